Background: an optimization exercise with open tools, aiming at small area. Do not read the settings as production practice. Where RTL was checked, it was by simulation tests only, not by an equivalence proof against the original. Runs are listed by start time; runs that overlapped did not see each other's results, and the first one shown may already differ from the original design. Not every run is shown, and edits may drop behaviour that the tests do not exercise. Function not checked in runs 8 and 9: the RTL went through the layout flow alone.

--- design.v ---
`timescale 1ns / 1ps
module atomik_delta_acc #(
    parameter DELTA_WIDTH = 64       
)(
    input  wire                     clk,             
    input  wire                     rst_n,           
    input  wire [DELTA_WIDTH-1:0]   delta_in,        
    input  wire                     delta_valid,     
    input  wire [DELTA_WIDTH-1:0]   initial_state_in,    
    input  wire                     load_initial,        
    output wire [DELTA_WIDTH-1:0]   initial_state_out,       
    output wire [DELTA_WIDTH-1:0]   delta_accumulator_out,   
    output wire                     accumulator_zero     
);
    reg [DELTA_WIDTH-1:0] initial_state;
    reg [DELTA_WIDTH-1:0] delta_accumulator;
    always @(posedge clk or negedge rst_n) begin
        if (!rst_n) begin
            initial_state     <= {DELTA_WIDTH{1'b0}};
            delta_accumulator <= {DELTA_WIDTH{1'b0}};
        end
        else begin
            if (load_initial) begin
                initial_state     <= initial_state_in;
                delta_accumulator <= {DELTA_WIDTH{1'b0}};   
            end
            if (delta_valid) begin
                delta_accumulator <= delta_accumulator ^ delta_in;
            end
        end
    end
    assign initial_state_out     = initial_state;
    assign delta_accumulator_out = delta_accumulator;
    assign accumulator_zero = ~(|delta_accumulator);
endmodule
`timescale 1ns / 1ps
module atomik_parallel_acc #(
    parameter DELTA_WIDTH = 64,      
    parameter N_BANKS     = 4,       
    parameter BANK_SEL_W  = (N_BANKS > 1) ? $clog2(N_BANKS) : 1   
)(
    input  wire                              clk,
    input  wire                              rst_n,
    input  wire [DELTA_WIDTH-1:0]            delta_in,
    input  wire                              delta_valid,
    input  wire [N_BANKS*DELTA_WIDTH-1:0]    delta_parallel_in,
    input  wire [N_BANKS-1:0]                delta_parallel_valid,
    input  wire                              parallel_mode,
    input  wire [DELTA_WIDTH-1:0]            initial_state_in,
    input  wire                              load_initial,
    output wire [DELTA_WIDTH-1:0]            current_state,
    output wire [DELTA_WIDTH-1:0]            merged_accumulator,
    output wire                              accumulator_zero,
    output wire [BANK_SEL_W-1:0]             current_bank,
    output wire [N_BANKS-1:0]                bank_active
);
    reg [DELTA_WIDTH-1:0] initial_state  ;
    reg [BANK_SEL_W-1:0] bank_sel;
    always @(posedge clk or negedge rst_n) begin
        if (!rst_n) begin
            initial_state <= {DELTA_WIDTH{1'b0}};
        end
        else if (load_initial) begin
            initial_state <= initial_state_in;
        end
    end
    always @(posedge clk or negedge rst_n) begin
        if (!rst_n) begin
            bank_sel <= {BANK_SEL_W{1'b0}};
        end
        else if (load_initial) begin
            bank_sel <= {BANK_SEL_W{1'b0}};
        end
        else if (!parallel_mode && delta_valid) begin
            if (bank_sel == N_BANKS - 1)
                bank_sel <= {BANK_SEL_W{1'b0}};
            else
                bank_sel <= bank_sel + 1'b1;
        end
    end
    wire [N_BANKS-1:0] bank_delta_valid;
    wire [DELTA_WIDTH-1:0] bank_delta_in [0:N_BANKS-1];
    genvar gi;
    generate
        for (gi = 0; gi < N_BANKS; gi = gi + 1) begin : bank_input_mux
            assign bank_delta_valid[gi] = parallel_mode
                ? delta_parallel_valid[gi]
                : (delta_valid && (bank_sel == gi));
            assign bank_delta_in[gi] = parallel_mode
                ? delta_parallel_in[(gi+1)*DELTA_WIDTH-1 -: DELTA_WIDTH]
                : delta_in;
        end
    endgenerate
    wire [DELTA_WIDTH-1:0] bank_acc [0:N_BANKS-1];
    generate
        for (gi = 0; gi < N_BANKS; gi = gi + 1) begin : banks
            atomik_delta_acc #(
                .DELTA_WIDTH(DELTA_WIDTH)
            ) u_bank (
                .clk                  (clk),
                .rst_n                (rst_n),
                .delta_in             (bank_delta_in[gi]),
                .delta_valid          (bank_delta_valid[gi]),
                .initial_state_in     ({DELTA_WIDTH{1'b0}}),
                .load_initial         (load_initial),
                .initial_state_out    (),   
                .delta_accumulator_out(bank_acc[gi]),
                .accumulator_zero     ()    
            );
        end
    endgenerate
    wire [DELTA_WIDTH-1:0] merge_node [0:2*N_BANKS-2];
    generate
        for (gi = 0; gi < N_BANKS; gi = gi + 1) begin : merge_leaf
            assign merge_node[gi] = bank_acc[gi];
        end
        for (gi = 0; gi < N_BANKS - 1; gi = gi + 1) begin : merge_inner
            assign merge_node[N_BANKS + gi] = merge_node[2*gi] ^ merge_node[2*gi + 1];
        end
    endgenerate
    wire [DELTA_WIDTH-1:0] merged_acc_comb  ;
    assign merged_acc_comb = merge_node[2*N_BANKS - 2];
    wire [DELTA_WIDTH-1:0] state_recon  ;
    assign state_recon        = initial_state ^ merged_acc_comb;
    assign current_state      = state_recon;
    assign merged_accumulator = merged_acc_comb;
    assign accumulator_zero   = ~(|merged_acc_comb);
    assign current_bank = bank_sel;
    assign bank_active  = bank_delta_valid;
endmodule
module atomik_top_parallel #(
    parameter integer SYS_CLK_HZ = 94_500_000,
    parameter integer BAUD_RATE  = 115200,
    parameter integer N_BANKS    = 4
)(
    input  wire       sys_clk,
    input  wire       sys_rst_n,
    input  wire       uart_rx,
    output wire       uart_tx,
    output wire [5:0] led
);
    wire clk_int;
    wire pll_lock;
    assign clk_int  = sys_clk;
    assign pll_lock = 1'b1;
    reg [15:0] por_cnt;
    always @(posedge sys_clk or negedge sys_rst_n) begin
        if (!sys_rst_n)
            por_cnt <= 16'd0;
        else if (por_cnt != 16'hFFFF)
            por_cnt <= por_cnt + 16'd1;
    end
    wire por_done = (por_cnt == 16'hFFFF);
    reg [2:0] rst_sync;
    always @(posedge clk_int or negedge sys_rst_n) begin
        if (!sys_rst_n)
            rst_sync <= 3'b000;
        else
            rst_sync <= {rst_sync[1:0], (por_done & pll_lock)};
    end
    wire internal_rst_n = rst_sync[2];
    reg [23:0] heartbeat_cnt;
    always @(posedge clk_int or negedge internal_rst_n) begin
        if (!internal_rst_n)
            heartbeat_cnt <= 24'd0;
        else
            heartbeat_cnt <= heartbeat_cnt + 24'd1;
    end
    localparam integer BAUD_DIV = SYS_CLK_HZ / BAUD_RATE;
    localparam integer HALF_BIT = BAUD_DIV / 2;
    reg [15:0] rx_baud_cnt;
    reg [3:0]  rx_bit_cnt;
    reg [7:0]  rx_shift;
    reg [7:0]  rx_data;
    reg        rx_valid;
    reg [1:0]  rx_state;
    reg [2:0]  rx_sync;
    wire rx_pin = rx_sync[2];
    always @(posedge clk_int or negedge internal_rst_n) begin
        if (!internal_rst_n)
            rx_sync <= 3'b111;
        else
            rx_sync <= {rx_sync[1:0], uart_rx};
    end
    localparam RX_IDLE  = 2'd0;
    localparam RX_START = 2'd1;
    localparam RX_DATA  = 2'd2;
    localparam RX_STOP  = 2'd3;
    always @(posedge clk_int or negedge internal_rst_n) begin
        if (!internal_rst_n) begin
            rx_state    <= RX_IDLE;
            rx_baud_cnt <= 16'd0;
            rx_bit_cnt  <= 4'd0;
            rx_shift    <= 8'd0;
            rx_data     <= 8'd0;
            rx_valid    <= 1'b0;
        end else begin
            rx_valid <= 1'b0;
            case (rx_state)
                RX_IDLE: begin
                    if (!rx_pin) begin
                        rx_state    <= RX_START;
                        rx_baud_cnt <= 16'd0;
                    end
                end
                RX_START: begin
                    if (rx_baud_cnt == HALF_BIT[15:0]) begin
                        if (!rx_pin) begin
                            rx_state    <= RX_DATA;
                            rx_baud_cnt <= 16'd0;
                            rx_bit_cnt  <= 4'd0;
                        end else begin
                            rx_state <= RX_IDLE;
                        end
                    end else begin
                        rx_baud_cnt <= rx_baud_cnt + 16'd1;
                    end
                end
                RX_DATA: begin
                    if (rx_baud_cnt == BAUD_DIV[15:0] - 1) begin
                        rx_baud_cnt <= 16'd0;
                        rx_shift    <= {rx_pin, rx_shift[7:1]};
                        if (rx_bit_cnt == 4'd7)
                            rx_state <= RX_STOP;
                        else
                            rx_bit_cnt <= rx_bit_cnt + 4'd1;
                    end else begin
                        rx_baud_cnt <= rx_baud_cnt + 16'd1;
                    end
                end
                RX_STOP: begin
                    if (rx_baud_cnt == BAUD_DIV[15:0] - 1) begin
                        rx_data  <= rx_shift;
                        rx_valid <= 1'b1;
                        rx_state <= RX_IDLE;
                    end else begin
                        rx_baud_cnt <= rx_baud_cnt + 16'd1;
                    end
                end
            endcase
        end
    end
    reg [15:0] tx_baud_cnt;
    reg [3:0]  tx_bit_cnt;
    reg [7:0]  tx_shift;
    reg        tx_busy;
    reg        tx_out;
    reg        tx_start;
    reg [7:0]  tx_data;
    assign uart_tx = tx_out;
    always @(posedge clk_int or negedge internal_rst_n) begin
        if (!internal_rst_n) begin
            tx_baud_cnt <= 16'd0;
            tx_bit_cnt  <= 4'd0;
            tx_shift    <= 8'hFF;
            tx_busy     <= 1'b0;
            tx_out      <= 1'b1;
        end else begin
            if (!tx_busy && tx_start) begin
                tx_shift    <= tx_data;
                tx_busy     <= 1'b1;
                tx_bit_cnt  <= 4'd0;
                tx_baud_cnt <= 16'd0;
                tx_out      <= 1'b0;
            end else if (tx_busy) begin
                if (tx_baud_cnt == BAUD_DIV[15:0] - 1) begin
                    tx_baud_cnt <= 16'd0;
                    tx_bit_cnt  <= tx_bit_cnt + 4'd1;
                    case (tx_bit_cnt)
                        4'd0, 4'd1, 4'd2, 4'd3, 4'd4, 4'd5, 4'd6, 4'd7: begin
                            tx_out   <= tx_shift[0];
                            tx_shift <= {1'b1, tx_shift[7:1]};
                        end
                        4'd8: tx_out <= 1'b1;
                        4'd9: begin
                            tx_busy <= 1'b0;
                            tx_out  <= 1'b1;
                        end
                        default: begin
                            tx_busy <= 1'b0;
                            tx_out  <= 1'b1;
                        end
                    endcase
                end else begin
                    tx_baud_cnt <= tx_baud_cnt + 16'd1;
                end
            end
        end
    end
    reg         par_delta_valid;
    reg  [63:0] par_delta_in;
    reg         par_load_initial;
    reg  [63:0] par_initial_state_in;
    wire [63:0] par_current_state;
    wire [63:0] par_merged_acc;
    wire        par_acc_zero;
    atomik_parallel_acc #(
        .DELTA_WIDTH (64),
        .N_BANKS     (N_BANKS)
    ) u_parallel_acc (
        .clk                  (clk_int),
        .rst_n                (internal_rst_n),
        .delta_in             (par_delta_in),
        .delta_valid          (par_delta_valid),
        .delta_parallel_in    ({N_BANKS*64{1'b0}}),
        .delta_parallel_valid ({N_BANKS{1'b0}}),
        .parallel_mode        (1'b0),    
        .initial_state_in     (par_initial_state_in),
        .load_initial         (par_load_initial),
        .current_state        (par_current_state),
        .merged_accumulator   (par_merged_acc),
        .accumulator_zero     (par_acc_zero),
        .current_bank         (),
        .bank_active          ()
    );
    localparam CMD_IDLE      = 4'd0;
    localparam CMD_LOAD      = 4'd1;
    localparam CMD_ACCUM     = 4'd2;
    localparam CMD_READ      = 4'd3;
    localparam CMD_READ_WAIT = 4'd4;
    localparam CMD_STATUS    = 4'd5;
    localparam CMD_TX_START  = 4'd7;
    localparam CMD_TX_WAIT   = 4'd8;
    localparam CMD_TX_DONE   = 4'd9;
    reg [3:0]  cmd_state;
    reg [3:0]  byte_cnt;
    reg [63:0] cmd_buffer;
    reg [63:0] tx_buffer;
    reg [3:0]  tx_byte_cnt;
    reg [3:0]  tx_bytes_total;
    reg        cmd_active;
    always @(posedge clk_int or negedge internal_rst_n) begin
        if (!internal_rst_n) begin
            cmd_state            <= CMD_IDLE;
            byte_cnt             <= 4'd0;
            cmd_buffer           <= 64'd0;
            tx_buffer            <= 64'd0;
            tx_byte_cnt          <= 4'd0;
            tx_bytes_total       <= 4'd0;
            tx_start             <= 1'b0;
            tx_data              <= 8'd0;
            cmd_active           <= 1'b0;
            par_delta_valid      <= 1'b0;
            par_delta_in         <= 64'd0;
            par_load_initial     <= 1'b0;
            par_initial_state_in <= 64'd0;
        end else begin
            tx_start         <= 1'b0;
            par_delta_valid  <= 1'b0;
            par_load_initial <= 1'b0;
            case (cmd_state)
                CMD_IDLE: begin
                    cmd_active <= 1'b0;
                    if (rx_valid) begin
                        case (rx_data)
                            8'h4C: begin   
                                cmd_state  <= CMD_LOAD;
                                byte_cnt   <= 4'd0;
                                cmd_buffer <= 64'd0;
                                cmd_active <= 1'b1;
                            end
                            8'h41: begin   
                                cmd_state  <= CMD_ACCUM;
                                byte_cnt   <= 4'd0;
                                cmd_buffer <= 64'd0;
                                cmd_active <= 1'b1;
                            end
                            8'h52: begin   
                                cmd_state  <= CMD_READ;
                                cmd_active <= 1'b1;
                            end
                            8'h53: begin   
                                cmd_state  <= CMD_STATUS;
                                cmd_active <= 1'b1;
                            end
                            default: ;
                        endcase
                    end
                end
                CMD_LOAD: begin
                    if (rx_valid) begin
                        cmd_buffer <= {cmd_buffer[55:0], rx_data};
                        if (byte_cnt == 4'd7) begin
                            par_initial_state_in <= {cmd_buffer[55:0], rx_data};
                            par_load_initial     <= 1'b1;
                            cmd_state            <= CMD_IDLE;
                            cmd_active           <= 1'b0;
                        end else begin
                            byte_cnt <= byte_cnt + 4'd1;
                        end
                    end
                end
                CMD_ACCUM: begin
                    if (rx_valid) begin
                        cmd_buffer <= {cmd_buffer[55:0], rx_data};
                        if (byte_cnt == 4'd7) begin
                            par_delta_in    <= {cmd_buffer[55:0], rx_data};
                            par_delta_valid <= 1'b1;
                            cmd_state       <= CMD_IDLE;
                            cmd_active      <= 1'b0;
                        end else begin
                            byte_cnt <= byte_cnt + 4'd1;
                        end
                    end
                end
                CMD_READ: begin
                    cmd_state <= CMD_READ_WAIT;
                end
                CMD_READ_WAIT: begin
                    tx_buffer      <= par_current_state;
                    tx_byte_cnt    <= 4'd0;
                    tx_bytes_total <= 4'd8;
                    cmd_state      <= CMD_TX_START;
                end
                CMD_STATUS: begin
                    tx_buffer      <= {par_acc_zero, 63'd0};
                    tx_byte_cnt    <= 4'd0;
                    tx_bytes_total <= 4'd1;
                    cmd_state      <= CMD_TX_START;
                end
                CMD_TX_START: begin
                    if (tx_byte_cnt < tx_bytes_total) begin
                        tx_data     <= tx_buffer[63:56];
                        tx_buffer   <= {tx_buffer[55:0], 8'd0};
                        tx_start    <= 1'b1;
                        tx_byte_cnt <= tx_byte_cnt + 4'd1;
                        cmd_state   <= CMD_TX_WAIT;
                    end else begin
                        cmd_state <= CMD_IDLE;
                    end
                end
                CMD_TX_WAIT: begin
                    if (tx_busy)
                        cmd_state <= CMD_TX_DONE;
                end
                CMD_TX_DONE: begin
                    if (!tx_busy) begin
                        if (tx_byte_cnt < tx_bytes_total)
                            cmd_state <= CMD_TX_START;
                        else
                            cmd_state <= CMD_IDLE;
                    end
                end
                default: cmd_state <= CMD_IDLE;
            endcase
        end
    end
    reg [19:0] rx_activity;
    always @(posedge clk_int or negedge internal_rst_n) begin
        if (!internal_rst_n)
            rx_activity <= 20'd0;
        else if (rx_valid)
            rx_activity <= 20'hFFFFF;
        else if (rx_activity != 20'd0)
            rx_activity <= rx_activity - 20'd1;
    end
    assign led[5] = ~pll_lock;
    assign led[4] = ~heartbeat_cnt[23];
    assign led[3] = ~cmd_active;
    assign led[2] = ~par_acc_zero;
    assign led[1] = ~tx_busy;
    assign led[0] = ~(rx_activity != 20'd0);
endmodule
--- run.sh ---
#!/bin/bash
# synth_recipe.tcl (not shown) runs the flow's synth.tcl, then flattens the netlist and writes it again
# the make line also repeats each setting of config.mk as NAME=value (left out here)
make -C /OpenROAD-flow-scripts/flow DESIGN_CONFIG=/design/flow/config.mk WORK_HOME=/design/flow/orfs CLKGATE_MAP_FILE= SYNTH_SCRIPT=/design/flow/synth_recipe.tcl finish
--- config.mk ---
export PLATFORM = sky130hd
export DESIGN_NAME = atomik_top_parallel
export DESIGN_NICKNAME = atomik_top_parallel
export VERILOG_FILES = /design/flow/design.v
export SDC_FILE = /design/flow/constraint.sdc
export NUM_CORES = 4
export LEC_CHECK = 0
export CAP_MARGIN = 20
export CORE_MARGIN = 2
export CORE_UTILIZATION = 40
export PLACE_DENSITY = 0.6
export SLEW_MARGIN = 20
--- constraint.sdc ---
create_clock -name core_clock -period 10.0 [get_ports {sys_clk}]
set_input_delay 2.0000 -clock core_clock [delete_from_list [all_inputs] [get_ports {sys_clk}]]
set_output_delay 2.0000 -clock core_clock [all_outputs]
set_load 0.01 [all_outputs]
==> results of run 1 <==
## per-stage QoR
stage | instance area, um2 | setup slack [ps] | cells
final | 37600 | 4370 | 4699
after global routing | 37600 | 4220 | 4699
after CTS | 37600 | 4370 | 4699
after detailed placement | 34800 | 5090 | 4548
after global placement | 34800 | 5140 | 4548
after floorplan | 33900 | 3110 | 3621
## per-layer routing
layer | vias up | share of wire, %
met5 | - | 0
li1 | 11878 | -
met3 | 136 | 5.4
met1 | 12451 | 46
met4 | 0 | 2.2
met2 | 602 | 46
## cell type report
class,count,area (um2)
fillers,7999,46200
inverters,40,150
repair buffers,44,395
multi-input cells,2599,14500
flip-flops and latches,731,18300
well taps,1134,1420
clock buffers,119,2360
clock inverters,32,432
## synthesized netlist by cell type, types with 24 or more instances
cell type / n / area share, %
nand2_1: 961 / 11
xnor2_1: 224 / 5.8
dfrtp_1: 719 / 53
nand3_1: 39 / 0.58
xor2_1: 70 / 1.8
a21oi_1: 51 / 0.75
a31oi_1: 37 / 0.68
o21ai_0: 636 / 9.4
nand4_1: 24 / 0.44
buf_1: 28 / 0.31
nor2_1: 144 / 1.6
a221o_1: 28 / 0.83
mux2_2: 135 / 4.5
nand2b_1: 27 / 0.50
clkbuf_1: 205 / 2.3
inv_1: 40 / 0.44
## cell families after synthesis
logic type | count (synthesis)
DFF | 731
muxes | 147
buffers and inverters | 291
and+or+nand+nor | 1331
xor gates and xnor gates | 294
adders and majority gates | 19
AOI/OAI and AO/OA | 807
other | 1
## final timing paths
kind | startpoint | end | slack (ps)
setup / recovery | flop | led[2] | 4370
max in group asynchronous | rst_sync[2] | par_delta_in[2] | 7300
hold / removal | rst_sync[0] | rst_sync[1] | 350
hold reg to reg | rst_sync[0] | rst_sync[1] | 350
setup reg to reg | tx_byte_cnt[0] | tx_data[5] | 6800
min in group asynchronous | rst_sync[2] | u_parallel_acc.bank_sel[0] | 420
## flip-flops by register name (all words and copies together) (netlist names), 16 cells and up, named ones only
register,count
par_initial_state_in,64
par_delta_in,64
cmd_buffer,56
u_parallel_acc.initial_state,64
u_parallel_acc.banks.u_bank.delta_accumulator,256
rx_baud_cnt,16
rx_activity,20
tx_buffer,64
tx_baud_cnt,16
heartbeat_cnt,24
por_cnt,16
## critical path, cell delays in order, from the launching register on
cell and delay, ps:
dfrtp_1 400, xnor2_1 140, xnor2_1 360, nand4_1 420
nor4_1 790, nand4_1 220, clkdlybuf4s50_1 640
==> results.ini, run 1 <==
[sta]
relSlewSlack_pct = 23.1
fin_skew_ps = 35.6
fmax_mhz = 177
fin_setup_tns_ps = 0
hold_violations = 0
whs_ps = 346
timing.final.crit_period_ps = 5630
maxSlewViolCount = 0
tightest_slew_ps = 1150
fin_crit_sh_pct = 56.3
setup_violations = 0
rsz0062_at_grt = no

[clock_network]
cts_hold_buf = 0
clock-root-buffer = clkbuf_16
post_cts_buffers = 0
cts_tree = built
numCtsBuffers = 83
cts_resized = 0
clock-sinks = 731
path_clk_slew_ps = 60
clock_latency_ps = 650
cts_buffer_depth = 3
htreeDepth = 3

[yosys]
synth-compound-area-share_pct = 13.0
synthXorXnorAreaFrac_pct = 7.60
postSynthCellCount = 3621
yosys.area_share.simple_pct = 16.5
synth_flop_cell = dfrtp_1
yosys-mux-area-fraction_pct = 4.84
avgSynthCellArea_um2 = 9.36
synth-async-reset-ratio_pct = 100
synth_area_um2 = 33900
synth_seq_area_share_pct = 54.0
synth-seq-cells = 731
ys_warn_count = 3
synth_adder_area_share_pct = 0.702
synth_cell_types = 64
synth_top_family_by_area = simple AND/OR/NAND/NOR gates
synth_nets = 3643
synth-edff-count = 0

[status]
status = timing/DRC/antenna clean

[setup_path]
critPathRequiredTime_ps = 8000
worst_ep_arrival_time_ps = 3630
endpoint_kind = output pin
cp_max_fo = 3
reg2regPathDepth = 9
startpoint_type = flop
criticalPathCategory = reg2out

[drt]
ant_nets = 0
wl_um = 89500
routedWlPerCell_um = 19.0
via_count = 25067
first_pass_iters = 5
vias_per_cell = 5.33
drt-initial-drc-count = 2263
drcViolationCount = 0

[hold_path]
whs_path_depth = 0
hp-class = reg2reg

[final_layout]
final_cell_mix = nand2_1, dfrtp_1, o21ai_0
layout_commonest_cell = nand2_1
final_nets = 3521
diodes = 0
area_growth_pct = 10.9
final_core_util_pct = 44.8
layout-drive-gt1-share_pct = 9.71

[global_routing]
met2_usage_pct = 33.6
grt_pass1_wl_um = 143000
grt-ovfl-total = 0
grt_max_degree = 165
track_usage_pct = 20.9
grtUsageMet1_pct = 29.4
use_met3_pct = 3.04
first_global_vias = 24475
grt-busiest-layer = met2
antenna_found_initial = 0

[floorplan]
rows = 106
initial_core_util_pct = 40.4
core_area_um2 = 83800
die_x_um = 295
die_h_um = 295
pin_count = 10
dieArea_um2 = 87100

[job]
maxCapViolations = 0

[placed_design]
numPortBuffers = 8
dp_hpwl_um = 49500
globalplace.congestion = 0.770

Power of run 1 is not shown: the default activity estimate is doubtful for this run.
==> run 2, diff against run 1 <==
==> design.v (replaced) <==
module atomik_top_parallel #(
    parameter integer SYS_CLK_HZ = 94_500_000,
    parameter integer BAUD_RATE  = 115200,
    parameter integer N_BANKS    = 4
)(
    input  wire       sys_clk,
    input  wire       sys_rst_n,
    input  wire       uart_rx,
    output wire       uart_tx,
    output wire [5:0] led
);
    localparam integer BAUD_DIV = SYS_CLK_HZ / BAUD_RATE;    
    localparam integer HALF_BIT = BAUD_DIV / 2;              
    wire clk = sys_clk;
    wire rst_n = sys_rst_n;
    localparam [22:0] HB_INIT = 23'h0AFD85;
    reg [22:0] hb;
    reg        por_done;
    reg        hb_top;
    wire       hb_low0 = ~|hb[21:0];
    always @(posedge clk or negedge rst_n) begin
        if (!rst_n) begin
            hb       <= HB_INIT;
            por_done <= 1'b0;
            hb_top   <= 1'b0;
        end else begin
            hb <= {hb[21:0], hb[22] ^ hb[17] ^ hb_low0};
            if (hb_low0 & ~hb[22]) begin
                if (por_done)
                    hb_top <= ~hb_top;
                else
                    por_done <= 1'b1;
            end
        end
    end
    reg [2:0] rx_sync;
    always @(posedge clk or negedge rst_n) begin
        if (!rst_n)
            rx_sync <= 3'b111;
        else
            rx_sync <= {rx_sync[1:0], uart_rx | ~por_done};
    end
    wire rx_pin = rx_sync[2];
    localparam RX_IDLE  = 2'd0;
    localparam RX_START = 2'd1;
    localparam RX_DATA  = 2'd2;
    localparam RX_STOP  = 2'd3;
    reg [1:0] rx_state;
    reg       rx_valid;
    reg [9:0] rx_cnt;
    reg [2:0] rx_bit;       
    reg [7:0] rx_shift;
    wire rx_sample = (rx_state == RX_DATA) && (rx_cnt == BAUD_DIV - 1);
    always @(posedge clk or negedge rst_n) begin
        if (!rst_n) begin
            rx_state <= RX_IDLE;
            rx_valid <= 1'b0;
        end else begin
            rx_valid <= 1'b0;
            case (rx_state)
                RX_IDLE:  if (!rx_pin) rx_state <= RX_START;
                RX_START: if (rx_cnt == HALF_BIT) rx_state <= rx_pin ? RX_IDLE : RX_DATA;
                RX_DATA:  if (rx_sample && rx_bit == 3'd6) rx_state <= RX_STOP;
                RX_STOP:  if (rx_cnt == BAUD_DIV - 1) begin
                              rx_valid <= 1'b1;
                              rx_state <= RX_IDLE;
                          end
            endcase
        end
    end
    always @(posedge clk) begin
        case (rx_state)
            RX_IDLE:  rx_cnt <= 10'd0;
            RX_START: if (rx_cnt == HALF_BIT) begin
                          rx_cnt <= 10'd0;
                          rx_bit <= 3'd7;
                      end else
                          rx_cnt <= rx_cnt + 10'd1;
            default:  if (rx_cnt == BAUD_DIV - 1)
                          rx_cnt <= 10'd0;
                      else
                          rx_cnt <= rx_cnt + 10'd1;
        endcase
        if (rx_sample) begin
            rx_shift <= {rx_pin, rx_shift[7:1]};
            rx_bit   <= rx_bit + 3'd1;
        end
    end
    localparam CMD_IDLE      = 4'd0;
    localparam CMD_LOAD      = 4'd1;
    localparam CMD_ACCUM     = 4'd2;
    localparam CMD_READ      = 4'd3;
    localparam CMD_READ_WAIT = 4'd4;
    localparam CMD_STATUS    = 4'd5;
    localparam CMD_TX_START  = 4'd7;
    localparam CMD_TX_WAIT   = 4'd8;
    localparam CMD_TX_DONE   = 4'd9;
    reg [3:0] cmd_state;
    reg       cmd_active;
    reg [2:0] byte_cnt;      
    reg       is_status;
    reg       tx_start;
    reg       upd;           
    reg       init_valid;    
    reg       acc_nz;        
    reg       nz;            
    reg       tx_busy;
    wire in_load  = (cmd_state == CMD_LOAD);
    wire in_accum = (cmd_state == CMD_ACCUM);
    reg  [5:0] ph;
    reg  [3:0] tx_bitn;      
    wire [2:0] tx_bit = tx_bitn[2:0];
    wire [2:0] slot_bit = (in_load | in_accum) ? rx_bit : tx_bit[2:0];
    wire       match    = (ph == {byte_cnt, slot_bit});
    reg wpend;
    always @(posedge clk)
        wpend <= rx_sample | (wpend & ~match);
    wire wr_i = wpend & match & in_load;
    wire wr_d = wpend & match & in_accum;
    reg [63:0] ring_i;
    reg [63:0] ring_d;
    wire d_new = (ring_d[63] & acc_nz) ^ rx_shift[7];
    always @(posedge clk) begin
        ph     <= ph + 6'd1;
        ring_i <= {ring_i[62:0], wr_i ? rx_shift[7] : ring_i[63]};
        ring_d <= {ring_d[62:0], wr_d ? d_new : ring_d[63]};
    end
    wire rd_bit = (ring_i[63] & init_valid) ^ (ring_d[63] & acc_nz);
    always @(posedge clk) begin
        if (cmd_state == CMD_IDLE)
            nz <= 1'b0;
        else if (wr_d)
            nz <= nz | d_new;
    end
    always @(posedge clk or negedge rst_n) begin
        if (!rst_n) begin
            cmd_state  <= CMD_IDLE;
            cmd_active <= 1'b0;
            tx_start   <= 1'b0;
            upd        <= 1'b0;
            init_valid <= 1'b0;
            acc_nz     <= 1'b0;
        end else begin
            tx_start <= 1'b0;
            upd      <= 1'b0;
            if (upd)
                acc_nz <= nz;
            case (cmd_state)
                CMD_IDLE: begin
                    cmd_active <= 1'b0;
                    if (rx_valid) begin
                        case (rx_shift)
                            8'h4C: begin cmd_state <= CMD_LOAD;   cmd_active <= 1'b1; end
                            8'h41: begin cmd_state <= CMD_ACCUM;  cmd_active <= 1'b1; end
                            8'h52: begin cmd_state <= CMD_READ;   cmd_active <= 1'b1; end
                            8'h53: begin cmd_state <= CMD_STATUS; cmd_active <= 1'b1; end
                            default: ;
                        endcase
                    end
                end
                CMD_LOAD, CMD_ACCUM: begin
                    if (rx_valid && byte_cnt == 3'd7) begin
                        cmd_state  <= CMD_IDLE;
                        cmd_active <= 1'b0;
                        upd        <= 1'b1;
                        if (in_load) init_valid <= 1'b1;
                    end
                end
                CMD_READ:      cmd_state <= CMD_READ_WAIT;
                CMD_READ_WAIT: cmd_state <= CMD_TX_START;
                CMD_STATUS:    cmd_state <= CMD_TX_START;
                CMD_TX_START: begin
                    tx_start  <= 1'b1;
                    cmd_state <= CMD_TX_WAIT;
                end
                CMD_TX_WAIT: if (tx_busy) cmd_state <= CMD_TX_DONE;
                CMD_TX_DONE: if (!tx_busy)
                                 cmd_state <= (!is_status && byte_cnt != 3'd7) ? CMD_TX_START : CMD_IDLE;
                default: cmd_state <= CMD_IDLE;
            endcase
        end
    end
    always @(posedge clk) begin
        case (cmd_state)
            CMD_IDLE:            byte_cnt <= 3'd0;
            CMD_LOAD, CMD_ACCUM: if (rx_valid) byte_cnt <= byte_cnt + 3'd1;
            CMD_TX_DONE:         if (!tx_busy) byte_cnt <= byte_cnt + 3'd1;
            default: ;
        endcase
        if (cmd_state == CMD_READ_WAIT) is_status <= 1'b0;
        if (cmd_state == CMD_STATUS)    is_status <= 1'b1;
    end
    reg [9:0] tx_cnt;
    reg       tx_out;
    reg       nb;            
    always @(posedge clk)
        if (match) nb <= rd_bit;
    wire tx_data_bit = is_status ? ((tx_bitn[2:0] == 3'd7) & ~acc_nz) : nb;
    always @(posedge clk or negedge rst_n) begin
        if (!rst_n) begin
            tx_busy <= 1'b0;
            tx_out  <= 1'b1;
        end else if (!tx_busy) begin
            if (tx_start) begin
                tx_busy <= 1'b1;
                tx_out  <= 1'b0;
            end
        end else if (tx_cnt == BAUD_DIV - 1) begin
            tx_out <= tx_bitn[3] ? 1'b1 : tx_data_bit;
            if (tx_bitn[3] & tx_bitn[0]) tx_busy <= 1'b0;
        end
    end
    always @(posedge clk) begin
        if (!tx_busy) begin
            tx_cnt  <= 10'd0;
            tx_bitn <= 4'd0;
        end else if (tx_cnt == BAUD_DIV - 1) begin
            tx_cnt  <= 10'd0;
            tx_bitn <= tx_bitn + 4'd1;
        end else
            tx_cnt <= tx_cnt + 10'd1;
    end
    assign uart_tx = tx_out;
    reg [19:0] act;
    wire act_low0 = ~|act[18:0];
    always @(posedge clk or negedge rst_n) begin
        if (!rst_n)
            act <= 20'd0;
        else if (rx_valid)
            act <= 20'd1;
        else
            act <= {act[18:0], act[19] ^ act[16] ^ (act[19] & act_low0)};
    end
    assign led[5] = 1'b0;
    assign led[4] = ~hb_top;
    assign led[3] = ~cmd_active;
    assign led[2] = acc_nz;
    assign led[1] = ~tx_busy;
    assign led[0] = act_low0 & ~act[19];
endmodule
==> run 2 against run 1 <==
  * Routed wire length decreased by 88%
  * Die area is 78% lower
  * Worst setup slack gained 1200 ps
  * Sequential share of layout area up 15 points
  * Synthesized cell count down 85%
  * Non-clock buffer count down 35
  * Largest cell class unchanged
==> results.ini, run 2 <==
[yosys]
synth-edff-count = 15  ; +15
synth-seq-cells = 238  ; -67%
synth_seq_area_share_pct = 73.8  ; +20 points
synth_flop_cell = dfxtp_1
synthTopCellsByCount = dfxtp_1, nor2_1, dfrtp_1, nor2b_1, nand2_1
yosysMostFrequentCell = dfxtp_1
synth_area_leaders = dfxtp_1, dfrtp_1, edfxtp_1
avgSynthCellArea_um2 = 13.4  ; +43%
postSynthCellCount = 531  ; -85%
synth_nets = 548  ; -85%
synth-async-reset-ratio_pct = 26.1  ; -74 points
synth_area_um2 = 7110  ; -79%
synth_cell_types = 60  ; -6.3%
synth_top_area_share_pct = 45.3  ; -7.8 points
ys_warn_count = 1  ; -2
synth_top_area_cell = dfxtp_1

[setup_path]
worst_ep_arrival_time_ps = 2440  ; -1190 ps
slowest_delay_ps = 530  ; -260 ps
startpoint_type = flop
cp_max_fo = 3  ; unchanged
criticalPathCategory = reg2out
crit_slowest_cell = clkdlybuf4s50_1
critPathRequiredTime_ps = 8000  ; about the same
endpoint_kind = output pin
path_cells = nor4_1 > nand4_1 > or4_1 > nor2_1 > clkdlybuf4s50_1

[clock_network]
cts_tree = built
clock_latency_ps = 500  ; -150 ps
cts_hold_buf = 0  ; unchanged
post_cts_buffers = 0  ; unchanged
cts_buffer_depth = 3  ; unchanged
path_clk_slew_ps = 60  ; about the same
numCtsBuffers = 22  ; -73%
cts_resized = 0  ; unchanged
clock-root-buffer = clkbuf_16
clock-sinks = 238  ; -67%
htreeDepth = 1  ; -2

[placed_design]
place_area_um2 = 7420  ; -79%
globalplace.congestion = 0.789  ; +2.6%
dp_hpwl_um = 6520  ; -87%
numPortBuffers = 8  ; unchanged

[floorplan]
die_x_um = 137  ; -53%
die_h_um = 137  ; -53%
dieArea_um2 = 18900  ; -78%
initial_core_util_pct = 41.0  ; +0.55 points
pin_count = 10  ; unchanged
core_area_um2 = 17400  ; -79%
rows = 48  ; -55%

[drt]
ant_nets = 0  ; unchanged
via_count = 3701  ; -85%
wl_um = 10400  ; -88%
drt-initial-drc-count = 154  ; -93%
vias_per_cell = 4.66  ; -13%
routedWlPerCell_um = 13.0  ; -32%
first_pass_iters = 4  ; -1
drcViolationCount = 0  ; unchanged

[global_routing]
track_usage_pct = 11.9  ; -9.0 points
grt_pass1_wl_um = 18100  ; -87%
grt_max_degree = 63  ; -62%
antenna_found_initial = 0  ; unchanged
grt-ovfl-total = 0  ; unchanged
first_global_vias = 3725  ; -85%

[sta]
fin_crit_sh_pct = 44.4  ; -12 points
fin_setup_tns_ps = 0  ; unchanged
setup_violations = 0  ; unchanged
relSlewSlack_pct = 46.2  ; +23 points
fin_skew_ps = 9.12  ; -26.4 ps
timing.final.crit_period_ps = 4440  ; -1200 ps
rsz0062_at_grt = no
maxSlewViolCount = 0  ; unchanged
tightest_slew_ps = 806  ; -347 ps
fmax_mhz = 225  ; +27%
hold_violations = 0  ; unchanged

[final_layout]
layout_commonest_cell = dfxtp_1
area_growth_pct = 14.9
diodes = 0  ; unchanged
final_nets = 572  ; -84%
layout-drive-gt1-share_pct = 11.8  ; +2.0 points
design_area_um2 = 8170  ; -78%
multi_input_area_um2 = 1740  ; -88%
reg.largest.list = ring_d (64), ring_i (64), hb (23)
final_cell_mix = dfxtp_1, nor2_1, dfrtp_1
fill_cells = 1483  ; -81%
seq_area_um2 = 5250  ; -71%

[status]
status = timing/DRC/antenna clean

[job]
maxCapViolations = 0  ; unchanged

[hold_path]
hp-class = reg2reg

-- run 2: cell count changes after synthesis, moves of 53 or more --
| cell | previous run | this run |
|---|---|---|
| nand2_1 | 961 | 22 |
| dfrtp_1 | 719 | 46 |
| o21ai_0 | 636 | 4 |
| xnor2_1 | 224 | 18 |
| clkbuf_1 | 205 | 3 |
| dfxtp_1 | 0 | 161 |
| mux2_2 | 135 | 1 |
| nor2_1 | 144 | 48 |
| xor2_1 | 70 | 17 |
-- run 2: worst paths after layout --
path,startpoint,end,slack (ps),cells after the start
max in group asynchronous,sys_rst_n,acc_nz,7870,2
setup reg to reg,rx_cnt[0],rx_bit[0],7870,5
min in group asynchronous,sys_rst_n,hb_top,1650,2
hold / removal,ring_d[23],ring_d[24],320,0
setup / recovery,act[14],led[0],5560,5
hold reg to reg,ring_d[23],ring_d[24],320,0
-- run 2: area by class of cell --
cell class                      instances  share of cell area, %
Clock buffer                           31                   8.16
Clock inverter                          8                   1.06
Inverter                               18                  0.827
Multi-Input combinational cell        266                   21.3
Sequential cell                       238                   64.2
Tap cell                              225                   3.45
Timing Repair Buffer                    9                   1.01
-- run 2: kinds of logic (layout without fill, tap and decap cells) --
kind of cell    count (synthesis)  count (layout)  synth area share [%]
buf+inv                        27              66                  1.76
flops                         238             238                  73.8
mux                             6               6                 0.880
other cells                     1               1                0.0527
xor+xnor                       35              35                  4.31
compound gates                 40              40                  3.77
fa+ha+maj                      14              14                  2.46
simple gates                  170             170                  13.0
-- run 2: through the flow --
stage | hold slack [ps] | utilization (%) | setup slack [ps] | std cells
2_1_floorplan | 310 | - | 6680 | 531
3_3_place_gp | 313 | 42.7 | 6090 | 756
3_5_place_dp | 312 | 42.7 | 6060 | 756
4_1_cts | 323 | 47.1 | 5520 | 795
5_1_grt | 331 | 47.1 | 5430 | 795
6_report | 320 | 47.1 | 5560 | 795
-- run 2: routing by layer --
| metal | global-route usage (%) | up-vias | routed length [um] |
|---|---|---|---|
| met3 | 2.87 | 22 | 468 |
| li1 | - | 1829 | - |
| met5 | 0 | - | 0 |
| met2 | 18.4 | 63 | 4650 |
| met1 | 16.5 | 1787 | 5000 |
| met4 | 3.89 | 0 | 240 |
-- run 2: worst max-delay path, delay by kind of cell, from the launching register on --
family / cells / cell delay [ps]
simple gates: 4 / 1030
buf+inv: 1 / 530
flops: 1 / 370
Power of run 2 is not shown: the default activity estimate is doubtful for this run.
==> run 3, diff against run 2 <==
==> design.v (replaced) <==
module atomik_top_parallel #(
    parameter integer SYS_CLK_HZ = 94_500_000,
    parameter integer BAUD_RATE  = 115200,
    parameter integer N_BANKS    = 4
)(
    input  wire       sys_clk,
    input  wire       sys_rst_n,
    input  wire       uart_rx,
    output wire       uart_tx,
    output wire [5:0] led
);
    wire clk   = sys_clk;
    wire rst_n = sys_rst_n;
    localparam [22:0] HB_INIT = 23'h0AFD85;
    reg [22:0] hb;
    reg        por_done;
    reg        hb_top;
    wire       hb_low0 = ~|hb[21:0];
    always @(posedge clk or negedge rst_n) begin
        if (!rst_n) begin
            hb       <= HB_INIT;
            por_done <= 1'b0;
            hb_top   <= 1'b0;
        end else begin
            hb <= {hb[21:0], hb[22] ^ hb[17] ^ hb_low0};
            if (hb_low0 & ~hb[22]) begin
                if (por_done)
                    hb_top <= ~hb_top;
                else
                    por_done <= 1'b1;
            end
        end
    end
    localparam [9:0] RX_HALF = 10'h268;
    localparam [9:0] RX_FULL = 10'h248;
    localparam [9:0] RX_END  = 10'h377;
    reg [2:0] rx_sync;
    always @(posedge clk or negedge rst_n) begin
        if (!rst_n)
            rx_sync <= 3'b111;
        else
            rx_sync <= {rx_sync[1:0], uart_rx | ~por_done};
    end
    wire rx_pin = rx_sync[2];
    localparam RX_IDLE  = 2'd0;
    localparam RX_START = 2'd1;
    localparam RX_DATA  = 2'd2;
    localparam RX_STOP  = 2'd3;
    reg [1:0] rx_state;
    reg       rx_valid;
    reg [9:0] rx_cnt;
    reg [2:0] rx_bit;       
    reg       rx_b;         
    reg       c0, c1, c_ok;  
    wire rx_end    = (rx_cnt == RX_END);
    wire rx_sample = (rx_state == RX_DATA) && rx_end;
    always @(posedge clk or negedge rst_n) begin
        if (!rst_n) begin
            rx_state <= RX_IDLE;
            rx_valid <= 1'b0;
        end else begin
            rx_valid <= 1'b0;
            case (rx_state)
                RX_IDLE:  if (!rx_pin) rx_state <= RX_START;
                RX_START: if (rx_end) rx_state <= rx_pin ? RX_IDLE : RX_DATA;
                RX_DATA:  if (rx_end && rx_bit == 3'd6) rx_state <= RX_STOP;
                RX_STOP:  if (rx_end) begin
                              rx_valid <= 1'b1;
                              rx_state <= RX_IDLE;
                          end
            endcase
        end
    end
    wire [2:0] k = rx_bit + 3'd1;
    wire exp_bit = ((k == 3'd2 || k == 3'd3) & ~c0 & ~c1) | ((k == 3'd4) & c1) | (k == 3'd6);
    always @(posedge clk) begin
        if (rx_state == RX_IDLE)
            rx_cnt <= RX_HALF;
        else if (rx_end)
            rx_cnt <= RX_FULL;
        else
            rx_cnt <= {rx_cnt[8:0], ~(rx_cnt[9] ^ rx_cnt[6])};
        if (rx_state == RX_START && rx_end)
            rx_bit <= 3'd7;
        if (rx_sample) begin
            rx_b   <= rx_pin;
            rx_bit <= k;
            if (k == 3'd0) c0 <= rx_pin;
            if (k == 3'd1) c1 <= rx_pin;
            c_ok <= (k[2:1] == 2'b00) | (c_ok & (rx_pin == exp_bit));
        end
    end
    wire rx_is_L = c_ok & ~c0 & ~c1;
    wire rx_is_A = c_ok &  c0 & ~c1;
    wire rx_is_R = c_ok & ~c0 &  c1;
    wire rx_is_S = c_ok &  c0 &  c1;
    localparam CMD_IDLE      = 4'd0;
    localparam CMD_LOAD      = 4'd1;
    localparam CMD_ACCUM     = 4'd2;
    localparam CMD_READ      = 4'd3;
    localparam CMD_READ_WAIT = 4'd4;
    localparam CMD_STATUS    = 4'd5;
    localparam CMD_TX_START  = 4'd7;
    localparam CMD_TX_WAIT   = 4'd8;
    localparam CMD_TX_DONE   = 4'd9;
    reg [3:0] cmd_state;
    reg       cmd_active;
    reg [2:0] byte_cnt;      
    reg       is_status;
    reg       init_valid;    
    reg       acc_nz;        
    reg       nz;            
    reg       tx_busy;
    reg [3:0] tx_bitn;       
    wire in_idle  = (cmd_state == CMD_IDLE);
    wire in_load  = (cmd_state == CMD_LOAD);
    wire in_accum = (cmd_state == CMD_ACCUM);
    wire tx_start = (cmd_state == CMD_TX_WAIT) & ~tx_busy;
    reg  [5:0] ph;
    wire [2:0] slot_bit = (in_load | in_accum) ? rx_bit : tx_bitn[2:0];
    wire       match    = (ph == {byte_cnt, slot_bit});
    reg wpend;
    always @(posedge clk)
        wpend <= rx_sample | (wpend & ~match);
    wire wr_i = wpend & match & in_load;
    wire wr_d = wpend & match & in_accum;
    reg [63:0] ring_i;
    reg [63:0] ring_d;
    wire d_new = (ring_d[63] & acc_nz) ^ rx_b;
    always @(posedge clk) begin
        ph     <= {ph[4:0], ph[5] ^ ph[4] ^ ~|ph[4:0]};
        ring_i <= {ring_i[62:0], wr_i ? rx_b  : ring_i[63]};
        ring_d <= {ring_d[62:0], wr_d ? d_new : ring_d[63]};
    end
    wire rd_bit = (ring_i[63] & init_valid) ^ (ring_d[63] & acc_nz);
    always @(posedge clk or negedge rst_n) begin
        if (!rst_n) begin
            cmd_state  <= CMD_IDLE;
            cmd_active <= 1'b0;
            init_valid <= 1'b0;
            acc_nz     <= 1'b0;
            nz         <= 1'b0;
        end else begin
            if (in_idle)
                acc_nz <= nz;
            if (wr_d)
                nz <= nz | d_new;
            case (cmd_state)
                CMD_IDLE: begin
                    cmd_active <= 1'b0;
                    if (rx_valid) begin
                        if (rx_is_L) begin
                            cmd_state  <= CMD_LOAD;
                            init_valid <= 1'b1;
                            nz         <= 1'b0;
                        end
                        if (rx_is_A) begin
                            cmd_state  <= CMD_ACCUM;
                            nz         <= 1'b0;
                        end
                        if (rx_is_R) cmd_state <= CMD_READ;
                        if (rx_is_S) cmd_state <= CMD_STATUS;
                        if (c_ok)    cmd_active <= 1'b1;
                    end
                end
                CMD_LOAD, CMD_ACCUM: begin
                    if (rx_valid && byte_cnt == 3'd7) begin
                        cmd_state  <= CMD_IDLE;
                        cmd_active <= 1'b0;
                    end
                end
                CMD_READ:      cmd_state <= CMD_READ_WAIT;
                CMD_READ_WAIT: cmd_state <= CMD_TX_START;
                CMD_STATUS:    cmd_state <= CMD_TX_START;
                CMD_TX_START:  cmd_state <= CMD_TX_WAIT;
                CMD_TX_WAIT:   if (tx_busy) cmd_state <= CMD_TX_DONE;
                CMD_TX_DONE:   if (!tx_busy)
                                   cmd_state <= (!is_status && byte_cnt != 3'd7) ? CMD_TX_START : CMD_IDLE;
                default:       cmd_state <= CMD_IDLE;
            endcase
        end
    end
    always @(posedge clk) begin
        case (cmd_state)
            CMD_IDLE:            byte_cnt <= 3'd0;
            CMD_LOAD, CMD_ACCUM: if (rx_valid) byte_cnt <= byte_cnt + 3'd1;
            CMD_TX_DONE:         if (!tx_busy) byte_cnt <= byte_cnt + 3'd1;
            default: ;
        endcase
        if (cmd_state == CMD_READ_WAIT) is_status <= 1'b0;
        if (cmd_state == CMD_STATUS)    is_status <= 1'b1;
    end
    localparam [9:0] TX_END = 10'h084;
    reg [9:0] tx_cnt;
    reg       tx_out;
    reg       nb;            
    wire tx_end = (tx_cnt == TX_END);
    always @(posedge clk)
        if (match) nb <= rd_bit;
    wire tx_data_bit = is_status ? ((tx_bitn[2:0] == 3'd7) & ~acc_nz) : nb;
    always @(posedge clk or negedge rst_n) begin
        if (!rst_n) begin
            tx_busy <= 1'b0;
            tx_out  <= 1'b1;
        end else if (!tx_busy) begin
            if (tx_start) begin
                tx_busy <= 1'b1;
                tx_out  <= 1'b0;
            end
        end else if (tx_end) begin
            tx_out <= tx_bitn[3] ? 1'b1 : tx_data_bit;
            if (tx_bitn[3] & tx_bitn[0]) tx_busy <= 1'b0;
        end
    end
    always @(posedge clk) begin
        if (!tx_busy || tx_end)
            tx_cnt <= 10'd0;
        else
            tx_cnt <= {tx_cnt[8:0], ~(tx_cnt[9] ^ tx_cnt[6])};
        if (!tx_busy)
            tx_bitn <= 4'd0;
        else if (tx_end)
            tx_bitn <= tx_bitn + 4'd1;
    end
    assign uart_tx = tx_out;
    reg [19:0] act;
    reg        act_on;
    wire act_low0 = ~|act[18:0];
    always @(posedge clk) begin
        if (rx_valid)
            act <= 20'd1;
        else
            act <= {act[18:0], act[19] ^ act[16] ^ (act[19] & act_low0)};
    end
    always @(posedge clk or negedge rst_n) begin
        if (!rst_n)
            act_on <= 1'b0;
        else if (rx_valid)
            act_on <= 1'b1;
    end
    assign led[5] = 1'b0;
    assign led[4] = ~hb_top;
    assign led[3] = ~cmd_active;
    assign led[2] = acc_nz;
    assign led[1] = ~tx_busy;
    assign led[0] = ~act_on | (act_low0 & ~act[19]);
endmodule
==> run 3 against run 2 <==
  * Area after synthesis down 7.5%
  * Clock-buffer cell count up 2
  * Via count decreased by 11%
  * Largest cell class unchanged
  * Fmax is 7.3% higher
  * Utilization is 1.2 points higher
  * Hold slack got worse by 2.3 ps
  * Routed wire length down 7.7%
  * First-iteration DRC count grew 40%
  * Sequential share of layout area up 0.65 points
  * Final cell count fell by 7.4%
==> results.ini, run 3 <==
[setup_path]
worst_ep_arrival_time_ps = 2130  ; -310 ps
startpoint_type = flop
reg2reg_from = rx_bit[0]
cp_max_fo = 2  ; -1
r2r_slack_ps = 7940  ; +70 ps
criticalPathCategory = reg2out
critPathRequiredTime_ps = 8000  ; about the same
timing.rr.end = c_ok
endpoint_kind = output pin
reg2regPathDepth = 6  ; +1

[placed_design]
place_area_um2 = 6860  ; -7.6%
dp_hpwl_um = 5810  ; -11%
numPortBuffers = 8  ; unchanged
globalplace.congestion = 0.842  ; +6.6%
place_ws_ps = 6360  ; +301 ps

[final_layout]
design_area_um2 = 7720  ; -5.5%
area_growth_pct = 17.4
layout-drive-gt1-share_pct = 13.7  ; +1.9 points
reg.largest.list = ring_d (64), ring_i (64), hb (23)
final_nets = 514  ; -10%
final_cell_mix = dfxtp_1, clkbuf_16, nand2_1, dfrtp_1, nor2_1
layout_commonest_cell = dfxtp_1
fill_cells = 1448  ; -2.4%
diodes = 0  ; unchanged

[yosys]
synth_top_area_cell = dfxtp_1
synth_top_family_by_area = simple AND/OR/NAND/NOR gates
synth_cell_types = 58  ; -3.3%
synthTopCellsByCount = dfxtp_1, dfrtp_1, nand2_1, nor2_1, nor2b_1
ys_warn_count = 1  ; unchanged
synth_area_leaders = dfxtp_1, dfrtp_1, dfstp_2
synth-compound-area-share_pct = 4.57  ; +0.80 points
synth_adder_area_share_pct = 1.71  ; -0.75 points
postSynthCellCount = 481  ; -9.4%
avgSynthCellArea_um2 = 13.7  ; +2.1%
synth_area_um2 = 6580  ; -7.5%
synth-async-reset-ratio_pct = 18.0  ; -8.0 points
synth_top_area_share_pct = 54.8  ; +9.5 points
yosys.area_share.simple_pct = 11.8  ; -1.2 points
synth-edff-count = 11  ; -4
synth-seq-cells = 233  ; -2.1%
yosys-mux-area-fraction_pct = 1.14  ; +0.26 points
synthXorXnorAreaFrac_pct = 2.91  ; -1.4 points
synth_nets = 493  ; -10%
yosysMostFrequentCell = dfxtp_1
synth_seq_area_share_pct = 76.1  ; +2.4 points
synth_flop_cell = dfxtp_1

[floorplan]
initial_core_util_pct = 41.1  ; +0.13 points
die_x_um = 132  ; -3.7%
dieArea_um2 = 17500  ; -7.3%
core_area_um2 = 16000  ; -7.8%
pin_count = 10  ; unchanged
die_h_um = 132  ; -3.7%
rows = 46  ; -4.2%

[global_routing]
met2_usage_pct = 16.9  ; -1.5 points
first_global_vias = 3447  ; -7.5%
track_usage_pct = 11.5  ; -0.43 points
antenna_found_initial = 0  ; unchanged
grt_pass1_wl_um = 16800  ; -7.5%
use_met3_pct = 2.35  ; -0.52 points
grt-busiest-layer = met2
grt-ovfl-total = 0  ; unchanged
grtUsageMet1_pct = 16.3  ; -0.18 points
grt_max_degree = 43  ; -32%

[clock_network]
clock-sinks = 233  ; -2.1%
path_clk_slew_ps = 60  ; about the same
numCtsBuffers = 24  ; +9.1%
cts_tree = built
cts_resized = 0  ; unchanged
cts_hold_buf = 0  ; unchanged
htreeDepth = 1  ; unchanged
cts_buffer_depth = 3  ; unchanged
post_cts_buffers = 0  ; unchanged
clock_latency_ps = 490  ; about the same
clock-root-buffer = clkbuf_16

[job]
maxCapViolations = 0  ; unchanged

[drt]
ant_nets = 0  ; unchanged
routedWlPerCell_um = 13.0  ; -0.35%
vias_per_cell = 4.48  ; -3.8%
drcViolationCount = 0  ; unchanged
via_count = 3296  ; -11%
drt-initial-drc-count = 215  ; +40%
first_pass_iters = 4  ; unchanged
wl_um = 9550  ; -7.7%

[hold_path]
hp-class = reg2reg
hold_end = ring_d[27]
whs_path_depth = 0  ; unchanged
min_from = ring_d[26]

[sta]
maxSlewViolCount = 0  ; unchanged
tightest_slew_ps = 938  ; +131 ps
fin_ws_ps = 5870  ; +302 ps
setup_violations = 0  ; unchanged
fin_skew_ps = 8.25  ; -0.874 ps
fin_setup_tns_ps = 0  ; unchanged
timing.final.crit_period_ps = 4130  ; -302 ps
fmax_mhz = 242  ; +7.3%
hold_violations = 0  ; unchanged
fin_crit_sh_pct = 41.3  ; -3.0 points
relSlewSlack_pct = 37.5  ; -8.8 points
rsz0062_at_grt = no

[status]
status = timing/DRC/antenna clean

-- run 3: cell types whose count changed after synthesis, sizes merged, moves of 5 or more --
cell	before	now
and2	5	14
nor2	49	24
ha	14	9
inv	18	13
nand3	16	6
dfxtp	161	180
clkbuf	3	8
xor2	17	5
nand4	9	2
dfrtp	46	26
-- run 3: worst max-delay path, cell delays in order, from the launching register on --
cell	delay, ps
dfxtp_1	310
or3_1	380
o41ai_1	360
clkdlybuf4s50_1	590
-- run 3: final cells by class --
cell class	count	area (um2)	area share, %
flip-flops and latches	233	5000	64.8
clock buffers	33	749	9.71
inverters	13	48.8	0.632
multi-input cells	222	1460	18.9
clock inverters	11	113	1.46
well taps	216	270	3.50
repair buffers	8	75.1	0.973
-- run 3: logic make-up after synthesis --
| logic type | Yosys count |
|---|---|
| AOI/OAI and AO/OA | 43 |
| xor gates and xnor gates | 21 |
| adders and majority gates | 9 |
| buffers and inverters | 26 |
| DFF | 233 |
| muxes | 7 |
| other | 1 |
| and+or+nand+nor | 141 |
-- run 3: per-stage QoR --
step	cells	util [%]	hold WS, ps
final	736	48.2	317
after floorplan	481	-	310
after CTS	736	48.2	320
after global placement	692	42.9	311
after global routing	736	48.2	331
after detailed placement	692	42.9	312
-- run 3: how the worst max path moves through the flow --
stage                     startpoint      to  slack, ps  depth (start not counted)
after floorplan              act[14]  led[0]       6800                          2
after global placement       act[14]  led[0]       6400                          3
after detailed placement     act[14]  led[0]       6360                          3
after CTS                     act[2]  led[0]       5830                          4
after global routing          act[2]  led[0]       5680                          4
final                        act[14]  led[0]       5870                          3
-- run 3: layer usage --
metal  part of all wire [%]  wire (um)
met5                      0          0
met2                     41       3950
met4                    3.6        345
met1                     51       4880
met3                    3.9        377
Power of run 3 is not shown: the default activity estimate is doubtful for this run.
==> run 4, diff against run 3 <==
--- a/config.mk
+++ b/config.mk
@@ -8,5 +8,6 @@
 export CAP_MARGIN = 20
 export CORE_MARGIN = 2
 export CORE_UTILIZATION = 40
+export CTS_BUF_LIST = sky130_fd_sc_hd__clkbuf_4
 export PLACE_DENSITY = 0.6
 export SLEW_MARGIN = 20
==> run 4 against run 3 <==
  * Sequential share of layout area rose by 1.2 points
  * Routed wire length grew 1.6%
  * Register-to-register slack worse by 50 ps
  * Non-clock buffer count stayed put
  * Final area fell by 1.8%
  * Area after synthesis did not move
  * Clock-buffer cell count grew 49
  * Utilization is 0.88 points lower
  * Fmax is 2.6% lower
  * First-iteration DRC count is 0.93% lower
  * Synthesized cell count stayed put
  * Via count increased by 6.5%
  * Largest cell class unchanged
==> results.ini, run 4 <==
[sta]
setup_violations = 0  ; unchanged
hold_violations = 0  ; unchanged
fin_crit_sh_pct = 42.5  ; +1.1 points
rsz0062_at_grt = no
timing.final.crit_period_ps = 4250  ; +112 ps
maxSlewViolCount = 0  ; unchanged
fin_setup_tns_ps = 0  ; unchanged
relSlewSlack_pct = 37.4  ; -0.089 points
tightest_slew_ps = 939  ; +1.34 ps
fin_skew_ps = 28.9  ; +20.7 ps
fmax_mhz = 236  ; -2.6%

[yosys]
yosys-mux-area-fraction_pct = 1.14  ; unchanged
synth-edff-count = 11  ; unchanged
yosysMostFrequentCell = dfxtp_1
synth-async-reset-ratio_pct = 18.0  ; unchanged
synth_adder_area_share_pct = 1.71  ; unchanged
yosys.area_share.simple_pct = 11.8  ; unchanged
synth_cell_types = 58  ; unchanged
avgSynthCellArea_um2 = 13.7  ; unchanged
synth_area_um2 = 6580  ; unchanged
synth-compound-area-share_pct = 4.57  ; unchanged
synth_nets = 493  ; unchanged
synth_top_area_cell = dfxtp_1
postSynthCellCount = 481  ; unchanged
synthXorXnorAreaFrac_pct = 2.91  ; unchanged
synth_top_family_by_area = simple AND/OR/NAND/NOR gates
synthTopCellsByCount = dfxtp_1, dfrtp_1, nand2_1, nor2_1, nor2b_1
synth_area_leaders = dfxtp_1, dfrtp_1, dfstp_2
synth_seq_area_share_pct = 76.1  ; unchanged
synth_top_area_share_pct = 54.8  ; unchanged
synth-seq-cells = 233  ; unchanged
synth_flop_cell = dfxtp_1
ys_warn_count = 1  ; unchanged

[global_routing]
grt_pass1_wl_um = 17100  ; +2.2%
grt_max_degree = 43  ; unchanged
grtUsageMet1_pct = 15.9  ; -0.38 points
first_global_vias = 3725  ; +8.1%
met2_usage_pct = 16.6  ; -0.26 points
grt-busiest-layer = met2
antenna_found_initial = 1  ; +1
track_usage_pct = 11.8  ; +0.37 points
grt-ovfl-total = 0  ; unchanged
use_met3_pct = 4.08  ; +1.7 points

[placed_design]
numPortBuffers = 8  ; unchanged
dp_hpwl_um = 5810  ; unchanged
globalplace.congestion = 0.842  ; unchanged
place_area_um2 = 6860  ; unchanged

[drt]
routedWlPerCell_um = 12.2  ; -5.8%
drcViolationCount = 0  ; unchanged
drt-initial-drc-count = 213  ; -0.93%
via_count = 3509  ; +6.5%
ant_nets = 0  ; unchanged
first_pass_iters = 4  ; unchanged
wl_um = 9700  ; +1.6%
vias_per_cell = 4.42  ; -1.3%

[hold_path]
hp-class = reg2reg

[final_layout]
final_cell_mix = dfxtp_1, clkbuf_4, nand2_1, dfrtp_1, nor2_1
reg.largest.list = ring_d (64), ring_i (64), hb (23)
layout_commonest_cell = dfxtp_1
design_area_um2 = 7580  ; -1.8%
final_nets = 545  ; +6.0%
area_growth_pct = 15.2
layout-drive-gt1-share_pct = 19.9  ; +6.3 points

[floorplan]
pin_count = 10  ; unchanged
die_h_um = 132  ; unchanged
core_area_um2 = 16000  ; unchanged
die_x_um = 132  ; unchanged
initial_core_util_pct = 41.1  ; unchanged
rows = 46  ; unchanged
dieArea_um2 = 17500  ; unchanged

[clock_network]
cts_tree = built
path_clk_slew_ps = 70  ; about the same
post_cts_buffers = 0  ; unchanged
clock-sinks = 233  ; unchanged
cts_resized = 0  ; unchanged
cts_hold_buf = 0  ; unchanged
clock_latency_ps = 620  ; +130 ps
clock-root-buffer = clkbuf_4
cts_buffer_depth = 3  ; unchanged
htreeDepth = 2  ; +1
numCtsBuffers = 55  ; +130%

[setup_path]
worst_ep_arrival_time_ps = 2250  ; +120 ps
endpoint_kind = output pin
criticalPathCategory = reg2out
r2r_slack_ps = 7890  ; -50 ps
crit_start = act[2]
reg2reg_from = rx_bit[0]
setup.worst_path.end = led[0]
timing.rr.end = c_ok
reg2regPathDepth = 6  ; unchanged
cp_max_fo = 2  ; unchanged
critPathRequiredTime_ps = 8000  ; about the same
startpoint_type = flop

[status]
status = timing/DRC/antenna clean

[job]
maxCapViolations = 0  ; unchanged

-- run 4: cell counts after synthesis --
Identical to the previous run, type by type.
-- run 4: final cells by class --
class | instances | area [um2]
Sequential cell | 233 | 5000
Inverter | 13 | 48.8
Timing Repair Buffer | 8 | 75.1
Multi-Input combinational cell | 222 | 1460
Tap cell | 216 | 270
Antenna cell | 1 | 2.50
Clock buffer | 82 | 616
Clock inverter | 19 | 104
Fill cell | 1494 | 8420
-- run 4: cell families (layout without fill, tap and decap cells) --
logic type | after synthesis | after routing
buf+inv | 26 | 122
xor+xnor | 21 | 21
mux | 7 | 7
other cells | 1 | 2
fa+ha+maj | 9 | 9
simple gates | 141 | 141
flops | 233 | 233
compound gates | 43 | 43
-- run 4: per-layer routing --
| metal | routed length (um) | part of all wire (%) |
|---|---|---|
| met5 | 0 | 0 |
| met4 | 175 | 1.8 |
| met3 | 499 | 5.1 |
| met2 | 4150 | 43 |
| met1 | 4880 | 50 |
-- run 4: worst min-delay path by stage --
stage	start	to	slack [ps]	depth (start not counted)
floorplan	ring_d[9]	ring_d[10]	310	0
global placement	ring_i[45]	ring_i[46]	310	0
detailed placement	ring_d[18]	ring_d[19]	310	0
CTS	ring_d[26]	ring_d[27]	310	0
global route	ring_i[53]	ring_i[54]	320	0
finish	ring_d[60]	ring_d[61]	320	0
-- run 4: stage by stage --
| step | setup slack (ps) | hold slack, ps | util (%) | instances |
|---|---|---|---|---|
| floorplan | 6800 | 310 | - | 481 |
| global placement | 6400 | 311 | 42.9 | 692 |
| detailed placement | 6360 | 312 | 42.9 | 692 |
| CTS | 5650 | 309 | 47.3 | 793 |
| global route | 5500 | 324 | 47.4 | 794 |
| finish | 5750 | 319 | 47.4 | 794 |
-- run 4: critical path, cell delays in order, from the launching register on --
cell             delay, ps
dfxtp_1                310
nor4_1                 280
nand2_1                120
o41ai_1                330
clkdlybuf4s50_1        590
Power of run 4 is not shown: the default activity estimate is doubtful for this run.
==> run 5, diff against run 4 <==
--- a/config.mk
+++ b/config.mk
@@ -7,7 +7,9 @@
 export LEC_CHECK = 0
 export CAP_MARGIN = 20
 export CORE_MARGIN = 2
-export CORE_UTILIZATION = 40
-export CTS_BUF_LIST = sky130_fd_sc_hd__clkbuf_4
-export PLACE_DENSITY = 0.6
+export CORE_UTILIZATION = 70
+export CTS_BUF_LIST = sky130_fd_sc_hd__clkbuf_8
+export CTS_CLUSTER_DIAMETER = 60
+export CTS_CLUSTER_SIZE = 18
+export PLACE_DENSITY = 0.85
 export SLEW_MARGIN = 20
==> run 5 against run 4 <==
  * Still clean
  * Area after synthesis stayed put
  * Hold slack improved by 4.9 ps
  * Final area decreased by 7.3%
  * Synthesized cell count stayed put
  * Clock-buffer cell count down 65
  * Non-clock buffer count is the same
  * Global-route usage is 8.1 points higher
  * Clock skew fell by 0.75 ps
  * Routed wire length decreased by 1.5%
  * Sequential cell count unchanged
  * Utilization grew 29 points
  * Largest cell class unchanged
==> results.ini, run 5 <==
[floorplan]
initial_core_util_pct = 71.5  ; +30 points
rows = 35  ; -24%
pin_count = 10  ; unchanged
die_x_um = 101  ; -24%
core_area_um2 = 9200  ; -43%
dieArea_um2 = 10200  ; -42%
die_h_um = 101  ; -24%

[final_layout]
diodes = 0  ; -1
area_growth_pct = 6.83
multi_input_area_um2 = 1460  ; unchanged
final_cell_mix = dfxtp_1, nand2_1, dfrtp_1
layout_commonest_cell = dfxtp_1
layout-drive-gt1-share_pct = 9.78  ; -10 points
seq_area_um2 = 5000  ; unchanged
design_area_um2 = 7030  ; -7.3%
final_nets = 507  ; -7.0%
reg.largest.list = ring_d (64), ring_i (64), hb (23)
fill_cells = 531  ; -64%

[yosys]
synth_area_um2 = 6580  ; unchanged
avgSynthCellArea_um2 = 13.7  ; unchanged
synth_flop_cell = dfxtp_1
synth_cell_types = 58  ; unchanged
synth_area_leaders = dfxtp_1, dfrtp_1, dfstp_2
ys_warn_count = 1  ; unchanged
postSynthCellCount = 481  ; unchanged
synth-async-reset-ratio_pct = 18.0  ; unchanged
synth_top_area_share_pct = 54.8  ; unchanged
synth-edff-count = 11  ; unchanged
synth-seq-cells = 233  ; unchanged
synthTopCellsByCount = dfxtp_1, dfrtp_1, nand2_1, nor2_1, nor2b_1
synth_seq_area_share_pct = 76.1  ; unchanged
synth_top_area_cell = dfxtp_1
yosysMostFrequentCell = dfxtp_1
synth_nets = 493  ; unchanged

[global_routing]
first_global_vias = 3291  ; -12%
grt_max_degree = 43  ; unchanged
track_usage_pct = 20.0  ; +8.1 points
grt-ovfl-total = 0  ; unchanged
grt-busiest-layer = met2
use_met3_pct = 3.68  ; -0.40 points
met2_usage_pct = 30.6  ; +14 points
antenna_found_initial = 0  ; -1
grtUsageMet1_pct = 28.3  ; +12 points
grt_pass1_wl_um = 16000  ; -6.4%

[sta]
fmax_mhz = 240  ; +1.9%
relSlewSlack_pct = 37.6  ; +0.22 points
hold_violations = 0  ; unchanged
rsz0062_at_grt = no
tightest_slew_ps = 927  ; -11.8 ps
maxSlewViolCount = 0  ; unchanged
fin_setup_tns_ps = 0  ; unchanged
fin_skew_ps = 28.2  ; -0.754 ps
timing.final.crit_period_ps = 4170  ; -78.2 ps
fin_crit_sh_pct = 41.7  ; -0.78 points
setup_violations = 0  ; unchanged

[job]
maxCapViolations = 0  ; unchanged

[clock_network]
cts_buffer_depth = 3  ; unchanged
cts_tree = built
clock-root-buffer = clkbuf_8
cts_resized = 0  ; unchanged
clock-sinks = 233  ; unchanged
numCtsBuffers = 17  ; -69%
path_clk_slew_ps = 110  ; +40 ps
htreeDepth = 1  ; -1
cts_hold_buf = 0  ; unchanged
clock_latency_ps = 490  ; -130 ps
post_cts_buffers = 0  ; unchanged

[hold_path]
hp-class = reg2reg

[drt]
ant_nets = 0  ; unchanged
drcViolationCount = 0  ; unchanged
drt-initial-drc-count = 115  ; -46%
first_pass_iters = 4  ; unchanged
vias_per_cell = 5.45  ; +23%
routedWlPerCell_um = 15.6  ; +28%
wl_um = 9550  ; -1.5%
via_count = 3338  ; -4.9%

[status]
status = timing/DRC/antenna clean

[placed_design]
dp_hpwl_um = 6060  ; +4.4%
numPortBuffers = 8  ; unchanged
globalplace.congestion = 0.821  ; -2.4%
place_area_um2 = 6730  ; -1.9%

[setup_path]
startpoint_type = flop
cp_max_fo = 2  ; unchanged
endpoint_kind = output pin
worst_ep_arrival_time_ps = 2170  ; -80 ps
criticalPathCategory = reg2out
critPathRequiredTime_ps = 8000  ; about the same

[run 5: cell types whose count changed in the layout (fill, tap and decap cells not counted), sizes merged]
cell    before  now
clkbuf      82   17
clkinv      17    0
diode        1    0
inv         14   20
[run 5: path summary, 6_finish.rpt]
check,from,end,slack [ps],cells after the start
worst min register to register,ring_i[9],ring_i[10],320,0
max in group asynchronous,sys_rst_n,hb_top,7810,1
worst max-delay path,act[10],led[0],5830,4
min in group asynchronous,sys_rst_n,hb[3],1630,1
worst min-delay path,ring_i[9],ring_i[10],320,0
worst max register to register,rx_bit[0],c_ok,7890,6
[run 5: metrics by stage]
step                worst slack [ps]  hold WS [ps]  instances  utilization (%)
finish                          5830           324        612             76.4
global route                    5720           340        612             76.4
CTS                             5820           335        612             76.4
detailed placement              6370           312        587             73.1
global placement                6410           312        587             73.1
floorplan                       6800           310        481                -
[run 5: cells by family (layout without fill, tap and decap cells)]
kind of cell             count (synthesis)  in the layout  share of synthesized area, %
AO/OA/AOI/OAI                           43             43                          4.57
XOR/XNOR                                21             21                          2.91
adder cells (fa/ha/maj)                  9              9                          1.71
buffers and inverters                   26             46                          1.73
flip-flops                             233            233                          76.1
multiplexers                             7              7                          1.14
other                                    1              1                        0.0570
AND/OR/NAND/NOR                        141            141                          11.8
[run 5: critical path, stage by stage, from the launching register on]
cell and delay, ps:
dfxtp_1 330, nor4_1 370, nand2_1 130, o41ai_1 250
clkdlybuf4s50_1 590
[run 5: cell type report]
type / count / area share [%]
Sequential cell: 233 / 71.2
Multi-Input combinational cell: 222 / 20.7
Clock buffer: 17 / 3.33
Tap cell: 111 / 1.98
Timing Repair Buffer: 8 / 1.07
Clock inverter: 8 / 0.944
Inverter: 13 / 0.695
[run 5: routing by layer]
| metal | vias to the layer above | wire (um) |
|---|---|---|
| met5 | - | 0 |
| met4 | 0 | 313 |
| met3 | 26 | 313 |
| met2 | 66 | 4490 |
| met1 | 1616 | 4440 |
| li1 | 1630 | - |
Power of run 5 is not shown: the default activity estimate is doubtful for this run.
==> run 6, diff against run 5 <==
--- a/design.v
+++ b/design.v
@@ -35,12 +35,8 @@
     localparam [9:0] RX_FULL = 10'h248;
     localparam [9:0] RX_END  = 10'h377;
     reg [2:0] rx_sync;
-    always @(posedge clk or negedge rst_n) begin
-        if (!rst_n)
-            rx_sync <= 3'b111;
-        else
-            rx_sync <= {rx_sync[1:0], uart_rx | ~por_done};
-    end
+    always @(posedge clk)
+        rx_sync <= {rx_sync[1:0], uart_rx | ~por_done};
     wire rx_pin = rx_sync[2];
     localparam RX_IDLE  = 2'd0;
     localparam RX_START = 2'd1;
@@ -94,16 +90,14 @@
     wire rx_is_A = c_ok &  c0 & ~c1;
     wire rx_is_R = c_ok & ~c0 &  c1;
     wire rx_is_S = c_ok &  c0 &  c1;
-    localparam CMD_IDLE      = 4'd0;
-    localparam CMD_LOAD      = 4'd1;
-    localparam CMD_ACCUM     = 4'd2;
-    localparam CMD_READ      = 4'd3;
-    localparam CMD_READ_WAIT = 4'd4;
-    localparam CMD_STATUS    = 4'd5;
-    localparam CMD_TX_START  = 4'd7;
-    localparam CMD_TX_WAIT   = 4'd8;
-    localparam CMD_TX_DONE   = 4'd9;
-    reg [3:0] cmd_state;
+    localparam [1:0] M_IDLE  = 2'b00;
+    localparam [1:0] M_LOAD  = 2'b01;
+    localparam [1:0] M_ACCUM = 2'b11;
+    localparam [1:0] M_RESP  = 2'b10;
+    localparam [9:0] TX_END = 10'h084;    
+    localparam [9:0] TX_G2  = 10'h221;
+    localparam [9:0] TX_G3  = 10'h110;
+    reg [1:0] mode;
     reg       cmd_active;
     reg [2:0] byte_cnt;      
     reg       is_status;
@@ -111,13 +105,22 @@
     reg       acc_nz;        
     reg       nz;            
     reg       tx_busy;
-    reg [3:0] tx_bitn;       
-    wire in_idle  = (cmd_state == CMD_IDLE);
-    wire in_load  = (cmd_state == CMD_LOAD);
-    wire in_accum = (cmd_state == CMD_ACCUM);
-    wire tx_start = (cmd_state == CMD_TX_WAIT) & ~tx_busy;
+    reg       tx_out;
+    reg [3:0] tx_bitn;
+    reg [9:0] tx_cnt;
+    reg       nb;            
+    wire in_idle  = (mode == M_IDLE);
+    wire in_load  = (mode == M_LOAD);
+    wire in_accum = (mode == M_ACCUM);
+    wire in_resp  = (mode == M_RESP);
+    wire in_pay   = mode[0];
+    wire accept   = in_idle & rx_valid & c_ok;
+    wire tx_end   = (tx_cnt == TX_END);
+    wire tx_tick  = in_resp & tx_busy & tx_end;                  
+    wire tx_go    = in_resp & ~tx_busy & tx_bitn[1] & tx_end;    
+    wire resp_fin = in_resp & (tx_bitn == 4'd10) & (byte_cnt == 3'd0);
     reg  [5:0] ph;
-    wire [2:0] slot_bit = (in_load | in_accum) ? rx_bit : tx_bitn[2:0];
+    wire [2:0] slot_bit = in_pay ? rx_bit : tx_bitn[2:0];
     wire       match    = (ph == {byte_cnt, slot_bit});
     reg wpend;
     always @(posedge clk)
@@ -135,66 +138,46 @@
     wire rd_bit = (ring_i[63] & init_valid) ^ (ring_d[63] & acc_nz);
     always @(posedge clk or negedge rst_n) begin
         if (!rst_n) begin
-            cmd_state  <= CMD_IDLE;
+            mode       <= M_IDLE;
             cmd_active <= 1'b0;
             init_valid <= 1'b0;
             acc_nz     <= 1'b0;
             nz         <= 1'b0;
         end else begin
-            if (in_idle)
+            if (!in_pay)
                 acc_nz <= nz;
             if (wr_d)
                 nz <= nz | d_new;
-            case (cmd_state)
-                CMD_IDLE: begin
-                    cmd_active <= 1'b0;
-                    if (rx_valid) begin
-                        if (rx_is_L) begin
-                            cmd_state  <= CMD_LOAD;
-                            init_valid <= 1'b1;
-                            nz         <= 1'b0;
-                        end
-                        if (rx_is_A) begin
-                            cmd_state  <= CMD_ACCUM;
-                            nz         <= 1'b0;
-                        end
-                        if (rx_is_R) cmd_state <= CMD_READ;
-                        if (rx_is_S) cmd_state <= CMD_STATUS;
-                        if (c_ok)    cmd_active <= 1'b1;
+            if (in_idle) begin
+                cmd_active <= c_ok & rx_valid;
+                if (rx_valid) begin
+                    if (rx_is_L) begin
+                        mode       <= M_LOAD;
+                        init_valid <= 1'b1;
+                        nz         <= 1'b0;
                     end
+                    if (rx_is_A) begin
+                        mode <= M_ACCUM;
+                        nz   <= 1'b0;
+                    end
+                    if (rx_is_R | rx_is_S) mode <= M_RESP;
                 end
-                CMD_LOAD, CMD_ACCUM: begin
-                    if (rx_valid && byte_cnt == 3'd7) begin
-                        cmd_state  <= CMD_IDLE;
-                        cmd_active <= 1'b0;
-                    end
-                end
-                CMD_READ:      cmd_state <= CMD_READ_WAIT;
-                CMD_READ_WAIT: cmd_state <= CMD_TX_START;
-                CMD_STATUS:    cmd_state <= CMD_TX_START;
-                CMD_TX_START:  cmd_state <= CMD_TX_WAIT;
-                CMD_TX_WAIT:   if (tx_busy) cmd_state <= CMD_TX_DONE;
-                CMD_TX_DONE:   if (!tx_busy)
-                                   cmd_state <= (!is_status && byte_cnt != 3'd7) ? CMD_TX_START : CMD_IDLE;
-                default:       cmd_state <= CMD_IDLE;
-            endcase
-        end
-    end
-    always @(posedge clk) begin
-        case (cmd_state)
-            CMD_IDLE:            byte_cnt <= 3'd0;
-            CMD_LOAD, CMD_ACCUM: if (rx_valid) byte_cnt <= byte_cnt + 3'd1;
-            CMD_TX_DONE:         if (!tx_busy) byte_cnt <= byte_cnt + 3'd1;
-            default: ;
-        endcase
-        if (cmd_state == CMD_READ_WAIT) is_status <= 1'b0;
-        if (cmd_state == CMD_STATUS)    is_status <= 1'b1;
-    end
-    localparam [9:0] TX_END = 10'h084;
-    reg [9:0] tx_cnt;
-    reg       tx_out;
-    reg       nb;            
-    wire tx_end = (tx_cnt == TX_END);
+            end
+            if (in_pay && rx_valid && byte_cnt == 3'd7) begin
+                mode       <= M_IDLE;
+                cmd_active <= 1'b0;
+            end
+            if (resp_fin)
+                mode <= M_IDLE;
+        end
+    end
+    always @(posedge clk) begin
+        if (in_idle) begin
+            byte_cnt  <= {3{c0 & c1}};      
+            is_status <= c0 & c1;
+        end else if ((in_pay & rx_valid) | (tx_tick & tx_bitn[3] & tx_bitn[0]))
+            byte_cnt <= byte_cnt + 3'd1;
+    end
     always @(posedge clk)
         if (match) nb <= rd_bit;
     wire tx_data_bit = is_status ? ((tx_bitn[2:0] == 3'd7) & ~acc_nz) : nb;
@@ -202,24 +185,28 @@
         if (!rst_n) begin
             tx_busy <= 1'b0;
             tx_out  <= 1'b1;
-        end else if (!tx_busy) begin
-            if (tx_start) begin
-                tx_busy <= 1'b1;
-                tx_out  <= 1'b0;
-            end
-        end else if (tx_end) begin
+        end else if (tx_go) begin
+            tx_busy <= 1'b1;
+            tx_out  <= 1'b0;
+        end else if (tx_tick) begin
             tx_out <= tx_bitn[3] ? 1'b1 : tx_data_bit;
             if (tx_bitn[3] & tx_bitn[0]) tx_busy <= 1'b0;
         end
     end
     always @(posedge clk) begin
-        if (!tx_busy || tx_end)
+        if (accept)
+            tx_cnt <= c1 & ~c0 ? TX_G3 : TX_G2;
+        else if (tx_tick & tx_bitn[3] & tx_bitn[0])
+            tx_cnt <= TX_G2;
+        else if (tx_end)
             tx_cnt <= 10'd0;
         else
             tx_cnt <= {tx_cnt[8:0], ~(tx_cnt[9] ^ tx_cnt[6])};
-        if (!tx_busy)
+        if (accept)
+            tx_bitn <= 4'd15;
+        else if (tx_go)
             tx_bitn <= 4'd0;
-        else if (tx_end)
+        else if (tx_tick)
             tx_bitn <= tx_bitn + 4'd1;
     end
     assign uart_tx = tx_out;
==> run 6 against run 5 <==
  * Hold slack lost 6.6 ps
  * Sequential cell count shrank 2
  * Sequential share of layout area grew 1.3 points
  * Worst setup slack lost 160 ps
  * Highest routed layer unchanged
  * Fmax shrank 3.7%
  * Clock skew shrank 8.7 ps
==> results.ini, run 6 <==
[sta]
rsz0062_at_grt = no
fin_skew_ps = 19.5  ; -8.66 ps
fin_crit_sh_pct = 43.3  ; +1.6 points
hold_violations = 0  ; unchanged
setup_violations = 0  ; unchanged
relSlewSlack_pct = 45.8  ; +8.2 points
fin_ws_ps = 5670  ; -158 ps
timing.final.crit_period_ps = 4330  ; +158 ps
maxSlewViolCount = 0  ; unchanged
fin_setup_tns_ps = 0  ; unchanged
tightest_slew_ps = 813  ; -115 ps
fmax_mhz = 231  ; -3.7%

[clock_network]
cts_hold_buf = 0  ; unchanged
clock-root-buffer = clkbuf_8
htreeDepth = 1  ; unchanged
cts_tree = built
path_clk_slew_ps = 110  ; about the same
cts_buffer_depth = 3  ; unchanged
numCtsBuffers = 16  ; -1
post_cts_buffers = 0  ; unchanged
clock-sinks = 231  ; -0.86%
cts_resized = 0  ; unchanged
clock_latency_ps = 490  ; about the same

[drt]
ant_nets = 0  ; unchanged
first_pass_iters = 4  ; unchanged
drt-initial-drc-count = 132  ; +15%
vias_per_cell = 5.37  ; -1.6%
via_count = 3151  ; -5.6%
wl_um = 9170  ; -4.1%
routedWlPerCell_um = 15.6  ; about the same
drcViolationCount = 0  ; unchanged

[final_layout]
final_nets = 488  ; -3.7%
layout_commonest_cell = dfxtp_1
reg.largest.list = ring_d (64), ring_i (64), hb (23)
final_cell_mix = dfxtp_1, dfrtp_1, nand2_1, nor2b_1, inv_1
diodes = 0  ; unchanged
layout-drive-gt1-share_pct = 9.81  ; +0.032 points
area_growth_pct = 6.70
fill_cells = 511  ; -3.8%

[status]
status = timing/DRC/antenna clean

[placed_design]
dp_hpwl_um = 5950  ; -1.9%
place_ws_ps = 6270  ; -101 ps
globalplace.congestion = 0.813  ; -1.1%
numPortBuffers = 8  ; unchanged

[setup_path]
crit_start = act[14]
startpoint_type = flop
endpoint_kind = output pin
critPathRequiredTime_ps = 8000  ; about the same
reg2reg_from = mode[0]
criticalPathCategory = reg2out
cp_max_fo = 2  ; unchanged
worst_ep_arrival_time_ps = 2330  ; +160 ps

[global_routing]
track_usage_pct = 19.7  ; -0.24 points
first_global_vias = 3324  ; +1.0%
grt_max_degree = 38  ; -12%
grt_pass1_wl_um = 15600  ; -2.4%
grt-ovfl-total = 0  ; unchanged
antenna_found_initial = 0  ; unchanged

[floorplan]
die_x_um = 99.5  ; -1.4%
rows = 34  ; -2.9%
core_area_um2 = 8810  ; -4.2%
initial_core_util_pct = 72.6  ; +1.1 points
die_h_um = 99.5  ; -1.4%
pin_count = 10  ; unchanged
dieArea_um2 = 9910  ; -2.7%

[hold_path]
hp-class = reg2reg
min_from = ring_d[60]

[yosys]
synth_top_area_cell = dfxtp_1
synthTopCellsByCount = dfxtp_1, dfrtp_1, nand2_1, nor2b_1, nor2_1
yosysMostFrequentCell = dfxtp_1
synth_top_area_share_pct = 57.0  ; +2.2 points
synth_flop_cell = dfxtp_1
synth-edff-count = 12  ; +1
synth_area_um2 = 6390  ; -2.8%
synth_nets = 470  ; -4.7%
ys_warn_count = 1  ; unchanged
synth-seq-cells = 231  ; -0.86%
avgSynthCellArea_um2 = 14.0  ; +2.5%
synth_seq_area_share_pct = 77.4  ; +1.3 points
postSynthCellCount = 456  ; -5.2%
synth-async-reset-ratio_pct = 16.0  ; -2.0 points
synth_cell_types = 47  ; -19%
synth_area_leaders = dfxtp_1, dfrtp_1, edfxtp_1

[job]
maxCapViolations = 0  ; unchanged

## run 6: metrics by stage
step / hold WS, ps / util, % / std cells / area (um2)
after floorplan: 310 / - / 456 / 6390
after CTS: 322 / 77.4 / 587 / 6820
after global routing: 324 / 77.4 / 587 / 6820
after detailed placement: 312 / 74.5 / 564 / 6560
after global placement: 312 / 74.5 / 564 / 6560
final: 318 / 77.4 / 587 / 6820
## run 6: critical path, stage by stage, from the launching register on
cell and delay [ps]:
dfxtp_1 330, or3_1 380, o41ai_1 490, clkdlybuf4s50_1 650
## run 6: cell type report
class	count	area (um2)	area share, %
Clock buffer	17	234	3.43
Clock inverter	6	23.8	0.349
Inverter	15	56.3	0.826
Multi-Input combinational cell	202	1350	19.8
Sequential cell	231	4950	72.5
Tap cell	108	135	1.98
Timing Repair Buffer	8	75.1	1.10
## run 6: path summary, 6_finish.rpt
kind / to / slack [ps] / depth (start not counted)
min in group asynchronous: hb[21] / 1600 / 1
max in group asynchronous: por_done / 7890 / 1
min: ring_d[61] / 320 / 0
max reg2reg: byte_cnt[0] / 7940 / 4
min reg2reg: ring_d[61] / 320 / 0
max: led[0] / 5670 / 3
## run 6: per-layer routing
metal | vias up | global-route usage [%] | wire (um)
li1 | 1552 | - | -
met1 | 1508 | 27.3 | 4320
met2 | 62 | 31.5 | 4250
met3 | 29 | 3.51 | 332
met4 | 0 | 7.59 | 267
met5 | - | 0 | 0
## run 6: logic make-up after synthesis
logic type | share of synthesized area, %
AND/OR/NAND/NOR | 11.5
adder cells (fa/ha/maj) | 2.15
buffers and inverters | 1.51
multiplexers | 1.33
AO/OA/AOI/OAI | 3.88
flip-flops | 77.4
XOR/XNOR | 2.19
other | 0.0587
Power of run 6 is not shown: the default activity estimate is doubtful for this run.
==> run 7, diff against run 6 <==
==> flow/run.sh (new file) <==
#!/bin/bash
# Own flow: the standard layout, with CTS told not to add dummy loads
# and with the smallest buffer on the ports.  Full tool output: flow.log
# here, ORFS's per-step logs under orfs/logs.
set -euo pipefail
export CTS_ARGS="-sink_clustering_enable -repair_clock_nets -dont_use_dummy_load -buf_list sky130_fd_sc_hd__clkbuf_8 -sink_clustering_size 18 -sink_clustering_max_diameter 60"
export BUFFER_PORTS_ARGS="-buffer_cell sky130_fd_sc_hd__buf_1"
bash standard.sh > flow.log 2>&1
==> standard.sh (new file) <==
#!/bin/bash
# synth_recipe.tcl (not shown) runs the flow's synth.tcl, then flattens the netlist and writes it again
# the make line also repeats each setting of config.mk as NAME=value (left out here)
make -C /OpenROAD-flow-scripts/flow DESIGN_CONFIG=/design/flow/config.mk WORK_HOME=/design/flow/orfs CLKGATE_MAP_FILE= SYNTH_SCRIPT=/design/flow/synth_recipe.tcl "${@:-finish}"
removed: run.sh
==> run 7 against run 6 <==
  * Fmax is 13% higher
  * Utilization is 0.92 points lower
  * Clock-buffer cell count is 1 lower
  * Via count is 0.32% lower
==> results.ini, run 7 <==
[setup_path]
endpoint_kind = output pin
startpoint_type = flop
critical_path_buf_inv_count = 1  ; unchanged
crit_slowest_cell = dfxtp_1
criticalPathCategory = reg2out
worst_ep_arrival_time_ps = 1810  ; -520 ps
critPathRequiredTime_ps = 8000  ; about the same
cp_max_fo = 2  ; unchanged
crit_start = act[2]
reg2reg_from = mode[0]
path_cells = nor4_1 > nand2_1 > o41ai_1 > buf_1
critPathTopFamily = simple AND/OR/NAND/NOR gates
slowest_delay_ps = 340  ; -310 ps

[final_layout]
seq_area_um2 = 4950  ; unchanged
reg.largest.list = ring_d (64), ring_i (64), hb (23)
final_cell_mix = dfxtp_1, dfrtp_1, nand2_1, nor2b_1, nor2_1
final_nets = 488  ; unchanged
area_growth_pct = 5.42
layout_commonest_cell = dfxtp_1
diodes = 0  ; unchanged
fill_cells = 517  ; +1.2%
multi_input_area_um2 = 1350  ; unchanged
layout-drive-gt1-share_pct = 9.53  ; -0.28 points

[sta]
hold_violations = 0  ; unchanged
setup_violations = 0  ; unchanged
rsz0062_at_grt = no
tightest_slew_ps = 879  ; +66.4 ps
fin_crit_sh_pct = 38.1  ; -5.1 points
fmax_mhz = 262  ; +13%
fin_setup_tns_ps = 0  ; unchanged
fin_skew_ps = 25.0  ; +5.52 ps
timing.final.crit_period_ps = 3810  ; -511 ps
maxSlewViolCount = 0  ; unchanged
relSlewSlack_pct = 41.4  ; -4.4 points

[clock_network]
cts_buffer_depth = 3  ; unchanged
path_clk_slew_ps = 100  ; about the same
cts_hold_buf = 0  ; unchanged
clock-root-buffer = clkbuf_8
clock-sinks = 231  ; unchanged
numCtsBuffers = 16  ; unchanged
htreeDepth = 1  ; unchanged
cts_resized = 0  ; unchanged
clock_latency_ps = 480  ; about the same
cts_tree = built
post_cts_buffers = 0  ; unchanged

[global_routing]
antenna_found_initial = 0  ; unchanged
track_usage_pct = 19.4  ; -0.36 points
grt_pass1_wl_um = 15400  ; -1.6%
grt-ovfl-total = 0  ; unchanged
grt_max_degree = 38  ; unchanged
first_global_vias = 3173  ; -4.5%

[yosys]
synth_top_area_share_pct = 57.0  ; unchanged
synth-async-reset-ratio_pct = 16.0  ; unchanged
synth-edff-count = 12  ; unchanged
synth-seq-cells = 231  ; unchanged
synth_cell_types = 47  ; unchanged
postSynthCellCount = 456  ; unchanged
synth_top_area_cell = dfxtp_1
synth_flop_cell = dfxtp_1
ys_warn_count = 1  ; unchanged
synth_seq_area_share_pct = 77.4  ; unchanged
synth_area_leaders = dfxtp_1, dfrtp_1, edfxtp_1
synthTopCellsByCount = dfxtp_1, dfrtp_1, nand2_1, nor2b_1, nor2_1
synth_area_um2 = 6390  ; unchanged
yosysMostFrequentCell = dfxtp_1
synth_nets = 470  ; unchanged
avgSynthCellArea_um2 = 14.0  ; unchanged

[drt]
drcViolationCount = 0  ; unchanged
wl_met2_um = 4130  ; -2.8%
ant_nets = 0  ; unchanged
wl_um = 8950  ; -2.4%
vias_per_cell = 5.42  ; +0.89%
drt-initial-drc-count = 227  ; +72%
wl_met1_um = 4220  ; -2.2%
top_layer = met4
routedWlPerCell_um = 15.4  ; -1.2%
first_pass_iters = 4  ; unchanged
wl_met3_um = 408  ; +23%
via_count = 3141  ; -0.32%

[status]
status = timing/DRC/antenna clean

[floorplan]
rows = 34  ; unchanged
initial_core_util_pct = 72.6  ; unchanged
pin_count = 10  ; unchanged
die_x_um = 99.5  ; unchanged
dieArea_um2 = 9910  ; unchanged
die_h_um = 99.5  ; unchanged
core_area_um2 = 8810  ; unchanged

[hold_path]
min_from = rx_sync[1]
hp-class = reg2reg

[placed_design]
globalplace.congestion = 0.817  ; +0.57%
dp_hpwl_um = 5710  ; -4.0%
numPortBuffers = 8  ; unchanged

[job]
maxCapViolations = 0  ; unchanged

-- run 7: area by class of cell --
| cell class | instances | share of cell area (%) |
|---|---|---|
| multi-input cells | 202 | 20.0 |
| well taps | 108 | 2.01 |
| repair buffers | 8 | 0.464 |
| flip-flops and latches | 231 | 73.4 |
| inverters | 15 | 0.836 |
| clock buffers | 16 | 3.27 |
-- run 7: cells by family after synthesis --
kind of cell,Yosys count,synth area share [%]
flops,231,77.4
simple gates,128,11.5
compound gates,38,3.88
buf+inv,23,1.51
xor+xnor,16,2.19
fa+ha+maj,11,2.15
mux,8,1.33
other cells,1,0.0587
-- run 7: path summary, 6_finish.rpt --
kind,cells past startpoint,to,slack (ps)
min,0,rx_sync[2],320
max in group asynchronous,1,hb[18],7810
min reg2reg,0,rx_sync[2],320
max,4,led[0],6190
min in group asynchronous,1,hb[16],1630
max reg2reg,4,byte_cnt[0],8030
-- run 7: worst reg2reg max path, cell delays in order (launching register included) --
cell     delay, ps
dfrtp_1        610
nor2b_1        330
and4_1         320
nand4_1        210
nand2_1        210
-- run 7: routing by layer --
layer | vias up | GRT usage (%)
met2 | 60 | 30.4
li1 | 1549 | -
met1 | 1515 | 28.0
met4 | 0 | 5.58
met5 | - | 0
met3 | 17 | 3.87
-- run 7: metrics by stage --
step | setup WS, ps | std cells | util, % | cell area (um2) | hold slack [ps]
floorplan | 6810 | 456 | - | 6390 | 310
global route | 6120 | 580 | 76.5 | 6740 | 331
CTS | 6180 | 580 | 76.5 | 6740 | 321
finish | 6190 | 580 | 76.5 | 6740 | 317
global placement | 6820 | 564 | 74.0 | 6520 | 312
detailed placement | 6710 | 564 | 74.0 | 6520 | 312
Power of run 7 is not shown: the default activity estimate is doubtful for this run.
==> run 8, diff against run 7 <==
--- a/design.v
+++ b/design.v
@@ -116,9 +116,9 @@
     wire in_pay   = mode[0];
     wire accept   = in_idle & rx_valid & c_ok;
     wire tx_end   = (tx_cnt == TX_END);
-    wire tx_tick  = in_resp & tx_busy & tx_end;                  
-    wire tx_go    = in_resp & ~tx_busy & tx_bitn[1] & tx_end;    
-    wire resp_fin = in_resp & (tx_bitn == 4'd10) & (byte_cnt == 3'd0);
+    wire tx_last  = tx_bitn[3] & tx_bitn[0];                   
+    wire tx_tick  = in_resp & ~(tx_last & tx_bitn[1]) & tx_end;  
+    wire resp_fin = in_resp & (tx_last & tx_bitn[1]);           
     reg  [5:0] ph;
     wire [2:0] slot_bit = in_pay ? rx_bit : tx_bitn[2:0];
     wire       match    = (ph == {byte_cnt, slot_bit});
@@ -175,7 +175,7 @@
         if (in_idle) begin
             byte_cnt  <= {3{c0 & c1}};      
             is_status <= c0 & c1;
-        end else if ((in_pay & rx_valid) | (tx_tick & tx_bitn[3] & tx_bitn[0]))
+        end else if ((in_pay & rx_valid) | (tx_tick & tx_last))
             byte_cnt <= byte_cnt + 3'd1;
     end
     always @(posedge clk)
@@ -185,29 +185,30 @@
         if (!rst_n) begin
             tx_busy <= 1'b0;
             tx_out  <= 1'b1;
-        end else if (tx_go) begin
-            tx_busy <= 1'b1;
-            tx_out  <= 1'b0;
         end else if (tx_tick) begin
-            tx_out <= tx_bitn[3] ? 1'b1 : tx_data_bit;
-            if (tx_bitn[3] & tx_bitn[0]) tx_busy <= 1'b0;
+            tx_busy <= ~tx_last;
+            tx_out  <= tx_bitn[3] ? ~tx_bitn[1] : tx_data_bit;
         end
     end
     always @(posedge clk) begin
         if (accept)
             tx_cnt <= c1 & ~c0 ? TX_G3 : TX_G2;
-        else if (tx_tick & tx_bitn[3] & tx_bitn[0])
+        else if (tx_tick & tx_last)
             tx_cnt <= TX_G2;
         else if (tx_end)
             tx_cnt <= 10'd0;
         else
             tx_cnt <= {tx_cnt[8:0], ~(tx_cnt[9] ^ tx_cnt[6])};
         if (accept)
-            tx_bitn <= 4'd15;
-        else if (tx_go)
-            tx_bitn <= 4'd0;
-        else if (tx_tick)
-            tx_bitn <= tx_bitn + 4'd1;
+            tx_bitn <= 4'd10;
+        else if (tx_tick) begin
+            if (tx_bitn[3] & tx_bitn[1])
+                tx_bitn <= 4'd0;
+            else if (tx_last)
+                tx_bitn <= {3'b101, byte_cnt == 3'd7};
+            else
+                tx_bitn <= tx_bitn + 4'd1;
+        end
     end
     assign uart_tx = tx_out;
     reg [19:0] act;
==> flow/run.sh (replaced) <==
#!/bin/bash
# Own flow: the standard layout, with CTS told not to add dummy loads
# and with the smallest buffer on the ports.  Full tool output: flow.log
# here, ORFS's per-step logs under orfs/logs.
set -euo pipefail
export CTS_ARGS="-sink_clustering_enable -repair_clock_nets -dont_use_dummy_load -buf_list sky130_fd_sc_hd__clkbuf_16 -sink_clustering_size 30 -sink_clustering_max_diameter 80"
export BUFFER_PORTS_ARGS="-buffer_cell sky130_fd_sc_hd__buf_1"
bash standard.sh > flow.log 2>&1
==> run 8 against run 7 <==
  * Still clean
  * Hold slack gained 8.6 ps
  * Clock skew shrank 3.9 ps
  * Global-route usage grew 1.4 points
  * Sequential share of layout area shrank 0.58 points
  * Clock-buffer cell count shrank 5
  * Area after synthesis is essentially flat
  * Final area grew 0.80%
  * Via count is essentially flat
  * Routed wire length grew 4.3%
  * First-iteration DRC count shrank 25%
  * Register-to-register slack lost 100 ps
  * Critical path type unchanged
  * Largest cell class unchanged
==> results.ini, run 8 <==
[status]
status = timing/DRC/antenna clean

[drt]
drcViolationCount = 0  ; unchanged
wl_um = 9330  ; +4.3%
via_count = 3138  ; -0.096%
first_pass_iters = 4  ; unchanged
ant_nets = 0  ; unchanged
vias_per_cell = 5.48  ; +1.1%
routedWlPerCell_um = 16.3  ; +5.6%
drt-initial-drc-count = 171  ; -25%

[yosys]
synth_area_um2 = 6390  ; about the same
synth_flop_cell = dfxtp_1
ys_warn_count = 1  ; unchanged
synth_top_area_share_pct = 57.1  ; about the same
synth-seq-cells = 231  ; unchanged
synth_seq_area_share_pct = 77.4  ; about the same
avgSynthCellArea_um2 = 14.1  ; +0.38%
synth_nets = 466  ; -0.85%
synth_cell_types = 51  ; +8.5%
synth_top_area_cell = dfxtp_1
synth_area_leaders = dfxtp_1, dfrtp_1, edfxtp_1
synthTopCellsByCount = dfxtp_1, nor2b_1, dfrtp_1, nand2_1, nor2_1
synth-edff-count = 12  ; unchanged
yosysMostFrequentCell = dfxtp_1
synth-async-reset-ratio_pct = 16.0  ; unchanged
postSynthCellCount = 454  ; -0.44%

[setup_path]
slowest_delay_ps = 320  ; -20 ps
criticalPathCategory = reg2out
cp_max_fo = 2  ; unchanged
endpoint_kind = output pin
startpoint_type = flop
critPathRequiredTime_ps = 8000  ; about the same
worst_ep_arrival_time_ps = 1680  ; -130 ps
path_cells = nor4_1 > nand2_1 > o41ai_1 > buf_1
crit_slowest_cell = dfxtp_1

[sta]
fin_setup_tns_ps = 0  ; unchanged
tightest_slew_ps = 903  ; +24.3 ps
fin_skew_ps = 21.1  ; -3.92 ps
rsz0062_at_grt = no
fmax_mhz = 272  ; +3.7%
maxSlewViolCount = 0  ; unchanged
setup_violations = 0  ; unchanged
fin_crit_sh_pct = 36.8  ; -1.4 points
hold_violations = 0  ; unchanged
timing.final.crit_period_ps = 3680  ; -136 ps
relSlewSlack_pct = 39.8  ; -1.6 points

[global_routing]
grt-ovfl-total = 0  ; unchanged
grt_pass1_wl_um = 16300  ; +6.3%
first_global_vias = 3248  ; +2.4%
track_usage_pct = 20.7  ; +1.4 points
antenna_found_initial = 0  ; unchanged
grt_max_degree = 38  ; unchanged

[placed_design]
globalplace.congestion = 0.792  ; -3.1%
numPortBuffers = 8  ; unchanged
dp_hpwl_um = 5540  ; -3.0%

[clock_network]
numCtsBuffers = 11  ; -5
cts_resized = 0  ; unchanged
clock-sinks = 231  ; unchanged
htreeDepth = 1  ; unchanged
cts_tree = built
cts_buffer_depth = 3  ; unchanged
path_clk_slew_ps = 100  ; about the same
clock_latency_ps = 450  ; -30 ps
clock-root-buffer = clkbuf_16
cts_hold_buf = 0  ; unchanged
post_cts_buffers = 0  ; unchanged

[floorplan]
die_x_um = 99.5  ; about the same
rows = 34  ; unchanged
dieArea_um2 = 9900  ; about the same
pin_count = 10  ; unchanged
die_h_um = 99.5  ; about the same
core_area_um2 = 8760  ; -0.48%
initial_core_util_pct = 72.9  ; +0.31 points

[final_layout]
diodes = 0  ; unchanged
layout-drive-gt1-share_pct = 9.46  ; -0.072 points
final_cell_mix = dfxtp_1, nor2b_1, dfrtp_1
area_growth_pct = 6.33
reg.largest.list = ring_d (64), ring_i (64), hb (23)
final_nets = 479  ; -1.8%
layout_commonest_cell = dfxtp_1

[hold_path]
hp-class = reg2reg

[job]
maxCapViolations = 0  ; unchanged

-- run 8: changes by cell type after synthesis, sizes merged, moves of 3 or more --
cell,delta
nor2b,+4
and2,-4
a21oi,+5
inv,-3
nor2,-3
a31oi,-3
-- run 8: final cells by class --
| type | instances | area, um2 |
|---|---|---|
| clock buffers | 11 | 275 |
| flip-flops and latches | 231 | 4950 |
| inverters | 12 | 45.0 |
| multi-input cells | 202 | 1350 |
| fillers | 506 | 1970 |
| repair buffers | 9 | 38.8 |
| well taps | 108 | 135 |
-- run 8: path summary, 6_finish.rpt --
kind,start,to,slack (ps),depth (start not counted)
max,act[2],led[0],6320,4
min,rx_sync[0],rx_sync[1],330,0
max reg2reg,rx_bit[0],c_ok,7930,5
min reg2reg,rx_sync[0],rx_sync[1],330,0
max in group asynchronous,sys_rst_n,act_on,7760,1
min in group asynchronous,sys_rst_n,rx_valid,1670,1
-- run 8: kinds of logic (layout without fill, tap and decap cells) --
family / Yosys count / count (layout) / share of synthesized area (%)
buffers and inverters: 21 / 32 / 1.41
muxes: 10 / 10 / 1.68
and+or+nand+nor: 124 / 124 / 11.2
AOI/OAI and AO/OA: 42 / 42 / 4.23
other: 1 / 1 / 0.0587
xor gates and xnor gates: 16 / 16 / 2.19
DFF: 231 / 231 / 77.4
adders and majority gates: 9 / 9 / 1.76
-- run 8: stage by stage --
step | instances | instance area (um2) | worst slack [ps] | hold slack [ps] | util, %
2_1_floorplan | 454 | 6390 | 6810 | 310 | -
3_3_place_gp | 562 | 6520 | 6820 | 311 | 74.3
3_5_place_dp | 562 | 6520 | 6820 | 312 | 74.3
4_1_cts | 573 | 6790 | 6320 | 332 | 77.5
5_1_grt | 573 | 6790 | 6190 | 338 | 77.5
6_report | 573 | 6790 | 6320 | 326 | 77.5
-- run 8: worst max-delay path: cells and delay by family, from the launching register on --
kind	cells	cell delay (ps)
AND/OR/NAND/NOR	2	410
flip-flops	1	320
buffers and inverters	1	180
AO/OA/AOI/OAI	1	320
-- run 8: layer usage --
| metal | vias to the layer above | share of wire (%) | global-route usage (%) |
|---|---|---|---|
| met5 | - | 0 | 0 |
| met2 | 56 | 47 | 32.7 |
| met1 | 1519 | 47 | 30.0 |
| met4 | 0 | 2.5 | 6.43 |
| li1 | 1543 | - | - |
| met3 | 20 | 3.8 | 3.58 |
Power of run 8 is not shown: the default activity estimate is doubtful for this run.
==> run 9, diff against run 8 <==
==> flow/run.sh (replaced) <==
#!/bin/bash
# Own flow: the standard layout, with CTS told not to add dummy loads
# and with the smallest buffer on the ports.  Full tool output: flow.log
# here, ORFS's per-step logs under orfs/logs.
set -euo pipefail
export CTS_ARGS="-sink_clustering_enable -repair_clock_nets -dont_use_dummy_load -buf_list sky130_fd_sc_hd__clkbuf_4 -sink_clustering_size 9 -sink_clustering_max_diameter 40"
export BUFFER_PORTS_ARGS="-buffer_cell sky130_fd_sc_hd__buf_1"
bash standard.sh > flow.log 2>&1
==> run 9 against run 8 <==
  * Final cell count grew 3.1%
  * Via count grew 1.1%
  * Register-to-register slack improved by 80 ps
  * Global-route usage down 1.6 points
  * First-iteration DRC count down 4.1%
  * Routed wire length is 7.8% lower
  * Non-clock buffer count stayed put
  * Sequential share of layout area grew 0.62 points
  * Critical endpoint unchanged
  * Largest cell class unchanged
==> results.ini, run 9 <==
[final_layout]
area_growth_pct = 5.43
multi_input_area_um2 = 1350  ; unchanged
final_cell_mix = dfxtp_1, clkbuf_4, nor2b_1
layout-drive-gt1-share_pct = 12.8  ; +3.4 points
final_nets = 497  ; +3.8%
final_core_util_pct = 76.8  ; -0.66 points
seq_area_um2 = 4950  ; unchanged
fill_cells = 529  ; +4.5%
layout_commonest_cell = dfxtp_1
reg.largest.list = ring_d (64), ring_i (64), hb (23)
diodes = 0  ; unchanged

[global_routing]
antenna_found_initial = 0  ; unchanged
track_usage_pct = 19.2  ; -1.6 points
grt_pass1_wl_um = 15300  ; -6.1%
first_global_vias = 3310  ; +1.9%
grt-ovfl-total = 0  ; unchanged
grt_max_degree = 38  ; unchanged

[placed_design]
numPortBuffers = 8  ; unchanged
globalplace.congestion = 0.792  ; unchanged
dp_hpwl_um = 5540  ; unchanged

[drt]
via_count = 3173  ; +1.1%
drcViolationCount = 0  ; unchanged
first_pass_iters = 4  ; unchanged
routedWlPerCell_um = 14.6  ; -11%
drt-initial-drc-count = 164  ; -4.1%
wl_um = 8600  ; -7.8%
ant_nets = 0  ; unchanged
vias_per_cell = 5.37  ; -2.0%

[floorplan]
die_h_um = 99.5  ; unchanged
core_area_um2 = 8760  ; unchanged
pin_count = 10  ; unchanged
dieArea_um2 = 9900  ; unchanged
initial_core_util_pct = 72.9  ; unchanged
die_x_um = 99.5  ; unchanged
rows = 34  ; unchanged

[setup_path]
critPathTopFamily = simple AND/OR/NAND/NOR gates
slowest_delay_ps = 380  ; +60 ps
critical_path_buf_inv_count = 1  ; unchanged
endpoint_kind = output pin
path_cells = or3_1 > o41ai_1 > buf_1
crit_slowest_cell = or3_1
criticalPathCategory = reg2out
critPathRequiredTime_ps = 8000  ; about the same
worst_ep_arrival_time_ps = 1800  ; +120 ps
startpoint_type = flop
cp_max_fo = 2  ; unchanged

[clock_network]
clock_latency_ps = 580  ; +130 ps
cts_resized = 0  ; unchanged
path_clk_slew_ps = 90  ; about the same
htreeDepth = 1  ; unchanged
post_cts_buffers = 0  ; unchanged
clock-sinks = 231  ; unchanged
clock-root-buffer = clkbuf_4
numCtsBuffers = 29  ; +18
cts_tree = built
cts_hold_buf = 0  ; unchanged
cts_buffer_depth = 3  ; unchanged

[yosys]
synth_top_area_cell = dfxtp_1
synth_cell_types = 51  ; unchanged
synth_seq_area_share_pct = 77.4  ; unchanged
synth_area_um2 = 6390  ; unchanged
synthTopCellsByCount = dfxtp_1, nor2b_1, dfrtp_1, nand2_1, nor2_1
ys_warn_count = 1  ; unchanged
synth_top_area_share_pct = 57.1  ; unchanged
synth-seq-cells = 231  ; unchanged
synth-async-reset-ratio_pct = 16.0  ; unchanged
synth_area_leaders = dfxtp_1, dfrtp_1, edfxtp_1
postSynthCellCount = 454  ; unchanged
synth-edff-count = 12  ; unchanged
yosysMostFrequentCell = dfxtp_1
synth_flop_cell = dfxtp_1
synth_nets = 466  ; unchanged
avgSynthCellArea_um2 = 14.1  ; unchanged

[sta]
rsz0062_at_grt = no
maxSlewViolCount = 0  ; unchanged
whs_ps = 327  ; +0.964 ps
hold_violations = 0  ; unchanged
fin_skew_ps = 24.1  ; +2.96 ps
fin_crit_sh_pct = 38.0  ; +1.2 points
fin_setup_tns_ps = 0  ; unchanged
setup_violations = 0  ; unchanged
fmax_mhz = 263  ; -3.2%
tightest_slew_ps = 894  ; -8.91 ps
timing.final.crit_period_ps = 3800  ; +120 ps
relSlewSlack_pct = 40.4  ; +0.59 points

[status]
status = timing/DRC/antenna clean

[hold_path]
hp-class = reg2reg

[job]
maxCapViolations = 0  ; unchanged

-- run 9: cell count changes in the layout (fill, tap and decap cells not counted) --
cell	previous run	this run
clkbuf_16	11	0
clkbuf_4	0	29
-- run 9: cell type report --
type	count	share of cell area, %
multi-input cells	202	20.1
flip-flops and latches	231	73.5
well taps	108	2.01
clock buffers	29	3.23
repair buffers	9	0.576
inverters	12	0.669
-- run 9: path summary, 6_finish.rpt --
path                            start    endpoint  slack, ps  depth (start not counted)
hold reg to reg            ring_i[50]  ring_i[51]        330                          0
hold / removal             ring_i[50]  ring_i[51]        330                          0
max in group asynchronous   sys_rst_n      acc_nz       7900                          1
setup reg to reg            rx_bit[0]        c_ok       8010                          5
setup / recovery              act[14]      led[0]       6200                          3
min in group asynchronous   sys_rst_n       hb[5]       1530                          1
-- run 9: metal layers --
layer	share of wire [%]	wire (um)	GRT usage, %
met5	0	0	0
met4	2.5	215	5.90
met3	4.0	341	3.51
met2	46	3950	29.4
met1	48	4090	28.4
-- run 9: logic make-up (layout without fill, tap and decap cells) --
logic type / Yosys count / count (layout) / synth area share (%)
DFF: 231 / 231 / 77.4
other: 1 / 1 / 0.0587
muxes: 10 / 10 / 1.68
buffers and inverters: 21 / 50 / 1.41
and+or+nand+nor: 124 / 124 / 11.2
AOI/OAI and AO/OA: 42 / 42 / 4.23
adders and majority gates: 9 / 9 / 1.76
xor gates and xnor gates: 16 / 16 / 2.19
-- run 9: worst register-to-register path, cell delays in order (launching register included) --
cell,delay (ps)
edfxtp_1,500
ha_1,260
xnor2_1,470
a21oi_1,180
o221ai_1,230
nand3_1,100
-- run 9: per-stage QoR --
stage                     cells  worst slack, ps  area, um2
final                       591             6200       6730
after global routing        591             6040       6730
after CTS                   591             6150       6730
after detailed placement    562             6820       6520
after global placement      562             6820       6520
after floorplan             454             6810       6390
Power of run 9 is not shown: the default activity estimate is doubtful for this run.
==> run 10, diff against run 9 <==
--- a/design.v
+++ b/design.v
@@ -38,52 +38,47 @@
     always @(posedge clk)
         rx_sync <= {rx_sync[1:0], uart_rx | ~por_done};
     wire rx_pin = rx_sync[2];
-    localparam RX_IDLE  = 2'd0;
-    localparam RX_START = 2'd1;
-    localparam RX_DATA  = 2'd2;
-    localparam RX_STOP  = 2'd3;
-    reg [1:0] rx_state;
+    localparam [3:0] RXP_IDLE = 4'd13;
+    reg [3:0] rx_ph;
     reg       rx_valid;
     reg [9:0] rx_cnt;
-    reg [2:0] rx_bit;       
-    reg       rx_b;         
+    reg       rx_b;          
     reg       c0, c1, c_ok;  
     wire rx_end    = (rx_cnt == RX_END);
-    wire rx_sample = (rx_state == RX_DATA) && rx_end;
-    always @(posedge clk or negedge rst_n) begin
-        if (!rst_n) begin
-            rx_state <= RX_IDLE;
+    wire rx_idle   = (rx_ph == RXP_IDLE);
+    wire rx_start  = (rx_ph == 4'd14);
+    wire rx_stop   = (rx_ph == 4'd7);
+    wire rx_data   = rx_ph[3] ? (rx_ph[1:0] == 2'b11) : ~rx_stop;    
+    wire rx_sample = rx_data & rx_end;
+    always @(posedge clk or negedge rst_n) begin
+        if (!rst_n) begin
+            rx_ph    <= RXP_IDLE;
             rx_valid <= 1'b0;
         end else begin
-            rx_valid <= 1'b0;
-            case (rx_state)
-                RX_IDLE:  if (!rx_pin) rx_state <= RX_START;
-                RX_START: if (rx_end) rx_state <= rx_pin ? RX_IDLE : RX_DATA;
-                RX_DATA:  if (rx_end && rx_bit == 3'd6) rx_state <= RX_STOP;
-                RX_STOP:  if (rx_end) begin
-                              rx_valid <= 1'b1;
-                              rx_state <= RX_IDLE;
-                          end
-            endcase
-        end
-    end
-    wire [2:0] k = rx_bit + 3'd1;
-    wire exp_bit = ((k == 3'd2 || k == 3'd3) & ~c0 & ~c1) | ((k == 3'd4) & c1) | (k == 3'd6);
-    always @(posedge clk) begin
-        if (rx_state == RX_IDLE)
+            rx_valid <= rx_stop & rx_end;
+            if (rx_idle) begin
+                if (!rx_pin) rx_ph <= 4'd14;
+            end else if (rx_end) begin
+                if (rx_stop | (rx_start & rx_pin))
+                    rx_ph <= RXP_IDLE;
+                else
+                    rx_ph <= rx_ph + 4'd1;
+            end
+        end
+    end
+    wire exp_bit = ((rx_ph == 4'd1 || rx_ph == 4'd2) & ~c0 & ~c1) | ((rx_ph == 4'd3) & c1) | (rx_ph == 4'd5);
+    always @(posedge clk) begin
+        if (rx_idle)
             rx_cnt <= RX_HALF;
         else if (rx_end)
             rx_cnt <= RX_FULL;
         else
             rx_cnt <= {rx_cnt[8:0], ~(rx_cnt[9] ^ rx_cnt[6])};
-        if (rx_state == RX_START && rx_end)
-            rx_bit <= 3'd7;
         if (rx_sample) begin
-            rx_b   <= rx_pin;
-            rx_bit <= k;
-            if (k == 3'd0) c0 <= rx_pin;
-            if (k == 3'd1) c1 <= rx_pin;
-            c_ok <= (k[2:1] == 2'b00) | (c_ok & (rx_pin == exp_bit));
+            rx_b <= rx_pin;
+            if (rx_ph == 4'd15) c0 <= rx_pin;
+            if (rx_ph == 4'd0)  c1 <= rx_pin;
+            c_ok <= (rx_ph == 4'd15) | (c_ok & ((rx_ph == 4'd0) | (rx_pin == exp_bit)));
         end
     end
     wire rx_is_L = c_ok & ~c0 & ~c1;
@@ -120,7 +115,7 @@
     wire tx_tick  = in_resp & ~(tx_last & tx_bitn[1]) & tx_end;  
     wire resp_fin = in_resp & (tx_last & tx_bitn[1]);           
     reg  [5:0] ph;
-    wire [2:0] slot_bit = in_pay ? rx_bit : tx_bitn[2:0];
+    wire [2:0] slot_bit = in_pay ? rx_ph[2:0] : tx_bitn[2:0];
     wire       match    = (ph == {byte_cnt, slot_bit});
     reg wpend;
     always @(posedge clk)
==> flow/run.sh (replaced) <==
#!/bin/bash
# Own flow: the standard layout, with CTS told not to add dummy loads
# and with the smallest buffer on the ports.  Full tool output: flow.log
# here, ORFS's per-step logs under orfs/logs.
set -euo pipefail
export CTS_ARGS="-sink_clustering_enable -repair_clock_nets -dont_use_dummy_load -buf_list sky130_fd_sc_hd__clkbuf_8 -sink_clustering_size 21 -sink_clustering_max_diameter 45"
export BUFFER_PORTS_ARGS="-buffer_cell sky130_fd_sc_hd__buf_1"
bash standard.sh > flow.log 2>&1
==> run 10 against run 9 <==
  * First-iteration DRC count shrank 7.3%
  * Final cell count down 0.34%
  * Routed wire length up 9.6%
  * Sequential cell count down 1
  * Synthesized cell count grew 3.1%
  * Area after synthesis decreased by 0.45%
  * Die area fell by 0.43%
  * Utilization shrank 0.51 points
  * Final area down 0.67%
  * Global-route usage grew 1.1 points
==> results.ini, run 10 <==
[yosys]
synth_nets = 479  ; +2.8%
synth_top_area_cell = dfxtp_1
synth-edff-count = 9  ; -3
synthTopCellsByCount = dfxtp_1, nand2_1, dfrtp_1, nor2b_1, o21ai_0
synth-seq-cells = 230  ; -0.43%
synth_seq_area_share_pct = 77.2  ; -0.22 points
postSynthCellCount = 468  ; +3.1%
yosysMostFrequentCell = dfxtp_1
synth_top_area_share_pct = 57.3  ; +0.26 points
avgSynthCellArea_um2 = 13.6  ; -3.4%
synth_area_um2 = 6360  ; -0.45%
synth-async-reset-ratio_pct = 17.0  ; +0.94 points
synth_cell_types = 48  ; -5.9%
synth_area_leaders = dfxtp_1, dfrtp_1, dfstp_2
synth_flop_cell = dfxtp_1
ys_warn_count = 1  ; unchanged

[placed_design]
dp_cells = 573  ; +2.0%
globalplace.congestion = 0.766  ; -3.3%
numPortBuffers = 8  ; unchanged
dp_hpwl_um = 5940  ; +7.3%
place_area_um2 = 6470  ; -0.73%

[sta]
fin_crit_sh_pct = 37.4  ; -0.61 points
timing.final.crit_period_ps = 3740  ; -61.4 ps
fin_skew_ps = 56.3  ; +32.3 ps
maxSlewViolCount = 0  ; unchanged
relSlewSlack_pct = 35.8  ; -4.6 points
hold_violations = 0  ; unchanged
fmax_mhz = 268  ; +1.6%
tightest_slew_ps = 964  ; +69.3 ps
fin_setup_tns_ps = 0  ; unchanged
setup_violations = 0  ; unchanged
rsz0062_at_grt = no

[setup_path]
worstSetupPathDepth = 3  ; unchanged
cp_max_fo = 2  ; unchanged
worst_ep_arrival_time_ps = 1740  ; -60 ps
startpoint_type = flop
critical_path_buf_inv_count = 1  ; unchanged
endpoint_kind = output pin
path_cells = or3_1 > o41ai_1 > buf_1
reg2regPathDepth = 4  ; -1
criticalPathCategory = reg2out
critPathTopFamily = simple AND/OR/NAND/NOR gates
crit_slowest_cell = or3_1
critPathRequiredTime_ps = 8000  ; about the same
slowest_delay_ps = 390  ; about the same

[clock_network]
cts_resized = 0  ; unchanged
htreeDepth = 1  ; unchanged
clock_latency_ps = 490  ; -90 ps
post_cts_buffers = 0  ; unchanged
numCtsBuffers = 16  ; -45%
cts_tree = built
clock-root-buffer = clkbuf_8
path_clk_slew_ps = 120  ; +30 ps
cts_hold_buf = 0  ; unchanged
clock-sinks = 230  ; -0.43%
cts_buffer_depth = 3  ; unchanged

[drt]
vias_per_cell = 5.51  ; +2.6%
drt-initial-drc-count = 152  ; -7.3%
routedWlPerCell_um = 16.0  ; +10%
via_count = 3246  ; +2.3%
first_pass_iters = 4  ; unchanged
ant_nets = 0  ; unchanged
wl_um = 9430  ; +9.6%
drcViolationCount = 0  ; unchanged

[final_layout]
design_area_um2 = 6690  ; -0.67%
area_growth_pct = 5.20
final_cell_mix = dfxtp_1, nand2_1, nor2b_1, dfrtp_1, o21ai_0
layout_commonest_cell = dfxtp_1
diodes = 0  ; unchanged
final_nets = 494  ; -0.60%
final_core_util_pct = 76.3  ; -0.51 points
reg.largest.list = ring_d (64), ring_i (64), hb (23)
final_cell_count_no_fill = 589  ; -0.34%
layout-drive-gt1-share_pct = 8.94  ; -3.9 points

[floorplan]
pin_count = 10  ; unchanged
dieArea_um2 = 9860  ; -0.43%
rows = 34  ; unchanged
die_h_um = 99.3  ; -0.22%
core_area_um2 = 8760  ; unchanged
initial_core_util_pct = 72.5  ; -0.33 points
die_x_um = 99.3  ; -0.22%

[global_routing]
grt_pass1_wl_um = 15800  ; +3.3%
first_global_vias = 3287  ; -0.69%
track_usage_pct = 20.2  ; +1.1 points
antenna_found_initial = 0  ; unchanged
grt-ovfl-total = 0  ; unchanged
grt_max_degree = 40  ; +5.3%

[job]
maxCapViolations = 0  ; unchanged

[hold_path]
whs_path_depth = 0  ; unchanged
hp-class = reg2reg

[status]
status = timing/DRC/antenna clean

run 10: cell type report:
type	count	area (um2)
timing repair buffer	8	31.3
sequential	230	4910
tap	108	135
fill	522	2080
inverter	11	41.3
clock buffer	16	220
multi-input combinational	216	1350
run 10: worst paths after layout:
kind / end / startpoint / slack (ps)
min in group asynchronous: rx_ph[1] / sys_rst_n / 1650
min reg2reg: ring_d[54] / ring_d[53] / 320
max in group asynchronous: mode[1] / sys_rst_n / 7720
min: ring_d[54] / ring_d[53] / 320
max reg2reg: byte_cnt[0] / tx_cnt[5] / 7800
max: led[0] / act[14] / 6260
run 10: logic make-up (layout without fill, tap and decap cells):
family	after synthesis	count (layout)	synth area share, %
AOI/OAI and AO/OA	49	49	4.47
xor gates and xnor gates	14	14	1.93
adders and majority gates	8	8	1.57
buffers and inverters	22	35	1.54
DFF	230	230	77.2
muxes	7	7	1.14
other	1	1	0.0590
and+or+nand+nor	137	137	12.1
run 10: metal layers:
layer	vias to the layer above	part of all wire, %	wire length (um)	GRT usage, %
li1	1583	-	-	-
met1	1571	46	4330	28.5
met2	70	48	4490	32.4
met3	22	3.6	340	3.44
met4	0	2.8	263	7.06
met5	-	0	0	0
run 10: worst reg2reg max path, delay by kind of cell, from the launching register on:
family           cells  cell delay [ps]
DFF                  1              320
and+or+nand+nor      4             1560
run 10: metrics by stage:
step,worst slack (ps),hold slack (ps)
after CTS,6260,334
after global routing,6100,336
after global placement,6800,312
after detailed placement,6780,312
final,6260,322
after floorplan,6800,310
Power of run 10 is not shown: the default activity estimate is doubtful for this run.
==> run 11, diff against run 10 <==
==> flow/run.sh (replaced) <==
#!/bin/bash
# Own flow: the standard layout, with CTS told not to add dummy loads
# and with the smallest buffer on the ports.  Full tool output: flow.log
# here, ORFS's per-step logs under orfs/logs.
set -euo pipefail
export CTS_ARGS="-sink_clustering_enable -repair_clock_nets -dont_use_dummy_load -buf_list sky130_fd_sc_hd__clkbuf_4 -sink_clustering_size 11 -sink_clustering_max_diameter 40"
export BUFFER_PORTS_ARGS="-buffer_cell sky130_fd_sc_hd__buf_1"
bash standard.sh > flow.log 2>&1
==> run 11 against run 10 <==
  * Hold slack got worse by 0.90 ps
  * Via count increased by 0.96%
  * Largest cell class unchanged
  * Critical path depth unchanged
==> results.ini, run 11 <==
[status]
status = timing/DRC/antenna clean

[clock_network]
cts_resized = 0  ; unchanged
numCtsBuffers = 25  ; +9
path_clk_slew_ps = 110  ; about the same
htreeDepth = 1  ; unchanged
cts_tree = built
clock-root-buffer = clkbuf_4
clock-sinks = 230  ; unchanged
cts_buffer_depth = 3  ; unchanged
clock_latency_ps = 600  ; +110 ps
cts_hold_buf = 0  ; unchanged
post_cts_buffers = 0  ; unchanged

[setup_path]
endpoint_kind = output pin
worst_ep_arrival_time_ps = 1860  ; +120 ps
criticalPathCategory = reg2out
critPathRequiredTime_ps = 8000  ; about the same
crit_slowest_cell = or3_1
cp_max_fo = 2  ; unchanged
slowest_delay_ps = 380  ; about the same
path_cells = or3_1 > o41ai_1 > buf_1
startpoint_type = flop

[sta]
relSlewSlack_pct = 36.0  ; +0.26 points
fmax_mhz = 259  ; -3.2%
rsz0062_at_grt = no
hold_violations = 0  ; unchanged
maxSlewViolCount = 0  ; unchanged
setup_violations = 0  ; unchanged
timing.final.crit_period_ps = 3860  ; +124 ps
fin_setup_tns_ps = 0  ; unchanged
tightest_slew_ps = 960  ; -3.88 ps
fin_skew_ps = 53.7  ; -2.62 ps
fin_crit_sh_pct = 38.6  ; +1.2 points

[yosys]
synth_top_area_cell = dfxtp_1
ys_warn_count = 1  ; unchanged
yosysMostFrequentCell = dfxtp_1
postSynthCellCount = 468  ; unchanged
synth_nets = 479  ; unchanged
synth-async-reset-ratio_pct = 17.0  ; unchanged
synth_seq_area_share_pct = 77.2  ; unchanged
synth_top_area_share_pct = 57.3  ; unchanged
synth_flop_cell = dfxtp_1
synthTopCellsByCount = dfxtp_1, nand2_1, dfrtp_1, nor2b_1, o21ai_0
avgSynthCellArea_um2 = 13.6  ; unchanged
synth_area_leaders = dfxtp_1, dfrtp_1, dfstp_2
synth_area_um2 = 6360  ; unchanged
synth-edff-count = 9  ; unchanged
synth_cell_types = 48  ; unchanged
synth-seq-cells = 230  ; unchanged

[global_routing]
grt-ovfl-total = 0  ; unchanged
first_global_vias = 3321  ; +1.0%
grt_max_degree = 40  ; unchanged
track_usage_pct = 19.8  ; -0.47 points
grt_pass1_wl_um = 15700  ; -1.2%
antenna_found_initial = 0  ; unchanged

[floorplan]
core_area_um2 = 8760  ; unchanged
initial_core_util_pct = 72.5  ; unchanged
die_x_um = 99.3  ; unchanged
dieArea_um2 = 9860  ; unchanged
die_h_um = 99.3  ; unchanged
pin_count = 10  ; unchanged
rows = 34  ; unchanged

[final_layout]
fill_cells = 517  ; -0.96%
final_core_util_pct = 75.9  ; -0.37 points
layout-drive-gt1-share_pct = 10.6  ; +1.7 points
area_growth_pct = 4.68
final_cell_count_no_fill = 598  ; +1.5%
design_area_um2 = 6660  ; -0.49%
final_cell_mix = dfxtp_1, nand2_1, clkbuf_4
layout_commonest_cell = dfxtp_1
diodes = 0  ; unchanged
final_nets = 503  ; +1.8%
reg.largest.list = ring_d (64), ring_i (64), hb (23)

[placed_design]
place_area_um2 = 6470  ; unchanged
numPortBuffers = 8  ; unchanged
dp_cells = 573  ; unchanged
dp_hpwl_um = 5940  ; unchanged
globalplace.congestion = 0.766  ; unchanged

[drt]
drcViolationCount = 0  ; unchanged
routedWlPerCell_um = 15.5  ; -3.0%
first_pass_iters = 4  ; unchanged
wl_um = 9290  ; -1.5%
via_count = 3277  ; +0.96%
ant_nets = 0  ; unchanged
vias_per_cell = 5.48  ; -0.56%
drt-initial-drc-count = 126  ; -17%

[hold_path]
hp-class = reg2reg

[job]
maxCapViolations = 0  ; unchanged

[run 11: cell counts after synthesis]
No cell type changed its count.
[run 11: path summary, 6_finish.rpt]
kind                                to  startpoint  slack, ps  cells after the start
min reg2reg                 ring_i[21]  ring_i[20]        320                      0
min in group asynchronous       hb[21]   sys_rst_n       1570                      1
max                             led[0]     act[14]       6140                      3
max reg2reg                byte_cnt[2]   tx_cnt[5]       7820                      4
max in group asynchronous      mode[1]   sys_rst_n       7820                      1
min                         ring_i[21]  ring_i[20]        320                      0
[run 11: through the flow]
stage	setup WS, ps	hold WS, ps
floorplan	6800	310
global placement	6800	312
detailed placement	6780	312
CTS	6100	323
global route	5960	306
finish	6140	321
[run 11: layout make-up]
type	instances	area (um2)	area share [%]
flip-flops and latches	230	4910	73.8
well taps	108	135	2.03
repair buffers	8	31.3	0.470
multi-input cells	216	1350	20.3
clock buffers	25	188	2.82
inverters	11	41.3	0.620
[run 11: cell families after synthesis]
logic type / count (synthesis) / synth area share [%]
flops: 230 / 77.2
buf+inv: 22 / 1.54
simple gates: 137 / 12.1
compound gates: 49 / 4.47
other cells: 1 / 0.0590
xor+xnor: 14 / 1.93
mux: 7 / 1.14
fa+ha+maj: 8 / 1.57
[run 11: critical path: cells and delay by family, from the launching register on]
kind                   cells  cell delay (ps)
buffers and inverters      1              190
AOI/OAI and AO/OA          1              370
DFF                        1              330
and+or+nand+nor            1              380
[run 11: per-layer routing]
metal | vias up | track usage (%) | routed length, um
met3 | 18 | 4.01 | 411
met4 | 0 | 5.58 | 151
li1 | 1613 | - | -
met1 | 1574 | 28.2 | 4420
met2 | 72 | 31.4 | 4300
met5 | - | 0 | 0
Power of run 11 is not shown: the default activity estimate is doubtful for this run.
==> run 12, diff against run 11 <==
==> flow/run.sh (replaced) <==
#!/bin/bash
# Own flow: the standard layout, with CTS told not to add dummy loads
# and with the smallest buffer on the ports.  Full tool output: flow.log
# here, ORFS's per-step logs under orfs/logs.
set -euo pipefail
export CTS_ARGS="-sink_clustering_enable -repair_clock_nets -dont_use_dummy_load -buf_list sky130_fd_sc_hd__clkbuf_4 -sink_clustering_size 13 -sink_clustering_max_diameter 30"
export BUFFER_PORTS_ARGS="-buffer_cell sky130_fd_sc_hd__buf_1"
bash standard.sh > flow.log 2>&1
==> run 12 against run 11 <==
  * Area after synthesis stayed put
  * Clock skew grew 23 ps
  * Register-to-register slack worse by 30 ps
  * Routed wire length up 0.75%
  * Hold slack got worse by 38 ps
  * Still clean
  * First-iteration DRC count is 7.9% lower
  * Sequential cell count unchanged
  * Worst setup slack improved by 91 ps
==> results.ini, run 12 <==
[setup_path]
reg2regPathDepth = 4  ; unchanged
endpoint_kind = output pin
critPathRequiredTime_ps = 8000  ; about the same
worst_ep_arrival_time_ps = 1770  ; -90 ps
criticalPathCategory = reg2out
cp_max_fo = 2  ; unchanged
startpoint_type = flop

[yosys]
avgSynthCellArea_um2 = 13.6  ; unchanged
synth_cell_types = 48  ; unchanged
yosys-mux-area-fraction_pct = 1.14  ; unchanged
synth-edff-count = 9  ; unchanged
synthXorXnorAreaFrac_pct = 1.93  ; unchanged
synth_seq_area_share_pct = 77.2  ; unchanged
synth_top_area_cell = dfxtp_1
synth_area_leaders = dfxtp_1, dfrtp_1, dfstp_2
synth-compound-area-share_pct = 4.47  ; unchanged
synth-seq-cells = 230  ; unchanged
synth_adder_area_share_pct = 1.57  ; unchanged
ys_warn_count = 1  ; unchanged
synth_area_um2 = 6360  ; unchanged
synth_nets = 479  ; unchanged
synth-async-reset-ratio_pct = 17.0  ; unchanged
yosys.area_share.simple_pct = 12.1  ; unchanged
yosysMostFrequentCell = dfxtp_1
synthTopCellsByCount = dfxtp_1, nand2_1, dfrtp_1, nor2b_1, o21ai_0
synth_top_area_share_pct = 57.3  ; unchanged
synth_top_family_by_area = simple AND/OR/NAND/NOR gates
postSynthCellCount = 468  ; unchanged
synth_flop_cell = dfxtp_1

[sta]
fmax_mhz = 265  ; +2.4%
setup_violations = 0  ; unchanged
hold_violations = 0  ; unchanged
fin_setup_tns_ps = 0  ; unchanged
relSlewSlack_pct = 35.4  ; -0.58 points
maxSlewViolCount = 0  ; unchanged
timing.final.crit_period_ps = 3770  ; -91.2 ps
tightest_slew_ps = 968  ; +8.75 ps
rsz0062_at_grt = no
fin_skew_ps = 77.0  ; +23.3 ps
fin_crit_sh_pct = 37.7  ; -0.91 points

[final_layout]
diodes = 0  ; unchanged
fill_cells = 523  ; +1.2%
final_nets = 512  ; +1.8%
final_cell_count_no_fill = 607  ; +1.5%
layout_commonest_cell = dfxtp_1
layout-drive-gt1-share_pct = 12.2  ; +1.6 points
final_cell_mix = dfxtp_1, clkbuf_4, nand2_1
final_core_util_pct = 76.7  ; +0.77 points
reg.largest.list = ring_d (64), ring_i (64), hb (23)
area_growth_pct = 5.75

[floorplan]
initial_core_util_pct = 72.5  ; unchanged
dieArea_um2 = 9860  ; unchanged
core_area_um2 = 8760  ; unchanged
die_x_um = 99.3  ; unchanged
die_h_um = 99.3  ; unchanged
pin_count = 10  ; unchanged
rows = 34  ; unchanged

[job]
maxCapViolations = 0  ; unchanged

[clock_network]
cts_hold_buf = 0  ; unchanged
cts_resized = 0  ; unchanged
path_clk_slew_ps = 110  ; about the same
htreeDepth = 2  ; +1
post_cts_buffers = 0  ; unchanged
cts_tree = built
cts_buffer_depth = 3  ; unchanged
clock_latency_ps = 550  ; -50 ps
numCtsBuffers = 34  ; +36%
clock-root-buffer = clkbuf_4
clock-sinks = 230  ; unchanged

[placed_design]
globalplace.congestion = 0.766  ; unchanged
numPortBuffers = 8  ; unchanged
dp_cells = 573  ; unchanged
dp_hpwl_um = 5940  ; unchanged

[global_routing]
track_usage_pct = 20.3  ; +0.50 points
first_global_vias = 3412  ; +2.7%
antenna_found_initial = 0  ; unchanged
grt_pass1_wl_um = 15900  ; +1.7%
grt_max_degree = 40  ; unchanged
grt-ovfl-total = 0  ; unchanged

[hold_path]
hp-class = reg2reg
whs_path_depth = 0  ; unchanged

[drt]
ant_nets = 0  ; unchanged
vias_per_cell = 5.41  ; -1.3%
drcViolationCount = 0  ; unchanged
routedWlPerCell_um = 15.4  ; -0.74%
via_count = 3284  ; +0.21%
wl_um = 9360  ; +0.75%
first_pass_iters = 7  ; +3
drt-initial-drc-count = 116  ; -7.9%

[status]
status = timing/DRC/antenna clean

run 12: changes by cell type in the layout (fill, tap and decap cells not counted), sizes merged:
| cell | before | now |
|---|---|---|
| clkbuf | 26 | 35 |
run 12: cells by family (layout without fill, tap and decap cells):
| kind of cell | count (synthesis) | after routing |
|---|---|---|
| adder cells (fa/ha/maj) | 8 | 8 |
| XOR/XNOR | 14 | 14 |
| multiplexers | 7 | 7 |
| buffers and inverters | 22 | 53 |
| flip-flops | 230 | 230 |
| AND/OR/NAND/NOR | 137 | 137 |
| AO/OA/AOI/OAI | 49 | 49 |
| other | 1 | 1 |
run 12: critical path, stage by stage, from the launching register on:
cell and delay [ps]:
dfxtp_1 310, or3_1 380, o41ai_1 370, buf_1 190
run 12: metal layers:
layer | track usage [%] | wire, um | vias to the layer above
li1 | - | - | 1631
met1 | 28.4 | 4510 | 1587
met2 | 31.9 | 4430 | 58
met3 | 4.57 | 339 | 8
met4 | 6.85 | 73 | 0
met5 | 0 | 0 | -
run 12: worst paths after layout:
| path | slack, ps | from | endpoint |
|---|---|---|---|
| setup / recovery | 6230 | act[14] | led[0] |
| hold / removal | 280 | hb[10] | hb[11] |
| min in group asynchronous | 1590 | sys_rst_n | hb[21] |
| setup reg to reg | 7790 | tx_cnt[5] | byte_cnt[1] |
| hold reg to reg | 280 | hb[10] | hb[11] |
| max in group asynchronous | 7760 | sys_rst_n | mode[1] |
run 12: metrics by stage:
| step | worst slack [ps] | hold slack [ps] | area (um2) |
|---|---|---|---|
| after global routing | 6050 | 288 | 6720 |
| after global placement | 6800 | 312 | 6470 |
| after CTS | 6190 | 282 | 6720 |
| final | 6230 | 283 | 6720 |
| after detailed placement | 6780 | 312 | 6470 |
| after floorplan | 6800 | 310 | 6360 |
run 12: final cells by class:
cell class	count	area (um2)	share of cell area [%]
tap	108	135	2.01
multi-input combinational	216	1350	20.1
clock buffer	34	255	3.80
timing repair buffer	8	31.3	0.465
inverter	11	41.3	0.614
sequential	230	4910	73.0
Power of run 12 is not shown: the default activity estimate is doubtful for this run.
==> run 13, diff against run 12 <==
==> flow/run.sh (replaced) <==
#!/bin/bash
# Own flow: the standard layout, with CTS told not to add dummy loads
# and with the smallest buffer on the ports.  Full tool output: flow.log
# here, ORFS's per-step logs under orfs/logs.
set -euo pipefail
export CTS_ARGS="-sink_clustering_enable -repair_clock_nets -dont_use_dummy_load -buf_list sky130_fd_sc_hd__clkbuf_8 -sink_clustering_size 24 -sink_clustering_max_diameter 35"
export BUFFER_PORTS_ARGS="-buffer_cell sky130_fd_sc_hd__buf_1"
bash standard.sh > flow.log 2>&1
==> run 13 against run 12 <==
  * Critical path depth stayed put
  * Worst setup slack better by 35 ps
  * Area after synthesis stayed put
  * Utilization is 0.39 points higher
  * Synthesized cell count stayed put
  * Final area is 0.50% higher
  * Clock-buffer cell count is 13 lower
  * Global-route usage is 0.54 points lower
  * Clock skew is 41 ps lower
  * Register-to-register slack hardly changed
  * Routed wire length hardly changed
  * Via count is 1.3% lower
  * Largest cell class unchanged
==> results.ini, run 13 <==
[placed_design]
globalplace.congestion = 0.766  ; unchanged
place_area_um2 = 6470  ; unchanged
dp_hpwl_um = 5940  ; unchanged
place_ws_ps = 6780  ; unchanged
numPortBuffers = 8  ; unchanged

[sta]
tightest_slew_ps = 952  ; -16.4 ps
fmax_mhz = 268  ; +0.94%
hold_violations = 0  ; unchanged
setup_violations = 0  ; unchanged
fin_skew_ps = 36.4  ; -40.6 ps
timing.final.crit_period_ps = 3740  ; -35.0 ps
maxSlewViolCount = 0  ; unchanged
rsz0062_at_grt = no
fin_crit_sh_pct = 37.4  ; -0.35 points
whs_ps = 299  ; +15.9 ps
fin_setup_tns_ps = 0  ; unchanged
fin_ws_ps = 6260  ; +35.0 ps
relSlewSlack_pct = 36.5  ; +1.1 points

[clock_network]
cts_hold_buf = 0  ; unchanged
clock-sinks = 230  ; unchanged
cts_tree = built
path_clk_slew_ps = 90  ; -20 ps
cts_buffer_depth = 3  ; unchanged
post_cts_buffers = 0  ; unchanged
clock_latency_ps = 500  ; -50 ps
clock-root-buffer = clkbuf_8
htreeDepth = 1  ; -1
cts_resized = 0  ; unchanged
numCtsBuffers = 21  ; -38%

[setup_path]
slowest_delay_ps = 380  ; about the same
startpoint_type = flop
cp_max_fo = 2  ; unchanged
worst_ep_arrival_time_ps = 1740  ; -30 ps
crit_slowest_cell = or3_1
path_cells = or3_1 > o41ai_1 > buf_1
critPathTopFamily = simple AND/OR/NAND/NOR gates
critPathRequiredTime_ps = 8000  ; about the same
criticalPathCategory = reg2out
critical_path_buf_inv_count = 1  ; unchanged
endpoint_kind = output pin

[yosys]
synth_nets = 479  ; unchanged
synth-seq-cells = 230  ; unchanged
synth_top_area_share_pct = 57.3  ; unchanged
synth_flop_cell = dfxtp_1
avgSynthCellArea_um2 = 13.6  ; unchanged
ys_warn_count = 1  ; unchanged
synth-async-reset-ratio_pct = 17.0  ; unchanged
synth_cell_types = 48  ; unchanged
synth-edff-count = 9  ; unchanged
yosysMostFrequentCell = dfxtp_1
synth_area_um2 = 6360  ; unchanged
synth_seq_area_share_pct = 77.2  ; unchanged
synth_area_leaders = dfxtp_1, dfrtp_1, dfstp_2
synthTopCellsByCount = dfxtp_1, nand2_1, dfrtp_1, nor2b_1, o21ai_0
postSynthCellCount = 468  ; unchanged
synth_top_area_cell = dfxtp_1

[drt]
first_pass_iters = 4  ; -3
via_count = 3240  ; -1.3%
vias_per_cell = 5.45  ; +0.82%
wl_um = 9350  ; about the same
routedWlPerCell_um = 15.7  ; +2.2%
ant_nets = 0  ; unchanged
drcViolationCount = 0  ; unchanged
drt-initial-drc-count = 124  ; +6.9%

[final_layout]
fill_cells = 510  ; -2.5%
reg.largest.list = ring_d (64), ring_i (64), hb (23)
final_cell_mix = dfxtp_1, nand2_1, nor2b_1, dfrtp_1, clkbuf_8
area_growth_pct = 6.28
layout_commonest_cell = dfxtp_1
design_area_um2 = 6760  ; +0.50%
final_nets = 499  ; -2.5%
layout-drive-gt1-share_pct = 9.88  ; -2.3 points
diodes = 0  ; unchanged

[floorplan]
core_area_um2 = 8760  ; unchanged
initial_core_util_pct = 72.5  ; unchanged
dieArea_um2 = 9860  ; unchanged
rows = 34  ; unchanged
pin_count = 10  ; unchanged
die_x_um = 99.3  ; unchanged
die_h_um = 99.3  ; unchanged

[global_routing]
grt_max_degree = 40  ; unchanged
track_usage_pct = 19.7  ; -0.54 points
grt_pass1_wl_um = 15600  ; -2.3%
grt-ovfl-total = 0  ; unchanged
first_global_vias = 3226  ; -5.5%
antenna_found_initial = 0  ; unchanged

[hold_path]
hp-class = reg2reg

[status]
status = timing/DRC/antenna clean

[job]
maxCapViolations = 0  ; unchanged

==> run 13: cell counts after synthesis <==
Identical to the previous run, type by type.
==> run 13: final cells by class <==
| type | count | area (um2) | area share, % |
|---|---|---|---|
| clock buffers | 21 | 289 | 4.28 |
| inverters | 11 | 41.3 | 0.611 |
| multi-input cells | 216 | 1350 | 20.0 |
| flip-flops and latches | 230 | 4910 | 72.7 |
| well taps | 108 | 135 | 2.00 |
| repair buffers | 8 | 31.3 | 0.463 |
==> run 13: stage by stage <==
stage | std cells | util, %
after detailed placement | 573 | 73.8
after global routing | 594 | 77.1
after CTS | 594 | 77.1
after global placement | 573 | 73.8
final | 594 | 77.1
after floorplan | 468 | -
==> run 13: layer usage <==
metal	GRT usage (%)	share of wire (%)
met5	0	0
met4	6.22	1.8
met3	4.08	4.4
met2	30.8	47
met1	28.4	47
==> run 13: kinds of logic (layout without fill, tap and decap cells) <==
logic type      Yosys count  in the layout  share of synthesized area (%)
flops                   230            230                           77.2
simple gates            137            137                           12.1
compound gates           49             49                           4.47
buf+inv                  22             40                           1.54
xor+xnor                 14             14                           1.93
fa+ha+maj                 8              8                           1.57
mux                       7              7                           1.14
other cells               1              1                         0.0590
==> run 13: final timing paths <==
path / startpoint / endpoint / slack (ps) / cells after the start
min in group asynchronous: sys_rst_n / hb[5] / 1630 / 1
hold / removal: ring_i[18] / ring_i[19] / 300 / 0
setup / recovery: act[14] / led[0] / 6260 / 3
max in group asynchronous: sys_rst_n / act_on / 7750 / 1
setup reg to reg: tx_cnt[5] / byte_cnt[1] / 7790 / 4
hold reg to reg: ring_i[18] / ring_i[19] / 300 / 0
Power of run 13 is not shown: the default activity estimate is doubtful for this run.
==> run 14, diff against run 13 <==
--- a/design.v
+++ b/design.v
@@ -93,15 +93,14 @@
     localparam [9:0] TX_G2  = 10'h221;
     localparam [9:0] TX_G3  = 10'h110;
     reg [1:0] mode;
-    reg       cmd_active;
     reg [2:0] byte_cnt;      
     reg       is_status;
     reg       init_valid;    
     reg       acc_nz;        
     reg       nz;            
-    reg       tx_busy;
     reg       tx_out;
     reg [3:0] tx_bitn;
+    wire      tx_busy = ~(tx_bitn[3] & tx_bitn[1]);
     reg [9:0] tx_cnt;
     reg       nb;            
     wire in_idle  = (mode == M_IDLE);
@@ -134,7 +133,6 @@
     always @(posedge clk or negedge rst_n) begin
         if (!rst_n) begin
             mode       <= M_IDLE;
-            cmd_active <= 1'b0;
             init_valid <= 1'b0;
             acc_nz     <= 1'b0;
             nz         <= 1'b0;
@@ -144,7 +142,6 @@
             if (wr_d)
                 nz <= nz | d_new;
             if (in_idle) begin
-                cmd_active <= c_ok & rx_valid;
                 if (rx_valid) begin
                     if (rx_is_L) begin
                         mode       <= M_LOAD;
@@ -158,10 +155,8 @@
                     if (rx_is_R | rx_is_S) mode <= M_RESP;
                 end
             end
-            if (in_pay && rx_valid && byte_cnt == 3'd7) begin
-                mode       <= M_IDLE;
-                cmd_active <= 1'b0;
-            end
+            if (in_pay && rx_valid && byte_cnt == 3'd7)
+                mode <= M_IDLE;
             if (resp_fin)
                 mode <= M_IDLE;
         end
@@ -177,13 +172,10 @@
         if (match) nb <= rd_bit;
     wire tx_data_bit = is_status ? ((tx_bitn[2:0] == 3'd7) & ~acc_nz) : nb;
     always @(posedge clk or negedge rst_n) begin
-        if (!rst_n) begin
-            tx_busy <= 1'b0;
-            tx_out  <= 1'b1;
-        end else if (tx_tick) begin
-            tx_busy <= ~tx_last;
-            tx_out  <= tx_bitn[3] ? ~tx_bitn[1] : tx_data_bit;
-        end
+        if (!rst_n)
+            tx_out <= 1'b1;
+        else if (tx_tick)
+            tx_out <= tx_bitn[3] ? ~tx_bitn[1] : tx_data_bit;
     end
     always @(posedge clk) begin
         if (accept)
@@ -194,7 +186,11 @@
             tx_cnt <= 10'd0;
         else
             tx_cnt <= {tx_cnt[8:0], ~(tx_cnt[9] ^ tx_cnt[6])};
-        if (accept)
+    end
+    always @(posedge clk or negedge rst_n) begin
+        if (!rst_n)
+            tx_bitn <= 4'd14;
+        else if (accept)
             tx_bitn <= 4'd10;
         else if (tx_tick) begin
             if (tx_bitn[3] & tx_bitn[1])
@@ -203,7 +199,10 @@
                 tx_bitn <= {3'b101, byte_cnt == 3'd7};
             else
                 tx_bitn <= tx_bitn + 4'd1;
-        end
+        end else if (tx_bitn == 4'd11)
+            tx_bitn <= 4'd15;
+        else if (tx_bitn == 4'd15)
+            tx_bitn <= 4'd14;
     end
     assign uart_tx = tx_out;
     reg [19:0] act;
@@ -223,7 +222,7 @@
     end
     assign led[5] = 1'b0;
     assign led[4] = ~hb_top;
-    assign led[3] = ~cmd_active;
+    assign led[3] = ~(in_load | in_accum | in_resp | (tx_bitn == 4'd15));
     assign led[2] = acc_nz;
     assign led[1] = ~tx_busy;
     assign led[0] = ~act_on | (act_low0 & ~act[19]);
==> flow/run.sh (replaced) <==
#!/bin/bash
# Own flow: the standard layout, with CTS told not to add dummy loads
# and with the smallest buffer on the ports.  Full tool output: flow.log
# here, ORFS's per-step logs under orfs/logs.
set -euo pipefail
export CTS_ARGS="-sink_clustering_enable -repair_clock_nets -dont_use_dummy_load -buf_list sky130_fd_sc_hd__clkbuf_4 -sink_clustering_size 11 -sink_clustering_max_diameter 40"
export BUFFER_PORTS_ARGS="-buffer_cell sky130_fd_sc_hd__buf_1"
bash standard.sh > flow.log 2>&1
==> run 14 against run 13 <==
  * Die area hardly changed
  * Synthesized cell count is 1.7% lower
  * Final area is 2.1% lower
  * Clock-buffer cell count is 3 higher
  * Fmax is 2.0% lower
  * Register-to-register slack hardly changed
  * Clock skew is 11 ps lower
  * Sequential share of layout area is 1.2 points higher
  * Utilization is 1.6 points lower
  * Sequential cell count is 2 lower
  * Largest cell class unchanged
==> results.ini, run 14 <==
[yosys]
synth-edff-count = 9  ; unchanged
synth_cell_types = 56  ; +17%
synth_area_leaders = dfxtp_1, dfrtp_1, dfstp_2
synth_adder_area_share_pct = 1.57  ; about the same
ys_warn_count = 1  ; unchanged
synth_top_area_cell = dfxtp_1
synth_top_area_share_pct = 56.1  ; -1.2 points
yosys.area_share.simple_pct = 11.0  ; -1.0 points
synth_top_family_by_area = simple AND/OR/NAND/NOR gates
synth_nets = 471  ; -1.7%
synth_area_um2 = 6360  ; about the same
synth-seq-cells = 228  ; -0.87%
synth-compound-area-share_pct = 5.39  ; +0.93 points
avgSynthCellArea_um2 = 13.8  ; +1.7%
synthTopCellsByCount = dfxtp_1, dfrtp_1, nand2_1, nor2_1, nor2b_1
synth_seq_area_share_pct = 76.8  ; -0.40 points
postSynthCellCount = 460  ; -1.7%
yosysMostFrequentCell = dfxtp_1
synthXorXnorAreaFrac_pct = 1.93  ; about the same
yosys-mux-area-fraction_pct = 1.14  ; about the same
synth-async-reset-ratio_pct = 18.0  ; +1.0 points
synth_flop_cell = dfxtp_1

[placed_design]
dp_hpwl_um = 5920  ; -0.30%
place_ws_ps = 6790  ; +7.66 ps
numPortBuffers = 8  ; unchanged
globalplace.congestion = 0.828  ; +8.1%

[clock_network]
cts_hold_buf = 0  ; unchanged
path_clk_slew_ps = 110  ; +20 ps
post_cts_buffers = 0  ; unchanged
clock-sinks = 228  ; -0.87%
numCtsBuffers = 24  ; +14%
cts_buffer_depth = 3  ; unchanged
htreeDepth = 1  ; unchanged
clock-root-buffer = clkbuf_4
clock_latency_ps = 580  ; +80 ps
cts_tree = built
cts_resized = 0  ; unchanged

[setup_path]
r2r_slack_ps = 7800  ; about the same
endpoint_kind = output pin
criticalPathCategory = reg2out
cp_max_fo = 2  ; unchanged
critPathRequiredTime_ps = 8000  ; about the same
worst_ep_arrival_time_ps = 1810  ; +70 ps
startpoint_type = flop

[sta]
fin_ws_ps = 6190  ; -78.1 ps
tightest_slew_ps = 874  ; -78.3 ps
rsz0062_at_grt = no
maxSlewViolCount = 0  ; unchanged
fin_skew_ps = 25.5  ; -11.0 ps
relSlewSlack_pct = 41.8  ; +5.2 points
setup_violations = 0  ; unchanged
timing.final.crit_period_ps = 3810  ; +78.1 ps
fin_crit_sh_pct = 38.1  ; +0.78 points
fin_setup_tns_ps = 0  ; unchanged
hold_violations = 0  ; unchanged
fmax_mhz = 262  ; -2.0%

[final_layout]
layout-drive-gt1-share_pct = 12.8  ; +2.9 points
layout_commonest_cell = dfxtp_1
final_nets = 490  ; -1.8%
diodes = 0  ; unchanged
reg.largest.list = ring_d (64), ring_i (64), hb (23)
area_growth_pct = 4.07
final_cell_mix = dfxtp_1, clkbuf_4, nand2_1, dfrtp_1, nor2_1

[global_routing]
track_usage_pct = 20.1  ; +0.35 points
grt-ovfl-total = 0  ; unchanged
first_global_vias = 3380  ; +4.8%
grt_pass1_wl_um = 16000  ; +2.7%
grt_max_degree = 42  ; +5.0%
antenna_found_initial = 0  ; unchanged

[drt]
wl_um = 9290  ; -0.68%
routedWlPerCell_um = 15.9  ; +0.84%
first_pass_iters = 5  ; +1
ant_nets = 0  ; unchanged
wl_met1_um = 4320  ; -1.8%
drcViolationCount = 0  ; unchanged
top_layer = met4
wl_met3_um = 409  ; -0.97%
vias_per_cell = 5.52  ; +1.3%
wl_met2_um = 4350  ; -0.59%
via_count = 3231  ; -0.28%
drt-initial-drc-count = 225  ; +81%

[job]
maxCapViolations = 0  ; unchanged

[floorplan]
dieArea_um2 = 9860  ; about the same
initial_core_util_pct = 72.5  ; about the same
core_area_um2 = 8760  ; unchanged
die_h_um = 99.3  ; about the same
rows = 34  ; unchanged
die_x_um = 99.3  ; about the same
pin_count = 10  ; unchanged

[status]
status = timing/DRC/antenna clean

[hold_path]
hp-class = reg2reg

## run 14: cell count changes after synthesis, moves of 3 or more
cell and delta:
dfxtp_1 -4, nor2b_1 -3, nor2_1 +7, nand3_1 -8, dfstp_2 +3, and2_1 -3, nand2_1 -9, o21ai_0 -9
## run 14: critical path, stage by stage (launching register included)
cell and delay [ps]:
dfxtp_1 330, or3_1 400, o41ai_1 350, buf_1 190
## run 14: stage by stage
stage	cell area, um2	instances	utilization (%)	hold slack [ps]
floorplan	6360	460	-	310
finish	6620	585	75.5	325
global placement	6430	561	73.4	311
detailed placement	6430	561	73.4	312
CTS	6620	585	75.5	320
global route	6620	585	75.5	310
## run 14: kinds of logic after synthesis
| family | Yosys count |
|---|---|
| other | 1 |
| AND/OR/NAND/NOR | 123 |
| adder cells (fa/ha/maj) | 8 |
| multiplexers | 7 |
| AO/OA/AOI/OAI | 53 |
| flip-flops | 228 |
| buffers and inverters | 26 |
| XOR/XNOR | 14 |
## run 14: metal layers
metal	vias to the layer above	GRT usage [%]
met1	1561	28.3
met4	0	7.48
li1	1569	-
met2	79	31.8
met3	22	3.51
met5	-	0
## run 14: layout make-up
class | count | area [um2]
clock buffer | 24 | 180
timing repair buffer | 8 | 31.3
multi-input combinational | 206 | 1340
tap | 108 | 135
sequential | 228 | 4880
inverter | 11 | 41.3
fill | 538 | 2150
## run 14: worst paths after layout
check / startpoint / end / cells after the start
hold / removal: ring_d[47] / ring_d[48] / 0
setup / recovery: act[14] / led[0] / 3
min in group asynchronous: sys_rst_n / hb[22] / 1
setup reg to reg: mode[0] / ring_i[0] / 5
hold reg to reg: ring_d[47] / ring_d[48] / 0
max in group asynchronous: sys_rst_n / hb[9] / 1
Power of run 14 is not shown: the default activity estimate is doubtful for this run.
==> run 15, diff against run 14 <==
==> flow/run.sh (replaced) <==
#!/bin/bash
# Own flow: the standard synthesis, then its combinational logic is
# re-mapped by ABC for area (registers untouched: same instances, names and
# cells), then the standard layout with CTS told not to add dummy loads
# and the smallest buffer on the ports.
# Logs in this folder: synth.log, remap.log, flow.log (ORFS's per-step logs
# are under orfs/logs).
set -euo pipefail
export CTS_ARGS="-sink_clustering_enable -repair_clock_nets -dont_use_dummy_load -buf_list sky130_fd_sc_hd__clkbuf_4 -sink_clustering_size 11 -sink_clustering_max_diameter 40"
export BUFFER_PORTS_ARGS="-buffer_cell sky130_fd_sc_hd__buf_1"

bash standard.sh synth > synth.log 2>&1

P=$FLOW_HOME/platforms/$FLOW_PLATFORM
LIB=$P/lib/sky130_fd_sc_hd__tt_025C_1v80.lib
R=orfs/results/$FLOW_PLATFORM/atomik_top_parallel/base
O=orfs/objects/$FLOW_PLATFORM/atomik_top_parallel/base
DU=$(sed -n '/DONT_USE_CELLS/,/^$/p' $P/config.mk | grep -o 'sky130_fd_sc_hd__[a-z0-9_]*' | sed 's/^/-dont_use /' | tr '\n' ' ')
python3 flow/mkmodels.py $LIB cells.v
cp $R/1_2_yosys.v standard_1_2_yosys.v
yosys -p "read_verilog cells.v; read_verilog standard_1_2_yosys.v; \
  hierarchy -top $FLOW_TOP; flatten; hierarchy -top $FLOW_TOP; rename -hide w:*.*; \
  techmap; opt -purge; \
  abc -script flow/remap.abc -liberty $LIB $DU -constr $O/abc.constr -D 10000; \
  opt_clean -purge; \
  hilomap -singleton -hicell sky130_fd_sc_hd__conb_1 HI -locell sky130_fd_sc_hd__conb_1 LO; \
  insbuf -buf sky130_fd_sc_hd__buf_4 A X; splitnets; opt_clean -purge; \
  stat -liberty $LIB; \
  write_verilog -noattr -nohex -nodec remapped.v" > remap.log 2>&1
grep -o '\\[^ ]*\$_[A-Z0-9_]*_ ' standard_1_2_yosys.v | sort > regs_standard.txt
grep -o '\\[^ ]*\$_[A-Z0-9_]*_ ' remapped.v | sort > regs_remapped.txt
if cmp -s regs_standard.txt regs_remapped.txt && [ -s regs_remapped.txt ]; then
  cp remapped.v $R/1_2_yosys.v
  touch $R/1_2_yosys.v
else
  echo "remap changed the registers; keeping the standard netlist" >> remap.log
fi

bash standard.sh > flow.log 2>&1
==> flow/mkmodels.py (new file) <==
# Verilog models of the library's cells for the remap step: combinational
# cells as logic (from their liberty functions), sequential cells as blackboxes.
# usage: mkmodels.py LIBERTY OUT.v
# Verilog models of sky130hd cells: combinational cells as logic, sequential cells as blackboxes
import re,sys
lib=open(sys.argv[1]).read()
out=[]
starts=[m.start() for m in re.finditer(r'\n    cell \(', lib)]+[len(lib)]
for a,b in zip(starts,starts[1:]):
    body=lib[a:b]
    name=re.search(r'cell \("?(\w+)"?\)',body).group(1)
    pins=re.findall(r'\n        pin \("?(\w+)"?\) \{(.*?)\n        \}',body,re.S)
    seq=re.search(r'\n        (ff|latch|statetable) ?\(',body) is not None
    ins=[];outs=[]
    for pn,pb in pins:
        d=re.search(r'direction : "?(\w+)"?',pb)
        if not d: continue
        if d.group(1)=='input': ins.append(pn)
        elif d.group(1)=='output':
            f=re.search(r'function : "([^"]*)"',pb); outs.append((pn,f.group(1) if f else None))
    ports=ins+[o[0] for o in outs]
    if not outs: continue
    if seq or any(f is None for _,f in outs):
        out.append(f"(* blackbox *) module {name}({', '.join(ports)});\n"+''.join(f"  input {p};\n" for p in ins)+''.join(f"  output {p};\n" for p,_ in outs)+"endmodule\n")
        continue
    def conv(f):
        f=f.replace('!','~').replace('+','|').replace('*','&')
        f=re.sub(r'(\w+|\))\s+(?=[\w(~])',r'\1 & ',f)   # implicit AND
        return f
    out.append(f"module {name}({', '.join(ports)});\n"+''.join(f"  input {p};\n" for p in ins)+''.join(f"  output {p};\n  assign {p} = {conv(f)};\n" for p,f in outs)+"endmodule\n")
open(sys.argv[2],'w').write('\n'.join(out))
==> flow/remap.abc (new file) <==
&get -n
&st
&synch2
&dch -f
&nf -a
&put
==> run 15 against run 14 <==
  * Still clean
  * Register-to-register slack worse by 60 ps
  * Routed wire length down 4.4%
  * Area after synthesis down 3.8%
  * Hold slack worse by 14 ps
  * Sequential share of layout area up 1.7 points
  * Die area down 3.7%
  * Via count down 4.1%
  * Clock-buffer cell count unchanged
  * Global-route usage down 0.65 points
  * Critical endpoint unchanged
  * Largest cell class unchanged
==> results.ini, run 15 <==
[final_layout]
final_cell_mix = dfxtp_1, clkbuf_4, dfrtp_1
design_area_um2 = 6460  ; -2.3%
area_growth_pct = 5.75
layout_commonest_cell = dfxtp_1
final_nets = 469  ; -4.3%
diodes = 0  ; unchanged
final_cell_count_no_fill = 572  ; -2.2%
layout-drive-gt1-share_pct = 9.70  ; -3.1 points
final_core_util_pct = 75.2  ; -0.27 points
reg.largest.list = ring_d (64), ring_i (64), hb (23)

[sta]
fin_skew_ps = 39.1  ; +13.7 ps
fin_setup_tns_ps = 0  ; unchanged
tightest_slew_ps = 738  ; -136 ps
fin_crit_sh_pct = 41.0  ; +2.9 points
rsz0062_at_grt = no
timing.final.crit_period_ps = 4100  ; +290 ps
hold_violations = 0  ; unchanged
setup_violations = 0  ; unchanged
fmax_mhz = 244  ; -7.1%
relSlewSlack_pct = 50.8  ; +9.1 points
maxSlewViolCount = 0  ; unchanged

[floorplan]
dieArea_um2 = 9490  ; -3.7%
die_x_um = 97.4  ; -1.9%
core_area_um2 = 8590  ; -1.9%
rows = 34  ; unchanged
initial_core_util_pct = 71.1  ; -1.4 points
pin_count = 10  ; unchanged
die_h_um = 97.4  ; -1.9%

[global_routing]
grt-ovfl-total = 0  ; unchanged
grt_max_degree = 42  ; unchanged
grt_pass1_wl_um = 15100  ; -5.5%
antenna_found_initial = 0  ; unchanged
first_global_vias = 3230  ; -4.4%
track_usage_pct = 19.4  ; -0.65 points

[placed_design]
dp_hpwl_um = 5620  ; -5.1%
dp_cells = 547  ; -2.5%
globalplace.congestion = 0.821  ; -0.83%
numPortBuffers = 8  ; unchanged
place_area_um2 = 6260  ; -2.7%

[job]
maxCapViolations = 0  ; unchanged

[yosys]
avgSynthCellArea_um2 = 14.1  ; +2.2%
postSynthCellCount = 433  ; -5.9%
ys_warn_count = 1  ; unchanged
synth_area_um2 = 6110  ; -3.8%
synth_nets = 436  ; -7.4%

[clock_network]
htreeDepth = 1  ; unchanged
path_clk_slew_ps = 110  ; about the same
numCtsBuffers = 24  ; unchanged
clock-root-buffer = clkbuf_4
cts_resized = 0  ; unchanged
post_cts_buffers = 0  ; unchanged
cts_tree = built
cts_buffer_depth = 3  ; unchanged
clock_latency_ps = 570  ; about the same
cts_hold_buf = 0  ; unchanged
clock-sinks = 228  ; unchanged

[drt]
first_pass_iters = 4  ; -1
wl_um = 8880  ; -4.4%
ant_nets = 0  ; unchanged
routedWlPerCell_um = 15.5  ; -2.2%
vias_per_cell = 5.42  ; -1.9%
drcViolationCount = 0  ; unchanged
via_count = 3100  ; -4.1%
drt-initial-drc-count = 97  ; -57%

[setup_path]
endpoint_kind = output pin
cp_max_fo = 2  ; unchanged
worst_ep_arrival_time_ps = 2100  ; +290 ps
r2r_slack_ps = 7740  ; -60 ps
startpoint_type = flop
critPathRequiredTime_ps = 8000  ; about the same
criticalPathCategory = reg2out

[hold_path]
hp-class = reg2reg

[status]
status = timing/DRC/antenna clean

==> run 15: area by class of cell <==
class / count / area, um2
fill: 527 / 2130
timing repair buffer: 9 / 51.3
sequential: 228 / 4880
inverter: 10 / 37.5
multi-input combinational: 193 / 1180
tap: 108 / 135
clock buffer: 24 / 180
==> run 15: worst max-delay path: stages (launching register included) <==
cell	delay, ps
dfxtp_1	330
nor4_1	310
nand4_1	120
or4_1	420
o21ai_0	180
buf_1	170
==> run 15: stage by stage <==
stage	setup WS [ps]	hold WS [ps]
2_1_floorplan	6650	310
3_3_place_gp	6530	313
4_1_cts	5850	298
5_1_grt	5750	295
6_report	5900	311
3_5_place_dp	6500	312
==> run 15: path summary, 6_finish.rpt <==
path | start | end | depth (start not counted)
worst min register to register | ring_i[19] | ring_i[20] | 0
worst min-delay path | ring_i[19] | ring_i[20] | 0
max in group asynchronous | sys_rst_n | hb[19] | 2
worst max-delay path | act[8] | led[0] | 5
min in group asynchronous | sys_rst_n | act_on | 1
worst max register to register | mode[0] | ring_i[0] | 5
==> run 15: routing by layer <==
layer	vias to the layer above	part of all wire, %	routed length, um	global-route usage (%)
li1	1520	-	-	-
met5	-	0	0	0
met1	1502	47	4210	27.3
met4	0	2.0	175	6.73
met3	18	3.5	308	3.45
met2	60	47	4190	31.1
Power of run 15 is not shown: the default activity estimate is doubtful for this run.
==> run 16, diff against run 15 <==
--- a/flow/run.sh
+++ b/flow/run.sh
@@ -6,7 +6,7 @@
 # Logs in this folder: synth.log, remap.log, flow.log (ORFS's per-step logs
 # are under orfs/logs).
 set -euo pipefail
-export CTS_ARGS="-sink_clustering_enable -repair_clock_nets -dont_use_dummy_load -buf_list sky130_fd_sc_hd__clkbuf_4 -sink_clustering_size 11 -sink_clustering_max_diameter 40"
+export CTS_ARGS="-sink_clustering_enable -repair_clock_nets -dont_use_dummy_load -buf_list sky130_fd_sc_hd__clkbuf_8 -sink_clustering_size 20 -sink_clustering_max_diameter 50"
 export BUFFER_PORTS_ARGS="-buffer_cell sky130_fd_sc_hd__buf_1"
 
 bash standard.sh synth > synth.log 2>&1
==> run 16 against run 15 <==
  * Critical path depth stayed put
  * Clock-buffer cell count down 7
  * Final cell count shrank 1.2%
  * Area after synthesis unchanged
  * Final area rose by 0.83%
  * Global-route usage fell by 0.25 points
  * Non-clock buffer count did not move
  * Still clean
==> results.ini, run 16 <==
[status]
status = timing/DRC/antenna clean

[yosys]
synth_area_um2 = 6110  ; unchanged
avgSynthCellArea_um2 = 14.1  ; unchanged
synth_nets = 436  ; unchanged
postSynthCellCount = 433  ; unchanged
ys_warn_count = 1  ; unchanged

[placed_design]
dp_hpwl_um = 5620  ; unchanged
globalplace.congestion = 0.821  ; unchanged
place_area_um2 = 6260  ; unchanged
numPortBuffers = 8  ; unchanged

[setup_path]
crit_slowest_cell = or4_1
critPathRequiredTime_ps = 8000  ; about the same
criticalPathCategory = reg2out
startpoint_type = flop
path_cells = nor4_1 > nand4_1 > or4_1 > o21ai_0 > buf_1
endpoint_kind = output pin
cp_max_fo = 2  ; unchanged
slowest_delay_ps = 420  ; about the same
critPathTopFamily = simple AND/OR/NAND/NOR gates
critical_path_buf_inv_count = 1  ; unchanged
worst_ep_arrival_time_ps = 2020  ; -80 ps

[floorplan]
die_x_um = 97.4  ; unchanged
die_h_um = 97.4  ; unchanged
initial_core_util_pct = 71.1  ; unchanged
rows = 34  ; unchanged
core_area_um2 = 8590  ; unchanged
pin_count = 10  ; unchanged
dieArea_um2 = 9490  ; unchanged

[clock_network]
clock-sinks = 228  ; unchanged
clock_latency_ps = 480  ; -90 ps
cts_buffer_depth = 3  ; unchanged
numCtsBuffers = 17  ; -29%
htreeDepth = 1  ; unchanged
path_clk_slew_ps = 100  ; about the same
cts_resized = 0  ; unchanged
cts_hold_buf = 0  ; unchanged
clock-root-buffer = clkbuf_8
post_cts_buffers = 0  ; unchanged
cts_tree = built

[sta]
tightest_slew_ps = 730  ; -7.80 ps
relSlewSlack_pct = 51.3  ; +0.52 points
rsz0062_at_grt = no
hold_violations = 0  ; unchanged
maxSlewViolCount = 0  ; unchanged
fin_crit_sh_pct = 40.2  ; -0.86 points
setup_violations = 0  ; unchanged
fin_setup_tns_ps = 0  ; unchanged
fmax_mhz = 249  ; +2.1%
fin_skew_ps = 40.8  ; +1.69 ps
timing.final.crit_period_ps = 4020  ; -85.5 ps

[drt]
vias_per_cell = 5.40  ; -0.43%
drt-initial-drc-count = 106  ; +9.3%
via_count = 3049  ; -1.6%
drcViolationCount = 0  ; unchanged
wl_um = 8770  ; -1.2%
ant_nets = 0  ; unchanged
first_pass_iters = 4  ; unchanged
routedWlPerCell_um = 15.5  ; about the same

[final_layout]
reg.largest.list = ring_d (64), ring_i (64), hb (23)
final_cell_mix = dfxtp_1, dfrtp_1, nor2b_1
layout_commonest_cell = dfxtp_1
diodes = 0  ; unchanged
area_growth_pct = 6.63
design_area_um2 = 6520  ; +0.83%
final_nets = 462  ; -1.5%
layout-drive-gt1-share_pct = 8.32  ; -1.4 points

[global_routing]
grt_pass1_wl_um = 14900  ; -1.3%
grt-ovfl-total = 0  ; unchanged
antenna_found_initial = 0  ; unchanged
grt_max_degree = 42  ; unchanged
first_global_vias = 3142  ; -2.7%
track_usage_pct = 19.2  ; -0.25 points

[job]
maxCapViolations = 0  ; unchanged

[hold_path]
hp-class = reg2reg

[run 16: metal layers]
metal	share of wire (%)	vias up	wire, um	track usage [%]
li1	-	1500	-	-
met1	48	1473	4200	27.8
met4	2.4	0	208	6.30
met5	0	-	0	0
met3	3.9	14	345	3.81
met2	46	62	4020	29.7
[run 16: final timing paths]
kind	start	to	slack, ps	cells after the start
max	act[4]	led[0]	5980	5
max reg2reg	mode[0]	ring_i[0]	7840	5
min in group asynchronous	sys_rst_n	act_on	1390	1
min	ring_i[19]	ring_i[20]	300	0
max in group asynchronous	sys_rst_n	hb[10]	8040	2
min reg2reg	ring_i[19]	ring_i[20]	300	0
[run 16: cell type report]
class	instances	area (um2)
Clock buffer	17	234
Fill cell	516	2080
Inverter	10	37.5
Multi-Input combinational cell	193	1180
Sequential cell	228	4880
Tap cell	108	135
Timing Repair Buffer	9	51.3
[run 16: stage by stage]
stage / utilization [%] / setup slack, ps / hold WS (ps) / cells
2_1_floorplan: - / 6650 / 310 / 433
4_1_cts: 75.6 / 5960 / 306 / 564
3_3_place_gp: 72.9 / 6530 / 313 / 547
5_1_grt: 75.8 / 5870 / 308 / 565
3_5_place_dp: 72.9 / 6500 / 312 / 547
6_report: 75.8 / 5980 / 299 / 565
Power of run 16 is not shown: the default activity estimate is doubtful for this run.
==> run 17, diff against run 16 <==
--- a/flow/run.sh
+++ b/flow/run.sh
@@ -6,7 +6,7 @@
 # Logs in this folder: synth.log, remap.log, flow.log (ORFS's per-step logs
 # are under orfs/logs).
 set -euo pipefail
-export CTS_ARGS="-sink_clustering_enable -repair_clock_nets -dont_use_dummy_load -buf_list sky130_fd_sc_hd__clkbuf_8 -sink_clustering_size 20 -sink_clustering_max_diameter 50"
+export CTS_ARGS="-sink_clustering_enable -repair_clock_nets -dont_use_dummy_load -buf_list sky130_fd_sc_hd__clkbuf_4 -sink_clustering_size 11 -sink_clustering_max_diameter 40"
 export BUFFER_PORTS_ARGS="-buffer_cell sky130_fd_sc_hd__buf_1"
 
 bash standard.sh synth > synth.log 2>&1
==> config.mk (replaced) <==
export PLATFORM = sky130hd
export DESIGN_NAME = atomik_top_parallel
export DESIGN_NICKNAME = atomik_top_parallel
export VERILOG_FILES = /design/flow/design.v
export SDC_FILE = /design/flow/constraint.sdc
export NUM_CORES = 4
export LEC_CHECK = 0
export CAP_MARGIN = 20
export CORE_MARGIN = 2
export CORE_UTILIZATION = 80
export PLACE_DENSITY = 0.9
export SLEW_MARGIN = 20
==> run 17 against run 16 <==
  * Still clean
  * Area after synthesis stayed put
  * Hold slack gained 19 ps
  * First-iteration DRC count grew 75%
  * Register-to-register slack got worse by 70 ps
  * Die area down 12%
  * Non-clock buffer count down 1
  * Critical path depth stayed put
  * Fmax is 2.9% lower
  * Via count rose by 8.1%
  * Final area down 1.3%
  * Sequential share of layout area grew 0.99 points
  * Global-route usage increased by 11 points
==> results.ini, run 17 <==
[hold_path]
min_from = ring_d[61]
hp-class = reg2reg

[floorplan]
initial_core_util_pct = 83.4  ; +12 points
rows = 31  ; -8.8%
die_x_um = 91.4  ; -6.2%
core_area_um2 = 7330  ; -15%
die_h_um = 91.4  ; -6.2%
dieArea_um2 = 8350  ; -12%
pin_count = 10  ; unchanged

[drt]
drt-initial-drc-count = 185  ; +75%
first_pass_iters = 7  ; +3
wl_met1_um = 4450  ; +6.0%
wl_met2_um = 5780  ; +44%
via_count = 3296  ; +8.1%
drcViolationCount = 0  ; unchanged
vias_per_cell = 5.86  ; +8.7%
wl_um = 11500  ; +31%
top_layer = met4
routedWlPerCell_um = 20.4  ; +31%
ant_nets = 0  ; unchanged
wl_met3_um = 601  ; +74%

[placed_design]
numPortBuffers = 8  ; unchanged
place_area_um2 = 6250  ; -0.18%
globalplace.congestion = 0.846  ; +3.0%
dp_hpwl_um = 7150  ; +27%

[sta]
fin_skew_ps = 27.9  ; -12.9 ps
whs_ps = 319  ; +19.3 ps
hold_violations = 0  ; unchanged
rsz0062_at_grt = no
relSlewSlack_pct = 38.8  ; -13 points
timing.final.crit_period_ps = 4140  ; +120 ps
fin_setup_tns_ps = 0  ; unchanged
setup_violations = 0  ; unchanged
tightest_slew_ps = 919  ; +189 ps
maxSlewViolCount = 0  ; unchanged
fin_crit_sh_pct = 41.4  ; +1.2 points
fmax_mhz = 242  ; -2.9%

[global_routing]
grt_pass1_wl_um = 18800  ; +26%
antenna_found_initial = 0  ; unchanged
track_usage_pct = 29.8  ; +11 points
first_global_vias = 3547  ; +13%
grt-ovfl-total = 0  ; unchanged
grt_max_degree = 42  ; unchanged

[clock_network]
clock-sinks = 228  ; unchanged
numCtsBuffers = 24  ; +7
cts_buffer_depth = 3  ; unchanged
cts_resized = 0  ; unchanged
clock_latency_ps = 590  ; +110 ps
post_cts_buffers = 0  ; unchanged
htreeDepth = 1  ; unchanged
cts_tree = built
clock-root-buffer = clkbuf_4
cts_hold_buf = 0  ; unchanged
path_clk_slew_ps = 120  ; +20 ps

[final_layout]
final_nets = 468  ; +1.3%
layout_commonest_cell = dfxtp_1
reg.largest.list = ring_d (64), ring_i (64), hb (23)
layout-drive-gt1-share_pct = 9.50  ; +1.2 points
diodes = 0  ; unchanged
area_growth_pct = 5.24
final_cell_mix = dfxtp_1, clkbuf_4, dfrtp_1
design_area_um2 = 6430  ; -1.3%

[setup_path]
crit_slowest_cell = or4_1
startpoint_type = flop
worst_ep_arrival_time_ps = 2140  ; +120 ps
slowest_delay_ps = 450  ; +30 ps
path_cells = nor4_1 > nand4_1 > or4_1 > o21ai_0 > buf_1
reg2reg_from = mode[0]
crit_start = act[4]
cp_max_fo = 2  ; unchanged
critPathRequiredTime_ps = 8000  ; about the same
criticalPathCategory = reg2out
endpoint_kind = output pin

[yosys]
postSynthCellCount = 433  ; unchanged
synth_area_um2 = 6110  ; unchanged
ys_warn_count = 1  ; unchanged
avgSynthCellArea_um2 = 14.1  ; unchanged
synth_nets = 436  ; unchanged

[job]
maxCapViolations = 0  ; unchanged

[status]
status = timing/DRC/antenna clean

==> run 17: final timing paths <==
| kind | cells after the start | slack [ps] | to |
|---|---|---|---|
| setup / recovery | 5 | 5860 | led[0] |
| hold / removal | 0 | 320 | ring_d[62] |
| setup reg to reg | 5 | 7770 | ring_i[0] |
| hold reg to reg | 0 | 320 | ring_d[62] |
| max in group asynchronous | 1 | 7880 | hb_top |
| min in group asynchronous | 1 | 1520 | tx_bitn[0] |
==> run 17: final cells by class <==
cell class	count	area [um2]
sequential	228	4880
multi-input combinational	193	1180
fill	311	898
clock buffer	24	180
tap	99	124
inverter	10	37.5
timing repair buffer	8	31.3
==> run 17: through the flow <==
| step | std cells | setup slack [ps] | util (%) |
|---|---|---|---|
| after floorplan | 433 | 6650 | - |
| after global placement | 538 | 6530 | 85.3 |
| after detailed placement | 538 | 6490 | 85.3 |
| after CTS | 562 | 5820 | 87.7 |
| after global routing | 562 | 5680 | 87.7 |
| final | 562 | 5860 | 87.7 |
==> run 17: per-layer routing <==
layer | vias up | global-route usage (%)
met5 | - | 0
met4 | 0 | 15.9
met3 | 44 | 5.81
met2 | 131 | 50.9
met1 | 1600 | 36.0
li1 | 1521 | -
==> run 17: worst max-delay path, delay by kind of cell (launching register included) <==
kind	cells	cell delay [ps]
DFF	1	340
and+or+nand+nor	3	880
AOI/OAI and AO/OA	1	160
buffers and inverters	1	160
Power of run 17 is not shown: the default activity estimate is doubtful for this run.
==> run 18, diff against run 17 <==
==> config.mk (replaced) <==
export PLATFORM = sky130hd
export DESIGN_NAME = atomik_top_parallel
export DESIGN_NICKNAME = atomik_top_parallel
export VERILOG_FILES = /design/flow/design.v
export SDC_FILE = /design/flow/constraint.sdc
export NUM_CORES = 4
export LEC_CHECK = 0
export CAP_MARGIN = 0
export CORE_MARGIN = 2
export CORE_UTILIZATION = 70
export PLACE_DENSITY = 0.85
export SLEW_MARGIN = 0
==> run 18 against run 17 <==
  * Clock-buffer cell count unchanged
  * Non-clock buffer count unchanged
  * Synthesized cell count unchanged
  * Worst setup slack improved by 33 ps
  * Critical path depth unchanged
  * Fmax increased by 0.81%
  * Final cell count increased by 1.6%
  * Clock skew increased by 14 ps
  * Hold slack got worse by 8.6 ps
  * Routed wire length decreased by 23%
==> results.ini, run 18 <==
[status]
status = timing/DRC/antenna clean

[sta]
fmax_mhz = 244  ; +0.81%
setup_violations = 0  ; unchanged
maxSlewViolCount = 0  ; unchanged
fin_crit_sh_pct = 41.0  ; -0.33 points
relSlewSlack_pct = 33.5  ; -5.2 points
rsz0062_at_grt = no
fin_setup_tns_ps = 0  ; unchanged
tightest_slew_ps = 997  ; +78.3 ps
fin_skew_ps = 42.4  ; +14.5 ps
timing.final.crit_period_ps = 4100  ; -33.4 ps
hold_violations = 0  ; unchanged

[floorplan]
die_x_um = 97.4  ; +6.6%
core_area_um2 = 8590  ; +17%
rows = 34  ; +9.7%
pin_count = 10  ; unchanged
die_h_um = 97.4  ; +6.6%
initial_core_util_pct = 71.1  ; -12 points
dieArea_um2 = 9490  ; +14%

[drt]
routedWlPerCell_um = 15.5  ; -24%
drt-initial-drc-count = 111  ; -40%
via_count = 3093  ; -6.2%
drcViolationCount = 0  ; unchanged
wl_um = 8840  ; -23%
first_pass_iters = 4  ; -3
ant_nets = 0  ; unchanged
vias_per_cell = 5.42  ; -7.6%

[final_layout]
layout_commonest_cell = dfxtp_1
final_cell_mix = dfxtp_1, clkbuf_4, dfrtp_1
design_area_um2 = 6440  ; +0.18%
final_core_util_pct = 75.0  ; -13 points
fill_cells = 532  ; +71%
layout-drive-gt1-share_pct = 9.50  ; unchanged
final_nets = 468  ; unchanged
diodes = 0  ; unchanged
area_growth_pct = 5.42
reg.largest.list = ring_d (64), ring_i (64), hb (23)

[setup_path]
reg2regPathDepth = 5  ; unchanged
worstSetupPathDepth = 5  ; unchanged
endpoint_kind = output pin
startpoint_type = flop
worst_ep_arrival_time_ps = 2100  ; -40 ps
cp_max_fo = 2  ; unchanged
path_cells = nor4_1 > nand4_1 > or4_1 > o21ai_0 > buf_1
critPathTopFamily = simple AND/OR/NAND/NOR gates
criticalPathCategory = reg2out
critPathRequiredTime_ps = 8000  ; about the same
critical_path_buf_inv_count = 1  ; unchanged
slowest_delay_ps = 420  ; -30 ps
crit_slowest_cell = or4_1

[placed_design]
numPortBuffers = 8  ; unchanged
globalplace.congestion = 0.821  ; -2.9%
dp_hpwl_um = 5620  ; -21%
place_area_um2 = 6260  ; +0.18%

[global_routing]
grt_max_degree = 42  ; unchanged
antenna_found_initial = 0  ; unchanged
grt-ovfl-total = 0  ; unchanged
grt_pass1_wl_um = 15100  ; -20%
first_global_vias = 3230  ; -8.9%
track_usage_pct = 19.4  ; -10 points

[job]
maxCapViolations = 0  ; unchanged

[clock_network]
htreeDepth = 1  ; unchanged
clock_latency_ps = 570  ; -20 ps
clock-sinks = 228  ; unchanged
clock-root-buffer = clkbuf_4
numCtsBuffers = 24  ; unchanged
cts_hold_buf = 0  ; unchanged
post_cts_buffers = 0  ; unchanged
cts_buffer_depth = 3  ; unchanged
cts_tree = built
cts_resized = 0  ; unchanged
path_clk_slew_ps = 110  ; about the same

[yosys]
ys_warn_count = 1  ; unchanged
synth_nets = 436  ; unchanged
synth_area_um2 = 6110  ; unchanged
avgSynthCellArea_um2 = 14.1  ; unchanged
postSynthCellCount = 433  ; unchanged

[hold_path]
whs_path_depth = 0  ; unchanged
hp-class = reg2reg

-- run 18: cell types whose count changed in the layout (fill, tap and decap cells not counted), sizes merged --
cell,change
buf,-1
clkbuf,+1
-- run 18: through the flow --
step                      setup WS (ps)  hold WS (ps)  cells
after floorplan                    6650           310    433
after global placement             6530           313    547
after detailed placement           6500           312    547
after CTS                          5850           298    571
after global routing               5750           295    571
final                              5900           310    571
-- run 18: cell type report --
class / instances / area [um2] / area share [%]
inverter: 10 / 37.5 / 0.583
clock buffer: 24 / 180 / 2.80
tap: 108 / 135 / 2.10
multi-input combinational: 193 / 1180 / 18.3
sequential: 228 / 4880 / 75.8
timing repair buffer: 8 / 31.3 / 0.485
-- run 18: worst register-to-register path, stage by stage, from the launching register on --
cell and delay, ps:
dfrtp_1 580, mux2i_1 310, xor2_1 170, nand4_1 270
nor3_1 390, mux2_1 390
-- run 18: path summary, 6_finish.rpt --
kind                                  from          to  slack, ps
worst max-delay path                act[8]      led[0]       5900
worst min-delay path            ring_i[19]  ring_i[20]        310
worst max register to register     mode[0]   ring_i[0]       7750
worst min register to register  ring_i[19]  ring_i[20]        310
max in group asynchronous        sys_rst_n    por_done       7780
min in group asynchronous        sys_rst_n      act_on       1570
-- run 18: routing by layer --
layer	part of all wire, %	vias to the layer above	GRT usage (%)
li1	-	1522	-
met4	1.9	0	6.73
met5	0	-	0
met1	48	1497	27.3
met3	3.4	18	3.45
met2	47	56	31.1
Power of run 18 is not shown: the default activity estimate is doubtful for this run.
==> run 19, diff against run 18 <==
--- a/flow/run.sh
+++ b/flow/run.sh
@@ -6,7 +6,7 @@
 # Logs in this folder: synth.log, remap.log, flow.log (ORFS's per-step logs
 # are under orfs/logs).
 set -euo pipefail
-export CTS_ARGS="-sink_clustering_enable -repair_clock_nets -dont_use_dummy_load -buf_list sky130_fd_sc_hd__clkbuf_4 -sink_clustering_size 11 -sink_clustering_max_diameter 40"
+export CTS_ARGS="-sink_clustering_enable -repair_clock_nets -dont_use_dummy_load -buf_list sky130_fd_sc_hd__clkbuf_4 -sink_clustering_size 12 -sink_clustering_max_diameter 35"
 export BUFFER_PORTS_ARGS="-buffer_cell sky130_fd_sc_hd__buf_1"
 
 bash standard.sh synth > synth.log 2>&1
==> run 19 against run 18 <==
  * Utilization is 0.087 points higher
  * Routed wire length decreased by 0.50%
  * First-iteration DRC count increased by 33%
  * Final cell count up 0.18%
  * Clock-buffer cell count grew 1
  * Non-clock buffer count is the same
  * Via count fell by 0.68%
  * Fmax decreased by 0.23%
  * Critical path type unchanged
  * Largest cell class unchanged
==> results.ini, run 19 <==
[status]
status = timing/DRC/antenna clean

[floorplan]
pin_count = 10  ; unchanged
die_h_um = 97.4  ; unchanged
initial_core_util_pct = 71.1  ; unchanged
rows = 34  ; unchanged
core_area_um2 = 8590  ; unchanged
die_x_um = 97.4  ; unchanged
dieArea_um2 = 9490  ; unchanged

[drt]
vias_per_cell = 5.37  ; -0.85%
first_pass_iters = 4  ; unchanged
routedWlPerCell_um = 15.4  ; -0.67%
wl_um = 8800  ; -0.50%
drcViolationCount = 0  ; unchanged
via_count = 3072  ; -0.68%
drt-initial-drc-count = 148  ; +33%
ant_nets = 0  ; unchanged

[final_layout]
fill_cells = 533  ; +0.19%
final_nets = 469  ; +0.21%
layout_commonest_cell = dfxtp_1
final_cell_mix = dfxtp_1, clkbuf_4, dfrtp_1
diodes = 0  ; unchanged
final_core_util_pct = 75.1  ; +0.087 points
area_growth_pct = 5.55
reg.largest.list = ring_d (64), ring_i (64), hb (23)
layout-drive-gt1-share_pct = 9.70  ; +0.20 points

[setup_path]
cp_max_fo = 2  ; unchanged
worstSetupPathDepth = 5  ; unchanged
setup.worst_path.end = led[0]
worst_ep_arrival_time_ps = 2110  ; about the same
critical_path_buf_inv_count = 1  ; unchanged
path_cells = nor4_1 > nand4_1 > or4_1 > o21ai_0 > buf_1
critPathRequiredTime_ps = 8000  ; about the same
reg2reg_from = mode[0]
timing.rr.end = ring_i[0]
crit_start = act[8]
crit_slowest_cell = or4_1
slowest_delay_ps = 420  ; about the same
reg2regPathDepth = 5  ; unchanged
endpoint_kind = output pin
r2r_slack_ps = 7760  ; about the same
critPathTopFamily = simple AND/OR/NAND/NOR gates
startpoint_type = flop
criticalPathCategory = reg2out

[sta]
rsz0062_at_grt = no
fin_skew_ps = 41.6  ; -0.847 ps
tightest_slew_ps = 990  ; -7.23 ps
timing.final.crit_period_ps = 4110  ; +9.63 ps
fin_setup_tns_ps = 0  ; unchanged
fin_crit_sh_pct = 41.1  ; +0.096 points
hold_violations = 0  ; unchanged
maxSlewViolCount = 0  ; unchanged
setup_violations = 0  ; unchanged
fin_ws_ps = 5890  ; -9.63 ps
whs_ps = 301  ; -9.60 ps
fmax_mhz = 243  ; -0.23%
relSlewSlack_pct = 34.0  ; +0.48 points

[hold_path]
hp-class = reg2reg

[global_routing]
grt_max_degree = 42  ; unchanged
antenna_found_initial = 0  ; unchanged
first_global_vias = 3228  ; -0.062%
track_usage_pct = 19.5  ; +0.063 points
grt-ovfl-total = 0  ; unchanged
grt_pass1_wl_um = 15100  ; about the same

[clock_network]
clock_latency_ps = 570  ; about the same
cts_tree = built
htreeDepth = 1  ; unchanged
clock-root-buffer = clkbuf_4
post_cts_buffers = 0  ; unchanged
cts_buffer_depth = 3  ; unchanged
numCtsBuffers = 25  ; +4.2%
cts_hold_buf = 0  ; unchanged
path_clk_slew_ps = 120  ; about the same
cts_resized = 0  ; unchanged
clock-sinks = 228  ; unchanged

[yosys]
avgSynthCellArea_um2 = 14.1  ; unchanged
synth_area_um2 = 6110  ; unchanged
synth_nets = 436  ; unchanged
postSynthCellCount = 433  ; unchanged
ys_warn_count = 1  ; unchanged

[placed_design]
place_ws_ps = 6500  ; unchanged
globalplace.congestion = 0.821  ; unchanged
dp_hpwl_um = 5620  ; unchanged
numPortBuffers = 8  ; unchanged

[job]
maxCapViolations = 0  ; unchanged

## run 19: routing by layer
| layer | vias to the layer above | share of wire [%] | global-route usage (%) |
|---|---|---|---|
| li1 | 1529 | - | - |
| met3 | 10 | 4.3 | 4.39 |
| met4 | 0 | 1.3 | 6.20 |
| met1 | 1476 | 48 | 27.8 |
| met5 | - | 0 | 0 |
| met2 | 57 | 47 | 30.4 |
## run 19: through the flow
stage	instance area, um2	cells
floorplan	6110	433
global placement	6260	547
detailed placement	6260	547
CTS	6450	572
global route	6450	572
finish	6450	572
## run 19: cell type report
type / instances / area [um2] / share of cell area, %
flip-flops and latches: 228 / 4880 / 75.7
well taps: 108 / 135 / 2.09
multi-input cells: 193 / 1180 / 18.2
inverters: 10 / 37.5 / 0.582
clock buffers: 25 / 188 / 2.91
repair buffers: 8 / 31.3 / 0.485
## run 19: worst reg2reg max path: stages, from the launching register on
cell and delay [ps]:
dfrtp_1 590, mux2i_1 310, xor2_1 160, nand4_1 290, nor3_1 380, mux2_1 390
## run 19: worst min-delay path by stage
stage	slack, ps	start	endpoint	depth (start not counted)
2_1_floorplan	310	ring_d[9]	ring_d[10]	0
6_report	300	ring_i[19]	ring_i[20]	0
4_1_cts	300	ring_i[19]	ring_i[20]	0
5_1_grt	280	ring_i[24]	ring_i[25]	0
3_3_place_gp	310	ring_i[21]	ring_i[22]	0
3_5_place_dp	310	ring_i[40]	ring_i[41]	0
Power of run 19 is not shown: the default activity estimate is doubtful for this run.
==> run 20, diff against run 19 <==
--- a/flow/run.sh
+++ b/flow/run.sh
@@ -6,7 +6,7 @@
 # Logs in this folder: synth.log, remap.log, flow.log (ORFS's per-step logs
 # are under orfs/logs).
 set -euo pipefail
-export CTS_ARGS="-sink_clustering_enable -repair_clock_nets -dont_use_dummy_load -buf_list sky130_fd_sc_hd__clkbuf_4 -sink_clustering_size 12 -sink_clustering_max_diameter 35"
+export CTS_ARGS="-sink_clustering_enable -repair_clock_nets -dont_use_dummy_load -buf_list sky130_fd_sc_hd__clkbuf_8 -sink_clustering_size 16 -sink_clustering_max_diameter 40"
 export BUFFER_PORTS_ARGS="-buffer_cell sky130_fd_sc_hd__buf_1"
 
 bash standard.sh synth > synth.log 2>&1
==> run 20 against run 19 <==
  * Via count up 0.68%
  * Fmax up 2.7%
  * Utilization up 0.86 points
  * Clock skew down 6.5 ps
  * Critical path type unchanged
  * Largest cell class unchanged
==> results.ini, run 20 <==
[placed_design]
place_area_um2 = 6260  ; unchanged
dp_hpwl_um = 5620  ; unchanged
numPortBuffers = 8  ; unchanged
globalplace.congestion = 0.821  ; unchanged

[drt]
drcViolationCount = 0  ; unchanged
via_count = 3093  ; +0.68%
drt-initial-drc-count = 137  ; -7.4%
ant_nets = 0  ; unchanged
wl_um = 9150  ; +4.0%
routedWlPerCell_um = 16.2  ; +5.1%
vias_per_cell = 5.46  ; +1.8%
first_pass_iters = 4  ; unchanged

[clock_network]
htreeDepth = 1  ; unchanged
numCtsBuffers = 19  ; -24%
cts_buffer_depth = 3  ; unchanged
clock-sinks = 228  ; unchanged
clock-root-buffer = clkbuf_8
post_cts_buffers = 0  ; unchanged
clock_latency_ps = 490  ; -80 ps
cts_hold_buf = 0  ; unchanged
cts_tree = built
path_clk_slew_ps = 90  ; -30 ps
cts_resized = 0  ; unchanged

[setup_path]
reg2reg_from = mode[0]
startpoint_type = flop
critPathRequiredTime_ps = 8000  ; about the same
cp_max_fo = 2  ; unchanged
r2r_slack_ps = 7760  ; about the same
criticalPathCategory = reg2out
worst_ep_arrival_time_ps = 2010  ; -100 ps
endpoint_kind = output pin
timing.rr.end = ring_i[0]
reg2regPathDepth = 5  ; unchanged

[global_routing]
grt-ovfl-total = 0  ; unchanged
met2_usage_pct = 31.1  ; +0.69 points
antenna_found_initial = 0  ; unchanged
grt-busiest-layer = met2
grt_pass1_wl_um = 15300  ; +1.6%
use_met3_pct = 4.17  ; -0.22 points
grtUsageMet1_pct = 27.7  ; -0.028 points
grt_max_degree = 42  ; unchanged
first_global_vias = 3213  ; -0.46%
track_usage_pct = 19.8  ; +0.31 points

[floorplan]
pin_count = 10  ; unchanged
die_h_um = 97.4  ; unchanged
dieArea_um2 = 9490  ; unchanged
rows = 34  ; unchanged
core_area_um2 = 8590  ; unchanged
initial_core_util_pct = 71.1  ; unchanged
die_x_um = 97.4  ; unchanged

[final_layout]
layout-drive-gt1-share_pct = 8.52  ; -1.2 points
diodes = 0  ; unchanged
final_nets = 463  ; -1.3%
design_area_um2 = 6530  ; +1.1%
fill_cells = 521  ; -2.3%
reg.largest.list = ring_d (64), ring_i (64), hb (23)
seq_area_um2 = 4880  ; unchanged
final_cell_mix = dfxtp_1, dfrtp_1, nor2b_1
layout_commonest_cell = dfxtp_1
multi_input_area_um2 = 1180  ; unchanged
area_growth_pct = 6.76

[sta]
timing.final.crit_period_ps = 4010  ; -108 ps
setup_violations = 0  ; unchanged
fin_crit_sh_pct = 40.1  ; -1.1 points
fmax_mhz = 250  ; +2.7%
whs_ps = 300  ; -0.815 ps
fin_skew_ps = 35.1  ; -6.48 ps
relSlewSlack_pct = 32.7  ; -1.4 points
fin_setup_tns_ps = 0  ; unchanged
hold_violations = 0  ; unchanged
tightest_slew_ps = 1010  ; +20.4 ps
maxSlewViolCount = 0  ; unchanged
rsz0062_at_grt = no

[yosys]
ys_warn_count = 1  ; unchanged
postSynthCellCount = 433  ; unchanged
synth_area_um2 = 6110  ; unchanged
synth_nets = 436  ; unchanged
avgSynthCellArea_um2 = 14.1  ; unchanged

[status]
status = timing/DRC/antenna clean

[hold_path]
whs_path_depth = 0  ; unchanged
hold_end = ring_i[20]
hp-class = reg2reg
min_from = ring_i[19]

[job]
maxCapViolations = 0  ; unchanged

[run 20: cell types whose count changed in the layout (fill, tap and decap cells not counted), sizes merged]
cell	previous run	this run
clkbuf	26	20
[run 20: area by class of cell]
class / instances / share of cell area, %
tap: 108 / 2.07
sequential: 228 / 74.8
clock buffer: 19 / 4.01
timing repair buffer: 8 / 0.479
multi-input combinational: 193 / 18.0
inverter: 10 / 0.575
[run 20: critical path, cell delays in order, from the launching register on]
cell and delay (ps):
dfxtp_1 320, nor4_1 310, nand4_1 120, or4_1 420, o21ai_0 180, buf_1 170
[run 20: through the flow]
step | cells | setup slack (ps) | utilization, %
3_3_place_gp | 547 | 6530 | 72.9
2_1_floorplan | 433 | 6650 | -
5_1_grt | 566 | 5870 | 75.9
3_5_place_dp | 547 | 6500 | 72.9
6_report | 566 | 5990 | 75.9
4_1_cts | 566 | 5950 | 75.9
[run 20: worst max-delay path by stage]
stage	start	endpoint	slack, ps	cells after the start
6_report	act[8]	led[0]	5990	5
5_1_grt	act[8]	led[0]	5870	5
4_1_cts	act[8]	led[0]	5950	5
3_5_place_dp	act[8]	led[0]	6500	5
3_3_place_gp	act[4]	led[0]	6530	5
2_1_floorplan	act[16]	led[0]	6650	4
[run 20: per-layer routing]
layer  share of wire (%)  wire [um]
met1                  47       4300
met4                 2.9        263
met5                   0          0
met2                  46       4170
met3                 4.5        412
Power of run 20 is not shown: the default activity estimate is doubtful for this run.

-- separate check: timing with driven ports --
In the flow no input, the clock included, has a driving cell. The finished layouts below were timed again as built, in two steps.
Step 1: set_driving_cell puts a clkbuf_16 on sys_clk and a buf_2 on each other input, an assumption about the parent block.
Step 2 moves the port delays by t, midway between the first and last clock arrival at a register: inputs arrive t later, outputs are due t later. That takes back most of the time a late clock gives input paths.
Slacks: no drivers / after step 1 / after step 2; pairs: no drivers / after step 1.
| run | t (ns) | setup slack, ns | hold WS [ns] | clock arrival spread, ns | worst register clock-pin slew, ns |
|---|---|---|---|---|---|
| run 1 | 0.697 | 4.365 / 4.298 / 4.995 | 0.346 / 0.346 / 0.346 | 0.038 / 0.038 | 0.06 / 0.06 |
| run 2 | 0.542 | 5.564 / 5.520 / 6.062 | 0.320 / 0.320 / 0.320 | 0.012 / 0.012 | 0.06 / 0.06 |
| run 3 | 0.526 | 5.867 / 5.828 / 6.355 | 0.317 / 0.317 / 0.317 | 0.011 / 0.011 | 0.06 / 0.06 |
| run 4 | 0.641 | 5.755 / 5.723 / 6.364 | 0.319 / 0.319 / 0.319 | 0.029 / 0.029 | 0.07 / 0.07 |
| run 5 | 0.514 | 5.833 / 5.797 / 6.311 | 0.324 / 0.324 / 0.324 | 0.029 / 0.028 | 0.11 / 0.11 |
| run 6 | 0.510 | 5.675 / 5.646 / 6.157 | 0.318 / 0.318 / 0.318 | 0.023 / 0.023 | 0.11 / 0.11 |
| run 7 | 0.495 | 6.185 / 6.154 / 6.650 | 0.317 / 0.317 / 0.317 | 0.027 / 0.027 | 0.10 / 0.10 |
| run 8 | 0.475 | 6.321 / 6.287 / 6.761 | 0.326 / 0.326 / 0.326 | 0.022 / 0.021 | 0.11 / 0.11 |
| run 9 | 0.600 | 6.201 / 6.172 / 6.772 | 0.327 / 0.327 / 0.327 | 0.024 / 0.024 | 0.10 / 0.10 |
| run 10 | 0.496 | 6.262 / 6.231 / 6.726 | 0.322 / 0.322 / 0.322 | 0.057 / 0.057 | 0.12 / 0.12 |
| run 11 | 0.599 | 6.138 / 6.111 / 6.710 | 0.321 / 0.321 / 0.321 | 0.054 / 0.055 | 0.12 / 0.12 |
| run 12 | 0.538 | 6.230 / 6.202 / 6.741 | 0.283 / 0.283 / 0.283 | 0.087 / 0.087 | 0.12 / 0.12 |
| run 13 | 0.516 | 6.265 / 6.232 / 6.748 | 0.299 / 0.299 / 0.299 | 0.043 / 0.043 | 0.10 / 0.10 |
| run 14 | 0.592 | 6.186 / 6.158 / 6.750 | 0.325 / 0.325 / 0.325 | 0.026 / 0.026 | 0.12 / 0.12 |
| run 15 | 0.581 | 5.897 / 5.868 / 6.449 | 0.311 / 0.311 / 0.311 | 0.040 / 0.040 | 0.12 / 0.12 |
| run 16 | 0.497 | 5.982 / 5.948 / 6.445 | 0.299 / 0.299 / 0.299 | 0.044 / 0.044 | 0.11 / 0.11 |
| run 17 | 0.610 | 5.863 / 5.831 / 6.441 | 0.319 / 0.319 / 0.319 | 0.028 / 0.028 | 0.12 / 0.12 |
| run 18 | 0.580 | 5.896 / 5.868 / 6.447 | 0.310 / 0.310 / 0.310 | 0.043 / 0.043 | 0.11 / 0.11 |
| run 19 | 0.589 | 5.887 / 5.854 / 6.442 | 0.301 / 0.301 / 0.301 | 0.048 / 0.049 | 0.12 / 0.12 |
| run 20 | 0.498 | 5.995 / 5.966 / 6.464 | 0.300 / 0.300 / 0.300 | 0.036 / 0.035 | 0.10 / 0.10 |
After both steps every run listed still meets setup and hold.
